From an optimization exercise on the open Yosys and OpenROAD flow, aimed at small area, a short achievable clock period and few clock cycles per item; shortcuts taken in it are not production practice. At most, simulation tests tie the RTL to the original design; equivalence was not proved. Order is by start time. A run may have started before the one above it ended, and the first run may already hold edits. Some runs may be left out. An edit can pass the tests and still lose a function that they never use. For runs 4 to 9, 11, 14 and 16, only the layout was checked, not whether the RTL still works. Power and IR drop assume default switching activity.

$ cat constraint.sdc
create_clock -name core_clock -period 6.0 [get_ports {clk}]
set_input_delay 1.2000 -clock core_clock [delete_from_list [all_inputs] [get_ports {clk}]]
set_output_delay 1.2000 -clock core_clock [all_outputs]
set_load 0.01 [all_outputs]
$ cat run.sh
#!/bin/bash
# synth_recipe.tcl (not shown) runs the flow's synth.tcl, then flattens the netlist and writes it again
# the make line also repeats each setting of config.mk as NAME=value (left out here)
make -C /OpenROAD-flow-scripts/flow DESIGN_CONFIG=/design/flow/config.mk WORK_HOME=/design/flow/orfs CLKGATE_MAP_FILE= SYNTH_SCRIPT=/design/flow/synth_recipe.tcl finish
$ cat config.mk
export PLATFORM = sky130hd
export DESIGN_NAME = multiplier_iterative
export DESIGN_NICKNAME = multiplier_iterative
export VERILOG_FILES = /design/flow/design.v
export SDC_FILE = /design/flow/constraint.sdc
export NUM_CORES = 4
export LEC_CHECK = 0
export CAP_MARGIN = 20
export CORE_MARGIN = 2
export CORE_UTILIZATION = 40
export SLEW_MARGIN = 20
$ cat design.v
module multiplier_iterative(
    input clk,
    input logic valid_in,
    input logic[31:0] a,
    input logic[31:0] b,
    output logic valid_out,
    output logic[63:0] r
);
    logic[31:0] mp, mp_next;
    logic[63:0] mc, mc_next;
    logic[63:0] acc, acc_next;
    logic[5:0] i, i_next;
    always @(*) begin
        mp_next = mp;
        mc_next = mc;
        acc_next = acc;
        i_next = i;
        if (valid_in == 1) begin
            mp_next = a;
            mc_next = b;
            acc_next = 0;
            i_next = 0;
        end
        else if (i != 32) begin
            acc_next = acc + ( mp[0] ? mc : 0 );
            mp_next = mp>>1;
            mc_next = mc<<1;
            if (mp==0)
                i_next=32;       
            else
                i_next = i + 1;
        end
    end
    always_ff @(posedge clk) begin
        mp <= mp_next;
        mc <= mc_next;
        acc <= acc_next;
        i <= i_next;
        if (i_next==32) begin
            r <= acc_next;
            valid_out <= 1;
        end
        else begin
            valid_out <= 0;
        end
    end
endmodule
==> results of run 1 <==
synth_stat cells (all sizes together), types with 3 or more instances:
cell,instances
a211oi,9
a21o,31
a21oi,139
a221o,5
a22o,18
a31oi,9
a41oi,3
and2,68
and3,7
buf,8
clkbuf,54
dfxtp,103
edfxtp,128
ha,65
inv,23
mux2,63
nand2,187
nand2b,7
nand3,18
nand4,20
nor2,51
nor2b,7
nor3,4
nor3b,3
nor4,10
o211ai,8
o21a,4
o21ai,38
o21bai,16
o31ai,3
or3,3
xnor2,31
xor2,29
layout by cell type (no fill, tap or decap), drive strengths merged, types with 10 or more instances in the layout:
cell | Yosys | layout
ha | 65 | 65
o21bai | 16 | 16
dfxtp | 103 | 103
inv | 23 | 23
nand3 | 18 | 18
o21ai | 38 | 38
nor2 | 51 | 51
clkdlybuf4s50 | 0 | 129
xnor2 | 31 | 31
buf | 8 | 12
nand2 | 187 | 187
a22o | 18 | 18
xor2 | 29 | 29
nand4 | 20 | 20
clkbuf | 54 | 32
a21o | 31 | 31
and2 | 68 | 68
a21oi | 139 | 139
edfxtp | 128 | 128
nor4 | 10 | 10
clkinv | 0 | 10
mux2 | 63 | 63
worst max-delay path, delay by kind of cell, from the launching register on:
family,cells,cell delay [ns]
buf+inv,2,0.48
fa+ha+maj,1,0.29
simple gates,3,0.34
flops,1,0.80
compound gates,10,2.52
kinds of logic after synthesis:
| family | after synthesis | share of synthesized area (%) |
|---|---|---|
| simple gates | 394 | 15.4 |
| compound gates | 306 | 16.1 |
| flops | 231 | 48.6 |
| buf+inv | 85 | 2.71 |
| fa+ha+maj | 66 | 6.86 |
| mux | 64 | 5.92 |
| xor+xnor | 60 | 4.33 |
sequential cells by signal, summed over array words and instances, names as in the netlist:
register,cells
i,6
mc,64
r,64
valid_out,1
acc,64
mp,32
cell type report:
type | instances | area [µm²] | area share, %
Multi-Input combinational cell | 890 | 5930 | 40.4
Sequential cell | 231 | 5910 | 40.2
Timing Repair Buffer | 141 | 1390 | 9.45
Clock buffer | 32 | 704 | 4.79
Tap cell | 390 | 488 | 3.32
Clock inverter | 16 | 193 | 1.31
Inverter | 23 | 86.3 | 0.587
power groups by stage:
stage | Clock [µW] | Combinational (µW) | Sequential (µW)
floorplan | 0 | 621 | 1890
global placement | 0 | 802 | 1920
finish | 1660 | 815 | 1890
global route | 1750 | 915 | 1910
CTS | 1710 | 813 | 1890
detailed placement | 0 | 806 | 1920
worst min-delay path by stage:
stage                        end  slack (ns)  depth (start not counted)
after global routing      mc[63]        0.48                          2
after global placement    mc[57]        0.45                          2
after CTS                 mc[42]        0.46                          2
final                     mc[57]        0.47                          2
after floorplan           mc[33]        0.44                          2
after detailed placement  mc[48]        0.46                          2
routing by layer:
layer	share of wire, %	vias to the layer above	global-route usage, %
li1	-	4581	-
met1	48	4334	25.7
met2	44	226	29.2
met3	5.8	38	3.50
met4	2.3	0	4.44
met5	0	-	0
per-stage QoR:
step                      util, %  setup WS [ns]
after global routing         49.3          0.854
after global placement       46.3           1.39
final                        49.3           1.23
after CTS                    49.3           1.27
after detailed placement     46.3           1.29
after floorplan                 -           1.39
==> flow_metrics.py, run 1 <==
metrics = {
    "outcome": {
        "status": "no timing/DRC/antenna violations",
    },
    "power_and_ir_drop": {
        "p_total_uw": 4370,
        "power.net_switching_uw": 1190,
        "seqPwrFrac_pct": 43.3,
        "powerDensity_nw_per_um2": 297,
        "combPwrFrac_pct": 18.6,
        "switching_share_pct": 27.3,
        "p_clk_share_pct": 38.0,
        "ir_drop_v": 0.000227,
        "internal_power_uw": 3180,
        "power.leakage_uw": 0.00576,
    },
    "floorplan": {
        "ios": 131,
        "dieArea_um2": 31800,
        "coreArea_um2": 29800,
        "std_cell_rows": 63,
        "start_util_pct": 40.8,
        "die_h_um": 178,
        "die_x_um": 178,
    },
    "clocking": {
        "cts_tree": "done",
        "cts-root-buf": "clkbuf_16",
        "clockBufferDepth": 3,
        "ctsResizeCount": 0,
        "cts_hold_buffers": 0,
        "insertion_delay_ns": 0.53,
        "clock_sinks": 231,
        "clk_pin_slew_ns": 0.06,
        "numCtsBuffers": 26,
        "postCtsSetupBuffers": 0,
        "htreeDepth": 1,
    },
    "sta": {
        "tightest_slew_ns": 0.961,
        "maxSlewHeadroom_pct": 35.8,
        "setup_tns_ns": 0,
        "fin_crit_ns": 4.77,
        "slew_viol_final": 0,
        "hold_ws_ns": 0.465,
        "fin_worst_skew_ns": 0.0173,
        "hold_viol": 0,
        "rsz0062_at_grt": "false",
        "fmax_ghz": 0.210,
        "fin_crit_sh_pct": 79.5,
        "setup_viol": 0,
    },
    "placement": {
        "placedCellCount": 1675,
        "routabilityCongestion": 0.893,
        "io_buffer_count": 130,
        "hpwlAfterDp_um": 20300,
        "placed_area_um2": 13800,
    },
    "yosys": {
        "synth_top_cell_area_share_pct": 31.6,
        "synth_ff_type": "edfxtp_1",
        "avgSynthCellArea_um2": 10.1,
        "synthCells": 1206,
        "netlist.top_cell.by_area": "edfxtp_1",
        "synth_nets": 1338,
        "ys_async_sr_fraction_pct": 0,
        "synth_seq_cells": 231,
        "synth_area_leaders": "edfxtp_1, dfxtp_1, ha_1, nand2_1, mux2_2",
        "yosysUniqueCellTypes": 67,
        "ys_seq_area_share_pct": 48.6,
        "synth_edf_count": 128,
        "netlist_area_um2": 12100,
        "ys_warn_count": 1,
    },
    "worst_hold_path": {
        "hp-start": "mc[57]",
        "worstHoldPathType": "reg2reg",
    },
    "grt": {
        "grt_pass1_wl_um": 47000,
        "first_global_vias": 9077,
        "antenna_found_initial": 0,
        "gr-usage-all-layers_pct": 18.3,
        "grt_max_degree": 75,
        "grt.overflow.total": 0,
    },
    "route": {
        "ant_nets": 0,
        "via_per_inst": 5.33,
        "via_count": 9179,
        "drc": 0,
        "wire_per_inst_um": 16.8,
        "dr.pass1.iters": 5,
        "drt_iter0_drc": 533,
        "drt_wl_total_um": 28900,
    },
    "run": {
        "drv_cap": 0,
    },
    "setup_path": {
        "r2r_start": "mp[0]",
        "startpoint": "mp[0]",
        "timing.rr.end": "r[62]",
        "crit_end": "r[62]",
        "worst_path_max_delay_cell": "edfxtp_1",
        "cp-start-kind": "flop",
        "worstPathArrival_ns": 5.00,
        "rrSetupSlack_ns": 1.23,
        "crit_top_cell": "buf_4",
        "crit_type": "reg2reg",
        "crit_path_cell_trace": "buf_4 -> buf_4 -> and2_1 -> ha_1 -> nand2_1 -> a21bo_1 -> a31oi_1 -> o2111ai_1 -> o211ai_1 -> a2111oi_0 -> o21bai_2 -> o31a_2 -> a21oi_1 -> a221o_1 -> nand4b_1 -> o221ai_1",
        "crit_fanout": 25,
        "slowest_delay_ns": 0.80,
        "rr_worst_depth": 16,
        "required_ns": 6.23,
        "critPathCaptureType": "flop",
    },
    "layout": {
        "fill_cells": 2768,
        "stdcell_area_um2": 14700,
        "syn_to_final_growth_pct": 21.0,
        "num_antenna_cells": 0,
        "nets": 1445,
        "layout-drive-gt1-share_pct": 10.1,
        "final_cells": 1723,
    },
}
Testbench counts, summed over its fixed seeds: cycles 420,122, items 24,000.
==> run 2: changes to the inputs <==
==> design.v (replaced) <==
module multiplier_iterative(
    input clk,
    input logic valid_in,
    input logic[31:0] a,
    input logic[31:0] b,
    output logic valid_out,
    output logic[63:0] r
);
    logic [31:0] mc;                    
    logic [2:0] n;                      
    function automatic [2:0] ndig(input [31:0] x);
        ndig = (x[31:24] != 0) ? 3'd4 : (x[23:16] != 0) ? 3'd3 :
               (x[15:8] != 0) ? 3'd2 : (x[7:0] != 0) ? 3'd1 : 3'd0;
    endfunction
    wire [2:0] na = ndig(a);
    wire [2:0] nb = ndig(b);
    wire swap = nb < na;                
    wire [2:0] nm = swap ? nb : na;
    wire [31:0] mp = swap ? b : a;
    logic [63:0] start;
    always @(*) begin
        case (nm)
            3'd4: start = {mp, 32'd0};
            3'd3: start = {mp[23:0], 40'd0};
            3'd2: start = {mp[15:0], 48'd0};
            default: start = {mp[7:0], 56'd0};
        endcase
    end
    always_ff @(posedge clk) begin
        if (valid_in) begin
            mc <= swap ? a : b;
            r <= start;
            n <= nm;
            valid_out <= (nm == 0);
        end else if (!valid_out) begin
            r <= (r << 8) + mc * r[63:56];
            n <= n - 1'b1;
            if (n == 3'd1) valid_out <= 1'b1;
        end
    end
endmodule
==> flow_metrics.py, run 2 <==
metrics = {
    "layout": {
        "top_register": "r",
        "layout-drive-gt1-share_pct": 9.50,
        "nets": 2166,
        "final_common_cell": "nand2_1",
        "num_antenna_cells": 0,
        "syn_to_final_growth_pct": 20.7,
        "multiInputGateArea_um2": 10600,
        "largest_register_ffs": 64,
        "layout_common_cells": "nand2_1, inv_1, fa_1, and2_1, clkdlybuf4s50_1",
        "final_util_pct": 48.6,
        "largestRegisters": "r (64), mc (32), n (3)",
        "fill_cells": 3469,
        "seqCellArea_um2": 2990,
        "final_cells": 2289,
    },
    "clocking": {
        "clockBufferDepth": 2,
        "numCtsBuffers": 9,
        "cts-root-buf": "clkbuf_16",
        "cts_tree": "done",
        "insertion_delay_ns": 0.38,
        "clock_sinks": 100,
        "htreeDepth": 3,
        "cts_hold_buffers": 0,
        "clk_pin_slew_ns": 0.07,
    },
    "setup_path": {
        "crit_fanout": 6,
        "crit_buf_inv": 3,
        "required_ns": 6.10,
        "crit_top_cell": "fa_1",
        "cp-start-kind": "flop",
        "slowest_delay_ns": 0.53,
        "worst_path_max_delay_cell": "fa_1",
        "crit_path_cell_trace": "buf_4 -> buf_4 -> and2_1 -> fa_1 -> fa_1 -> fa_1 -> fa_1 -> ha_4 -> nand3_1 -> nor4_4 -> o31ai_4 -> a311oi_4 -> buf_4 -> a31oi_2 -> o21a_1 -> or3_4 -> nor2_4 -> xnor2_1 -> o21ai_1",
        "crit_type": "reg2reg",
        "critPathCaptureType": "flop",
        "worstPathArrival_ns": 5.97,
        "critPathTopFamily": "adder cells",
    },
    "yosys": {
        "avgSynthCellArea_um2": 8.96,
        "ys_warn_count": 1,
        "synth_edf_count": 99,
        "synth_nets": 1985,
        "ys_async_sr_fraction_pct": 0,
        "synth_compound_area_share_pct": 10.6,
        "netlist.top_cell.by_area": "fa_1",
        "synth_area_leaders": "fa_1, edfxtp_1, nand2_1, inv_1, and2_1",
        "netlist_area_um2": 14700,
        "synth_seq_cells": 100,
        "synth-simple-area-share_pct": 20.7,
        "synth_fa_ha_area_share_pct": 35.1,
        "synth_ff_type": "edfxtp_1",
        "yosysUniqueCellTypes": 77,
        "ys_seq_area_share_pct": 20.4,
        "yosysMostFrequentCell": "nand2_1",
        "yosys-top-cells-count": "nand2_1, inv_1, fa_1",
        "synth_xor_area_share_pct": 2.99,
        "synth_top_cell_area_share_pct": 28.8,
        "synthCells": 1635,
        "synthMuxAreaShare_pct": 1.67,
        "synth_top_family_by_area": "adder cells",
    },
    "grt": {
        "grt_max_degree": 75,
        "grt_pass1_wl_um": 71900,
        "first_global_vias": 12700,
        "grt.overflow.total": 0,
        "antenna_found_initial": 0,
        "gr-usage-all-layers_pct": 24.5,
    },
    "placement": {
        "hpwlAfterDp_um": 36800,
        "io_buffer_count": 130,
        "placedCellCount": 2270,
        "routabilityCongestion": 0.931,
    },
    "sta": {
        "setup_tns_ns": 0,
        "fin_crit_ns": 5.87,
        "maxSlewHeadroom_pct": 28.6,
        "hold_viol": 0,
        "fmax_ghz": 0.170,
        "fin_crit_sh_pct": 97.8,
        "slew_viol_final": 0,
        "rsz0062_at_grt": "true",
        "setup_viol": 0,
        "hold_ws_ns": 0.610,
        "tightest_slew_ns": 1.07,
        "fin_worst_skew_ns": 0.0170,
    },
    "floorplan": {
        "die_h_um": 195,
        "dieArea_um2": 38200,
        "std_cell_rows": 70,
        "start_util_pct": 40.3,
        "ios": 131,
        "die_x_um": 195,
        "coreArea_um2": 36300,
    },
    "run": {
        "drv_cap": 0,
    },
    "worst_hold_path": {
        "worstHoldPathType": "reg2reg",
    },
    "route": {
        "drt_wl_total_um": 45400,
        "ant_nets": 0,
        "via_per_inst": 5.36,
        "via_count": 12300,
        "dr.pass1.iters": 5,
        "drc": 0,
        "drt_iter0_drc": 887,
        "wire_per_inst_um": 19.8,
    },
    "outcome": {
        "status": "no timing/DRC/antenna violations",
    },
}
[run 2: cell types whose count changed after synthesis, moves of 22 or more]
cell	previous run	this run
mux2i_1	1	23
inv_1	23	259
fa_1	1	211
o22ai_1	2	27
mux2_2	62	0
and2_1	68	147
dfxtp_1	103	1
nand2_1	187	274
edfxtp_1	128	99
a21oi_1	138	45
[run 2: metrics by stage]
stage / setup WS [ns] / instance area [µm²]
6_report: 0.130 / 17700
3_5_place_dp: 0.0686 / 17100
4_1_cts: 0.0378 / 17400
5_1_grt: -0.0777 / 17700
2_1_floorplan: 0.289 / 14700
3_3_place_gp: 0.0902 / 17100
[run 2: what timing repair did]
action / CTS / global route
gates resized for setup: 0 / 44
endpoints found under the hold margin: 0 / 0
buffers inserted: 0 / 4
setup endpoints to repair: 0 / 21
[run 2: path summary, 6_finish.rpt]
kind | startpoint | end | slack, ns | cells after the start
setup / recovery | r[59] | r[62] | 0.13 | 19
hold / removal | valid_out | valid_out | 0.61 | 2
setup reg to reg | r[59] | r[62] | 0.13 | 19
hold reg to reg | valid_out | valid_out | 0.61 | 2
[run 2: logic make-up (layout without fill, tap and decap cells)]
family / count (synthesis) / after routing
adder cells (fa/ha/maj): 284 / 284
multiplexers: 24 / 24
buffers and inverters: 329 / 515
AO/OA/AOI/OAI: 227 / 227
flip-flops: 100 / 100
AND/OR/NAND/NOR: 621 / 621
XOR/XNOR: 50 / 50
[run 2: routing by layer]
| metal | vias to the layer above | GRT usage, % | routed length [µm] |
|---|---|---|---|
| met3 | 63 | 3.16 | 2750 |
| li1 | 5655 | - | - |
| met5 | - | 0 | 0 |
| met4 | 0 | 6.14 | 902 |
| met2 | 423 | 41.0 | 21700 |
| met1 | 6134 | 33.8 | 20000 |
[run 2: tightest hold or removal path, stage by stage, from the launching register on]
cell	delay, ns
dfxtp_1	0.40
o21ai_0	0.11
o31ai_1	0.07
[run 2: layout make-up]
type                            instances  share of cell area [%]
Multi-Input combinational cell       1206                    60.0
Clock buffer                           10                    1.30
Inverter                              260                    5.52
Timing Repair Buffer                  239                    12.6
Clock inverter                          6                   0.396
Sequential cell                       100                    16.9
Tap cell                              468                    3.31
Testbench counts for the RTL of run 2, summed over its fixed seeds: cycles 65,401, items 24,000.
Power of run 2 is left out: the tool's default activity adds up to more than one toggle a clock period on the data nets, which glitch-free logic cannot reach.
==> run 3: changes to the inputs <==
--- a/config.mk
+++ b/config.mk
@@ -7,5 +7,5 @@
 export LEC_CHECK = 0
-export CAP_MARGIN = 20
+export CAP_MARGIN = 0
 export CORE_MARGIN = 2
 export CORE_UTILIZATION = 40
-export SLEW_MARGIN = 20
+export SLEW_MARGIN = 0
==> flow_metrics.py, run 3 <==
metrics = {
    "outcome": {
        "status": "no timing/DRC/antenna violations",
    },
    "route": {
        "top_layer_used": "met4",
        "dr.pass1.iters": 5,
        "via_per_inst": 5.36,
        "m1WireLength_um": 20000,
        "drt_wl_total_um": 45400,
        "via_count": 12300,
        "wl_met3_um": 2750,
        "drt_iter0_drc": 887,
        "drc": 0,
        "wire_per_inst_um": 19.8,
        "met2WireLength_um": 21700,
        "ant_nets": 0,
    },
    "layout": {
        "fill_cells": 3469,
        "largest_register_ffs": 64,
        "seqCellArea_um2": 2990,
        "layout-drive-gt1-share_pct": 9.50,
        "final_common_cell": "nand2_1",
        "syn_to_final_growth_pct": 20.7,
        "multiInputGateArea_um2": 10600,
        "nets": 2166,
        "top_register": "r",
        "layout_common_cells": "nand2_1, inv_1, fa_1, and2_1, clkdlybuf4s50_1",
        "largestRegisters": "r (64), mc (32), n (3)",
        "final_util_pct": 48.6,
        "num_antenna_cells": 0,
    },
    "placement": {
        "io_buffer_count": 130,
        "hpwlAfterDp_um": 36800,
        "routabilityCongestion": 0.931,
    },
    "setup_path": {
        "critPathTopFamily": "adder cells",
        "cp-start-kind": "flop",
        "timing.rr.end": "r[62]",
        "required_ns": 6.10,
        "rrSetupSlack_ns": 0.13,
        "crit_fanout": 6,
        "crit_type": "reg2reg",
        "critPathCaptureType": "flop",
        "crit_path_cell_trace": "buf_4 -> buf_4 -> and2_1 -> fa_1 -> fa_1 -> fa_1 -> fa_1 -> ha_4 -> nand3_1 -> nor4_4 -> o31ai_4 -> a311oi_4 -> buf_4 -> a31oi_2 -> o21a_1 -> or3_4 -> nor2_4 -> xnor2_1 -> o21ai_1",
        "crit_end": "r[62]",
        "r2r_start": "r[59]",
        "startpoint": "r[59]",
        "rr_worst_depth": 19,
        "worst_path_max_delay_cell": "fa_1",
        "crit_buf_inv": 3,
        "slowest_delay_ns": 0.53,
        "crit_top_cell": "fa_1",
        "cp.depth": 19,
        "worstPathArrival_ns": 5.97,
    },
    "clocking": {
        "htreeDepth": 3,
        "clk_pin_slew_ns": 0.07,
        "numCtsBuffers": 9,
        "clockBufferDepth": 2,
        "clock_sinks": 100,
        "cts_tree": "done",
        "cts-root-buf": "clkbuf_16",
        "insertion_delay_ns": 0.38,
    },
    "floorplan": {
        "ios": 131,
        "dieArea_um2": 38200,
        "std_cell_rows": 70,
        "start_util_pct": 40.3,
        "coreArea_um2": 36300,
        "die_x_um": 195,
        "die_h_um": 195,
    },
    "grt": {
        "antenna_found_initial": 0,
        "grt_max_degree": 75,
        "grt_pass1_wl_um": 71900,
        "first_global_vias": 12700,
        "grt.overflow.total": 0,
        "gr-usage-all-layers_pct": 24.5,
    },
    "yosys": {
        "yosysUniqueCellTypes": 77,
        "yosysMostFrequentCell": "nand2_1",
        "synth_xor_area_share_pct": 2.99,
        "synth_nets": 1985,
        "synth_fa_ha_area_share_pct": 35.1,
        "synthMuxAreaShare_pct": 1.67,
        "netlist_area_um2": 14700,
        "avgSynthCellArea_um2": 8.96,
        "synth_top_cell_area_share_pct": 28.8,
        "ys_seq_area_share_pct": 20.4,
        "synth_seq_cells": 100,
        "ys_async_sr_fraction_pct": 0,
        "yosys-top-cells-count": "nand2_1, inv_1, fa_1",
        "synth_edf_count": 99,
        "synth-simple-area-share_pct": 20.7,
        "synthCells": 1635,
        "synth_top_family_by_area": "adder cells",
        "synth_area_leaders": "fa_1, edfxtp_1, nand2_1, inv_1, and2_1",
        "synth_compound_area_share_pct": 10.6,
        "netlist.top_cell.by_area": "fa_1",
        "ys_warn_count": 1,
        "synth_ff_type": "edfxtp_1",
    },
    "sta": {
        "fmax_ghz": 0.170,
        "setup_viol": 0,
        "fin_worst_skew_ns": 0.0170,
        "fin_crit_sh_pct": 97.8,
        "tightest_slew_ns": 1.07,
        "hold_ws_ns": 0.610,
        "slew_viol_final": 0,
        "hold_viol": 0,
        "rsz0062_at_grt": "true",
        "fin_crit_ns": 5.87,
        "maxSlewHeadroom_pct": 28.6,
        "setup_tns_ns": 0,
    },
    "run": {
        "drv_cap": 0,
    },
    "worst_hold_path": {
        "worstHoldPathType": "reg2reg",
    },
}
-- run 3: cell counts after synthesis --
Identical to the previous run, type by type.
-- run 3: layout make-up --
type | count | share of cell area (%)
Tap cell | 468 | 3.31
Clock buffer | 10 | 1.30
Timing Repair Buffer | 239 | 12.6
Inverter | 260 | 5.52
Multi-Input combinational cell | 1206 | 60.0
Clock inverter | 6 | 0.396
Sequential cell | 100 | 16.9
-- run 3: per-stage QoR --
stage               instance area [µm²]  setup slack (ns)  std cells
detailed placement                17100            0.0686       2270
floorplan                         14700             0.289       1635
global route                      17700           -0.0777       2289
global placement                  17100            0.0902       2270
CTS                               17400            0.0378       2286
finish                            17700             0.130       2289
-- run 3: worst min-delay path by stage --
stage / end / start / slack (ns) / cells after the start
CTS: valid_out / valid_out / 0.62 / 2
global route: n[0] / n[0] / 0.67 / 1
detailed placement: valid_out / valid_out / 0.59 / 2
floorplan: valid_out / valid_out / 0.55 / 2
finish: valid_out / valid_out / 0.61 / 2
global placement: valid_out / valid_out / 0.59 / 2
-- run 3: layer usage --
metal,GRT usage (%),up-vias
li1,-,5655
met1,33.8,6134
met2,41.0,423
met3,3.16,63
met4,6.14,0
met5,0,-
-- run 3: what timing repair did --
action                                  4_1_cts  5_1_grt
setup buffers                                 0        4
endpoints found under the setup margin        0       21
hold endpoints to repair                      0        0
resized for setup                             0       44
hold buffers                                  0        0
-- run 3: worst min-delay path, delay by kind of cell (launching register included) --
kind            cells  cell delay [ns]
compound gates      2             0.18
flops               1             0.40
-- run 3: cell families (layout without fill, tap and decap cells) --
group	count (synthesis)	after routing
buffers and inverters	329	515
adder cells (fa/ha/maj)	284	284
AO/OA/AOI/OAI	227	227
multiplexers	24	24
flip-flops	100	100
XOR/XNOR	50	50
AND/OR/NAND/NOR	621	621
Power of run 3 is left out for the same reason.
==> run 4: changes to the inputs <==
--- a/design.v
+++ b/design.v
@@ -14,4 +14,10 @@
     endfunction
-    wire [2:0] na = ndig(a);
-    wire [2:0] nb = ndig(b);
+    function automatic lead1(input [31:0] x);
+        lead1 = (x[31:24] != 0) ? (x[31:24] == 1) : (x[23:16] != 0) ? (x[23:16] == 1) :
+                (x[15:8] != 0) ? (x[15:8] == 1) : (x[7:0] == 1);
+    endfunction
+    wire la = lead1(a);
+    wire lb = lead1(b);
+    wire [2:0] na = ndig(a) - la;       
+    wire [2:0] nb = ndig(b) - lb;
     wire swap = nb < na;                
@@ -19,2 +25,4 @@
     wire [31:0] mp = swap ? b : a;
+    wire [31:0] mcs = swap ? a : b;
+    wire lm = swap ? lb : la;
     logic [63:0] start;
@@ -25,4 +33,6 @@
             3'd2: start = {mp[15:0], 48'd0};
-            default: start = {mp[7:0], 56'd0};
+            3'd1: start = {mp[7:0], 56'd0};
+            default: start = 64'd0;
         endcase
+        if (lm) start[31:0] = mcs;
     end
@@ -30,3 +40,3 @@
         if (valid_in) begin
-            mc <= swap ? a : b;
+            mc <= mcs;
             r <= start;
--- a/config.mk
+++ b/config.mk
@@ -7,5 +7,5 @@
 export LEC_CHECK = 0
-export CAP_MARGIN = 0
+export CAP_MARGIN = 20
 export CORE_MARGIN = 2
 export CORE_UTILIZATION = 40
-export SLEW_MARGIN = 0
+export SLEW_MARGIN = 20
==> flow_metrics.py, run 4 <==
metrics = {
    "yosys": {
        "ys_seq_area_share_pct": 19.8,
        "synth_top_cell_area_share_pct": 28.0,
        "synth_nets": 1992,
        "yosys-top-cells-count": "inv_1, fa_1, and2_1",
        "synth_ff_type": "edfxtp_1",
        "avgSynthCellArea_um2": 9.22,
        "synth_edf_count": 99,
        "ys_async_sr_fraction_pct": 0,
        "yosysMostFrequentCell": "inv_1",
        "synth_area_leaders": "fa_1, edfxtp_1, and2_1, inv_1, ha_1",
        "synthCells": 1638,
        "synth_seq_cells": 100,
        "netlist.top_cell.by_area": "fa_1",
        "ys_warn_count": 1,
        "netlist_area_um2": 15100,
        "yosysUniqueCellTypes": 61,
    },
    "run": {
        "drv_cap": 0,
    },
    "clocking": {
        "cts_tree": "done",
        "htreeDepth": 3,
        "clk_pin_slew_ns": 0.08,
        "postCtsSetupBuffers": 0,
        "cts_hold_buffers": 0,
        "ctsResizeCount": 0,
        "cts-root-buf": "clkbuf_16",
        "clockBufferDepth": 2,
        "insertion_delay_ns": 0.38,
        "numCtsBuffers": 9,
        "clock_sinks": 100,
    },
    "setup_path": {
        "crit_top_cell": "fa_1",
        "crit_fanout": 8,
        "critPathTopFamily": "adder cells",
        "crit_path_cell_trace": "and2_1 -> fa_1 -> fa_1 -> fa_1 -> inv_1 -> fa_1 -> inv_1 -> ha_1 -> a21o_1 -> or3_1 -> o21ai_1 -> a211oi_1 -> buf_4 -> a31oi_1 -> o211ai_1 -> o21ai_0 -> xor2_1 -> o21ai_0",
        "critPathCaptureType": "flop",
        "slowest_delay_ns": 0.56,
        "worst_path_max_delay_cell": "edfxtp_1",
        "crit_type": "reg2reg",
        "crit_buf_inv": 3,
        "required_ns": 6.10,
        "r2r_start": "mc[7]",
        "worstPathArrival_ns": 5.72,
        "startpoint": "mc[7]",
        "cp-start-kind": "flop",
    },
    "floorplan": {
        "ios": 131,
        "std_cell_rows": 71,
        "die_x_um": 198,
        "coreArea_um2": 37400,
        "dieArea_um2": 39300,
        "die_h_um": 198,
        "start_util_pct": 40.4,
    },
    "layout": {
        "final_common_cell": "inv_1",
        "syn_to_final_growth_pct": 17.5,
        "largestRegisters": "r (64), mc (32), n (3)",
        "nets": 2130,
        "seqCellArea_um2": 2990,
        "multiInputGateArea_um2": 10800,
        "largest_register_ffs": 64,
        "layout-drive-gt1-share_pct": 7.92,
        "fill_cells": 3550,
        "top_register": "r",
        "num_antenna_cells": 0,
        "layout_common_cells": "inv_1, fa_1, and2_1, nand2_1, clkdlybuf4s50_1",
    },
    "sta": {
        "fin_crit_ns": 5.61,
        "maxSlewHeadroom_pct": 45.5,
        "hold_viol": 0,
        "tightest_slew_ns": 0.814,
        "slew_viol_final": 0,
        "setup_viol": 0,
        "fin_crit_sh_pct": 93.6,
        "setup_tns_ns": 0,
        "fin_worst_skew_ns": 0.0147,
        "rsz0062_at_grt": "false",
        "fmax_ghz": 0.178,
    },
    "grt": {
        "grt_max_degree": 68,
        "grt.overflow.total": 0,
        "grt_pass1_wl_um": 74400,
        "gr-usage-all-layers_pct": 25.4,
        "antenna_found_initial": 0,
        "first_global_vias": 12800,
    },
    "route": {
        "drc": 0,
        "ant_nets": 0,
        "wire_per_inst_um": 20.9,
        "via_count": 12400,
        "via_per_inst": 5.43,
        "dr.pass1.iters": 5,
        "drt_wl_total_um": 47900,
        "drt_iter0_drc": 1029,
    },
    "outcome": {
        "status": "no timing/DRC/antenna violations",
    },
    "worst_hold_path": {
        "hp-start": "n[2]",
        "worstHoldPathType": "reg2reg",
    },
    "placement": {
        "io_buffer_count": 130,
        "routabilityCongestion": 0.962,
        "hpwlAfterDp_um": 38000,
    },
}
[run 4: cell count changes after synthesis, sizes merged, moves of 28 or more]
cell / before / now
and2: 147 / 192
inv: 259 / 287
mux2: 1 / 39
nand2: 275 / 156
nor2: 73 / 31
o21ai: 53 / 88
[run 4: metal layers]
metal	share of wire [%]	routed length, µm	GRT usage [%]	up-vias
met5	0	0	0	-
met4	3.1	1500	8.49	0
met3	7.9	3800	5.21	65
met2	45	21800	39.8	492
met1	43	20800	34.9	6246
li1	-	-	-	5646
[run 4: per-stage QoR]
stage	std cells	util, %	area [µm²]	hold WS (ns)	worst slack [ns]
6_report	2292	47.4	17700	0.645	0.385
5_1_grt	2292	47.4	17700	0.667	0.0158
4_1_cts	2292	47.4	17700	0.618	0.408
3_5_place_dp	2276	46.6	17400	0.605	0.0936
3_3_place_gp	2276	46.6	17400	0.625	0.151
2_1_floorplan	1638	-	15100	0.549	0.552
[run 4: cell type report]
type / count / area share [%]
Multi-Input combinational cell: 1178 / 60.6
Sequential cell: 100 / 16.9
Timing Repair Buffer: 199 / 11.2
Inverter: 288 / 6.09
Tap cell: 511 / 3.60
Clock buffer: 10 / 1.29
Clock inverter: 6 / 0.360
[run 4: worst paths after layout]
kind,cells after the start,slack [ns],to
setup / recovery,18,0.39,r[40]
hold / removal,3,0.65,valid_out
setup reg to reg,18,0.39,r[40]
hold reg to reg,3,0.65,valid_out
[run 4: cell families after synthesis]
family | after synthesis | share of synthesized area, %
AO/OA/AOI/OAI | 256 | 10.9
XOR/XNOR | 45 | 2.61
flip-flops | 100 | 19.8
adder cells (fa/ha/maj) | 288 | 34.4
AND/OR/NAND/NOR | 510 | 17.6
buffers and inverters | 360 | 9.10
multiplexers | 79 | 5.56
[run 4: worst register-to-register path, cell delays in order (launching register included)]
cell      delay, ns
edfxtp_1       0.56
and2_1         0.27
fa_1           0.52
fa_1           0.51
fa_1           0.51
inv_1          0.06
fa_1           0.52
inv_1          0.04
ha_1           0.30
a21o_1         0.18
or3_1          0.30
o21ai_1        0.17
a211oi_1       0.10
buf_4          0.16
a31oi_1        0.29
o211ai_1       0.24
o21ai_0        0.29
xor2_1         0.20
o21ai_0        0.11
Power of run 4 is left out for the same reason.
==> run 5: changes to the inputs <==
--- a/config.mk
+++ b/config.mk
@@ -10,2 +10,3 @@
 export CORE_UTILIZATION = 40
+export GPL_TIMING_DRIVEN = 0
 export SLEW_MARGIN = 20
==> flow_metrics.py, run 5 <==
metrics = {
    "yosys": {
        "synth_area_leaders": "fa_1, edfxtp_1, and2_1, inv_1, ha_1",
        "netlist.top_cell.by_area": "fa_1",
        "avgSynthCellArea_um2": 9.22,
        "synth_ff_type": "edfxtp_1",
        "yosys-top-cells-count": "inv_1, fa_1, and2_1",
        "ys_seq_area_share_pct": 19.8,
        "synth_nets": 1992,
        "ys_warn_count": 1,
        "synth_seq_cells": 100,
        "synth_edf_count": 99,
        "netlist_area_um2": 15100,
        "yosysMostFrequentCell": "inv_1",
        "ys_async_sr_fraction_pct": 0,
        "synth_top_cell_area_share_pct": 28.0,
        "synthCells": 1638,
        "yosysUniqueCellTypes": 61,
    },
    "outcome": {
        "status": "no timing/DRC/antenna violations",
    },
    "clocking": {
        "cts_hold_buffers": 0,
        "insertion_delay_ns": 0.38,
        "clk_pin_slew_ns": 0.08,
        "clockBufferDepth": 2,
        "clock_sinks": 100,
        "numCtsBuffers": 9,
        "cts-root-buf": "clkbuf_16",
        "cts_tree": "done",
        "htreeDepth": 3,
    },
    "layout": {
        "num_antenna_cells": 0,
        "final_cells": 2317,
        "layout_common_cells": "inv_1, fa_1, and2_1, nand2_1, clkdlybuf4s50_1",
        "stdcell_area_um2": 17900,
        "multiInputGateArea_um2": 10900,
        "top_register": "r",
        "final_common_cell": "inv_1",
        "largestRegisters": "r (64), mc (32), n (3)",
        "seqCellArea_um2": 2990,
        "nets": 2155,
        "layout-drive-gt1-share_pct": 9.03,
        "syn_to_final_growth_pct": 18.5,
        "fill_cells": 3553,
        "largest_register_ffs": 64,
    },
    "grt": {
        "gr-usage-all-layers_pct": 28.5,
        "grt.overflow.total": 0,
        "first_global_vias": 13400,
        "grt_max_degree": 38,
        "grt_pass1_wl_um": 81700,
        "antenna_found_initial": 2,
    },
    "setup_path": {
        "worstPathArrival_ns": 5.95,
        "critPathCaptureType": "flop",
        "cp-start-kind": "flop",
        "crit_fanout": 10,
        "crit_type": "reg2reg",
        "required_ns": 6.06,
    },
    "floorplan": {
        "dieArea_um2": 39300,
        "std_cell_rows": 71,
        "start_util_pct": 40.4,
        "die_x_um": 198,
        "die_h_um": 198,
        "coreArea_um2": 37400,
        "ios": 131,
    },
    "route": {
        "via_count": 13000,
        "ant_nets": 0,
        "drt_iter0_drc": 1122,
        "dr.pass1.iters": 5,
        "drt_wl_total_um": 54400,
        "wire_per_inst_um": 23.5,
        "m1WireLength_um": 22400,
        "met2WireLength_um": 25300,
        "drc": 0,
        "top_layer_used": "met5",
        "wl_met3_um": 4400,
        "via_per_inst": 5.60,
    },
    "placement": {
        "io_buffer_count": 130,
        "placed_area_um2": 17100,
        "placedCellCount": 2281,
        "routabilityCongestion": 0.976,
        "hpwlAfterDp_um": 43500,
        "pre_cts_slack_ns": -1.02,
    },
    "sta": {
        "fmax_ghz": 0.170,
        "slew_viol_final": 0,
        "hold_viol": 0,
        "fin_crit_ns": 5.89,
        "fin_ws_ns": 0.108,
        "setup_tns_ns": 0,
        "tightest_slew_ns": 0.815,
        "setup_viol": 0,
        "fin_worst_skew_ns": 0.0190,
        "maxSlewHeadroom_pct": 45.7,
        "fin_crit_sh_pct": 98.2,
        "rsz0062_at_grt": "true",
    },
    "run": {
        "drv_cap": 0,
    },
    "worst_hold_path": {
        "worstHoldPathType": "reg2reg",
    },
}
==> run 5: cell counts after synthesis <==
No cell type changed its count.
==> run 5: repair_timing <==
action	4_1_cts	5_1_grt
pin swaps	1	10
buffers inserted	16	12
gates resized for setup	48	71
endpoints found under the setup margin	44	34
==> run 5: worst max-delay path, stage by stage, from the launching register on <==
cell and delay, ns:
edfxtp_1 0.37, buf_4 0.19, buf_4 0.20, and2_1 0.17, fa_1 0.55, fa_1 0.43, fa_1 0.50, inv_1 0.06
fa_1 0.54, inv_1 0.04, ha_1 0.36, a21o_1 0.21, or3_1 0.33, o21ai_2 0.23, a211oi_2 0.14, buf_4 0.17
a31o_2 0.29, a21oi_1 0.36, xor2_1 0.24, o22ai_1 0.16
==> run 5: metrics by stage <==
stage,hold WS [ns],utilization [%]
after global placement,0.595,45.6
after detailed placement,0.629,45.7
after CTS,0.638,47.1
final,0.651,47.8
after floorplan,0.549,-
after global routing,0.671,47.8
==> run 5: final timing paths <==
kind                                 from         to  slack, ns  depth (start not counted)
worst min register to register  valid_out  valid_out       0.65                          2
worst max register to register      r[61]      r[32]       0.11                         19
worst max-delay path                r[61]      r[32]       0.11                         19
worst min-delay path            valid_out  valid_out       0.65                          2
==> run 5: logic make-up after synthesis <==
logic type / synth area share (%)
and+or+nand+nor: 17.6
muxes: 5.56
AOI/OAI and AO/OA: 10.9
buffers and inverters: 9.10
DFF: 19.8
adders and majority gates: 34.4
xor gates and xnor gates: 2.61
==> run 5: per-layer routing <==
layer,track usage [%],up-vias
li1,-,5697
met4,11.5,4
met5,0,-
met3,3.66,114
met2,46.3,645
met1,38.4,6526
==> run 5: final cells by class <==
| class | instances | area share (%) |
|---|---|---|
| Buffer | 64 | 2.33 |
| Clock buffer | 10 | 1.28 |
| Clock inverter | 6 | 0.308 |
| Inverter | 288 | 6.04 |
| Multi-Input combinational cell | 1178 | 61.0 |
| Sequential cell | 100 | 16.7 |
| Tap cell | 511 | 3.57 |
| Timing Repair Buffer | 160 | 8.76 |
Power of run 5 is left out for the same reason.
==> run 6: changes to the inputs <==
--- a/config.mk
+++ b/config.mk
@@ -10,3 +10,3 @@
 export CORE_UTILIZATION = 40
-export GPL_TIMING_DRIVEN = 0
+export SETUP_SLACK_MARGIN = 0.6
 export SLEW_MARGIN = 20
==> flow_metrics.py, run 6 <==
metrics = {
    "outcome": {
        "status": "no timing/DRC/antenna violations",
    },
    "route": {
        "drt_iter0_drc": 952,
        "drc": 0,
        "wire_per_inst_um": 21.2,
        "top_layer_used": "met4",
        "m1WireLength_um": 22400,
        "met2WireLength_um": 23300,
        "via_per_inst": 5.39,
        "dr.pass1.iters": 6,
        "wl_met3_um": 3080,
        "ant_nets": 0,
        "via_count": 12600,
        "drt_wl_total_um": 49500,
    },
    "sta": {
        "fin_crit_ns": 5.56,
        "setup_viol": 0,
        "hold_viol": 0,
        "tightest_slew_ns": 1.07,
        "setup_tns_ns": 0,
        "fin_crit_sh_pct": 92.7,
        "maxSlewHeadroom_pct": 29.0,
        "fin_worst_skew_ns": 0.0102,
        "rsz0062_at_grt": "true",
        "slew_viol_final": 0,
        "fmax_ghz": 0.180,
    },
    "clocking": {
        "clock_sinks": 100,
        "htreeDepth": 3,
        "cts-root-buf": "clkbuf_16",
        "clk_pin_slew_ns": 0.08,
        "clockBufferDepth": 2,
        "cts_tree": "done",
        "insertion_delay_ns": 0.37,
        "numCtsBuffers": 9,
    },
    "grt": {
        "gr-usage-all-layers_pct": 25.5,
        "grt_pass1_wl_um": 75500,
        "grt.overflow.total": 0,
        "antenna_found_initial": 0,
        "first_global_vias": 12900,
        "grt_max_degree": 89,
    },
    "setup_path": {
        "rrSetupSlack_ns": 0.44,
        "crit_top_cell": "fa_1",
        "worstPathArrival_ns": 5.66,
        "crit_type": "reg2reg",
        "critPathCaptureType": "flop",
        "required_ns": 6.10,
        "timing.rr.end": "r[55]",
        "rr_worst_depth": 20,
        "crit_end": "r[55]",
        "startpoint": "r[61]",
        "crit_fanout": 8,
        "worst_path_max_delay_cell": "fa_1",
        "r2r_start": "r[61]",
        "crit_path_cell_trace": "buf_12 -> buf_4 -> buf_8 -> and2_4 -> fa_1 -> fa_1 -> fa_1 -> inv_1 -> fa_1 -> inv_1 -> ha_4 -> a21o_1 -> a21o_1 -> a21o_1 -> a221o_1 -> a41o_1 -> a221o_2 -> buf_12 -> nand4_1 -> o311ai_2",
        "slowest_delay_ns": 0.51,
        "cp-start-kind": "flop",
    },
    "yosys": {
        "yosysUniqueCellTypes": 61,
        "synth_nets": 1992,
        "synth_edf_count": 99,
        "yosysMostFrequentCell": "inv_1",
        "yosys-top-cells-count": "inv_1, fa_1, and2_1",
        "synth_ff_type": "edfxtp_1",
        "synth_seq_cells": 100,
        "synth_area_leaders": "fa_1, edfxtp_1, and2_1, inv_1, ha_1",
        "avgSynthCellArea_um2": 9.22,
        "netlist.top_cell.by_area": "fa_1",
        "synthCells": 1638,
        "ys_async_sr_fraction_pct": 0,
        "ys_seq_area_share_pct": 19.8,
        "ys_warn_count": 1,
        "netlist_area_um2": 15100,
        "synth_top_cell_area_share_pct": 28.0,
    },
    "layout": {
        "final_cells": 2334,
        "syn_to_final_growth_pct": 24.0,
        "final_util_pct": 50.1,
        "nets": 2172,
        "final_common_cell": "inv_1",
        "layout_common_cells": "inv_1, fa_1, and2_1, nand2_1, clkdlybuf4s50_1",
        "largest_register_ffs": 64,
        "top_register": "r",
        "layout-drive-gt1-share_pct": 13.9,
        "stdcell_area_um2": 18700,
        "num_antenna_cells": 0,
        "largestRegisters": "r (64), mc (32), n (3)",
    },
    "placement": {
        "hpwlAfterDp_um": 38000,
        "placedCellCount": 2280,
        "routabilityCongestion": 0.951,
        "io_buffer_count": 130,
        "placed_area_um2": 17400,
    },
    "floorplan": {
        "dieArea_um2": 39300,
        "start_util_pct": 40.4,
        "std_cell_rows": 71,
        "die_h_um": 198,
        "die_x_um": 198,
        "ios": 131,
        "coreArea_um2": 37400,
    },
    "run": {
        "drv_cap": 0,
    },
    "worst_hold_path": {
        "worstHoldPathType": "reg2reg",
    },
}
-- run 6: cell count changes in the layout (fill, tap and decap cells not counted), sizes merged --
cell,delta
inv,+4
clkbuf,-33
clkinv,-3
buf,+49
clkinvlp,+1
bufinv,-1
-- run 6: metal layers --
metal | GRT usage [%] | vias to the layer above
li1 | - | 5723
met4 | 4.29 | 0
met3 | 3.27 | 40
met2 | 41.3 | 432
met5 | 0 | -
met1 | 37.0 | 6376
-- run 6: logic make-up after synthesis --
family | Yosys count | share of synthesized area (%)
simple gates | 510 | 17.6
buf+inv | 360 | 9.10
fa+ha+maj | 288 | 34.4
compound gates | 256 | 10.9
flops | 100 | 19.8
mux | 79 | 5.56
xor+xnor | 45 | 2.61
-- run 6: worst min path at each step --
stage / end / from / depth (start not counted)
CTS: valid_out / valid_out / 2
detailed placement: valid_out / valid_out / 2
finish: valid_out / valid_out / 2
floorplan: valid_out / valid_out / 2
global placement: valid_out / valid_out / 2
global route: valid_out / valid_out / 2
-- run 6: worst max-delay path: cells and delay by family, from the launching register on --
kind                       cells  cell delay (ns)
buffers and inverters          6             0.74
and+or+nand+nor                2             0.24
AOI/OAI and AO/OA              7             1.70
adders and majority gates      5             2.17
DFF                            1             0.43
-- run 6: area by class of cell --
class,instances,area [µm²]
Clock buffer,9,225
Clock inverter,7,57.6
Fill cell,3515,18700
Inverter,288,1080
Multi-Input combinational cell,1178,11200
Sequential cell,100,2990
Tap cell,511,639
Timing Repair Buffer,241,2480
-- run 6: per-stage QoR --
step	setup slack, ns	hold slack [ns]
6_report	0.437	0.616
5_1_grt	0.246	0.671
4_1_cts	0.423	0.638
3_5_place_dp	0.215	0.620
3_3_place_gp	0.206	0.590
2_1_floorplan	0.635	0.549
-- run 6: what timing repair did --
| action | 4_1_cts | 5_1_grt |
|---|---|---|
| hold buffers | 0 | 0 |
| setup buffers | 14 | 18 |
| pin swaps | 5 | 50 |
| gates resized for setup | 38 | 85 |
| endpoints found under the setup margin | 41 | 64 |
| gates cloned | 3 | 3 |
Power of run 6 is left out for the same reason.
==> run 7: changes to the inputs <==
==> design.v (replaced) <==
module multiplier_iterative(
    input clk,
    input logic valid_in,
    input logic[31:0] a,
    input logic[31:0] b,
    output logic valid_out,
    output logic[63:0] r
);
    logic [31:0] mc;                    
    logic [2:0] n;                      
    wire [3:0] ga = {|a[31:25], |a[31:17], |a[31:9], |a[31:1]};
    wire [3:0] gb = {|b[31:25], |b[31:17], |b[31:9], |b[31:1]};
    wire [3:0] ha = {|a[31:24], |a[31:16], |a[31:8], |a[31:0]};
    wire [3:0] hb = {|b[31:24], |b[31:16], |b[31:8], |b[31:0]};
    wire la = |(ha & ~ga);              
    wire lb = |(hb & ~gb);
    wire swap = |(ga & ~gb);            
    wire [3:0] gm = ga & gb;
    wire [31:0] mp = swap ? b : a;
    wire [31:0] mcs = swap ? a : b;
    wire lm = swap ? lb : la;
    logic [63:0] start;
    always @(*) begin
        if (gm[3])      start = {mp, 32'd0};
        else if (gm[2]) start = {mp[23:0], 40'd0};
        else if (gm[1]) start = {mp[15:0], 48'd0};
        else if (gm[0]) start = {mp[7:0], 56'd0};
        else            start = 64'd0;
        if (lm) start[31:0] = mcs;
    end
    wire [2:0] nm = {1'b0, gm[0]} + {1'b0, gm[1]} + {1'b0, gm[2]} + {1'b0, gm[3]};
    always_ff @(posedge clk) begin
        if (valid_in) begin
            mc <= mcs;
            r <= start;
            n <= nm;
            valid_out <= !gm[0];
        end else if (!valid_out) begin
            r <= (r << 8) + mc * r[63:56];
            n <= n - 1'b1;
            if (n == 3'd1) valid_out <= 1'b1;
        end
    end
endmodule
--- a/config.mk
+++ b/config.mk
@@ -10,3 +10,2 @@
 export CORE_UTILIZATION = 40
-export SETUP_SLACK_MARGIN = 0.6
 export SLEW_MARGIN = 20
==> flow_metrics.py, run 7 <==
metrics = {
    "outcome": {
        "status": "no timing/DRC/antenna violations",
    },
    "yosys": {
        "yosysMostFrequentCell": "inv_1",
        "ys_warn_count": 1,
        "ys_seq_area_share_pct": 20.3,
        "synth_ff_type": "edfxtp_1",
        "netlist.top_cell.by_area": "fa_1",
        "netlist_area_um2": 14800,
        "synth_edf_count": 99,
        "synth_area_leaders": "fa_1, edfxtp_1, and2_1, inv_1, ha_1",
        "avgSynthCellArea_um2": 9.30,
        "synth_nets": 1938,
        "ys_async_sr_fraction_pct": 0,
        "synthCells": 1588,
        "yosysUniqueCellTypes": 66,
        "synth_seq_cells": 100,
        "yosys-top-cells-count": "inv_1, fa_1, and2_1",
        "synth_top_cell_area_share_pct": 28.7,
    },
    "clocking": {
        "htreeDepth": 3,
        "cts-root-buf": "clkbuf_16",
        "clockBufferDepth": 2,
        "cts_tree": "done",
        "clk_pin_slew_ns": 0.08,
        "insertion_delay_ns": 0.37,
        "clock_sinks": 100,
        "numCtsBuffers": 9,
    },
    "route": {
        "via_per_inst": 5.47,
        "dr.pass1.iters": 6,
        "wire_per_inst_um": 20.8,
        "via_count": 12000,
        "drt_wl_total_um": 45800,
        "ant_nets": 0,
        "drc": 0,
        "drt_iter0_drc": 1184,
    },
    "grt": {
        "grt_pass1_wl_um": 72700,
        "grt.overflow.total": 0,
        "grt_max_degree": 68,
        "first_global_vias": 12700,
        "antenna_found_initial": 0,
        "gr-usage-all-layers_pct": 24.6,
    },
    "layout": {
        "final_cells": 2195,
        "top_register": "r",
        "final_common_cell": "inv_1",
        "largestRegisters": "r (64), mc (32), n (3)",
        "largest_register_ffs": 64,
        "nets": 2072,
        "syn_to_final_growth_pct": 16.7,
        "stdcell_area_um2": 17200,
        "layout_common_cells": "inv_1, fa_1, and2_1, nand2_1, clkdlybuf4s50_1",
        "layout-drive-gt1-share_pct": 5.33,
        "num_antenna_cells": 0,
    },
    "sta": {
        "setup_tns_ns": 0,
        "fin_crit_ns": 5.82,
        "fin_worst_skew_ns": 0.0122,
        "fin_crit_sh_pct": 97.0,
        "setup_viol": 0,
        "slew_viol_final": 0,
        "tightest_slew_ns": 1.09,
        "fmax_ghz": 0.172,
        "hold_viol": 0,
        "maxSlewHeadroom_pct": 27.6,
    },
    "floorplan": {
        "std_cell_rows": 70,
        "start_util_pct": 40.4,
        "die_x_um": 196,
        "coreArea_um2": 36500,
        "ios": 131,
        "dieArea_um2": 38500,
        "die_h_um": 196,
    },
    "placement": {
        "io_buffer_count": 130,
        "placedCellCount": 2177,
        "routabilityCongestion": 0.946,
        "hpwlAfterDp_um": 36900,
        "placed_area_um2": 16900,
    },
    "worst_hold_path": {
        "worstHoldPathType": "reg2reg",
    },
    "run": {
        "drv_cap": 0,
    },
    "setup_path": {
        "required_ns": 6.11,
        "cp-start-kind": "flop",
        "worstPathArrival_ns": 5.93,
        "critPathCaptureType": "flop",
        "crit_fanout": 27,
        "crit_type": "reg2reg",
    },
}
==> run 7: path summary, 6_finish.rpt <==
path,start,end,slack [ns],depth (start not counted)
worst max-delay path,r[59],r[58],0.18,18
worst min register to register,valid_out,valid_out,0.59,2
worst max register to register,r[59],r[58],0.18,18
worst min-delay path,valid_out,valid_out,0.59,2
==> run 7: kinds of logic (layout without fill, tap and decap cells) <==
kind of cell    count (synthesis)  after routing  share of synthesized area (%)
buf+inv                       374            513                           9.70
mux                            47             47                           3.52
fa+ha+maj                     284            284                           34.8
xor+xnor                       53             53                           3.14
flops                         100            100                           20.3
simple gates                  457            457                           16.6
compound gates                273            273                           12.0
==> run 7: area by class of cell <==
class                      instances  area, µm²
fill                            3491      19300
multi-input combinational       1114      10400
sequential                       100       2990
timing repair buffer             185       1770
inverter                         312       1170
tap                              468        586
clock buffer                      10        229
clock inverter                     6        103
==> run 7: critical path, stage by stage, from the launching register on <==
cell and delay [ns]:
edfxtp_1 0.59, buf_12 0.25, and2_1 0.20, fa_1 0.48
fa_1 0.50, fa_1 0.49, inv_1 0.05, fa_1 0.47
inv_1 0.04, ha_1 0.41, nand4_1 0.23, or4_1 0.62
inv_1 0.08, o211a_1 0.19, o21ai_2 0.10, buf_4 0.19
a211oi_1 0.24, xnor2_1 0.26, mux2i_1 0.14
==> run 7: repair_timing <==
action,4_1_cts,5_1_grt
resized for setup,0,3
setup buffers,0,2
hold buffers,0,0
endpoints found under the setup margin,0,16
==> run 7: layer usage <==
metal	track usage (%)	vias up	routed length [µm]
met5	0	-	0
met4	6.23	0	1050
met3	3.71	78	3190
met2	40.1	478	21600
met1	34.5	6008	19900
li1	-	5450	-
==> run 7: stage by stage <==
step / utilization, % / hold slack [ns] / setup WS [ns]
floorplan: - / 0.542 / 0.774
global placement: 46.2 / 0.560 / 0.0693
detailed placement: 46.2 / 0.569 / 0.0629
CTS: 47.1 / 0.591 / 0.0348
global route: 47.2 / 0.656 / -0.00312
finish: 47.2 / 0.587 / 0.179
Power of run 7 is left out for the same reason.
==> run 8: changes to the inputs <==
--- a/config.mk
+++ b/config.mk
@@ -9,3 +9,3 @@
 export CORE_MARGIN = 2
-export CORE_UTILIZATION = 40
+export CORE_UTILIZATION = 60
 export SLEW_MARGIN = 20
==> flow_metrics.py, run 8 <==
metrics = {
    "outcome": {
        "status": "no timing/DRC/antenna violations",
    },
    "floorplan": {
        "die_h_um": 161,
        "start_util_pct": 60.9,
        "coreArea_um2": 24200,
        "dieArea_um2": 25900,
        "std_cell_rows": 57,
        "die_x_um": 161,
        "ios": 131,
    },
    "layout": {
        "fill_cells": 1967,
        "nets": 2056,
        "syn_to_final_growth_pct": 14.1,
        "largestRegisters": "r (64), mc (32), n (3)",
        "top_register": "r",
        "multiInputGateArea_um2": 10400,
        "layout-drive-gt1-share_pct": 4.39,
        "seqCellArea_um2": 2990,
        "largest_register_ffs": 64,
        "layout_common_cells": "inv_1, fa_1, and2_1, nand2_1, clkdlybuf4s50_1",
        "final_common_cell": "inv_1",
    },
    "clocking": {
        "numCtsBuffers": 9,
        "cts-root-buf": "clkbuf_16",
        "clk_pin_slew_ns": 0.08,
        "cts_tree": "done",
        "clock_sinks": 100,
        "insertion_delay_ns": 0.36,
        "htreeDepth": 3,
        "clockBufferDepth": 2,
    },
    "setup_path": {
        "crit_top_cell": "fa_1",
        "required_ns": 6.09,
        "worstPathArrival_ns": 5.85,
        "crit_type": "reg2reg",
        "critPathTopFamily": "adder cells",
        "crit_path_cell_trace": "buf_4 -> and2_1 -> fa_1 -> fa_1 -> fa_1 -> inv_1 -> fa_1 -> inv_1 -> ha_1 -> o21a_1 -> o31a_1 -> o311ai_1 -> o21ai_1 -> a21oi_1 -> o41ai_1 -> buf_4 -> o211ai_1 -> xor2_1 -> o21ai_1",
        "slowest_delay_ns": 0.56,
        "critPathCaptureType": "flop",
        "crit_buf_inv": 4,
        "worst_path_max_delay_cell": "fa_1",
        "crit_fanout": 21,
        "cp-start-kind": "flop",
    },
    "sta": {
        "hold_viol": 0,
        "fmax_ghz": 0.174,
        "maxSlewHeadroom_pct": 30.9,
        "fin_crit_ns": 5.76,
        "fin_ws_ns": 0.245,
        "tightest_slew_ns": 1.04,
        "setup_viol": 0,
        "setup_tns_ns": 0,
        "fin_worst_skew_ns": 0.0120,
        "fin_crit_sh_pct": 95.9,
        "rsz0062_at_grt": "false",
        "slew_viol_final": 0,
    },
    "placement": {
        "io_buffer_count": 130,
        "hpwlAfterDp_um": 35000,
        "routabilityCongestion": 0.992,
        "pre_cts_slack_ns": 0.267,
    },
    "grt": {
        "first_global_vias": 12400,
        "grt.overflow.total": 0,
        "antenna_found_initial": 0,
        "gr-usage-all-layers_pct": 35.2,
        "grt_max_degree": 68,
        "grt_pass1_wl_um": 69700,
    },
    "route": {
        "wire_per_inst_um": 21.5,
        "via_per_inst": 5.95,
        "via_count": 12100,
        "drt_wl_total_um": 43700,
        "dr.pass1.iters": 5,
        "drc": 0,
        "ant_nets": 0,
        "drt_iter0_drc": 1315,
    },
    "yosys": {
        "synth_top_cell_area_share_pct": 28.7,
        "synth_edf_count": 99,
        "avgSynthCellArea_um2": 9.30,
        "yosys-top-cells-count": "inv_1, fa_1, and2_1",
        "synth_seq_cells": 100,
        "yosysUniqueCellTypes": 66,
        "ys_async_sr_fraction_pct": 0,
        "ys_warn_count": 1,
        "synthCells": 1588,
        "netlist.top_cell.by_area": "fa_1",
        "synth_area_leaders": "fa_1, edfxtp_1, and2_1, inv_1, ha_1",
        "ys_seq_area_share_pct": 20.3,
        "yosysMostFrequentCell": "inv_1",
        "synth_ff_type": "edfxtp_1",
        "netlist_area_um2": 14800,
        "synth_nets": 1938,
    },
    "run": {
        "drv_cap": 0,
    },
    "worst_hold_path": {
        "worstHoldPathType": "reg2reg",
    },
}
run 8: cell counts after synthesis:
No cell type changed its count.
run 8: metal layers:
layer / global-route usage [%] / share of wire [%] / wire length, µm
met1: 49.6 / 40 / 17600
met2: 57.6 / 48 / 21000
met3: 4.96 / 9.0 / 3950
met4: 9.82 / 2.6 / 1150
met5: 0 / 0 / 0
run 8: worst paths after layout:
kind             start   endpoint  slack [ns]  depth (start not counted)
max              r[61]      r[48]        0.24                         19
min          valid_out  valid_out        0.59                          2
max reg2reg      r[61]      r[48]        0.24                         19
min reg2reg  valid_out  valid_out        0.59                          2
run 8: cell type report:
type | count | area share, %
Inverter | 312 | 6.95
Sequential cell | 100 | 17.8
Multi-Input combinational cell | 1114 | 61.5
Clock inverter | 5 | 0.230
Timing Repair Buffer | 169 | 9.74
Clock buffer | 10 | 1.36
Antenna cell | 1 | 0.0148
Tap cell | 324 | 2.41
run 8: cell families (layout without fill, tap and decap cells):
kind of cell / count (synthesis) / after routing / synth area share [%]
and+or+nand+nor: 457 / 457 / 16.6
DFF: 100 / 100 / 20.3
other: 0 / 1 / 0
buffers and inverters: 374 / 496 / 9.70
muxes: 47 / 47 / 3.52
AOI/OAI and AO/OA: 273 / 273 / 12.0
adders and majority gates: 284 / 284 / 34.8
xor gates and xnor gates: 53 / 53 / 3.14
run 8: repair_timing:
item                                    CTS  global route
endpoints found under the setup margin    0             7
resized for setup                         0             2
setup buffers                             0             2
hold buffers                              0             0
run 8: through the flow:
| stage | instance area (µm²) | util (%) | instances | hold WS, ns |
|---|---|---|---|---|
| finish | 16900 | 69.5 | 2035 | 0.595 |
| global route | 16800 | 69.5 | 2034 | 0.639 |
| CTS | 16800 | 69.4 | 2032 | 0.603 |
| detailed placement | 16600 | 68.3 | 2017 | 0.581 |
| global placement | 16600 | 68.3 | 2017 | 0.557 |
| floorplan | 14800 | - | 1588 | 0.542 |
run 8: worst min-delay path: cells and delay by family (launching register included):
family | cells | cell delay [ns]
AOI/OAI and AO/OA | 2 | 0.17
DFF | 1 | 0.40
Power of run 8 is left out for the same reason.
==> run 9: changes to the inputs <==
--- a/config.mk
+++ b/config.mk
@@ -9,3 +9,3 @@
 export CORE_MARGIN = 2
-export CORE_UTILIZATION = 60
+export CORE_UTILIZATION = 75
 export SLEW_MARGIN = 20
==> flow_metrics.py, run 9 <==
metrics = {
    "outcome": {
        "status": "no timing/DRC/antenna violations",
    },
    "sta": {
        "maxSlewHeadroom_pct": 42.6,
        "rsz0062_at_grt": "false",
        "fin_crit_sh_pct": 97.2,
        "setup_tns_ns": 0,
        "fin_ws_ns": 0.166,
        "tightest_slew_ns": 0.860,
        "setup_viol": 0,
        "fmax_ghz": 0.171,
        "fin_crit_ns": 5.83,
        "hold_ws_ns": 0.555,
        "slew_viol_final": 0,
        "fin_worst_skew_ns": 0.0165,
        "hold_viol": 0,
    },
    "layout": {
        "fill_cells": 1032,
        "layout_common_cells": "inv_1, fa_1, and2_1, nand2_1, clkdlybuf4s50_1",
        "syn_to_final_growth_pct": 13.9,
        "largest_register_ffs": 64,
        "seqCellArea_um2": 2990,
        "layout-drive-gt1-share_pct": 4.56,
        "num_antenna_cells": 0,
        "final_common_cell": "inv_1",
        "top_register": "r",
        "multiInputGateArea_um2": 10400,
        "nets": 2057,
        "final_cells": 1977,
        "largestRegisters": "r (64), mc (32), n (3)",
    },
    "placement": {
        "io_buffer_count": 130,
        "routabilityCongestion": 1.04,
        "placedCellCount": 1961,
        "pre_cts_slack_ns": 0.324,
        "hpwlAfterDp_um": 36400,
    },
    "grt": {
        "grt_pass1_wl_um": 75400,
        "grt_max_degree": 78,
        "first_global_vias": 14000,
        "grt.overflow.total": 0,
        "antenna_found_initial": 1,
        "gr-usage-all-layers_pct": 49.0,
    },
    "yosys": {
        "yosysMostFrequentCell": "inv_1",
        "yosys-top-cells-count": "inv_1, fa_1, and2_1",
        "synth_seq_cells": 100,
        "synthCells": 1588,
        "ys_seq_area_share_pct": 20.3,
        "yosysUniqueCellTypes": 66,
        "avgSynthCellArea_um2": 9.30,
        "ys_async_sr_fraction_pct": 0,
        "synth_top_cell_area_share_pct": 28.7,
        "synth_edf_count": 99,
        "synth_nets": 1938,
        "ys_warn_count": 1,
        "netlist.top_cell.by_area": "fa_1",
        "synth_ff_type": "edfxtp_1",
        "netlist_area_um2": 14800,
        "synth_area_leaders": "fa_1, edfxtp_1, and2_1, inv_1, ha_1",
    },
    "route": {
        "via_count": 13300,
        "via_per_inst": 6.75,
        "drt_iter0_drc": 1994,
        "drc": 0,
        "ant_nets": 0,
        "dr.pass1.iters": 8,
        "drt_wl_total_um": 48500,
        "wire_per_inst_um": 24.5,
    },
    "clocking": {
        "htreeDepth": 3,
        "cts-root-buf": "clkbuf_16",
        "clockBufferDepth": 2,
        "clock_sinks": 100,
        "numCtsBuffers": 9,
        "insertion_delay_ns": 0.38,
        "cts_hold_buffers": 0,
        "clk_pin_slew_ns": 0.07,
        "postCtsSetupBuffers": 0,
        "cts_tree": "done",
    },
    "setup_path": {
        "rrSetupSlack_ns": 0.17,
        "crit_type": "reg2reg",
        "crit_fanout": 33,
        "critPathCaptureType": "flop",
        "worstPathArrival_ns": 5.92,
        "cp-start-kind": "flop",
        "required_ns": 6.08,
    },
    "run": {
        "drv_cap": 0,
    },
    "floorplan": {
        "dieArea_um2": 20800,
        "std_cell_rows": 51,
        "start_util_pct": 76.1,
        "coreArea_um2": 19400,
        "die_h_um": 144,
        "die_x_um": 144,
        "ios": 131,
    },
    "worst_hold_path": {
        "worstHoldPathType": "reg2reg",
    },
}
run 9: cell types whose count changed in the layout (fill, tap and decap cells not counted), sizes merged:
cell	change
diode	-1
inv	-1
clkinv	+2
clkinvlp	-1
bufinv	+1
buf	+1
run 9: layout make-up:
| type | count | share of cell area, % |
|---|---|---|
| repair buffers | 170 | 9.81 |
| well taps | 265 | 1.97 |
| clock buffers | 10 | 1.36 |
| inverters | 312 | 6.96 |
| clock inverters | 6 | 0.387 |
| flip-flops and latches | 100 | 17.8 |
| multi-input cells | 1114 | 61.7 |
run 9: metal layers:
metal	track usage (%)	vias up	share of wire (%)
met5	0	-	0.027
met4	30.6	2	7.7
met3	16.7	359	13
met2	75.4	1192	46
met1	59.6	6372	33
li1	-	5414	-
run 9: cell families (layout without fill, tap and decap cells):
family          Yosys count  in the layout  share of synthesized area, %
fa+ha+maj               284            284                          34.8
xor+xnor                 53             53                          3.14
flops                   100            100                          20.3
simple gates            457            457                          16.6
compound gates          273            273                          12.0
mux                      47             47                          3.52
buf+inv                 374            498                          9.70
run 9: path summary, 6_finish.rpt:
path,startpoint,endpoint,cells after the start
worst max-delay path,r[58],r[30],19
worst min-delay path,valid_out,valid_out,2
worst max register to register,r[58],r[30],19
worst min register to register,valid_out,valid_out,2
run 9: timing repair:
item	4_1_cts	5_1_grt
setup endpoints to repair	0	2
endpoints found under the hold margin	0	0
resized for setup	0	3
run 9: metrics by stage:
step                instance area [µm²]  utilization [%]
floorplan                         14800                -
global placement                  16500             85.1
detailed placement                16500             85.1
CTS                               16800             86.6
global route                      16800             86.7
finish                            16800             86.7
run 9: worst max-delay path, stage by stage, from the launching register on:
cell      delay [ns]
edfxtp_1        0.32
buf_4           0.40
nand2_1         0.14
fa_1            0.51
fa_1            0.52
inv_1           0.08
fa_1            0.58
inv_1           0.08
fa_1            0.50
inv_1           0.05
ha_1            0.33
o21a_1          0.13
o31a_1          0.20
o311ai_1        0.15
o21ai_1         0.32
o21ai_0         0.12
and2_1          0.22
o41ai_1         0.48
xnor2_1         0.27
o22ai_1         0.14
Power of run 9 is left out for the same reason.
==> run 10: changes to the inputs <==
--- a/design.v
+++ b/design.v
@@ -10,2 +10,4 @@
     logic [2:0] n;                      
+    logic [63:0] x;                     
+    logic [6:0] p;                      
     wire [3:0] ga = {|a[31:25], |a[31:17], |a[31:9], |a[31:1]};
@@ -31,2 +33,470 @@
     wire [2:0] nm = {1'b0, gm[0]} + {1'b0, gm[1]} + {1'b0, gm[2]} + {1'b0, gm[3]};
+    wire [31:0] pp0 = x[56] ? mc : 32'd0;
+    wire [31:0] pp1 = x[57] ? mc : 32'd0;
+    wire [31:0] pp2 = x[58] ? mc : 32'd0;
+    wire [31:0] pp3 = x[59] ? mc : 32'd0;
+    wire [31:0] pp4 = x[60] ? mc : 32'd0;
+    wire [31:0] pp5 = x[61] ? mc : 32'd0;
+    wire [31:0] pp6 = x[62] ? mc : 32'd0;
+    wire [31:0] pp7 = x[63] ? mc : 32'd0;
+    wire hs0 = pp0[6] ^ pp1[5];
+    wire hc0 = pp0[6] & pp1[5];
+    wire fs0 = pp0[7] ^ pp1[6] ^ pp2[5];
+    wire fc0 = (pp0[7] & pp1[6]) | (pp0[7] & pp2[5]) | (pp1[6] & pp2[5]);
+    wire hs1 = pp3[4] ^ pp4[3];
+    wire hc1 = pp3[4] & pp4[3];
+    wire fs1 = x[0] ^ pp0[8] ^ pp1[7];
+    wire fc1 = (x[0] & pp0[8]) | (x[0] & pp1[7]) | (pp0[8] & pp1[7]);
+    wire fs2 = pp2[6] ^ pp3[5] ^ pp4[4];
+    wire fc2 = (pp2[6] & pp3[5]) | (pp2[6] & pp4[4]) | (pp3[5] & pp4[4]);
+    wire hs2 = pp5[3] ^ pp6[2];
+    wire hc2 = pp5[3] & pp6[2];
+    wire fs3 = x[1] ^ pp0[9] ^ pp1[8];
+    wire fc3 = (x[1] & pp0[9]) | (x[1] & pp1[8]) | (pp0[9] & pp1[8]);
+    wire fs4 = pp2[7] ^ pp3[6] ^ pp4[5];
+    wire fc4 = (pp2[7] & pp3[6]) | (pp2[7] & pp4[5]) | (pp3[6] & pp4[5]);
+    wire fs5 = pp5[4] ^ pp6[3] ^ pp7[2];
+    wire fc5 = (pp5[4] & pp6[3]) | (pp5[4] & pp7[2]) | (pp6[3] & pp7[2]);
+    wire fs6 = x[2] ^ pp0[10] ^ pp1[9];
+    wire fc6 = (x[2] & pp0[10]) | (x[2] & pp1[9]) | (pp0[10] & pp1[9]);
+    wire fs7 = pp2[8] ^ pp3[7] ^ pp4[6];
+    wire fc7 = (pp2[8] & pp3[7]) | (pp2[8] & pp4[6]) | (pp3[7] & pp4[6]);
+    wire fs8 = pp5[5] ^ pp6[4] ^ pp7[3];
+    wire fc8 = (pp5[5] & pp6[4]) | (pp5[5] & pp7[3]) | (pp6[4] & pp7[3]);
+    wire fs9 = x[3] ^ pp0[11] ^ pp1[10];
+    wire fc9 = (x[3] & pp0[11]) | (x[3] & pp1[10]) | (pp0[11] & pp1[10]);
+    wire fs10 = pp2[9] ^ pp3[8] ^ pp4[7];
+    wire fc10 = (pp2[9] & pp3[8]) | (pp2[9] & pp4[7]) | (pp3[8] & pp4[7]);
+    wire fs11 = pp5[6] ^ pp6[5] ^ pp7[4];
+    wire fc11 = (pp5[6] & pp6[5]) | (pp5[6] & pp7[4]) | (pp6[5] & pp7[4]);
+    wire fs12 = x[4] ^ pp0[12] ^ pp1[11];
+    wire fc12 = (x[4] & pp0[12]) | (x[4] & pp1[11]) | (pp0[12] & pp1[11]);
+    wire fs13 = pp2[10] ^ pp3[9] ^ pp4[8];
+    wire fc13 = (pp2[10] & pp3[9]) | (pp2[10] & pp4[8]) | (pp3[9] & pp4[8]);
+    wire fs14 = pp5[7] ^ pp6[6] ^ pp7[5];
+    wire fc14 = (pp5[7] & pp6[6]) | (pp5[7] & pp7[5]) | (pp6[6] & pp7[5]);
+    wire fs15 = x[5] ^ pp0[13] ^ pp1[12];
+    wire fc15 = (x[5] & pp0[13]) | (x[5] & pp1[12]) | (pp0[13] & pp1[12]);
+    wire fs16 = pp2[11] ^ pp3[10] ^ pp4[9];
+    wire fc16 = (pp2[11] & pp3[10]) | (pp2[11] & pp4[9]) | (pp3[10] & pp4[9]);
+    wire fs17 = pp5[8] ^ pp6[7] ^ pp7[6];
+    wire fc17 = (pp5[8] & pp6[7]) | (pp5[8] & pp7[6]) | (pp6[7] & pp7[6]);
+    wire fs18 = x[6] ^ pp0[14] ^ pp1[13];
+    wire fc18 = (x[6] & pp0[14]) | (x[6] & pp1[13]) | (pp0[14] & pp1[13]);
+    wire fs19 = pp2[12] ^ pp3[11] ^ pp4[10];
+    wire fc19 = (pp2[12] & pp3[11]) | (pp2[12] & pp4[10]) | (pp3[11] & pp4[10]);
+    wire fs20 = pp5[9] ^ pp6[8] ^ pp7[7];
+    wire fc20 = (pp5[9] & pp6[8]) | (pp5[9] & pp7[7]) | (pp6[8] & pp7[7]);
+    wire fs21 = x[7] ^ pp0[15] ^ pp1[14];
+    wire fc21 = (x[7] & pp0[15]) | (x[7] & pp1[14]) | (pp0[15] & pp1[14]);
+    wire fs22 = pp2[13] ^ pp3[12] ^ pp4[11];
+    wire fc22 = (pp2[13] & pp3[12]) | (pp2[13] & pp4[11]) | (pp3[12] & pp4[11]);
+    wire fs23 = pp5[10] ^ pp6[9] ^ pp7[8];
+    wire fc23 = (pp5[10] & pp6[9]) | (pp5[10] & pp7[8]) | (pp6[9] & pp7[8]);
+    wire fs24 = x[8] ^ pp0[16] ^ pp1[15];
+    wire fc24 = (x[8] & pp0[16]) | (x[8] & pp1[15]) | (pp0[16] & pp1[15]);
+    wire fs25 = pp2[14] ^ pp3[13] ^ pp4[12];
+    wire fc25 = (pp2[14] & pp3[13]) | (pp2[14] & pp4[12]) | (pp3[13] & pp4[12]);
+    wire fs26 = pp5[11] ^ pp6[10] ^ pp7[9];
+    wire fc26 = (pp5[11] & pp6[10]) | (pp5[11] & pp7[9]) | (pp6[10] & pp7[9]);
+    wire fs27 = x[9] ^ pp0[17] ^ pp1[16];
+    wire fc27 = (x[9] & pp0[17]) | (x[9] & pp1[16]) | (pp0[17] & pp1[16]);
+    wire fs28 = pp2[15] ^ pp3[14] ^ pp4[13];
+    wire fc28 = (pp2[15] & pp3[14]) | (pp2[15] & pp4[13]) | (pp3[14] & pp4[13]);
+    wire fs29 = pp5[12] ^ pp6[11] ^ pp7[10];
+    wire fc29 = (pp5[12] & pp6[11]) | (pp5[12] & pp7[10]) | (pp6[11] & pp7[10]);
+    wire fs30 = x[10] ^ pp0[18] ^ pp1[17];
+    wire fc30 = (x[10] & pp0[18]) | (x[10] & pp1[17]) | (pp0[18] & pp1[17]);
+    wire fs31 = pp2[16] ^ pp3[15] ^ pp4[14];
+    wire fc31 = (pp2[16] & pp3[15]) | (pp2[16] & pp4[14]) | (pp3[15] & pp4[14]);
+    wire fs32 = pp5[13] ^ pp6[12] ^ pp7[11];
+    wire fc32 = (pp5[13] & pp6[12]) | (pp5[13] & pp7[11]) | (pp6[12] & pp7[11]);
+    wire fs33 = x[11] ^ pp0[19] ^ pp1[18];
+    wire fc33 = (x[11] & pp0[19]) | (x[11] & pp1[18]) | (pp0[19] & pp1[18]);
+    wire fs34 = pp2[17] ^ pp3[16] ^ pp4[15];
+    wire fc34 = (pp2[17] & pp3[16]) | (pp2[17] & pp4[15]) | (pp3[16] & pp4[15]);
+    wire fs35 = pp5[14] ^ pp6[13] ^ pp7[12];
+    wire fc35 = (pp5[14] & pp6[13]) | (pp5[14] & pp7[12]) | (pp6[13] & pp7[12]);
+    wire fs36 = x[12] ^ pp0[20] ^ pp1[19];
+    wire fc36 = (x[12] & pp0[20]) | (x[12] & pp1[19]) | (pp0[20] & pp1[19]);
+    wire fs37 = pp2[18] ^ pp3[17] ^ pp4[16];
+    wire fc37 = (pp2[18] & pp3[17]) | (pp2[18] & pp4[16]) | (pp3[17] & pp4[16]);
+    wire fs38 = pp5[15] ^ pp6[14] ^ pp7[13];
+    wire fc38 = (pp5[15] & pp6[14]) | (pp5[15] & pp7[13]) | (pp6[14] & pp7[13]);
+    wire fs39 = x[13] ^ pp0[21] ^ pp1[20];
+    wire fc39 = (x[13] & pp0[21]) | (x[13] & pp1[20]) | (pp0[21] & pp1[20]);
+    wire fs40 = pp2[19] ^ pp3[18] ^ pp4[17];
+    wire fc40 = (pp2[19] & pp3[18]) | (pp2[19] & pp4[17]) | (pp3[18] & pp4[17]);
+    wire fs41 = pp5[16] ^ pp6[15] ^ pp7[14];
+    wire fc41 = (pp5[16] & pp6[15]) | (pp5[16] & pp7[14]) | (pp6[15] & pp7[14]);
+    wire fs42 = x[14] ^ pp0[22] ^ pp1[21];
+    wire fc42 = (x[14] & pp0[22]) | (x[14] & pp1[21]) | (pp0[22] & pp1[21]);
+    wire fs43 = pp2[20] ^ pp3[19] ^ pp4[18];
+    wire fc43 = (pp2[20] & pp3[19]) | (pp2[20] & pp4[18]) | (pp3[19] & pp4[18]);
+    wire fs44 = pp5[17] ^ pp6[16] ^ pp7[15];
+    wire fc44 = (pp5[17] & pp6[16]) | (pp5[17] & pp7[15]) | (pp6[16] & pp7[15]);
+    wire fs45 = x[15] ^ pp0[23] ^ pp1[22];
+    wire fc45 = (x[15] & pp0[23]) | (x[15] & pp1[22]) | (pp0[23] & pp1[22]);
+    wire fs46 = pp2[21] ^ pp3[20] ^ pp4[19];
+    wire fc46 = (pp2[21] & pp3[20]) | (pp2[21] & pp4[19]) | (pp3[20] & pp4[19]);
+    wire fs47 = pp5[18] ^ pp6[17] ^ pp7[16];
+    wire fc47 = (pp5[18] & pp6[17]) | (pp5[18] & pp7[16]) | (pp6[17] & pp7[16]);
+    wire fs48 = x[16] ^ pp0[24] ^ pp1[23];
+    wire fc48 = (x[16] & pp0[24]) | (x[16] & pp1[23]) | (pp0[24] & pp1[23]);
+    wire fs49 = pp2[22] ^ pp3[21] ^ pp4[20];
+    wire fc49 = (pp2[22] & pp3[21]) | (pp2[22] & pp4[20]) | (pp3[21] & pp4[20]);
+    wire fs50 = pp5[19] ^ pp6[18] ^ pp7[17];
+    wire fc50 = (pp5[19] & pp6[18]) | (pp5[19] & pp7[17]) | (pp6[18] & pp7[17]);
+    wire fs51 = x[17] ^ pp0[25] ^ pp1[24];
+    wire fc51 = (x[17] & pp0[25]) | (x[17] & pp1[24]) | (pp0[25] & pp1[24]);
+    wire fs52 = pp2[23] ^ pp3[22] ^ pp4[21];
+    wire fc52 = (pp2[23] & pp3[22]) | (pp2[23] & pp4[21]) | (pp3[22] & pp4[21]);
+    wire fs53 = pp5[20] ^ pp6[19] ^ pp7[18];
+    wire fc53 = (pp5[20] & pp6[19]) | (pp5[20] & pp7[18]) | (pp6[19] & pp7[18]);
+    wire fs54 = x[18] ^ pp0[26] ^ pp1[25];
+    wire fc54 = (x[18] & pp0[26]) | (x[18] & pp1[25]) | (pp0[26] & pp1[25]);
+    wire fs55 = pp2[24] ^ pp3[23] ^ pp4[22];
+    wire fc55 = (pp2[24] & pp3[23]) | (pp2[24] & pp4[22]) | (pp3[23] & pp4[22]);
+    wire fs56 = pp5[21] ^ pp6[20] ^ pp7[19];
+    wire fc56 = (pp5[21] & pp6[20]) | (pp5[21] & pp7[19]) | (pp6[20] & pp7[19]);
+    wire fs57 = x[19] ^ pp0[27] ^ pp1[26];
+    wire fc57 = (x[19] & pp0[27]) | (x[19] & pp1[26]) | (pp0[27] & pp1[26]);
+    wire fs58 = pp2[25] ^ pp3[24] ^ pp4[23];
+    wire fc58 = (pp2[25] & pp3[24]) | (pp2[25] & pp4[23]) | (pp3[24] & pp4[23]);
+    wire fs59 = pp5[22] ^ pp6[21] ^ pp7[20];
+    wire fc59 = (pp5[22] & pp6[21]) | (pp5[22] & pp7[20]) | (pp6[21] & pp7[20]);
+    wire fs60 = x[20] ^ pp0[28] ^ pp1[27];
+    wire fc60 = (x[20] & pp0[28]) | (x[20] & pp1[27]) | (pp0[28] & pp1[27]);
+    wire fs61 = pp2[26] ^ pp3[25] ^ pp4[24];
+    wire fc61 = (pp2[26] & pp3[25]) | (pp2[26] & pp4[24]) | (pp3[25] & pp4[24]);
+    wire fs62 = pp5[23] ^ pp6[22] ^ pp7[21];
+    wire fc62 = (pp5[23] & pp6[22]) | (pp5[23] & pp7[21]) | (pp6[22] & pp7[21]);
+    wire fs63 = x[21] ^ pp0[29] ^ pp1[28];
+    wire fc63 = (x[21] & pp0[29]) | (x[21] & pp1[28]) | (pp0[29] & pp1[28]);
+    wire fs64 = pp2[27] ^ pp3[26] ^ pp4[25];
+    wire fc64 = (pp2[27] & pp3[26]) | (pp2[27] & pp4[25]) | (pp3[26] & pp4[25]);
+    wire fs65 = pp5[24] ^ pp6[23] ^ pp7[22];
+    wire fc65 = (pp5[24] & pp6[23]) | (pp5[24] & pp7[22]) | (pp6[23] & pp7[22]);
+    wire fs66 = x[22] ^ pp0[30] ^ pp1[29];
+    wire fc66 = (x[22] & pp0[30]) | (x[22] & pp1[29]) | (pp0[30] & pp1[29]);
+    wire fs67 = pp2[28] ^ pp3[27] ^ pp4[26];
+    wire fc67 = (pp2[28] & pp3[27]) | (pp2[28] & pp4[26]) | (pp3[27] & pp4[26]);
+    wire fs68 = pp5[25] ^ pp6[24] ^ pp7[23];
+    wire fc68 = (pp5[25] & pp6[24]) | (pp5[25] & pp7[23]) | (pp6[24] & pp7[23]);
+    wire fs69 = x[23] ^ pp0[31] ^ pp1[30];
+    wire fc69 = (x[23] & pp0[31]) | (x[23] & pp1[30]) | (pp0[31] & pp1[30]);
+    wire fs70 = pp2[29] ^ pp3[28] ^ pp4[27];
+    wire fc70 = (pp2[29] & pp3[28]) | (pp2[29] & pp4[27]) | (pp3[28] & pp4[27]);
+    wire fs71 = pp5[26] ^ pp6[25] ^ pp7[24];
+    wire fc71 = (pp5[26] & pp6[25]) | (pp5[26] & pp7[24]) | (pp6[25] & pp7[24]);
+    wire fs72 = x[24] ^ pp1[31] ^ pp2[30];
+    wire fc72 = (x[24] & pp1[31]) | (x[24] & pp2[30]) | (pp1[31] & pp2[30]);
+    wire fs73 = pp3[29] ^ pp4[28] ^ pp5[27];
+    wire fc73 = (pp3[29] & pp4[28]) | (pp3[29] & pp5[27]) | (pp4[28] & pp5[27]);
+    wire hs3 = pp6[26] ^ pp7[25];
+    wire hc3 = pp6[26] & pp7[25];
+    wire fs74 = x[25] ^ pp2[31] ^ pp3[30];
+    wire fc74 = (x[25] & pp2[31]) | (x[25] & pp3[30]) | (pp2[31] & pp3[30]);
+    wire fs75 = pp4[29] ^ pp5[28] ^ pp6[27];
+    wire fc75 = (pp4[29] & pp5[28]) | (pp4[29] & pp6[27]) | (pp5[28] & pp6[27]);
+    wire fs76 = x[26] ^ pp3[31] ^ pp4[30];
+    wire fc76 = (x[26] & pp3[31]) | (x[26] & pp4[30]) | (pp3[31] & pp4[30]);
+    wire hs4 = pp0[4] ^ pp1[3];
+    wire hc4 = pp0[4] & pp1[3];
+    wire fs77 = pp0[5] ^ pp1[4] ^ pp2[3];
+    wire fc77 = (pp0[5] & pp1[4]) | (pp0[5] & pp2[3]) | (pp1[4] & pp2[3]);
+    wire hs5 = pp3[2] ^ pp4[1];
+    wire hc5 = pp3[2] & pp4[1];
+    wire fs78 = hs0 ^ pp2[4] ^ pp3[3];
+    wire fc78 = (hs0 & pp2[4]) | (hs0 & pp3[3]) | (pp2[4] & pp3[3]);
+    wire fs79 = pp4[2] ^ pp5[1] ^ pp6[0];
+    wire fc79 = (pp4[2] & pp5[1]) | (pp4[2] & pp6[0]) | (pp5[1] & pp6[0]);
+    wire fs80 = fs0 ^ hs1 ^ pp5[2];
+    wire fc80 = (fs0 & hs1) | (fs0 & pp5[2]) | (hs1 & pp5[2]);
+    wire fs81 = pp6[1] ^ pp7[0] ^ hc0;
+    wire fc81 = (pp6[1] & pp7[0]) | (pp6[1] & hc0) | (pp7[0] & hc0);
+    wire fs82 = fs1 ^ fs2 ^ hs2;
+    wire fc82 = (fs1 & fs2) | (fs1 & hs2) | (fs2 & hs2);
+    wire fs83 = pp7[1] ^ fc0 ^ hc1;
+    wire fc83 = (pp7[1] & fc0) | (pp7[1] & hc1) | (fc0 & hc1);
+    wire fs84 = fs3 ^ fs4 ^ fs5;
+    wire fc84 = (fs3 & fs4) | (fs3 & fs5) | (fs4 & fs5);
+    wire fs85 = fc1 ^ fc2 ^ hc2;
+    wire fc85 = (fc1 & fc2) | (fc1 & hc2) | (fc2 & hc2);
+    wire fs86 = fs6 ^ fs7 ^ fs8;
+    wire fc86 = (fs6 & fs7) | (fs6 & fs8) | (fs7 & fs8);
+    wire fs87 = fc3 ^ fc4 ^ fc5;
+    wire fc87 = (fc3 & fc4) | (fc3 & fc5) | (fc4 & fc5);
+    wire fs88 = fs9 ^ fs10 ^ fs11;
+    wire fc88 = (fs9 & fs10) | (fs9 & fs11) | (fs10 & fs11);
+    wire fs89 = fc6 ^ fc7 ^ fc8;
+    wire fc89 = (fc6 & fc7) | (fc6 & fc8) | (fc7 & fc8);
+    wire fs90 = fs12 ^ fs13 ^ fs14;
+    wire fc90 = (fs12 & fs13) | (fs12 & fs14) | (fs13 & fs14);
+    wire fs91 = fc9 ^ fc10 ^ fc11;
+    wire fc91 = (fc9 & fc10) | (fc9 & fc11) | (fc10 & fc11);
+    wire fs92 = fs15 ^ fs16 ^ fs17;
+    wire fc92 = (fs15 & fs16) | (fs15 & fs17) | (fs16 & fs17);
+    wire fs93 = fc12 ^ fc13 ^ fc14;
+    wire fc93 = (fc12 & fc13) | (fc12 & fc14) | (fc13 & fc14);
+    wire fs94 = fs18 ^ fs19 ^ fs20;
+    wire fc94 = (fs18 & fs19) | (fs18 & fs20) | (fs19 & fs20);
+    wire fs95 = fc15 ^ fc16 ^ fc17;
+    wire fc95 = (fc15 & fc16) | (fc15 & fc17) | (fc16 & fc17);
+    wire fs96 = fs21 ^ fs22 ^ fs23;
+    wire fc96 = (fs21 & fs22) | (fs21 & fs23) | (fs22 & fs23);
+    wire fs97 = fc18 ^ fc19 ^ fc20;
+    wire fc97 = (fc18 & fc19) | (fc18 & fc20) | (fc19 & fc20);
+    wire fs98 = fs24 ^ fs25 ^ fs26;
+    wire fc98 = (fs24 & fs25) | (fs24 & fs26) | (fs25 & fs26);
+    wire fs99 = fc21 ^ fc22 ^ fc23;
+    wire fc99 = (fc21 & fc22) | (fc21 & fc23) | (fc22 & fc23);
+    wire fs100 = fs27 ^ fs28 ^ fs29;
+    wire fc100 = (fs27 & fs28) | (fs27 & fs29) | (fs28 & fs29);
+    wire fs101 = fc24 ^ fc25 ^ fc26;
+    wire fc101 = (fc24 & fc25) | (fc24 & fc26) | (fc25 & fc26);
+    wire fs102 = fs30 ^ fs31 ^ fs32;
+    wire fc102 = (fs30 & fs31) | (fs30 & fs32) | (fs31 & fs32);
+    wire fs103 = fc27 ^ fc28 ^ fc29;
+    wire fc103 = (fc27 & fc28) | (fc27 & fc29) | (fc28 & fc29);
+    wire fs104 = fs33 ^ fs34 ^ fs35;
+    wire fc104 = (fs33 & fs34) | (fs33 & fs35) | (fs34 & fs35);
+    wire fs105 = fc30 ^ fc31 ^ fc32;
+    wire fc105 = (fc30 & fc31) | (fc30 & fc32) | (fc31 & fc32);
+    wire fs106 = fs36 ^ fs37 ^ fs38;
+    wire fc106 = (fs36 & fs37) | (fs36 & fs38) | (fs37 & fs38);
+    wire fs107 = fc33 ^ fc34 ^ fc35;
+    wire fc107 = (fc33 & fc34) | (fc33 & fc35) | (fc34 & fc35);
+    wire fs108 = fs39 ^ fs40 ^ fs41;
+    wire fc108 = (fs39 & fs40) | (fs39 & fs41) | (fs40 & fs41);
+    wire fs109 = fc36 ^ fc37 ^ fc38;
+    wire fc109 = (fc36 & fc37) | (fc36 & fc38) | (fc37 & fc38);
+    wire fs110 = fs42 ^ fs43 ^ fs44;
+    wire fc110 = (fs42 & fs43) | (fs42 & fs44) | (fs43 & fs44);
+    wire fs111 = fc39 ^ fc40 ^ fc41;
+    wire fc111 = (fc39 & fc40) | (fc39 & fc41) | (fc40 & fc41);
+    wire fs112 = fs45 ^ fs46 ^ fs47;
+    wire fc112 = (fs45 & fs46) | (fs45 & fs47) | (fs46 & fs47);
+    wire fs113 = fc42 ^ fc43 ^ fc44;
+    wire fc113 = (fc42 & fc43) | (fc42 & fc44) | (fc43 & fc44);
+    wire fs114 = fs48 ^ fs49 ^ fs50;
+    wire fc114 = (fs48 & fs49) | (fs48 & fs50) | (fs49 & fs50);
+    wire fs115 = fc45 ^ fc46 ^ fc47;
+    wire fc115 = (fc45 & fc46) | (fc45 & fc47) | (fc46 & fc47);
+    wire fs116 = fs51 ^ fs52 ^ fs53;
+    wire fc116 = (fs51 & fs52) | (fs51 & fs53) | (fs52 & fs53);
+    wire fs117 = fc48 ^ fc49 ^ fc50;
+    wire fc117 = (fc48 & fc49) | (fc48 & fc50) | (fc49 & fc50);
+    wire fs118 = fs54 ^ fs55 ^ fs56;
+    wire fc118 = (fs54 & fs55) | (fs54 & fs56) | (fs55 & fs56);
+    wire fs119 = fc51 ^ fc52 ^ fc53;
+    wire fc119 = (fc51 & fc52) | (fc51 & fc53) | (fc52 & fc53);
+    wire fs120 = fs57 ^ fs58 ^ fs59;
+    wire fc120 = (fs57 & fs58) | (fs57 & fs59) | (fs58 & fs59);
+    wire fs121 = fc54 ^ fc55 ^ fc56;
+    wire fc121 = (fc54 & fc55) | (fc54 & fc56) | (fc55 & fc56);
+    wire fs122 = fs60 ^ fs61 ^ fs62;
+    wire fc122 = (fs60 & fs61) | (fs60 & fs62) | (fs61 & fs62);
+    wire fs123 = fc57 ^ fc58 ^ fc59;
+    wire fc123 = (fc57 & fc58) | (fc57 & fc59) | (fc58 & fc59);
+    wire fs124 = fs63 ^ fs64 ^ fs65;
+    wire fc124 = (fs63 & fs64) | (fs63 & fs65) | (fs64 & fs65);
+    wire fs125 = fc60 ^ fc61 ^ fc62;
+    wire fc125 = (fc60 & fc61) | (fc60 & fc62) | (fc61 & fc62);
+    wire fs126 = fs66 ^ fs67 ^ fs68;
+    wire fc126 = (fs66 & fs67) | (fs66 & fs68) | (fs67 & fs68);
+    wire fs127 = fc63 ^ fc64 ^ fc65;
+    wire fc127 = (fc63 & fc64) | (fc63 & fc65) | (fc64 & fc65);
+    wire fs128 = fs69 ^ fs70 ^ fs71;
+    wire fc128 = (fs69 & fs70) | (fs69 & fs71) | (fs70 & fs71);
+    wire fs129 = fc66 ^ fc67 ^ fc68;
+    wire fc129 = (fc66 & fc67) | (fc66 & fc68) | (fc67 & fc68);
+    wire fs130 = fs72 ^ fs73 ^ hs3;
+    wire fc130 = (fs72 & fs73) | (fs72 & hs3) | (fs73 & hs3);
+    wire fs131 = fc69 ^ fc70 ^ fc71;
+    wire fc131 = (fc69 & fc70) | (fc69 & fc71) | (fc70 & fc71);
+    wire fs132 = fs74 ^ fs75 ^ pp7[26];
+    wire fc132 = (fs74 & fs75) | (fs74 & pp7[26]) | (fs75 & pp7[26]);
+    wire fs133 = fc72 ^ fc73 ^ hc3;
+    wire fc133 = (fc72 & fc73) | (fc72 & hc3) | (fc73 & hc3);
+    wire fs134 = fs76 ^ pp5[29] ^ pp6[28];
+    wire fc134 = (fs76 & pp5[29]) | (fs76 & pp6[28]) | (pp5[29] & pp6[28]);
+    wire fs135 = pp7[27] ^ fc74 ^ fc75;
+    wire fc135 = (pp7[27] & fc74) | (pp7[27] & fc75) | (fc74 & fc75);
+    wire fs136 = x[27] ^ pp4[31] ^ pp5[30];
+    wire fc136 = (x[27] & pp4[31]) | (x[27] & pp5[30]) | (pp4[31] & pp5[30]);
+    wire fs137 = pp6[29] ^ pp7[28] ^ fc76;
+    wire fc137 = (pp6[29] & pp7[28]) | (pp6[29] & fc76) | (pp7[28] & fc76);
+    wire fs138 = x[28] ^ pp5[31] ^ pp6[30];
+    wire fc138 = (x[28] & pp5[31]) | (x[28] & pp6[30]) | (pp5[31] & pp6[30]);
+    wire hs6 = pp0[3] ^ pp1[2];
+    wire hc6 = pp0[3] & pp1[2];
+    wire fs139 = hs4 ^ pp2[2] ^ pp3[1];
+    wire fc139 = (hs4 & pp2[2]) | (hs4 & pp3[1]) | (pp2[2] & pp3[1]);
+    wire fs140 = fs77 ^ hs5 ^ pp5[0];
+    wire fc140 = (fs77 & hs5) | (fs77 & pp5[0]) | (hs5 & pp5[0]);
+    wire fs141 = fs78 ^ fs79 ^ fc77;
+    wire fc141 = (fs78 & fs79) | (fs78 & fc77) | (fs79 & fc77);
+    wire fs142 = fs80 ^ fs81 ^ fc78;
+    wire fc142 = (fs80 & fs81) | (fs80 & fc78) | (fs81 & fc78);
+    wire fs143 = fs82 ^ fs83 ^ fc80;
+    wire fc143 = (fs82 & fs83) | (fs82 & fc80) | (fs83 & fc80);
+    wire fs144 = fs84 ^ fs85 ^ fc82;
+    wire fc144 = (fs84 & fs85) | (fs84 & fc82) | (fs85 & fc82);
+    wire fs145 = fs86 ^ fs87 ^ fc84;
+    wire fc145 = (fs86 & fs87) | (fs86 & fc84) | (fs87 & fc84);
+    wire fs146 = fs88 ^ fs89 ^ fc86;
+    wire fc146 = (fs88 & fs89) | (fs88 & fc86) | (fs89 & fc86);
+    wire fs147 = fs90 ^ fs91 ^ fc88;
+    wire fc147 = (fs90 & fs91) | (fs90 & fc88) | (fs91 & fc88);
+    wire fs148 = fs92 ^ fs93 ^ fc90;
+    wire fc148 = (fs92 & fs93) | (fs92 & fc90) | (fs93 & fc90);
+    wire fs149 = fs94 ^ fs95 ^ fc92;
+    wire fc149 = (fs94 & fs95) | (fs94 & fc92) | (fs95 & fc92);
+    wire fs150 = fs96 ^ fs97 ^ fc94;
+    wire fc150 = (fs96 & fs97) | (fs96 & fc94) | (fs97 & fc94);
+    wire fs151 = fs98 ^ fs99 ^ fc96;
+    wire fc151 = (fs98 & fs99) | (fs98 & fc96) | (fs99 & fc96);
+    wire fs152 = fs100 ^ fs101 ^ fc98;
+    wire fc152 = (fs100 & fs101) | (fs100 & fc98) | (fs101 & fc98);
+    wire fs153 = fs102 ^ fs103 ^ fc100;
+    wire fc153 = (fs102 & fs103) | (fs102 & fc100) | (fs103 & fc100);
+    wire fs154 = fs104 ^ fs105 ^ fc102;
+    wire fc154 = (fs104 & fs105) | (fs104 & fc102) | (fs105 & fc102);
+    wire fs155 = fs106 ^ fs107 ^ fc104;
+    wire fc155 = (fs106 & fs107) | (fs106 & fc104) | (fs107 & fc104);
+    wire fs156 = fs108 ^ fs109 ^ fc106;
+    wire fc156 = (fs108 & fs109) | (fs108 & fc106) | (fs109 & fc106);
+    wire fs157 = fs110 ^ fs111 ^ fc108;
+    wire fc157 = (fs110 & fs111) | (fs110 & fc108) | (fs111 & fc108);
+    wire fs158 = fs112 ^ fs113 ^ fc110;
+    wire fc158 = (fs112 & fs113) | (fs112 & fc110) | (fs113 & fc110);
+    wire fs159 = fs114 ^ fs115 ^ fc112;
+    wire fc159 = (fs114 & fs115) | (fs114 & fc112) | (fs115 & fc112);
+    wire fs160 = fs116 ^ fs117 ^ fc114;
+    wire fc160 = (fs116 & fs117) | (fs116 & fc114) | (fs117 & fc114);
+    wire fs161 = fs118 ^ fs119 ^ fc116;
+    wire fc161 = (fs118 & fs119) | (fs118 & fc116) | (fs119 & fc116);
+    wire fs162 = fs120 ^ fs121 ^ fc118;
+    wire fc162 = (fs120 & fs121) | (fs120 & fc118) | (fs121 & fc118);
+    wire fs163 = fs122 ^ fs123 ^ fc120;
+    wire fc163 = (fs122 & fs123) | (fs122 & fc120) | (fs123 & fc120);
+    wire fs164 = fs124 ^ fs125 ^ fc122;
+    wire fc164 = (fs124 & fs125) | (fs124 & fc122) | (fs125 & fc122);
+    wire fs165 = fs126 ^ fs127 ^ fc124;
+    wire fc165 = (fs126 & fs127) | (fs126 & fc124) | (fs127 & fc124);
+    wire fs166 = fs128 ^ fs129 ^ fc126;
+    wire fc166 = (fs128 & fs129) | (fs128 & fc126) | (fs129 & fc126);
+    wire fs167 = fs130 ^ fs131 ^ fc128;
+    wire fc167 = (fs130 & fs131) | (fs130 & fc128) | (fs131 & fc128);
+    wire fs168 = fs132 ^ fs133 ^ fc130;
+    wire fc168 = (fs132 & fs133) | (fs132 & fc130) | (fs133 & fc130);
+    wire fs169 = fs134 ^ fs135 ^ fc132;
+    wire fc169 = (fs134 & fs135) | (fs134 & fc132) | (fs135 & fc132);
+    wire fs170 = fs136 ^ fs137 ^ fc134;
+    wire fc170 = (fs136 & fs137) | (fs136 & fc134) | (fs137 & fc134);
+    wire fs171 = fs138 ^ pp7[29] ^ fc136;
+    wire fc171 = (fs138 & pp7[29]) | (fs138 & fc136) | (pp7[29] & fc136);
+    wire fs172 = x[29] ^ pp6[31] ^ pp7[30];
+    wire fc172 = (x[29] & pp6[31]) | (x[29] & pp7[30]) | (pp6[31] & pp7[30]);
+    wire hs7 = pp0[2] ^ pp1[1];
+    wire hc7 = pp0[2] & pp1[1];
+    wire fs173 = hs6 ^ pp2[1] ^ pp3[0];
+    wire fc173 = (hs6 & pp2[1]) | (hs6 & pp3[0]) | (pp2[1] & pp3[0]);
+    wire fs174 = fs139 ^ pp4[0] ^ hc6;
+    wire fc174 = (fs139 & pp4[0]) | (fs139 & hc6) | (pp4[0] & hc6);
+    wire fs175 = fs140 ^ hc4 ^ fc139;
+    wire fc175 = (fs140 & hc4) | (fs140 & fc139) | (hc4 & fc139);
+    wire fs176 = fs141 ^ hc5 ^ fc140;
+    wire fc176 = (fs141 & hc5) | (fs141 & fc140) | (hc5 & fc140);
+    wire fs177 = fs142 ^ fc79 ^ fc141;
+    wire fc177 = (fs142 & fc79) | (fs142 & fc141) | (fc79 & fc141);
+    wire fs178 = fs143 ^ fc81 ^ fc142;
+    wire fc178 = (fs143 & fc81) | (fs143 & fc142) | (fc81 & fc142);
+    wire fs179 = fs144 ^ fc83 ^ fc143;
+    wire fc179 = (fs144 & fc83) | (fs144 & fc143) | (fc83 & fc143);
+    wire fs180 = fs145 ^ fc85 ^ fc144;
+    wire fc180 = (fs145 & fc85) | (fs145 & fc144) | (fc85 & fc144);
+    wire fs181 = fs146 ^ fc87 ^ fc145;
+    wire fc181 = (fs146 & fc87) | (fs146 & fc145) | (fc87 & fc145);
+    wire fs182 = fs147 ^ fc89 ^ fc146;
+    wire fc182 = (fs147 & fc89) | (fs147 & fc146) | (fc89 & fc146);
+    wire fs183 = fs148 ^ fc91 ^ fc147;
+    wire fc183 = (fs148 & fc91) | (fs148 & fc147) | (fc91 & fc147);
+    wire fs184 = fs149 ^ fc93 ^ fc148;
+    wire fc184 = (fs149 & fc93) | (fs149 & fc148) | (fc93 & fc148);
+    wire fs185 = fs150 ^ fc95 ^ fc149;
+    wire fc185 = (fs150 & fc95) | (fs150 & fc149) | (fc95 & fc149);
+    wire fs186 = fs151 ^ fc97 ^ fc150;
+    wire fc186 = (fs151 & fc97) | (fs151 & fc150) | (fc97 & fc150);
+    wire fs187 = fs152 ^ fc99 ^ fc151;
+    wire fc187 = (fs152 & fc99) | (fs152 & fc151) | (fc99 & fc151);
+    wire fs188 = fs153 ^ fc101 ^ fc152;
+    wire fc188 = (fs153 & fc101) | (fs153 & fc152) | (fc101 & fc152);
+    wire fs189 = fs154 ^ fc103 ^ fc153;
+    wire fc189 = (fs154 & fc103) | (fs154 & fc153) | (fc103 & fc153);
+    wire fs190 = fs155 ^ fc105 ^ fc154;
+    wire fc190 = (fs155 & fc105) | (fs155 & fc154) | (fc105 & fc154);
+    wire fs191 = fs156 ^ fc107 ^ fc155;
+    wire fc191 = (fs156 & fc107) | (fs156 & fc155) | (fc107 & fc155);
+    wire fs192 = fs157 ^ fc109 ^ fc156;
+    wire fc192 = (fs157 & fc109) | (fs157 & fc156) | (fc109 & fc156);
+    wire fs193 = fs158 ^ fc111 ^ fc157;
+    wire fc193 = (fs158 & fc111) | (fs158 & fc157) | (fc111 & fc157);
+    wire fs194 = fs159 ^ fc113 ^ fc158;
+    wire fc194 = (fs159 & fc113) | (fs159 & fc158) | (fc113 & fc158);
+    wire fs195 = fs160 ^ fc115 ^ fc159;
+    wire fc195 = (fs160 & fc115) | (fs160 & fc159) | (fc115 & fc159);
+    wire fs196 = fs161 ^ fc117 ^ fc160;
+    wire fc196 = (fs161 & fc117) | (fs161 & fc160) | (fc117 & fc160);
+    wire fs197 = fs162 ^ fc119 ^ fc161;
+    wire fc197 = (fs162 & fc119) | (fs162 & fc161) | (fc119 & fc161);
+    wire fs198 = fs163 ^ fc121 ^ fc162;
+    wire fc198 = (fs163 & fc121) | (fs163 & fc162) | (fc121 & fc162);
+    wire fs199 = fs164 ^ fc123 ^ fc163;
+    wire fc199 = (fs164 & fc123) | (fs164 & fc163) | (fc123 & fc163);
+    wire fs200 = fs165 ^ fc125 ^ fc164;
+    wire fc200 = (fs165 & fc125) | (fs165 & fc164) | (fc125 & fc164);
+    wire fs201 = fs166 ^ fc127 ^ fc165;
+    wire fc201 = (fs166 & fc127) | (fs166 & fc165) | (fc127 & fc165);
+    wire fs202 = fs167 ^ fc129 ^ fc166;
+    wire fc202 = (fs167 & fc129) | (fs167 & fc166) | (fc129 & fc166);
+    wire fs203 = fs168 ^ fc131 ^ fc167;
+    wire fc203 = (fs168 & fc131) | (fs168 & fc167) | (fc131 & fc167);
+    wire fs204 = fs169 ^ fc133 ^ fc168;
+    wire fc204 = (fs169 & fc133) | (fs169 & fc168) | (fc133 & fc168);
+    wire fs205 = fs170 ^ fc135 ^ fc169;
+    wire fc205 = (fs170 & fc135) | (fs170 & fc169) | (fc135 & fc169);
+    wire fs206 = fs171 ^ fc137 ^ fc170;
+    wire fc206 = (fs171 & fc137) | (fs171 & fc170) | (fc137 & fc170);
+    wire fs207 = fs172 ^ fc138 ^ fc171;
+    wire fc207 = (fs172 & fc138) | (fs172 & fc171) | (fc138 & fc171);
+    wire fs208 = x[30] ^ pp7[31] ^ fc172;
+    wire fc208 = (x[30] & pp7[31]) | (x[30] & fc172) | (pp7[31] & fc172);
+    wire [40:0] s = {1'b0, x[31], fs208, fs207, fs206, fs205, fs204, fs203, fs202, fs201, fs200, fs199, fs198, fs197, fs196, fs195, fs194, fs193, fs192, fs191, fs190, fs189, fs188, fs187, fs186, fs185, fs184, fs183, fs182, fs181, fs180, fs179, fs178, fs177, fs176, fs175, fs174, fs173, hs7, pp0[1], pp0[0]};
+    wire [40:0] c = {1'b0, fc208, fc207, fc206, fc205, fc204, fc203, fc202, fc201, fc200, fc199, fc198, fc197, fc196, fc195, fc194, fc193, fc192, fc191, fc190, fc189, fc188, fc187, fc186, fc185, fc184, fc183, fc182, fc181, fc180, fc179, fc178, fc177, fc176, fc175, fc174, fc173, hc7, pp2[0], pp1[0], 1'b0};
+    function automatic [8:0] add8(input [7:0] u, input [7:0] v, input ci);
+        logic [7:0] g, t, gg, tt;
+        integer k, m;
+        g = u & v;
+        t = u ^ v;
+        g[0] = g[0] | (t[0] & ci);
+        gg = g;
+        tt = t;
+        for (m = 1; m < 8; m = m * 2)
+            for (k = 7; k >= m; k = k - 1) begin
+                gg[k] = gg[k] | (tt[k] & gg[k-m]);
+                tt[k] = tt[k] & tt[k-m];
+            end
+        add8 = {gg[7], t ^ {gg[6:0], ci}};
+    endfunction
+    wire [8:0] s0 = add8(s[7:0], c[7:0], 1'b0);
+    wire [8:0] s1 = add8(s[15:8], c[15:8], 1'b0);
+    wire [8:0] s2 = add8(s[23:16], c[23:16], p[0]);
+    wire [8:0] s3 = add8(s[31:24], c[31:24], p[1]);
+    wire [8:0] s4 = add8(s[39:32], c[39:32], p[2]);
+    wire [8:0] s5 = add8(x[39:32], {7'd0, s[40] | c[40]}, p[3]);    
+    wire [8:0] s6 = add8(x[47:40], 8'd0, p[4]);
+    wire [8:0] s7 = add8(x[55:48], 8'd0, p[5]);
+    assign r = x + {p[6], 7'd0, p[5], 7'd0, p[4], 7'd0, p[3], 7'd0, p[2], 7'd0, p[1], 7'd0, p[0], 8'd0};
     always_ff @(posedge clk) begin
@@ -34,3 +504,4 @@
             mc <= mcs;
-            r <= start;
+            x <= start;
+            p <= 7'd0;
             n <= nm;
@@ -38,3 +509,4 @@
         end else if (!valid_out) begin
-            r <= (r << 8) + mc * r[63:56];
+            x <= {s7[7:0], s6[7:0], s5[7:0], s4[7:0], s3[7:0], s2[7:0], s1[7:0], s0[7:0]};
+            p <= {s6[8], s5[8], s4[8], s3[8], s2[8], s1[8], s0[8]};
             n <= n - 1'b1;
--- a/config.mk
+++ b/config.mk
@@ -9,3 +9,3 @@
 export CORE_MARGIN = 2
-export CORE_UTILIZATION = 75
+export CORE_UTILIZATION = 60
 export SLEW_MARGIN = 20
==> flow_metrics.py, run 10 <==
metrics = {
    "worst_hold_path": {
        "worstHoldPathType": "reg2reg",
    },
    "layout": {
        "fill_cells": 2057,
        "seqCellArea_um2": 3130,
        "multiInputGateArea_um2": 10200,
        "layout_common_cells": "inv_1, fa_1, nand2_1, clkdlybuf4s50_1, and2_1",
        "stdcell_area_um2": 17000,
        "nets": 2085,
        "layout-drive-gt1-share_pct": 3.43,
        "syn_to_final_growth_pct": 12.3,
        "largest_register_ffs": 64,
        "num_antenna_cells": 0,
        "final_common_cell": "inv_1",
        "final_cells": 2077,
        "largestRegisters": "x (64), mc (32), p (7)",
        "top_register": "x",
    },
    "grt": {
        "grt_pass1_wl_um": 70800,
        "gr-usage-all-layers_pct": 35.6,
        "grt.overflow.total": 0,
        "antenna_found_initial": 1,
        "grt_max_degree": 51,
        "first_global_vias": 12300,
    },
    "clocking": {
        "ctsResizeCount": 0,
        "postCtsSetupBuffers": 0,
        "cts-root-buf": "clkbuf_16",
        "numCtsBuffers": 9,
        "insertion_delay_ns": 0.37,
        "clockBufferDepth": 2,
        "clock_sinks": 107,
        "clk_pin_slew_ns": 0.08,
        "cts_tree": "done",
        "cts_hold_buffers": 0,
        "htreeDepth": 3,
    },
    "route": {
        "ant_nets": 0,
        "drt_wl_total_um": 45100,
        "wire_per_inst_um": 21.7,
        "via_per_inst": 5.94,
        "drt_iter0_drc": 1270,
        "drc": 0,
        "dr.pass1.iters": 5,
        "via_count": 12300,
    },
    "sta": {
        "rsz0062_at_grt": "false",
        "fin_worst_skew_ns": 0.0102,
        "setup_tns_ns": 0,
        "tightest_slew_ns": 0.936,
        "fmax_ghz": 0.183,
        "maxSlewHeadroom_pct": 37.1,
        "slew_viol_final": 0,
        "hold_ws_ns": 0.490,
        "hold_viol": 0,
        "fin_crit_ns": 5.46,
        "setup_viol": 0,
        "fin_crit_sh_pct": 91.0,
    },
    "setup_path": {
        "cp-start-kind": "flop",
        "crit_type": "reg2reg",
        "critPathCaptureType": "flop",
        "crit_fanout": 15,
        "worstPathArrival_ns": 5.72,
        "required_ns": 6.26,
    },
    "floorplan": {
        "dieArea_um2": 26500,
        "ios": 131,
        "std_cell_rows": 58,
        "coreArea_um2": 25000,
        "die_x_um": 163,
        "start_util_pct": 60.5,
        "die_h_um": 163,
    },
    "yosys": {
        "synth_top_cell_area_share_pct": 28.9,
        "synth_ff_type": "edfxtp_1",
        "ys_warn_count": 1,
        "synth_nets": 2002,
        "ys_async_sr_fraction_pct": 0,
        "yosysUniqueCellTypes": 66,
        "synth_area_leaders": "fa_1, edfxtp_1, inv_1, ha_1, nand2_1",
        "avgSynthCellArea_um2": 9.10,
        "netlist.top_cell.by_area": "fa_1",
        "yosysMostFrequentCell": "inv_1",
        "synth_edf_count": 99,
        "yosys-top-cells-count": "inv_1, fa_1, nand2_1",
        "synthCells": 1659,
        "ys_seq_area_share_pct": 20.7,
        "synth_seq_cells": 107,
        "netlist_area_um2": 15100,
    },
    "placement": {
        "placed_area_um2": 16600,
        "placedCellCount": 2061,
        "io_buffer_count": 130,
        "hpwlAfterDp_um": 35500,
        "routabilityCongestion": 0.970,
    },
    "run": {
        "drv_cap": 0,
    },
    "outcome": {
        "status": "no timing/DRC/antenna violations",
    },
}
-- run 10: changes by cell type in the layout (fill, tap and decap cells not counted), sizes merged, moves of 10 or more --
| cell | before | now |
|---|---|---|
| a211oi | 21 | 0 |
| a21o | 27 | 9 |
| a21oi | 62 | 42 |
| a221oi | 3 | 13 |
| and2 | 195 | 118 |
| buf | 41 | 26 |
| ha | 72 | 59 |
| inv | 312 | 366 |
| nand2 | 133 | 196 |
| nor2 | 34 | 52 |
| o21ai | 46 | 29 |
| o22ai | 51 | 22 |
| xnor2 | 31 | 54 |
| xor2 | 22 | 32 |
-- run 10: cell families after synthesis --
| group | after synthesis | share of synthesized area [%] |
|---|---|---|
| DFF | 107 | 20.7 |
| buffers and inverters | 448 | 11.7 |
| muxes | 47 | 3.22 |
| and+or+nand+nor | 481 | 15.8 |
| AOI/OAI and AO/OA | 213 | 9.79 |
| adders and majority gates | 277 | 33.8 |
| xor gates and xnor gates | 86 | 4.99 |
-- run 10: final timing paths --
check / slack [ns] / start / end / depth (start not counted)
max: 0.54 / x[56] / p[2] / 16
min: 0.49 / p[4] / p[4] / 2
max reg2reg: 0.54 / x[56] / p[2] / 16
min reg2reg: 0.49 / p[4] / p[4] / 2
-- run 10: per-layer routing --
layer / routed length (µm) / share of wire (%) / GRT usage (%) / vias to the layer above
met3: 4560 / 10 / 6.39 / 107
met4: 1580 / 3.5 / 13.4 / 2
met5: 13 / 0.029 / 0 / -
met2: 19700 / 44 / 53.5 / 700
met1: 19200 / 43 / 51.9 / 6077
li1: - / - / - / 5448
-- run 10: through the flow --
step                      util, %  setup slack (ns)
final                        67.9             0.540
after global routing         67.9            0.0969
after CTS                    67.9             0.528
after detailed placement     66.7             0.588
after global placement       66.7             0.710
after floorplan                 -              1.03
-- run 10: cell type report --
cell class,count,share of cell area [%]
Inverter,365,8.08
Tap cell,330,2.44
Sequential cell,107,18.5
Clock buffer,9,1.33
Clock inverter,7,0.458
Multi-Input combinational cell,1104,60.4
Timing Repair Buffer,155,8.84
-- run 10: critical path, cell delays in order (launching register included) --
cell,delay (ns)
edfxtp_1,0.91
nand2_1,0.16
fa_1,0.54
inv_1,0.05
fa_1,0.53
inv_1,0.06
fa_1,0.50
fa_1,0.51
fa_1,0.45
fa_1,0.43
nor2b_1,0.12
o21ai_0,0.11
a21boi_0,0.25
o21ai_0,0.15
a21oi_1,0.21
o21ai_0,0.10
a221oi_1,0.27
Testbench counts for the RTL of run 10, summed over its fixed seeds: cycles 61,899, items 24,000.
Power of run 10 is not shown: the default activity estimate is doubtful for this run.
==> run 11: changes to the inputs <==
--- a/design.v
+++ b/design.v
@@ -11,3 +11,3 @@
     logic [63:0] x;                     
-    logic [6:0] p;                      
+    logic [14:0] p;                     
     wire [3:0] ga = {|a[31:25], |a[31:17], |a[31:9], |a[31:1]};
@@ -477,26 +477,24 @@
     wire [40:0] c = {1'b0, fc208, fc207, fc206, fc205, fc204, fc203, fc202, fc201, fc200, fc199, fc198, fc197, fc196, fc195, fc194, fc193, fc192, fc191, fc190, fc189, fc188, fc187, fc186, fc185, fc184, fc183, fc182, fc181, fc180, fc179, fc178, fc177, fc176, fc175, fc174, fc173, hc7, pp2[0], pp1[0], 1'b0};
-    function automatic [8:0] add8(input [7:0] u, input [7:0] v, input ci);
-        logic [7:0] g, t, gg, tt;
-        integer k, m;
-        g = u & v;
-        t = u ^ v;
-        g[0] = g[0] | (t[0] & ci);
-        gg = g;
-        tt = t;
-        for (m = 1; m < 8; m = m * 2)
-            for (k = 7; k >= m; k = k - 1) begin
-                gg[k] = gg[k] | (tt[k] & gg[k-m]);
-                tt[k] = tt[k] & tt[k-m];
-            end
-        add8 = {gg[7], t ^ {gg[6:0], ci}};
+    function automatic [4:0] add4(input [3:0] u, input [3:0] v, input ci);
+        add4 = {1'b0, u} + {1'b0, v} + {4'd0, ci};
     endfunction
-    wire [8:0] s0 = add8(s[7:0], c[7:0], 1'b0);
-    wire [8:0] s1 = add8(s[15:8], c[15:8], 1'b0);
-    wire [8:0] s2 = add8(s[23:16], c[23:16], p[0]);
-    wire [8:0] s3 = add8(s[31:24], c[31:24], p[1]);
-    wire [8:0] s4 = add8(s[39:32], c[39:32], p[2]);
-    wire [8:0] s5 = add8(x[39:32], {7'd0, s[40] | c[40]}, p[3]);    
-    wire [8:0] s6 = add8(x[47:40], 8'd0, p[4]);
-    wire [8:0] s7 = add8(x[55:48], 8'd0, p[5]);
-    assign r = x + {p[6], 7'd0, p[5], 7'd0, p[4], 7'd0, p[3], 7'd0, p[2], 7'd0, p[1], 7'd0, p[0], 8'd0};
+    logic [4:0] sg [0:15];
+    integer j;
+    always @(*) begin
+        for (j = 0; j < 10; j = j + 1)
+            sg[j] = add4(s[4*j +: 4], c[4*j +: 4], (j >= 3) ? p[j-3] : 1'b0);
+        sg[10] = add4(x[35:32], {3'd0, s[40] | c[40]}, p[7]);    
+        for (j = 11; j < 16; j = j + 1)
+            sg[j] = add4(x[4*j-8 +: 4], 4'd0, p[j-3]);
+    end
+    logic [63:0] xs;
+    logic [14:0] ps;
+    logic [63:0] pw;
+    always @(*) begin
+        for (j = 0; j < 16; j = j + 1) xs[4*j +: 4] = sg[j][3:0];
+        for (j = 0; j < 15; j = j + 1) ps[j] = sg[j][4];
+        pw = 64'd0;
+        for (j = 0; j < 15; j = j + 1) pw[4*j+4] = p[j];
+    end
+    assign r = x + pw;
     always_ff @(posedge clk) begin
@@ -505,3 +503,3 @@
             x <= start;
-            p <= 7'd0;
+            p <= 15'd0;
             n <= nm;
@@ -509,4 +507,4 @@
         end else if (!valid_out) begin
-            x <= {s7[7:0], s6[7:0], s5[7:0], s4[7:0], s3[7:0], s2[7:0], s1[7:0], s0[7:0]};
-            p <= {s6[8], s5[8], s4[8], s3[8], s2[8], s1[8], s0[8]};
+            x <= xs;
+            p <= ps;
             n <= n - 1'b1;
==> flow_metrics.py, run 11 <==
metrics = {
    "sta": {
        "fin_worst_skew_ns": 0.0153,
        "hold_viol": 0,
        "setup_viol": 0,
        "fmax_ghz": 0.181,
        "hold_ws_ns": 0.500,
        "maxSlewHeadroom_pct": 31.5,
        "fin_crit_sh_pct": 92.2,
        "slew_viol_final": 0,
        "setup_tns_ns": 0,
        "fin_crit_ns": 5.53,
        "rsz0062_at_grt": "false",
        "tightest_slew_ns": 1.03,
    },
    "route": {
        "via_count": 13300,
        "dr.pass1.iters": 5,
        "drt_iter0_drc": 1537,
        "via_per_inst": 6.05,
        "wire_per_inst_um": 22.6,
        "ant_nets": 0,
        "drt_wl_total_um": 49600,
        "drc": 0,
    },
    "clocking": {
        "cts_hold_buffers": 0,
        "clock_sinks": 115,
        "numCtsBuffers": 17,
        "cts_tree": "done",
        "ctsResizeCount": 0,
        "insertion_delay_ns": 0.43,
        "htreeDepth": 4,
        "cts-root-buf": "clkbuf_16",
        "clockBufferDepth": 2,
        "clk_pin_slew_ns": 0.06,
        "postCtsSetupBuffers": 0,
    },
    "yosys": {
        "netlist.top_cell.by_area": "fa_1",
        "synth_top_cell_area_share_pct": 28.7,
        "yosys-top-cells-count": "inv_1, nand2_1, fa_1",
        "synth_edf_count": 99,
        "synthCells": 1759,
        "synth_ff_type": "edfxtp_1",
        "synth_seq_cells": 115,
        "yosysUniqueCellTypes": 70,
        "avgSynthCellArea_um2": 8.99,
        "netlist_area_um2": 15800,
        "yosysMostFrequentCell": "inv_1",
        "ys_async_sr_fraction_pct": 0,
        "ys_seq_area_share_pct": 20.8,
        "synth_area_leaders": "fa_1, edfxtp_1, inv_1, nand2_1, ha_1",
        "synth_nets": 2118,
        "ys_warn_count": 2,
    },
    "setup_path": {
        "rrSetupSlack_ns": 0.94,
        "crit_fanout": 4,
        "required_ns": 4.80,
        "worst_path_max_delay_cell": "o21ai_0",
        "crit_end": "r[63]",
        "cp-start-kind": "flop",
        "slowest_delay_ns": 0.64,
        "worstPathArrival_ns": 4.33,
        "critPathCaptureType": "output pin",
        "crit_path_cell_trace": "ha_1 -> nand3_1 -> o21ai_0 -> nand4_1 -> a211oi_1 -> o21ai_0 -> a21oi_1 -> xor2_1 -> clkdlybuf4s50_1",
        "rr_worst_depth": 12,
        "startpoint": "x[8]",
        "crit_top_cell": "o21ai_0",
        "r2r_start": "x[60]",
        "crit_type": "reg2out",
        "timing.rr.end": "x[22]",
    },
    "layout": {
        "layout_common_cells": "inv_1, nand2_1, fa_1, clkdlybuf4s50_1, and2_1",
        "num_antenna_cells": 0,
        "fill_cells": 2117,
        "nets": 2211,
        "layout-drive-gt1-share_pct": 3.91,
        "largest_register_ffs": 64,
        "largestRegisters": "x (64), mc (32), p (15)",
        "top_register": "x",
        "final_common_cell": "inv_1",
        "syn_to_final_growth_pct": 13.8,
    },
    "run": {
        "drv_cap": 0,
    },
    "grt": {
        "first_global_vias": 13900,
        "antenna_found_initial": 1,
        "grt_max_degree": 76,
        "grt.overflow.total": 0,
        "gr-usage-all-layers_pct": 37.0,
        "grt_pass1_wl_um": 78000,
    },
    "floorplan": {
        "start_util_pct": 60.8,
        "die_h_um": 166,
        "coreArea_um2": 26000,
        "ios": 131,
        "die_x_um": 166,
        "std_cell_rows": 59,
        "dieArea_um2": 27700,
    },
    "worst_hold_path": {
        "worstHoldPathType": "reg2reg",
    },
    "placement": {
        "hpwlAfterDp_um": 38400,
        "routabilityCongestion": 0.986,
        "io_buffer_count": 130,
    },
    "outcome": {
        "status": "no timing/DRC/antenna violations",
    },
}
run 11: worst max-delay path: cells and delay by family, from the launching register on:
family                   cells  cell delay, ns
XOR/XNOR                     1            0.32
AND/OR/NAND/NOR              2            0.53
flip-flops                   1            0.41
buffers and inverters        1            0.60
adder cells (fa/ha/maj)      1            0.35
AO/OA/AOI/OAI                4            1.69
run 11: worst min path at each step:
| stage | from | slack [ns] | to | cells past startpoint |
|---|---|---|---|---|
| finish | p[13] | 0.50 | p[13] | 2 |
| global placement | p[9] | 0.48 | p[9] | 2 |
| CTS | p[9] | 0.50 | p[9] | 2 |
| floorplan | p[7] | 0.45 | p[7] | 2 |
| global route | p[11] | 0.53 | p[11] | 2 |
| detailed placement | p[9] | 0.49 | p[9] | 2 |
run 11: cells by family (layout without fill, tap and decap cells):
logic type | after synthesis | count (layout) | share of synthesized area, %
mux | 23 | 23 | 1.49
flops | 115 | 115 | 20.8
compound gates | 250 | 250 | 11.3
simple gates | 567 | 567 | 17.3
xor+xnor | 87 | 87 | 4.82
buf+inv | 424 | 530 | 10.3
fa+ha+maj | 293 | 293 | 34.0
run 11: routing by layer:
| metal | global-route usage [%] | wire length [µm] | up-vias |
|---|---|---|---|
| met4 | 16.5 | 2330 | 0 |
| li1 | - | - | 5825 |
| met3 | 6.41 | 4900 | 153 |
| met2 | 56.7 | 22100 | 808 |
| met1 | 52.2 | 20300 | 6521 |
| met5 | 0 | 0 | - |
run 11: through the flow:
step | cell area [µm²] | setup slack, ns | utilization (%) | cells
finish | 18000 | 0.469 | 69.2 | 2200
floorplan | 15800 | 1.49 | - | 1759
detailed placement | 17400 | 1.03 | 66.8 | 2168
CTS | 18000 | 0.572 | 69.2 | 2200
global route | 18000 | 0.431 | 69.2 | 2200
global placement | 17400 | 1.08 | 66.8 | 2168
run 11: cell type report:
cell class | instances | area [µm²] | area share [%]
clock buffer | 17 | 425 | 2.36
clock inverter | 15 | 205 | 1.14
inverter | 346 | 1300 | 7.22
multi-input combinational | 1220 | 10900 | 60.5
sequential | 115 | 3290 | 18.3
tap | 335 | 419 | 2.33
timing repair buffer | 152 | 1460 | 8.14
Power of run 11 is not shown: the default activity estimate is doubtful for this run.
==> run 12: changes to the inputs <==
==> design.v: back to that of run 10 <==
==> flow/run.sh (new file) <==
#!/bin/bash
# Standard layout, with one netlist step between synthesis and floorplan:
# fapol.py flips full adders (a full adder is self-dual) so that fewer
# inverters are needed between them. Registers are not touched.
set -euo pipefail
R=orfs/results/${FLOW_PLATFORM}/multiplier_iterative/base
bash standard.sh synth > synth.log 2>&1
cp "$R/1_2_yosys.v" yosys_netlist.v
python3 flow/fapol.py yosys_netlist.v "$R/1_2_yosys.v" > fapol.log 2>&1
touch "$R/1_2_yosys.v"
rm -f "$R/1_synth.odb" "$R/1_synth.sdc"
bash standard.sh synth > synth_odb.log 2>&1
bash standard.sh > layout.log 2>&1
==> flow/fapol.py (new file) <==
#!/usr/bin/env python3
"""Remove inverters between full adders in a mapped sky130 netlist.

A full adder is self-dual: FA(~a, ~b, ~c) = (~sum, ~cout). So each full adder
may be flipped to work on complemented inputs and give complemented outputs.
This picks, for every fa cell, whether to flip it so that as few inverters as
possible are needed, then rewires the netlist. Registers and every other cell
are left as they are; the logic function is unchanged.

usage: fapol.py IN.v OUT.v
"""
import re
import sys

OUT_PINS = {"X", "Y", "Q", "Q_N", "SUM", "COUT", "HI", "LO"}
INV_RE = re.compile(r"^sky130_fd_sc_hd__(inv|clkinv)_\d+$")
FA_RE = re.compile(r"^sky130_fd_sc_hd__fa_\d+$")
CELL_RE = re.compile(r"^\s*(sky130_fd_sc_hd__\w+)\s+(\S+)\s*\((.*?)\);\s*$", re.S | re.M)
PIN_RE = re.compile(r"\.(\w+)\(\s*([^()]*?)\s*\)")


def main(src, dst):
    text = re.sub(r"\(\*.*?\*\)", "", open(src).read())
    m_start = text.index("module ")
    m_end = text.rindex("endmodule")
    body = text[m_start:m_end]

    cells = []   # [type, name, {pin: net}]
    spans = []
    for m in CELL_RE.finditer(body):
        pins = {p: n for p, n in PIN_RE.findall(m.group(3))}
        cells.append([m.group(1), m.group(2), pins])
        spans.append((m.start(), m.end()))
    # text without cells: header, declarations, assigns
    rest = []
    last = 0
    for s, e in spans:
        rest.append(body[last:s])
        last = e
    rest.append(body[last:])
    rest_text = "".join(rest)

    def idents(s):
        return set(re.findall(r"\\\S+|[A-Za-z_][\w$]*(?:\[\d+\])?", s))
    header_end = rest_text.index(";")
    pinned = set()
    for line in rest_text.split(";"):
        ls = line.strip()
        if ls.startswith("assign"):
            pinned |= idents(ls[len("assign"):])
    port_names = set()
    for line in rest_text.split(";"):
        ls = line.strip()
        if ls.startswith("output") or ls.startswith("input"):
            nm = ls.split()[-1]
            port_names.add(nm)
    def is_pinned(net):
        if net in pinned:
            return True
        base = re.sub(r"\[\d+\]$", "", net)
        return base in port_names or net in port_names or base in pinned

    drv = {}
    loads = {}
    for ci, (typ, name, pins) in enumerate(cells):
        for p, n in pins.items():
            if p in OUT_PINS:
                drv[n] = (ci, p)
            else:
                loads.setdefault(n, []).append((ci, p))

    fas = [ci for ci, c in enumerate(cells) if FA_RE.match(c[0])]
    is_inv = [bool(INV_RE.match(c[0])) for c in cells]

    # literal seen at a net: (base net, inverted)
    def literal(net):
        d = drv.get(net)
        if d is not None and is_inv[d[0]] and not is_pinned(net):
            return cells[d[0]][2]["A"], 1
        return net, 0

    # managed base nets: FA outputs and FA input bases
    fa_of_out = {}
    for f in fas:
        for p in ("SUM", "COUT"):
            fa_of_out[cells[f][2][p]] = f
    managed = set(fa_of_out)
    fa_in = {}
    for f in fas:
        lits = {}
        for p in ("A", "B", "CIN"):
            lits[p] = literal(cells[f][2][p])
            managed.add(lits[p][0])
        fa_in[f] = lits

    # removable inverters: driven by a managed net, output not pinned
    removable = set()
    for ci, c in enumerate(cells):
        if is_inv[ci] and c[2]["A"] in managed and not is_pinned(c[2]["Y"]):
            removable.add(ci)

    # consumers of each managed base net: list of (kind, data, need_inv)
    #   kind 'fa': data = (f, pin), need = lit_inv xor p_f
    #   kind 'fix': data = (ci, pin), need fixed
    cons = {n: [] for n in managed}
    for n in managed:
        for ci, p in loads.get(n, []):
            if ci in removable:
                for cj, pj in loads.get(cells[ci][2]["Y"], []):
                    if FA_RE.match(cells[cj][0]) and pj in ("A", "B", "CIN"):
                        cons[n].append(("fa", (cj, pj), 1))
                    else:
                        cons[n].append(("fix", (cj, pj), 1))
            elif FA_RE.match(cells[ci][0]) and p in ("A", "B", "CIN"):
                cons[n].append(("fa", (ci, p), 0))
            else:
                cons[n].append(("fix", (ci, p), 0))
        if is_pinned(n):
            cons[n].append(("pin", None, 0))

    pol = {f: 0 for f in fas}

    def phys(n):
        f = fa_of_out.get(n)
        return pol[f] if f is not None else 0

    def need(c):
        kind, data, inv = c
        if kind == "fa":
            return inv ^ pol[data[0]]
        return inv

    def cost(n):
        ph = phys(n)
        if is_pinned(n) and ph:
            return 1000
        return 1 if any(need(c) != ph for c in cons[n] if c[0] != "pin") else 0

    nets_of_fa = {}
    for n in managed:
        for c in cons[n]:
            if c[0] == "fa":
                nets_of_fa.setdefault(c[1][0], set()).add(n)
    for n, f in fa_of_out.items():
        nets_of_fa.setdefault(f, set()).add(n)

    before = len(removable)

    def descend():
        improved = True
        rounds = 0
        while improved and rounds < 100:
            improved = False
            rounds += 1
            for f in fas:
                ns = nets_of_fa.get(f, ())
                old = sum(cost(n) for n in ns)
                pol[f] ^= 1
                new = sum(cost(n) for n in ns)
                if new < old:
                    improved = True
                else:
                    pol[f] ^= 1
        return sum(cost(n) for n in managed)

    import random
    rng = random.Random(1)
    best = descend()
    best_pol = dict(pol)
    for trial in range(40):
        for f in fas:
            if rng.random() < 0.15:
                pol[f] ^= 1
        c = descend()
        if c < best:
            best, best_pol = c, dict(pol)
        else:
            pol.update(best_pol)
    pol.update(best_pol)

    # rebuild connections
    new_cells = []
    inv_net = {}
    counter = [0]

    def inverted(n):
        if n not in inv_net:
            counter[0] += 1
            y = f"fapol_n{counter[0]}"
            inv_net[n] = y
            new_cells.append(["sky130_fd_sc_hd__inv_1", f"fapol_i{counter[0]}", {"A": n, "Y": y}])
        return inv_net[n]

    for n in managed:
        ph = phys(n)
        for c in cons[n]:
            if c[0] == "pin":
                if ph != 0:
                    raise SystemExit("pinned net would change polarity: " + n)
                continue
            want = need(c)
            ci, p = c[1]
            cells[ci][2][p] = n if want == ph else inverted(n)
    # flipped FAs: their inputs were already rewired through need() (which
    # includes pol); outputs keep their net names, now carrying the complement
    kept = [c for ci, c in enumerate(cells) if ci not in removable]
    allc = kept + new_cells

    def fmt(c):
        typ, name, pins = c
        ps = ",\n".join(f"    .{p}({n}{' ' if n.startswith(chr(92)) else ''})" for p, n in pins.items())
        return f"  {typ} {name} (\n{ps}\n  );\n"

    decl = "".join(f"  wire {y};\n" for y in inv_net.values())
    # insert declarations after the module header's first ';'
    hdr = rest_text[: header_end + 1]
    tail = rest_text[header_end + 1:]
    out = text[:m_start] + hdr + "\n" + decl + tail.rstrip() + "\n" + "".join(fmt(c) for c in allc) + text[m_end:]
    open(dst, "w").write(out)
    print(f"fapol: {len(fas)} full adders, {sum(pol.values())} flipped; "
          f"inverters on managed nets {before} -> {len(inv_net)}", file=sys.stderr)


if __name__ == "__main__":
    main(sys.argv[1], sys.argv[2])
==> standard.sh (new file) <==
#!/bin/bash
# synth_recipe.tcl (not shown) runs the flow's synth.tcl, then flattens the netlist and writes it again
# the make line also repeats each setting of config.mk as NAME=value (left out here)
make -C /OpenROAD-flow-scripts/flow DESIGN_CONFIG=/design/flow/config.mk WORK_HOME=/design/flow/orfs CLKGATE_MAP_FILE= SYNTH_SCRIPT=/design/flow/synth_recipe.tcl "${@:-finish}"
removed: run.sh
==> flow_metrics.py, run 12 <==
metrics = {
    "outcome": {
        "status": "no timing/DRC/antenna violations",
    },
    "clocking": {
        "htreeDepth": 3,
        "clk_pin_slew_ns": 0.08,
        "ctsResizeCount": 0,
        "postCtsSetupBuffers": 0,
        "cts_hold_buffers": 0,
        "clock_sinks": 107,
        "cts_tree": "done",
        "cts-root-buf": "clkbuf_16",
        "clockBufferDepth": 2,
        "numCtsBuffers": 9,
        "insertion_delay_ns": 0.36,
    },
    "route": {
        "ant_nets": 0,
        "drt_wl_total_um": 45000,
        "dr.pass1.iters": 7,
        "via_count": 11900,
        "via_per_inst": 6.25,
        "wire_per_inst_um": 23.6,
        "drc": 0,
        "drt_iter0_drc": 1314,
    },
    "placement": {
        "hpwlAfterDp_um": 35400,
        "placed_area_um2": 16100,
        "routabilityCongestion": 1.01,
        "io_buffer_count": 130,
    },
    "run": {
        "drv_cap": 0,
    },
    "layout": {
        "nets": 1927,
        "syn_to_final_growth_pct": 12.7,
        "largest_register_ffs": 64,
        "num_antenna_cells": 0,
        "layout_common_cells": "fa_1, inv_1, nand2_1, clkdlybuf4s50_1, and2_1",
        "layout-drive-gt1-share_pct": 3.52,
        "stdcell_area_um2": 16300,
        "top_register": "x",
        "largestRegisters": "x (64), mc (32), p (7)",
        "final_common_cell": "fa_1",
    },
    "worst_hold_path": {
        "worstHoldPathType": "reg2reg",
    },
    "setup_path": {
        "crit_fanout": 19,
        "rrSetupSlack_ns": 0.61,
        "r2r_start": "x[58]",
        "crit_type": "reg2reg",
        "startpoint": "x[58]",
        "rr_worst_depth": 17,
        "required_ns": 6.20,
        "worstPathArrival_ns": 5.59,
        "crit_end": "x[23]",
        "critPathCaptureType": "flop",
        "cp-start-kind": "flop",
        "timing.rr.end": "x[23]",
    },
    "sta": {
        "fmax_ghz": 0.185,
        "fin_worst_skew_ns": 0.0101,
        "hold_viol": 0,
        "slew_viol_final": 0,
        "fin_crit_sh_pct": 89.9,
        "setup_viol": 0,
        "setup_tns_ns": 0,
        "maxSlewHeadroom_pct": 29.6,
        "rsz0062_at_grt": "false",
        "tightest_slew_ns": 1.05,
        "fin_crit_ns": 5.39,
    },
    "yosys": {
        "ys_warn_count": 1,
        "avgSynthCellArea_um2": 9.66,
        "netlist_area_um2": 14500,
        "synthCells": 1502,
        "synth_nets": 1845,
    },
    "grt": {
        "grt_pass1_wl_um": 70900,
        "gr-usage-all-layers_pct": 36.5,
        "grt.overflow.total": 0,
        "first_global_vias": 12400,
        "antenna_found_initial": 0,
        "grt_max_degree": 66,
    },
    "floorplan": {
        "dieArea_um2": 25400,
        "coreArea_um2": 23600,
        "std_cell_rows": 56,
        "ios": 131,
        "die_h_um": 160,
        "die_x_um": 160,
        "start_util_pct": 61.5,
    },
}
==> run 12: changes by cell type in the layout (fill, tap and decap cells not counted), sizes merged, moves of 9 or more <==
cell / change
a21o: -12
a22o: -22
a2bb2oi: -11
fa: -9
inv: -139
mux2i: +19
nand2: -74
o21ai: -11
o22ai: +11
==> run 12: critical path, cell delays in order (launching register included) <==
cell and delay [ns]:
edfxtp_1 0.39, buf_4 0.32, nand2_1 0.13, fa_1 0.55, inv_1 0.05, fa_1 0.48
fa_1 0.55, inv_1 0.05, fa_1 0.59, inv_1 0.06, ha_1 0.27, nor2b_1 0.13
o21ai_0 0.26, a21boi_0 0.20, o21ai_0 0.29, a21oi_1 0.15, or4b_2 0.65, o211ai_1 0.10
==> run 12: layout make-up <==
type | instances | area, µm²
timing repair buffer | 154 | 1520
inverter | 208 | 781
clock buffer | 12 | 236
multi-input combinational | 1104 | 10200
clock inverter | 4 | 51.3
fill | 1891 | 7260
tap | 319 | 399
sequential | 107 | 3130
==> run 12: layer usage <==
layer  vias to the layer above  track usage (%)  part of all wire [%]
li1                       5133                -                     -
met1                      5941             52.2                    41
met2                       733             55.5                    45
met3                       113             6.90                    11
met4                         0             14.2                   4.0
met5                         -                0                     0
==> run 12: worst min path at each step <==
stage / from / endpoint / slack [ns] / depth (start not counted)
after floorplan: p[4] / p[4] / 0.45 / 2
after global placement: p[4] / p[4] / 0.48 / 2
after detailed placement: p[4] / p[4] / 0.49 / 2
after CTS: p[4] / p[4] / 0.51 / 2
after global routing: p[4] / p[4] / 0.54 / 2
final: p[4] / p[4] / 0.51 / 2
==> run 12: through the flow <==
step	hold WS, ns	util (%)	instances	setup WS [ns]
finish	0.507	69.2	1908	0.607
global route	0.545	69.2	1908	0.370
CTS	0.508	69.2	1908	0.665
detailed placement	0.491	68.0	1892	0.709
global placement	0.476	68.0	1892	0.831
floorplan	0.450	-	1502	0.966
Testbench counts for the RTL of run 12, summed over its fixed seeds: cycles 61,899, items 24,000.
Power of run 12 is not shown: the default activity estimate is doubtful for this run.
==> run 13: changes to the inputs <==
==> run.sh (new file) <==
#!/bin/bash
# synth_recipe.tcl (not shown) runs the flow's synth.tcl, then flattens the netlist and writes it again
# the make line also repeats each setting of config.mk as NAME=value (left out here)
make -C /OpenROAD-flow-scripts/flow DESIGN_CONFIG=/design/flow/config.mk WORK_HOME=/design/flow/orfs CLKGATE_MAP_FILE= SYNTH_SCRIPT=/design/flow/synth_recipe.tcl finish
--- a/config.mk
+++ b/config.mk
@@ -10,2 +10,3 @@
 export CORE_UTILIZATION = 60
+export CTS_BUF_LIST = sky130_fd_sc_hd__clkbuf_8 sky130_fd_sc_hd__clkbuf_4
 export SLEW_MARGIN = 20
removed: flow/run.sh
removed: flow/fapol.py
removed: standard.sh
==> flow_metrics.py, run 13 <==
metrics = {
    "floorplan": {
        "coreArea_um2": 25000,
        "ios": 131,
        "dieArea_um2": 26500,
        "die_h_um": 163,
        "start_util_pct": 60.5,
        "std_cell_rows": 58,
        "die_x_um": 163,
    },
    "sta": {
        "fmax_ghz": 0.183,
        "rsz0062_at_grt": "false",
        "tightest_slew_ns": 0.953,
        "slew_viol_final": 0,
        "setup_tns_ns": 0,
        "fin_crit_sh_pct": 91.0,
        "maxSlewHeadroom_pct": 36.0,
        "setup_viol": 0,
        "fin_worst_skew_ns": 0.0145,
        "fin_crit_ns": 5.46,
        "hold_viol": 0,
    },
    "setup_path": {
        "slowest_delay_ns": 0.93,
        "worst_path_max_delay_cell": "edfxtp_1",
        "cp-start-kind": "flop",
        "crit_fanout": 15,
        "worstPathArrival_ns": 5.69,
        "crit_type": "reg2reg",
        "required_ns": 6.23,
        "crit_path_cell_trace": "nand2_1 -> fa_1 -> inv_1 -> fa_1 -> inv_1 -> fa_1 -> inv_1 -> fa_1 -> ha_1 -> nor2b_1 -> o21ai_0 -> a21boi_0 -> o21ai_0 -> a21oi_1 -> or4b_2 -> o211ai_1",
        "critPathCaptureType": "flop",
        "crit_top_cell": "fa_1",
    },
    "layout": {
        "nets": 2085,
        "fill_cells": 2067,
        "syn_to_final_growth_pct": 11.6,
        "stdcell_area_um2": 16800,
        "largest_register_ffs": 64,
        "final_cells": 2077,
        "final_common_cell": "inv_1",
        "layout_common_cells": "inv_1, fa_1, nand2_1, clkdlybuf4s50_1, and2_1",
        "top_register": "x",
        "largestRegisters": "x (64), mc (32), p (7)",
        "num_antenna_cells": 0,
        "layout-drive-gt1-share_pct": 3.43,
    },
    "worst_hold_path": {
        "worstHoldPathType": "reg2reg",
    },
    "yosys": {
        "netlist_area_um2": 15100,
        "yosysMostFrequentCell": "inv_1",
        "yosys-top-cells-count": "inv_1, fa_1, nand2_1",
        "synth_ff_type": "edfxtp_1",
        "ys_seq_area_share_pct": 20.7,
        "synth_seq_cells": 107,
        "netlist.top_cell.by_area": "fa_1",
        "avgSynthCellArea_um2": 9.10,
        "synth_nets": 2002,
        "synth_edf_count": 99,
        "ys_warn_count": 1,
        "ys_async_sr_fraction_pct": 0,
        "synthCells": 1659,
        "yosysUniqueCellTypes": 66,
        "synth_top_cell_area_share_pct": 28.9,
        "synth_area_leaders": "fa_1, edfxtp_1, inv_1, ha_1, nand2_1",
    },
    "placement": {
        "hpwlAfterDp_um": 35500,
        "io_buffer_count": 130,
        "placedCellCount": 2061,
        "routabilityCongestion": 0.970,
        "placed_area_um2": 16600,
    },
    "route": {
        "wire_per_inst_um": 21.6,
        "drc": 0,
        "ant_nets": 0,
        "dr.pass1.iters": 6,
        "via_count": 12300,
        "drt_wl_total_um": 44800,
        "drt_iter0_drc": 1341,
        "via_per_inst": 5.90,
    },
    "grt": {
        "grt_pass1_wl_um": 70500,
        "antenna_found_initial": 1,
        "grt_max_degree": 51,
        "gr-usage-all-layers_pct": 35.5,
        "grt.overflow.total": 0,
        "first_global_vias": 12200,
    },
    "clocking": {
        "cts-root-buf": "clkbuf_8",
        "clock_sinks": 107,
        "numCtsBuffers": 9,
        "htreeDepth": 3,
        "clk_pin_slew_ns": 0.11,
        "ctsResizeCount": 0,
        "cts_hold_buffers": 0,
        "cts_tree": "done",
        "insertion_delay_ns": 0.39,
        "postCtsSetupBuffers": 0,
        "clockBufferDepth": 2,
    },
    "outcome": {
        "status": "no timing/DRC/antenna violations",
    },
    "run": {
        "drv_cap": 0,
    },
}
[run 13: cell types whose count changed in the layout (fill, tap and decap cells not counted)]
cell        previous run  this run
buf_12                 3         1
buf_4                 22        25
clkbuf_1               3         0
clkbuf_16              9         0
clkbuf_8               0         9
clkinv_4               0         1
clkinvlp_4             1         3
inv_1                208       365
inv_6                  1         0
inv_8                  0         1
[run 13: final timing paths]
path	from	slack, ns	cells past startpoint	to
setup / recovery	x[56]	0.54	16	x[23]
hold / removal	p[4]	0.50	2	p[4]
setup reg to reg	x[56]	0.54	16	x[23]
hold reg to reg	p[4]	0.50	2	p[4]
[run 13: critical path, delay by kind of cell, from the launching register on]
kind,cells,cell delay [ns]
flops,1,0.93
simple gates,3,0.93
compound gates,5,0.87
buf+inv,3,0.17
fa+ha+maj,5,2.41
[run 13: cells by family after synthesis]
logic type	Yosys count	synth area share, %
muxes	47	3.22
and+or+nand+nor	481	15.8
adders and majority gates	277	33.8
buffers and inverters	448	11.7
xor gates and xnor gates	86	4.99
AOI/OAI and AO/OA	213	9.79
DFF	107	20.7
[run 13: cell type report]
class / count / area, µm² / area share [%]
multi-input combinational: 1104 / 10200 / 60.7
sequential: 107 / 3130 / 18.6
timing repair buffer: 155 / 1500 / 8.90
inverter: 365 / 1370 / 8.13
tap: 330 / 413 / 2.45
clock buffer: 9 / 124 / 0.735
clock inverter: 7 / 77.6 / 0.460
[run 13: stage by stage]
step	setup WS, ns	util, %	hold slack (ns)
CTS	0.582	67.5	0.495
global placement	0.710	66.7	0.474
floorplan	1.03	-	0.450
global route	0.180	67.5	0.516
detailed placement	0.588	66.7	0.471
finish	0.539	67.5	0.499
[run 13: per-layer routing]
metal	global-route usage (%)	up-vias	share of wire, %
met4	12.0	2	3.2
met3	6.21	104	11
met2	53.6	685	44
met1	52.1	6015	42
li1	-	5450	-
met5	0	-	0.029
Power of run 13 is not shown: the default activity estimate is doubtful for this run.
==> run 14: changes to the inputs <==
==> design.v: back to that of run 11 <==
==> flow/run.sh (new file) <==
#!/bin/bash
# Standard layout, with one netlist step between synthesis and floorplan:
# fapol.py flips full adders (a full adder is self-dual) so that fewer
# inverters are needed between them. Registers are not touched.
set -euo pipefail
R=orfs/results/${FLOW_PLATFORM}/multiplier_iterative/base
bash standard.sh synth > synth.log 2>&1
cp "$R/1_2_yosys.v" yosys_netlist.v
python3 flow/fapol.py yosys_netlist.v "$R/1_2_yosys.v" > fapol.log 2>&1
touch "$R/1_2_yosys.v"
rm -f "$R/1_synth.odb" "$R/1_synth.sdc"
bash standard.sh synth > synth_odb.log 2>&1
bash standard.sh > layout.log 2>&1
==> flow/fapol.py (new file) <==
#!/usr/bin/env python3
"""Remove inverters between full adders in a mapped sky130 netlist.

A full adder is self-dual: FA(~a, ~b, ~c) = (~sum, ~cout). So each full adder
may be flipped to work on complemented inputs and give complemented outputs.
This picks, for every fa cell, whether to flip it so that as few inverters as
possible are needed, then rewires the netlist. Registers and every other cell
are left as they are; the logic function is unchanged.

usage: fapol.py IN.v OUT.v
"""
import re
import sys

OUT_PINS = {"X", "Y", "Q", "Q_N", "SUM", "COUT", "HI", "LO"}
INV_RE = re.compile(r"^sky130_fd_sc_hd__(inv|clkinv)_\d+$")
FA_RE = re.compile(r"^sky130_fd_sc_hd__fa_\d+$")
CELL_RE = re.compile(r"^\s*(sky130_fd_sc_hd__\w+)\s+(\S+)\s*\((.*?)\);\s*$", re.S | re.M)
PIN_RE = re.compile(r"\.(\w+)\(\s*([^()]*?)\s*\)")


def main(src, dst):
    text = re.sub(r"\(\*.*?\*\)", "", open(src).read())
    m_start = text.index("module ")
    m_end = text.rindex("endmodule")
    body = text[m_start:m_end]

    cells = []   # [type, name, {pin: net}]
    spans = []
    for m in CELL_RE.finditer(body):
        pins = {p: n for p, n in PIN_RE.findall(m.group(3))}
        cells.append([m.group(1), m.group(2), pins])
        spans.append((m.start(), m.end()))
    # text without cells: header, declarations, assigns
    rest = []
    last = 0
    for s, e in spans:
        rest.append(body[last:s])
        last = e
    rest.append(body[last:])
    rest_text = "".join(rest)

    def idents(s):
        return set(re.findall(r"\\\S+|[A-Za-z_][\w$]*(?:\[\d+\])?", s))
    header_end = rest_text.index(";")
    pinned = set()
    for line in rest_text.split(";"):
        ls = line.strip()
        if ls.startswith("assign"):
            pinned |= idents(ls[len("assign"):])
    port_names = set()
    for line in rest_text.split(";"):
        ls = line.strip()
        if ls.startswith("output") or ls.startswith("input"):
            nm = ls.split()[-1]
            port_names.add(nm)
    def is_pinned(net):
        if net in pinned:
            return True
        base = re.sub(r"\[\d+\]$", "", net)
        return base in port_names or net in port_names or base in pinned

    drv = {}
    loads = {}
    for ci, (typ, name, pins) in enumerate(cells):
        for p, n in pins.items():
            if p in OUT_PINS:
                drv[n] = (ci, p)
            else:
                loads.setdefault(n, []).append((ci, p))

    fas = [ci for ci, c in enumerate(cells) if FA_RE.match(c[0])]
    is_inv = [bool(INV_RE.match(c[0])) for c in cells]

    # literal seen at a net: (base net, inverted)
    def literal(net):
        d = drv.get(net)
        if d is not None and is_inv[d[0]] and not is_pinned(net):
            return cells[d[0]][2]["A"], 1
        return net, 0

    # managed base nets: FA outputs and FA input bases
    fa_of_out = {}
    for f in fas:
        for p in ("SUM", "COUT"):
            fa_of_out[cells[f][2][p]] = f
    managed = set(fa_of_out)
    fa_in = {}
    for f in fas:
        lits = {}
        for p in ("A", "B", "CIN"):
            lits[p] = literal(cells[f][2][p])
            managed.add(lits[p][0])
        fa_in[f] = lits

    # removable inverters: driven by a managed net, output not pinned
    removable = set()
    for ci, c in enumerate(cells):
        if is_inv[ci] and c[2]["A"] in managed and not is_pinned(c[2]["Y"]):
            removable.add(ci)

    # consumers of each managed base net: list of (kind, data, need_inv)
    #   kind 'fa': data = (f, pin), need = lit_inv xor p_f
    #   kind 'fix': data = (ci, pin), need fixed
    cons = {n: [] for n in managed}
    for n in managed:
        for ci, p in loads.get(n, []):
            if ci in removable:
                for cj, pj in loads.get(cells[ci][2]["Y"], []):
                    if FA_RE.match(cells[cj][0]) and pj in ("A", "B", "CIN"):
                        cons[n].append(("fa", (cj, pj), 1))
                    else:
                        cons[n].append(("fix", (cj, pj), 1))
            elif FA_RE.match(cells[ci][0]) and p in ("A", "B", "CIN"):
                cons[n].append(("fa", (ci, p), 0))
            else:
                cons[n].append(("fix", (ci, p), 0))
        if is_pinned(n):
            cons[n].append(("pin", None, 0))

    pol = {f: 0 for f in fas}

    # gates that can be swapped for their complement: cell -> (other, extra area)
    FLIP = {"nand2_1": ("and2_1", 2.5), "and2_1": ("nand2_1", -2.5),
            "nor2_1": ("or2_1", 2.5), "or2_1": ("nor2_1", -2.5),
            "xor2_1": ("xnor2_1", 0.0), "xnor2_1": ("xor2_1", 0.0)}
    src_of = {}
    for n in managed:
        d = drv.get(n)
        if d is None or n in fa_of_out or is_pinned(n):
            continue
        short = cells[d[0]][0].replace("sky130_fd_sc_hd__", "")
        if short in FLIP:
            src_of[n] = d[0]
            pol[d[0]] = 0
    gates = sorted(set(src_of.values()))

    def phys(n):
        f = fa_of_out.get(n)
        if f is not None:
            return pol[f]
        g = src_of.get(n)
        return pol[g] if g is not None else 0

    def gate_cost(g):
        short = cells[g][0].replace("sky130_fd_sc_hd__", "")
        return FLIP[short][1] / 3.75 if pol[g] else 0.0

    def need(c):
        kind, data, inv = c
        if kind == "fa":
            return inv ^ pol[data[0]]
        return inv

    def cost(n):
        ph = phys(n)
        if is_pinned(n) and ph:
            return 1000
        return 1 if any(need(c) != ph for c in cons[n] if c[0] != "pin") else 0

    nets_of_fa = {}
    for n in managed:
        for c in cons[n]:
            if c[0] == "fa":
                nets_of_fa.setdefault(c[1][0], set()).add(n)
    for n, f in fa_of_out.items():
        nets_of_fa.setdefault(f, set()).add(n)
    for n, g in src_of.items():
        nets_of_fa.setdefault(g, set()).add(n)
    movers = fas + gates

    def local(v):
        c = sum(cost(n) for n in nets_of_fa.get(v, ()))
        return c + (gate_cost(v) if v in src_of.values() else 0.0)

    before = len(removable)

    def descend():
        improved = True
        rounds = 0
        while improved and rounds < 100:
            improved = False
            rounds += 1
            for f in movers:
                old = local(f)
                pol[f] ^= 1
                new = local(f)
                if new < old - 1e-9:
                    improved = True
                else:
                    pol[f] ^= 1
        return sum(cost(n) for n in managed) + sum(gate_cost(g) for g in gates)

    import math
    import random
    rng = random.Random(1)
    cur = descend()
    best, best_pol = cur, dict(pol)
    temp = 2.0
    steps = 400 * len(movers)
    for it in range(steps):
        f = movers[rng.randrange(len(movers))]
        old = local(f)
        pol[f] ^= 1
        delta = local(f) - old
        if delta <= 0 or rng.random() < math.exp(-delta / temp):
            cur += delta
            if cur < best:
                best, best_pol = cur, dict(pol)
        else:
            pol[f] ^= 1
        temp = max(0.02, 2.0 * (1 - it / steps))
    pol.update(best_pol)
    descend()

    # rebuild connections
    new_cells = []
    inv_net = {}
    counter = [0]

    def inverted(n):
        if n not in inv_net:
            counter[0] += 1
            y = f"fapol_n{counter[0]}"
            inv_net[n] = y
            new_cells.append(["sky130_fd_sc_hd__inv_1", f"fapol_i{counter[0]}", {"A": n, "Y": y}])
        return inv_net[n]

    for n in managed:
        ph = phys(n)
        for c in cons[n]:
            if c[0] == "pin":
                if ph != 0:
                    raise SystemExit("pinned net would change polarity: " + n)
                continue
            want = need(c)
            ci, p = c[1]
            cells[ci][2][p] = n if want == ph else inverted(n)
    # flipped FAs: their inputs were already rewired through need() (which
    # includes pol); outputs keep their net names, now carrying the complement
    for g in gates:
        if pol[g]:
            short = cells[g][0].replace("sky130_fd_sc_hd__", "")
            cells[g][0] = "sky130_fd_sc_hd__" + FLIP[short][0]
            pins = cells[g][2]
            if "X" in pins:
                pins["Y"] = pins.pop("X")
            else:
                pins["X"] = pins.pop("Y")
    kept = [c for ci, c in enumerate(cells) if ci not in removable]
    allc = kept + new_cells

    def fmt(c):
        typ, name, pins = c
        ps = ",\n".join(f"    .{p}({n}{' ' if n.startswith(chr(92)) else ''})" for p, n in pins.items())
        return f"  {typ} {name} (\n{ps}\n  );\n"

    decl = "".join(f"  wire {y};\n" for y in inv_net.values())
    # insert declarations after the module header's first ';'
    hdr = rest_text[: header_end + 1]
    tail = rest_text[header_end + 1:]
    out = text[:m_start] + hdr + "\n" + decl + tail.rstrip() + "\n" + "".join(fmt(c) for c in allc) + text[m_end:]
    open(dst, "w").write(out)
    print(f"fapol: {len(fas)} full adders, {sum(pol[f] for f in fas)} flipped, "
          f"{sum(pol[g] for g in gates)} of {len(gates)} gates swapped; "
          f"inverters on managed nets {before} -> {len(inv_net)}", file=sys.stderr)


if __name__ == "__main__":
    main(sys.argv[1], sys.argv[2])
==> standard.sh (new file) <==
#!/bin/bash
# synth_recipe.tcl (not shown) runs the flow's synth.tcl, then flattens the netlist and writes it again
# the make line also repeats each setting of config.mk as NAME=value (left out here)
make -C /OpenROAD-flow-scripts/flow DESIGN_CONFIG=/design/flow/config.mk WORK_HOME=/design/flow/orfs CLKGATE_MAP_FILE= SYNTH_SCRIPT=/design/flow/synth_recipe.tcl "${@:-finish}"
--- a/config.mk
+++ b/config.mk
@@ -10,3 +10,2 @@
 export CORE_UTILIZATION = 60
-export CTS_BUF_LIST = sky130_fd_sc_hd__clkbuf_8 sky130_fd_sc_hd__clkbuf_4
 export SLEW_MARGIN = 20
removed: run.sh
==> flow_metrics.py, run 14 <==
metrics = {
    "sta": {
        "rsz0062_at_grt": "false",
        "fin_crit_sh_pct": 91.4,
        "tightest_slew_ns": 0.911,
        "setup_tns_ns": 0,
        "maxSlewHeadroom_pct": 38.6,
        "fin_worst_skew_ns": 0.0179,
        "setup_viol": 0,
        "fin_crit_ns": 5.49,
        "hold_viol": 0,
        "fmax_ghz": 0.182,
        "slew_viol_final": 0,
    },
    "route": {
        "drt_wl_total_um": 47900,
        "via_count": 12500,
        "dr.pass1.iters": 6,
        "drc": 0,
        "drt_iter0_drc": 1389,
        "ant_nets": 0,
        "via_per_inst": 6.45,
        "wire_per_inst_um": 24.7,
    },
    "layout": {
        "layout-drive-gt1-share_pct": 4.20,
        "fill_cells": 1877,
        "final_util_pct": 70.0,
        "top_register": "x",
        "nets": 1965,
        "final_cells": 1943,
        "final_common_cell": "nand2_1",
        "syn_to_final_growth_pct": 14.1,
        "multiInputGateArea_um2": 11000,
        "layout_common_cells": "nand2_1, fa_1, and2_1, clkdlybuf4s50_1, inv_1",
        "num_antenna_cells": 0,
        "seqCellArea_um2": 3290,
        "largestRegisters": "x (64), mc (32), p (15)",
        "largest_register_ffs": 64,
    },
    "worst_hold_path": {
        "holdPathStages": 2,
        "hold_end": "p[13]",
        "worstHoldPathType": "reg2reg",
        "hp-start": "p[13]",
    },
    "placement": {
        "routabilityCongestion": 1.00,
        "io_buffer_count": 130,
        "placedCellCount": 1911,
        "hpwlAfterDp_um": 36100,
    },
    "setup_path": {
        "critPathCaptureType": "output pin",
        "rr_worst_depth": 11,
        "required_ns": 4.80,
        "worstPathArrival_ns": 4.29,
        "crit_type": "reg2out",
        "timing.rr.end": "x[34]",
        "r2r_start": "x[62]",
        "rrSetupSlack_ns": 1.20,
        "cp-start-kind": "flop",
        "crit_fanout": 5,
    },
    "yosys": {
        "synthCells": 1516,
        "netlist_area_um2": 15000,
        "synth_nets": 1875,
        "ys_warn_count": 2,
        "avgSynthCellArea_um2": 9.87,
    },
    "clocking": {
        "postCtsSetupBuffers": 0,
        "clk_pin_slew_ns": 0.06,
        "clock_sinks": 115,
        "htreeDepth": 4,
        "ctsResizeCount": 0,
        "cts_hold_buffers": 0,
        "insertion_delay_ns": 0.43,
        "cts-root-buf": "clkbuf_16",
        "numCtsBuffers": 17,
        "clockBufferDepth": 2,
        "cts_tree": "done",
    },
    "floorplan": {
        "die_h_um": 162,
        "dieArea_um2": 26200,
        "die_x_um": 162,
        "ios": 131,
        "coreArea_um2": 24400,
        "std_cell_rows": 57,
        "start_util_pct": 61.3,
    },
    "grt": {
        "antenna_found_initial": 0,
        "grt_pass1_wl_um": 74600,
        "grt_max_degree": 55,
        "grt.overflow.total": 0,
        "gr-usage-all-layers_pct": 38.0,
        "first_global_vias": 13000,
    },
    "outcome": {
        "status": "no timing/DRC/antenna violations",
    },
    "run": {
        "drv_cap": 0,
    },
}
==> run 14: area by class of cell <==
class | instances | share of cell area (%)
sequential | 115 | 19.3
clock buffer | 21 | 2.64
inverter | 103 | 2.26
tap | 324 | 2.37
clock inverter | 11 | 0.659
multi-input combinational | 1220 | 64.1
timing repair buffer | 149 | 8.66
==> run 14: worst max path at each step <==
stage | from | to | slack, ns | cells after the start
after floorplan | x[57] | x[30] | 1.65 | 12
after global placement | x[4] | r[62] | 1.20 | 10
after detailed placement | x[4] | r[62] | 1.11 | 10
after CTS | x[4] | r[62] | 0.65 | 10
after global routing | x[4] | r[54] | 0.44 | 10
final | x[4] | r[62] | 0.51 | 10
==> run 14: per-stage QoR <==
step	area, µm²	hold slack (ns)	worst slack (ns)
final	17100	0.497	0.514
after global routing	17100	0.519	0.436
after CTS	17100	0.497	0.651
after detailed placement	16500	0.485	1.11
after global placement	16500	0.478	1.20
after floorplan	15000	0.455	1.65
==> run 14: metal layers <==
layer | vias up | track usage [%] | share of wire [%]
met2 | 875 | 59.0 | 45
met3 | 134 | 7.07 | 11
li1 | 5337 | - | -
met5 | - | 0 | 0
met4 | 0 | 13.6 | 3.8
met1 | 6177 | 53.9 | 40
==> run 14: worst max-delay path, stage by stage (launching register included) <==
cell,delay (ns)
edfxtp_1,0.42
ha_1,0.28
ha_1,0.25
a41o_1,0.28
a31oi_1,0.40
o21ai_0,0.45
and4_1,0.40
o31ai_1,0.50
nand3_1,0.14
o211ai_1,0.15
clkdlybuf4s50_1,0.57
Power of run 14 is not shown: the default activity estimate is doubtful for this run.
==> run 15: changes to the inputs <==
==> design.v: back to that of run 10 <==
==> flow_metrics.py, run 15 <==
metrics = {
    "layout": {
        "num_antenna_cells": 0,
        "final_common_cell": "fa_1",
        "fill_cells": 1882,
        "top_register": "x",
        "largestRegisters": "x (64), mc (32), p (7)",
        "largest_register_ffs": 64,
        "layout-drive-gt1-share_pct": 4.26,
        "nets": 1864,
        "syn_to_final_growth_pct": 13.3,
        "layout_common_cells": "fa_1, nand2_1, inv_1, and2_1, clkdlybuf4s50_1",
    },
    "yosys": {
        "synthCells": 1433,
        "ys_warn_count": 1,
        "avgSynthCellArea_um2": 9.97,
        "netlist_area_um2": 14300,
        "synth_nets": 1776,
    },
    "route": {
        "drt_iter0_drc": 1422,
        "dr.pass1.iters": 6,
        "drc": 0,
        "ant_nets": 0,
        "drt_wl_total_um": 44500,
        "wire_per_inst_um": 24.1,
        "via_per_inst": 6.37,
        "via_count": 11700,
    },
    "clocking": {
        "cts_hold_buffers": 0,
        "clock_sinks": 107,
        "numCtsBuffers": 9,
        "cts_tree": "done",
        "htreeDepth": 3,
        "insertion_delay_ns": 0.37,
        "clk_pin_slew_ns": 0.08,
        "postCtsSetupBuffers": 0,
        "clockBufferDepth": 2,
        "ctsResizeCount": 0,
        "cts-root-buf": "clkbuf_16",
    },
    "grt": {
        "grt.overflow.total": 0,
        "gr-usage-all-layers_pct": 37.0,
        "grt_max_degree": 68,
        "grt_pass1_wl_um": 68200,
        "first_global_vias": 11700,
        "antenna_found_initial": 1,
    },
    "floorplan": {
        "coreArea_um2": 23400,
        "dieArea_um2": 25100,
        "std_cell_rows": 56,
        "die_x_um": 158,
        "ios": 131,
        "die_h_um": 158,
        "start_util_pct": 61.1,
    },
    "sta": {
        "maxSlewHeadroom_pct": 36.0,
        "rsz0062_at_grt": "false",
        "slew_viol_final": 0,
        "fin_worst_skew_ns": 0.0179,
        "fin_crit_ns": 5.41,
        "hold_viol": 0,
        "tightest_slew_ns": 0.960,
        "fmax_ghz": 0.185,
        "fin_crit_sh_pct": 90.2,
        "setup_viol": 0,
        "setup_tns_ns": 0,
    },
    "setup_path": {
        "critPathCaptureType": "flop",
        "crit_path_cell_trace": "buf_12 -> nand2_1 -> fa_1 -> fa_1 -> fa_1 -> fa_1 -> fa_1 -> fa_1 -> nor2b_1 -> o21ai_0 -> a21boi_0 -> o21ai_0 -> a21oi_1 -> o21ai_0 -> a221oi_1",
        "crit_fanout": 26,
        "crit_top_cell": "fa_1",
        "cp-start-kind": "flop",
        "slowest_delay_ns": 0.67,
        "worstPathArrival_ns": 5.68,
        "worst_path_max_delay_cell": "edfxtp_1",
        "crit_type": "reg2reg",
        "required_ns": 6.27,
    },
    "placement": {
        "io_buffer_count": 130,
        "hpwlAfterDp_um": 34400,
        "routabilityCongestion": 1.03,
    },
    "worst_hold_path": {
        "worstHoldPathType": "reg2reg",
    },
    "run": {
        "drv_cap": 0,
    },
    "outcome": {
        "status": "no timing/DRC/antenna violations",
    },
}
[run 15: routing by layer]
layer / track usage, % / vias up / wire [µm]
li1: - / 5027 / -
met1: 53.8 / 5823 / 18200
met2: 54.9 / 782 / 19600
met3: 8.06 / 110 / 5190
met4: 13.2 / 2 / 1470
met5: 0 / - / 12
[run 15: per-stage QoR]
stage / cell area, µm² / util, % / setup WS [ns] / hold WS, ns / instances
global placement: 15900 / 67.8 / 0.800 / 0.484 / 1829
finish: 16200 / 69.2 / 0.586 / 0.509 / 1845
detailed placement: 15900 / 67.8 / 0.703 / 0.491 / 1829
floorplan: 14300 / - / 1.08 / 0.450 / 1433
CTS: 16200 / 69.2 / 0.694 / 0.502 / 1845
global route: 16200 / 69.2 / 0.331 / 0.515 / 1845
[run 15: critical path, delay by kind of cell, from the launching register on]
kind | cells | cell delay (ns)
simple gates | 2 | 0.24
flops | 1 | 0.67
buf+inv | 1 | 0.27
fa+ha+maj | 6 | 2.92
compound gates | 6 | 1.21
[run 15: layout make-up]
cell class | count | area [µm²] | share of cell area [%]
inverters | 139 | 522 | 3.22
clock buffers | 10 | 239 | 1.48
multi-input cells | 1104 | 10300 | 63.5
clock inverters | 6 | 72.6 | 0.448
well taps | 319 | 399 | 2.47
repair buffers | 160 | 1550 | 9.57
flip-flops and latches | 107 | 3130 | 19.4
[run 15: final timing paths]
kind	start	end	slack, ns	cells after the start
worst max-delay path	x[60]	p[3]	0.59	15
worst min-delay path	p[6]	p[6]	0.51	2
worst max register to register	x[60]	p[3]	0.59	15
worst min register to register	p[6]	p[6]	0.51	2
Testbench counts for the RTL of run 15, summed over its fixed seeds: cycles 61,899, items 24,000.
Power of run 15 is not shown: the default activity estimate is doubtful for this run.
==> run 16: changes to the inputs <==
--- a/design.v
+++ b/design.v
@@ -12,2 +12,3 @@
     logic [6:0] p;                      
+    logic [7:0] d;                      
     wire [3:0] ga = {|a[31:25], |a[31:17], |a[31:9], |a[31:1]};
@@ -33,10 +34,10 @@
     wire [2:0] nm = {1'b0, gm[0]} + {1'b0, gm[1]} + {1'b0, gm[2]} + {1'b0, gm[3]};
-    wire [31:0] pp0 = x[56] ? mc : 32'd0;
-    wire [31:0] pp1 = x[57] ? mc : 32'd0;
-    wire [31:0] pp2 = x[58] ? mc : 32'd0;
-    wire [31:0] pp3 = x[59] ? mc : 32'd0;
-    wire [31:0] pp4 = x[60] ? mc : 32'd0;
-    wire [31:0] pp5 = x[61] ? mc : 32'd0;
-    wire [31:0] pp6 = x[62] ? mc : 32'd0;
-    wire [31:0] pp7 = x[63] ? mc : 32'd0;
+    wire [31:0] pp0 = {x[56] ? mc[31:16] : 16'd0, d[0] ? mc[15:0] : 16'd0};
+    wire [31:0] pp1 = {x[57] ? mc[31:16] : 16'd0, d[1] ? mc[15:0] : 16'd0};
+    wire [31:0] pp2 = {x[58] ? mc[31:16] : 16'd0, d[2] ? mc[15:0] : 16'd0};
+    wire [31:0] pp3 = {x[59] ? mc[31:16] : 16'd0, d[3] ? mc[15:0] : 16'd0};
+    wire [31:0] pp4 = {x[60] ? mc[31:16] : 16'd0, d[4] ? mc[15:0] : 16'd0};
+    wire [31:0] pp5 = {x[61] ? mc[31:16] : 16'd0, d[5] ? mc[15:0] : 16'd0};
+    wire [31:0] pp6 = {x[62] ? mc[31:16] : 16'd0, d[6] ? mc[15:0] : 16'd0};
+    wire [31:0] pp7 = {x[63] ? mc[31:16] : 16'd0, d[7] ? mc[15:0] : 16'd0};
     wire hs0 = pp0[6] ^ pp1[5];
@@ -505,2 +506,3 @@
             x <= start;
+            d <= start[63:56];
             p <= 7'd0;
@@ -510,2 +512,3 @@
             x <= {s7[7:0], s6[7:0], s5[7:0], s4[7:0], s3[7:0], s2[7:0], s1[7:0], s0[7:0]};
+            d <= x[55:48];
             p <= {s6[8], s5[8], s4[8], s3[8], s2[8], s1[8], s0[8]};
==> flow_metrics.py, run 16 <==
metrics = {
    "placement": {
        "routabilityCongestion": 0.975,
        "io_buffer_count": 130,
        "hpwlAfterDp_um": 35000,
    },
    "setup_path": {
        "crit_fanout": 6,
        "worstPathArrival_ns": 4.22,
        "cp-start-kind": "flop",
        "crit_type": "reg2out",
        "timing.rr.end": "x[39]",
        "r2r_start": "x[59]",
        "startpoint": "x[8]",
        "required_ns": 4.80,
        "critPathCaptureType": "output pin",
        "rrSetupSlack_ns": 0.60,
        "rr_worst_depth": 15,
    },
    "clocking": {
        "cts-root-buf": "clkbuf_16",
        "cts_hold_buffers": 0,
        "insertion_delay_ns": 0.42,
        "clockBufferDepth": 2,
        "clk_pin_slew_ns": 0.06,
        "clock_sinks": 115,
        "numCtsBuffers": 17,
        "htreeDepth": 4,
        "ctsResizeCount": 0,
        "cts_tree": "done",
        "postCtsSetupBuffers": 0,
    },
    "yosys": {
        "avgSynthCellArea_um2": 10.0,
        "synthCells": 1479,
        "netlist_area_um2": 14800,
        "synth_nets": 1822,
        "ys_warn_count": 1,
    },
    "grt": {
        "grt_max_degree": 74,
        "grt.overflow.total": 0,
        "grt_pass1_wl_um": 71000,
        "first_global_vias": 12300,
        "antenna_found_initial": 0,
        "gr-usage-all-layers_pct": 36.4,
    },
    "sta": {
        "fin_crit_ns": 5.42,
        "rsz0062_at_grt": "false",
        "fin_crit_sh_pct": 90.3,
        "slew_viol_final": 0,
        "maxSlewHeadroom_pct": 32.5,
        "tightest_slew_ns": 1.01,
        "fin_worst_skew_ns": 0.0148,
        "setup_viol": 0,
        "fmax_ghz": 0.185,
        "setup_tns_ns": 0,
        "hold_viol": 0,
    },
    "layout": {
        "top_register": "x",
        "num_antenna_cells": 0,
        "nets": 1911,
        "syn_to_final_growth_pct": 13.9,
        "final_util_pct": 69.5,
        "final_common_cell": "fa_1",
        "largest_register_ffs": 64,
        "layout-drive-gt1-share_pct": 4.94,
        "largestRegisters": "x (64), mc (32), d (8)",
        "layout_common_cells": "fa_1, nand2_1, and2_1, inv_1, clkdlybuf4s50_1",
    },
    "worst_hold_path": {
        "holdPathStages": 2,
        "hold_end": "p[4]",
        "worstHoldPathType": "reg2reg",
        "hp-start": "p[4]",
    },
    "floorplan": {
        "die_x_um": 161,
        "dieArea_um2": 26000,
        "die_h_um": 161,
        "start_util_pct": 61.0,
        "ios": 131,
        "std_cell_rows": 57,
        "coreArea_um2": 24300,
    },
    "route": {
        "via_per_inst": 6.29,
        "ant_nets": 0,
        "via_count": 12000,
        "dr.pass1.iters": 6,
        "wire_per_inst_um": 23.7,
        "drc": 0,
        "drt_iter0_drc": 1207,
        "drt_wl_total_um": 45200,
    },
    "run": {
        "drv_cap": 0,
    },
    "outcome": {
        "status": "no timing/DRC/antenna violations",
    },
}
run 16: worst max-delay path by stage:
| stage | end |
|---|---|
| 6_report | r[54] |
| 5_1_grt | x[39] |
| 4_1_cts | x[39] |
| 3_5_place_dp | x[30] |
| 3_3_place_gp | x[39] |
| 2_1_floorplan | x[30] |
run 16: final cells by class:
cell class	instances	area, µm²
multi-input cells	1153	10600
fillers	1898	7410
flip-flops and latches	115	3370
repair buffers	145	1420
inverters	136	510
clock buffers	19	453
well taps	324	405
clock inverters	11	136
run 16: per-layer routing:
| layer | track usage, % | part of all wire, % | vias to the layer above |
|---|---|---|---|
| li1 | - | - | 5197 |
| met1 | 54.4 | 42 | 5888 |
| met2 | 53.3 | 43 | 765 |
| met3 | 7.22 | 11 | 120 |
| met4 | 12.8 | 3.5 | 0 |
| met5 | 0 | 0 | - |
run 16: critical path, cell delays in order, from the launching register on:
cell and delay, ns:
edfxtp_1 0.44, ha_1 0.25, ha_1 0.20, and2_1 0.21
a41o_1 0.34, a21oi_1 0.57, o21ai_1 0.41, a41oi_1 0.47
nand2b_1 0.17, xnor2_1 0.16, clkdlybuf4s50_1 0.59
run 16: per-stage QoR:
stage               hold slack (ns)  setup slack (ns)  cells  cell area [µm²]
floorplan                     0.445              1.07   1479            14800
global placement              0.470             0.837   1872            16300
detailed placement            0.481             0.648   1872            16300
CTS                           0.495             0.687   1902            16900
global route                  0.529             0.316   1903            16900
finish                        0.497             0.584   1903            16900
Power of run 16 is not shown: the default activity estimate is doubtful for this run.

==> separate check: timing with driven ports <==
In the flow no input, the clock included, has a driving cell. The finished layouts below were timed again as built, in two steps.
Step 1 assumes that a clkbuf_16 drives the clock port and a buf_2 every other input.
Step 2 times the ports against the registers' clock, not the clock port: input delays grow and output delays shrink by t, the midpoint of the rising clock arrivals with the driver on.
Slacks: ideal / step 1 / step 2; pairs: ideal / step 1.
run	shift t [ns]	slack for setup (ns)	worst data-port slew with drivers (ns)
run 1	0.575	1.230 / 1.230 / 1.230	0.05
run 2	0.416	0.130 / 0.130 / 0.130	0.06
run 3	0.416	0.130 / 0.130 / 0.130	0.06
run 4	0.418	0.385 / 0.385 / 0.026	0.04
run 5	0.413	0.108 / 0.108 / -0.201	0.05
run 6	0.408	0.437 / 0.437 / 0.343	0.05
run 7	0.417	0.179 / 0.179 / 0.179	0.06
run 8	0.406	0.245 / 0.245 / 0.245	0.06
run 9	0.411	0.166 / 0.166 / 0.166	0.05
run 10	0.410	0.540 / 0.540 / 0.540	0.04
run 11	0.468	0.469 / 0.421 / 0.889	0.04
run 12	0.402	0.607 / 0.607 / 0.588	0.05
run 13	0.427	0.539 / 0.539 / 0.539	0.04
run 14	0.464	0.514 / 0.467 / 0.931	0.04
run 15	0.412	0.586 / 0.586 / 0.586	0.04
run 16	0.459	0.584 / 0.534 / 0.604	0.04
Met with ideal ports but missed after step 2: setup timing in run 5. The setup slack of run 4, which loses most, moves by 0.000 ns with the drivers and by -0.359 ns with both steps.
